What follows belongs to an exercise in optimizing a design on an open flow for small area; a production flow would make more cautious choices. Function was checked by simulation only, so behaviour that the tests miss may differ from the original. The runs stand in the order in which they began. Some may have run side by side, so a run need not build on the results above it, and the first need not be the original design. Some runs may be left out. An edit can pass the tests and still lose a function that they never use. The clock port is modelled as an ideal driver; clocking choices that lean on that would not hold on a real chip. Power and IR drop assume default switching activity.

===== design/flow/config.mk =====
export PLATFORM = sky130hd
export DESIGN_NAME = watch
export DESIGN_NICKNAME = watch
export VERILOG_FILES = /design/flow/design.v
export SDC_FILE = /design/flow/constraint.sdc
export NUM_CORES = 4
export LEC_CHECK = 0
export CAP_MARGIN = 20
export CORE_MARGIN = 2
export CORE_UTILIZATION = 40
export SLEW_MARGIN = 20

===== design/flow/constraint.sdc =====
create_clock -name core_clock -period 12.0 [get_ports {mclk}]
set_input_delay 2.4000 -clock core_clock [delete_from_list [all_inputs] [get_ports {mclk}]]
set_output_delay 2.4000 -clock core_clock [all_outputs]
set_load 0.01 [all_outputs]

===== design/flow/design.v =====
module bin2bcd
(
	input [7:0] binary,
	output reg [3:0] Hundreds,
	output reg [3:0] Tens,
	output reg [3:0] Ones
);
integer i;
always @(binary)
begin
	Hundreds = 4'b0;
	Tens = 4'b0;
	Ones = 4'b0;
	for(i=7; i>=0; i=i-1)
	begin
		if(Hundreds >= 5)
			Hundreds = Hundreds + 3;
		if(Tens >= 5)
			Tens = Tens + 3;
		if(Ones >= 5)
			Ones = Ones + 3;
		Hundreds = Hundreds << 1;
		Hundreds[0] = Tens[3];
		Tens = Tens << 1;
		Tens[0] = Ones[3];
		Ones = Ones << 1;
		Ones[0] = binary[i];
	end
end
endmodule
module seg7dec 
(
	input [3:0] val,
	output reg [6:0] seg  
);
always @(*)
begin
	case (val[3:0])
		4'h0: seg[6:0] = 7'b111_1110;
		4'h1: seg[6:0] = 7'b011_0000;
		4'h2: seg[6:0] = 7'b110_1101;
		4'h3: seg[6:0] = 7'b111_1001;
		4'h4: seg[6:0] = 7'b011_0011;
		4'h5: seg[6:0] = 7'b101_1011;
		4'h6: seg[6:0] = 7'b101_1111;
		4'h7: seg[6:0] = 7'b111_0010;
		4'h8: seg[6:0] = 7'b111_1111;
		4'h9: seg[6:0] = 7'b111_1011;
		4'hA: seg[6:0] = 7'b111_0111;
		4'hB: seg[6:0] = 7'b111_1111;
		4'hC: seg[6:0] = 7'b100_1110;
		4'hD: seg[6:0] = 7'b111_1110;
		4'hE: seg[6:0] = 7'b100_1111;
		default: seg[6:0] = 7'b100_0111;  
	endcase
end
endmodule
module seg7dec2
(
	input [7:0] val,
	output [6:0] highDigit,
	output [6:0] lowDigit
);
wire [3:0] hundreds;
wire [3:0] tens;
wire [3:0] ones;
bin2bcd bcd(.binary(val), .Hundreds(hundreds), .Tens(tens), .Ones(ones));
seg7dec high(.val(tens), .seg(highDigit));
seg7dec low(.val(ones), .seg(lowDigit));
endmodule
module seg7Display
(
	input mclk,
	input reset,
	input run,
	input b2Posedge,
	input [7:0] min,  
	input [7:0] sec,  
	input [7:0] mil,  
	output [6:0] minHigh,  
	output [6:0] minLow,  
	output [6:0] secHigh,  
	output [6:0] secLow,  
	output [6:0] milHigh,  
	output [6:0] milLow  
);
reg laptimeState;
reg [7:0] minBuf;
reg [7:0] secBuf;
reg [7:0] milBuf;
reg [7:0] outputMin;
reg [7:0] outputSec;
reg [7:0] outputMil;
reg b2Delayed0;
reg b2Delayed1;
reg b2Delayed2;
wire posedgeDetect2;
assign posedgeDetect2 = ~b2Delayed2 & b2Delayed1;
always @(posedge mclk)
begin
	if(reset == 1'b1)
	begin
		laptimeState = 1'b0;  
		minBuf = 8'b0000_0000;  
		secBuf = 8'b0000_0000;  
		milBuf = 8'b0000_0000;  
		outputMin = 8'b0000_0000;
		outputSec = 8'b0000_0000;
		outputMil = 8'b0000_0000;
		b2Delayed0 = 1'b0;
		b2Delayed1 = 1'b0;
		b2Delayed2 = 1'b0;
	end
	else
	begin
		b2Delayed0 <= b2Posedge;
		b2Delayed1 <= b2Delayed0;
		b2Delayed2 <= b2Delayed1;
		if(posedgeDetect2 && (run == 1'b1))
		begin
			laptimeState = 1'b1;
			minBuf[7:0] <= min[7:0];
			secBuf[7:0] <= sec[7:0];
			milBuf[7:0] <= mil[7:0];
		end
		if((run == 1'b1) && (laptimeState == 1'b1))  
		begin
			outputMin[7:0] <= minBuf[7:0];
			outputSec[7:0] <= secBuf[7:0];
			outputMil[7:0] <= milBuf[7:0];
		end
		else if(run == 1'b0)  
		begin
			laptimeState <= 1'b0;
			outputMin[7:0] <= min[7:0];
			outputSec[7:0] <= sec[7:0];
			outputMil[7:0] <= mil[7:0];
		end
		else  
		begin
			outputMin[7:0] <= min[7:0];
			outputSec[7:0] <= sec[7:0];
			outputMil[7:0] <= mil[7:0];
		end
	end
end
seg7dec2 minseg(.val(outputMin), .highDigit(minHigh), .lowDigit(minLow));  
seg7dec2 secseg(.val(outputSec), .highDigit(secHigh), .lowDigit(secLow));  
seg7dec2 milseg(.val(outputMil), .highDigit(milHigh), .lowDigit(milLow));  
endmodule
module ledbar
(
	input mclk,
	input b1,
	input reset,
	input run,
	output reg [3:0] led
);
reg b1Delayed0;
reg b1Delayed1;
reg b1Delayed2;
wire posedgeDetect1;
assign posedgeDetect1 = ~b1Delayed2 & b1Delayed1;
reg [19:0] clk100hz;
reg [2:0] ledState;
always @(posedge mclk)
begin
	if(reset == 1'b1)
	begin
	led <= 4'b0000;
	clk100hz <= 20'h0_0000;
	ledState <= 3'h0;
	b1Delayed0 <= 1'b0;
	b1Delayed1 <= 1'b0;
	b1Delayed2 <= 1'b0;
	end
	else
	begin
		b1Delayed0 <= b1;
		b1Delayed1 <= b1Delayed0;
		b1Delayed2 <= b1Delayed1;
		if(run == 1'b1)
		begin
			clk100hz <= clk100hz + 20'h0_0001;
			if(clk100hz >= 20'h0_00C8)  
			begin
				clk100hz <= 20'h0_0000;
				case (ledState[2:0])
					3'h0:
					begin
						led <= 4'b0001;
						ledState <= 3'h1;
					end
					3'h1:
					begin
						led <= 4'b0011;
						ledState <= 3'h2;
					end
					3'h2:
					begin	
						led <= 4'b0111;
						ledState <= 3'h3;
					end
					3'h3:
					begin
						led <= 4'b1111;
						ledState <= 3'h4;
					end
					default:
					begin
						led <= 4'b0000;
						ledState <= 3'h0;
					end
				endcase
			end
		end
		else
		begin
			if(posedgeDetect1)
			begin
				led <= 4'b0000;
				clk100hz <= 20'h0_0000;
				ledState <= 3'h0;
			end
		end
	end
end
endmodule
module timer
(
	input mclk,
	input reset,
	input run,
	input b1Posedge,
	output reg [7:0] minute,
	output reg [7:0] second,
	output reg [7:0] ms10
);
reg b1Delayed0;
reg b1Delayed1;
reg b1Delayed2;
wire posedgeDetect1;
assign posedgeDetect1 = ~b1Delayed2 & b1Delayed1;
reg resetState;
reg [19:0] clk100hz;
always @(posedge mclk)
begin
	if(reset == 1'b1)  
	begin
		b1Delayed0 = 1'b0;
		b1Delayed1 = 1'b0;
		b1Delayed2 = 1'b0;
		resetState = 1'b0;
		clk100hz = 20'h0_0000;
		minute[7:0] <= 8'b0000_0000;
		second[7:0] <= 8'b0000_0000;
		ms10[7:0] <= 8'b0000_0000;
	end
	else
	begin
		b1Delayed0 <= b1Posedge;
		b1Delayed1 <= b1Delayed0;
		b1Delayed2 <= b1Delayed1;
		if((run == 1'b0) && posedgeDetect1)
		begin
			resetState <= 1'b1;
		end
		if((run == 1'b0) && (resetState == 1'b1))  
		begin
			minute[7:0] <= 8'b0000_0000;
			second[7:0] <= 8'b0000_0000;
			ms10[7:0] <= 8'b0000_0000;
			resetState <= 1'b0;
			clk100hz <= 20'h0_0000;
		end
		else if(run == 1'b1) 
		begin
			clk100hz <= clk100hz + 20'h0_0001;
			if(clk100hz >= 20'h0_000A)  
			begin
				clk100hz <= 20'h0_0000;
				if(minute == 8'b0110_0100)  
				begin
					minute[7:0] <= 8'b0000_0000;
				end
				if(second == 8'b0011_1100)  
				begin
					minute[7:0] <= minute[7:0] + 8'b1;
					second[7:0] <= 8'b0000_0000;
				end
				if(ms10 == 8'b0110_0011)  
				begin
					second[7:0] <= second[7:0] + 8'b1;
					ms10[7:0] <= 8'b0000_0000;
				end
				else
				begin
					ms10[7:0] <= ms10[7:0] + 8'b1;
				end
			end
		end
	end
end
endmodule
module buttonStateMachine
(
	input mclk,
	input b0,
	input b1,
	input b2,
	input reset,
	output run,
	output b1pos,
	output b2pos,
	output resetAll
);
reg b0Delayed0;
reg b0Delayed1;
reg b0Delayed2;
wire posedgeDetect0;
reg rsDelayed0;
reg rsDelayed1;
reg rsDelayed2;
wire posedgeDetectrs;
always @(posedge mclk)
begin
	rsDelayed0 <= reset;
	rsDelayed1 <= rsDelayed0;
	rsDelayed2 <= rsDelayed1;
	if(rsDelayed2 == 1'b1)
	begin
		b0Delayed0 <= 1'b0;
		b0Delayed1 <= 1'b0;
		b0Delayed2 <= 1'b0;
	end
	else
	begin
		b0Delayed0 <= b0;
		b0Delayed1 <= b0Delayed0;
		b0Delayed2 <= b0Delayed1;
	end
end
assign posedgeDetect0 = ~b0Delayed2 & b0Delayed1;
assign b1pos = b1;
assign b2pos = b2;
reg runState;
always @(posedge mclk)
begin
	if(rsDelayed2 == 1'b1)
	begin
		runState <= 1'b0;
	end
	else
	begin
		if(posedgeDetect0)  
		begin
			runState <= ~runState;
		end
	end
end
assign run = runState;  
assign resetAll = rsDelayed2;  
endmodule
module watch
(
	input mclk,
	input b0,
	input b1,
	input b2,
	input reset,
	output [6:0] segMin1,  
	output [6:0] segMin2,  
	output [6:0] segSec1,  
	output [6:0] segSec2,  
	output [6:0] segmil1,  
	output [6:0] segmil2,  
	output [3:0] led
);
wire runState;
wire b1Posedge;
wire b2Posedge;
wire resetAll;
wire resetin;
assign resetin = ~reset;
buttonStateMachine bsm(	.mclk(mclk), .b0(b0), .b1(b1), .b2(b2), .reset(resetin)
						, .run(runState), .b1pos(b1Posedge), .b2pos(b2Posedge), .resetAll(resetAll));
wire [7:0] min;  
wire [7:0] sec;  
wire [7:0] mil;  
timer gettimer(	.mclk(mclk), .reset(resetAll)
				, .run(runState), .b1Posedge(b1Posedge)
				, .minute(min), .second(sec), .ms10(mil));  
ledbar ledb(.mclk(mclk), .b1(b1Posedge), .reset(resetAll), .run(runState), .led(led));
seg7Display seg(.mclk(mclk), .reset(resetAll)
				, .run(runState), .b2Posedge(b2Posedge)  
				, .min(min), .sec(sec), .mil(mil)  
				, .minHigh(segMin1), .minLow(segMin2)  
				, .secHigh(segSec1), .secLow(segSec2)
				, .milHigh(segmil1), .milLow(segmil2));
endmodule

===== design/flow/run.sh =====
#!/bin/bash
# synth_recipe.tcl (not shown) runs the flow's synth.tcl, then flattens the netlist and writes it again
# the make line also repeats each setting of config.mk as NAME=value (left out here)
make -C /OpenROAD-flow-scripts/flow DESIGN_CONFIG=/design/flow/config.mk WORK_HOME=/design/flow/orfs CLKGATE_MAP_FILE= SYNTH_SCRIPT=/design/flow/synth_recipe.tcl finish

==> results of run 1 <==
[cell usage in the layout (no fill, tap or decap), types with 20 or more instances in the layout]
cell	instances
sky130_fd_sc_hd__a21oi_1	109
sky130_fd_sc_hd__and2_1	23
sky130_fd_sc_hd__clkdlybuf4s50_1	50
sky130_fd_sc_hd__dfxtp_1	132
sky130_fd_sc_hd__ha_1	72
sky130_fd_sc_hd__inv_1	65
sky130_fd_sc_hd__mux2i_1	24
sky130_fd_sc_hd__nand2_1	154
sky130_fd_sc_hd__nand3_1	29
sky130_fd_sc_hd__nor2_1	126
sky130_fd_sc_hd__nor2b_1	20
sky130_fd_sc_hd__o21ai_0	46
sky130_fd_sc_hd__xnor2_1	23
sky130_fd_sc_hd__xor2_1	20
[per-layer routing]
metal	vias to the layer above	track usage (%)	share of wire [%]
met5	-	0	0
met4	0	4.10	0.86
met3	15	2.91	3.3
met2	130	26.3	45
met1	3633	21.8	51
li1	4182	-	-
[cells in the mapped netlist, types with 4 or more instances]
| master | n |
|---|---|
| sky130_fd_sc_hd__nor2b_1 | 20 |
| sky130_fd_sc_hd__xnor2_1 | 23 |
| sky130_fd_sc_hd__o22ai_1 | 14 |
| sky130_fd_sc_hd__a21oi_2 | 5 |
| sky130_fd_sc_hd__nor2_1 | 126 |
| sky130_fd_sc_hd__and4_1 | 5 |
| sky130_fd_sc_hd__xor2_1 | 20 |
| sky130_fd_sc_hd__o21ai_0 | 46 |
| sky130_fd_sc_hd__or3_1 | 10 |
| sky130_fd_sc_hd__dfxtp_1 | 133 |
| sky130_fd_sc_hd__clkbuf_1 | 30 |
| sky130_fd_sc_hd__nand3_1 | 29 |
| sky130_fd_sc_hd__mux2_2 | 14 |
| sky130_fd_sc_hd__ha_1 | 72 |
| sky130_fd_sc_hd__a31oi_1 | 11 |
| sky130_fd_sc_hd__a22oi_1 | 8 |
| sky130_fd_sc_hd__mux2_4 | 4 |
| sky130_fd_sc_hd__and3_1 | 12 |
| sky130_fd_sc_hd__o21ai_1 | 4 |
| sky130_fd_sc_hd__nor3_1 | 19 |
| sky130_fd_sc_hd__and2_1 | 23 |
| sky130_fd_sc_hd__nand4_1 | 7 |
| sky130_fd_sc_hd__a221o_1 | 5 |
| sky130_fd_sc_hd__a21o_1 | 7 |
| sky130_fd_sc_hd__o21a_1 | 9 |
| sky130_fd_sc_hd__inv_1 | 65 |
| sky130_fd_sc_hd__nor4_1 | 13 |
| sky130_fd_sc_hd__o31ai_1 | 4 |
| sky130_fd_sc_hd__o22a_1 | 4 |
| sky130_fd_sc_hd__nand4b_1 | 4 |
| sky130_fd_sc_hd__a211o_1 | 8 |
| sky130_fd_sc_hd__nand2_1 | 154 |
| sky130_fd_sc_hd__o221a_2 | 4 |
| sky130_fd_sc_hd__a311oi_1 | 5 |
| sky130_fd_sc_hd__nand3b_1 | 4 |
| sky130_fd_sc_hd__a211oi_1 | 12 |
| sky130_fd_sc_hd__mux2i_1 | 24 |
| sky130_fd_sc_hd__nand2b_1 | 11 |
| sky130_fd_sc_hd__a21oi_1 | 110 |
| sky130_fd_sc_hd__o211ai_1 | 7 |
[logic make-up (layout without fill, tap and decap cells)]
logic type               count (synthesis)  after routing  synth area share (%)
AND/OR/NAND/NOR                        450            450                  23.2
flip-flops                             133            133                  29.3
XOR/XNOR                                45             45                  4.51
adder cells (fa/ha/maj)                 72             72                  9.92
multiplexers                            45             45                  5.69
buffers and inverters                  107            153                  4.63
AO/OA/AOI/OAI                          309            309                  22.7
[sequential cells by signal (all words and copies together), names as in the netlist, 2 cells and up]
register           cells
gettimer.clk100hz     20
ledb.clk100hz         20
gettimer.minute        8
gettimer.ms10          8
gettimer.second        8
seg.milBuf             8
seg.minBuf             8
seg.outputMil          8
seg.outputMin          8
seg.outputSec          8
seg.secBuf             8
ledb.led               4
ledb.ledState          2
[layout make-up]
| type | instances | area share (%) |
|---|---|---|
| clock inverter | 5 | 0.483 |
| inverter | 68 | 2.46 |
| multi-input combinational | 921 | 58.0 |
| clock buffer | 25 | 4.69 |
| timing repair buffer | 55 | 5.20 |
| tap | 285 | 3.44 |
| sequential | 133 | 25.7 |
[report_power, final]
part,switching [mW],internal [mW],total [mW]
registers,0.00291,0.445,0.448
logic,0.0129,0.00517,0.0180
clock network,0.173,0.297,0.470
total,0.189,0.747,0.936
[metrics by stage]
step | hold WS (ps) | setup WS [ps]
floorplan | 310 | 4000
detailed placement | 318 | 2770
CTS | 323 | 2310
global placement | 311 | 3000
finish | 320 | 2390
global route | 336 | 1490
[worst paths after layout]
| path | startpoint | end | slack [ps] | cells past startpoint |
|---|---|---|---|---|
| min reg2reg | bsm.rsDelayed0 | bsm.rsDelayed1 | 320 | 0 |
| max reg2reg | bsm.runState | gettimer.second[6] | 8680 | 8 |
| max | seg.outputSec[5] | segSec1[3] | 2390 | 29 |
| min | bsm.rsDelayed0 | bsm.rsDelayed1 | 320 | 0 |
[worst max-delay path: cells and delay by family, from the launching register on]
kind                       cells  cell delay (ps)
DFF                            1              340
AOI/OAI and AO/OA              8             1450
and+or+nand+nor                4              420
muxes                          1              530
buffers and inverters          6             1110
adders and majority gates      6             1410
xor gates and xnor gates       4             1530
==> run notes, run 1 <==
| Stage | Metric | Value |
|:---|:---|:---|
| outcome | Status | finished clean |
| routing | Routed len/inst | 12.4 um |
| sta | Final setup fails | 0 |
| global route | Combined global-route utilization of all metal layers | 16.0% |
| routing | Total length of routed wires | 18,500 um |
| run | MaxCap Viol Count | 0 |
| synthesis | Most instantiated flip-flop cell in the synthesis netlist | sky130_fd_sc_hd__dfxtp_1 |
| sta | Unrepaired setup endpoints after global routing | no |
| final layout | Area of all placed cells without fillers | 10,400 um2 |
| final layout | Final-layout fill cell count | 2,224 |
| routing | Number of detailed-route iterations in the first pass | 5 |
| sta | Time the final worst path needs with I/O delays and setup | 9610 ps |
| final layout | Count of placed standard cells in the final layout, fillers left out | 1,492 |
| cts | Clock tree from TritonCTS | built |
| floorplanning | Initial Util | 40.5% |
| placement | Count of placed standard cells including taps | 1,462 |
| synthesis | Number of warnings printed during yosys synthesis | 6 |
| placement | Gp weighted congestion | 0.846 |
| routing | Average vias per placed instance | 5.34 |
| synthesis | Portion of the post-synthesis area used by sequential elements | 29.3% |
| final layout | Total number of nets in the final design | 1,273 |
| global route | Number of global-route vias before repair | 7,436 |
| routing | Final ANT Viol Nets | 0 |
| pwr | Peak ir drop on the vdd network | 0.107 mV |
| synthesis | Cell area after synthesis | 9080 um2 |
| cts | CTS max path bufs | 2 |
| critical path | Cell repeated most along the worst path | sky130_fd_sc_hd__ha_1 |
| sta | Slew HR | 35.0% |
| synthesis | FFs w/ async S/R, synth | 0% |
| min path | Classification of the worst-slack hold path | flop to flop |
| sta | Total Negative Setup Slacks | 0 ps |
| routing | Detailed router's first-iteration violation count | 439 |
| final layout | Total area of sequential cells | 2660 um2 |
| sta | Clock Skew | 7.04 ps |
| synthesis | Instance count of the mapped netlist | 1,161 |
| routing | Vias after detailed routing | 7,960 |
| global route | Antenna violations before repair | 0 |
| critical path | Worst Setup Start Kind | flop |
| floorplanning | Floorplan Core Area | 22,400 um2 |
| pwr | Total power after layout | 0.936 mW |
| cts | Post-CTS Setup Inserts | 0 |
| cts | Clk latency of the worst-skew pair | 410 ps |
| final layout | Core Util, Final | 46.2% |
| synthesis | Synth top area cells | sky130_fd_sc_hd__dfxtp_1 29%, sky130_fd_sc_hd__ha_1 9.9%, sky130_fd_sc_hd__nand2_1 6.4% |
| placement | DP Area | 9820 um2 |
| floorplanning | Area of the die | 23,900 um2 |
| sta | Actual transition at the worst max-transition pin | 973 ps |
| synthesis | Number of enable flip-flop cells after synthesis | 0 |
| sta | Total count of hold-check failures in the final report | 0 |
| placement | Count of buffers inserted at the top-level ports | 50 |
| synthesis | Mapped Avg Cell Area | 7.82 um2 |
| routing | Number of design rule violations left after detail routing | 0 |
| cts | Clk root buf | sky130_fd_sc_hd__clkbuf_16 |
| sta | Fmax achieved | 0.104 GHz |
| placement | HPWL after detailed placement | 13,100 um |
| synthesis | Net count of the mapped netlist | 1,238 |
| cts | Clk sink count | 133 |
| critical path | Highest cell delay on the worst timing path | 570 ps |
| floorplanning | Die width | 155 um |
| critical path | Highest net fanout along the worst path | 7 |
| final layout | Synth-to-layout area growth | 14.0% |
| cts | Post-CTS resize count | 0 |
| global route | Largest net degree at the start of global routing | 78 |
| pwr | Static Leakage | 3.90 nW |
| floorplanning | Number of standard-cell rows in the floorplan | 55 |
| critical path | Sort of element at the end of the critical path | primary output |
| floorplanning | Top-level port count | 51 |
| global route | Leftover overflow at the end of global routing | 0 |
| critical path | Critical-path cell with the highest stage delay | sky130_fd_sc_hd__clkdlybuf4s50_1 |
| cts | Number of levels in the clock H-tree | 4 |
| final layout | Fraction of final layout cells with drive strength greater than 1 | 7.29% |
| cts | Total of hold buffers inserted after clock tree synthesis | 0 |
| critical path | Worst setup path class | flop to primary output |
| synthesis | Leading area contributor after synthesis | sky130_fd_sc_hd__dfxtp_1 |
| cts | Number of CTS-inserted buffers | 17 |
| cts | Clk pin slew, worst setup/hold paths | 50 ps |
| synthesis | Count of cell types in the netlist | 89 |
| critical path | Arrival time at the worst endpoint | 7210 ps |
| final layout | Multi-input gate area in the final layout | 6010 um2 |
| critical path | Req. time, crit path | 9600 ps |
| floorplanning | Chip height | 155 um |
| synthesis | Seq cells post-synth | 133 |
| synthesis | Post-synth top area share | 29.3% |
| sta | Max Transition Viols Final | 0 |
| final layout | Number of diodes | 0 |
| sta | Fraction of the cycle the final worst path needs | 80.1% |
| global route | Global-route wire length before repair | 33,100 um |
| pwr | Cell Pwr Density | 90.4 nW/um2 |
==> run 2, diff against run 1 <==
==> design/flow/design.v (replaced) <==
module seg7dec
(
	input [3:0] val,
	output reg [6:0] seg  
);
always @(*)
begin
	case (val[3:0])
		4'h0: seg[6:0] = 7'b111_1110;
		4'h1: seg[6:0] = 7'b011_0000;
		4'h2: seg[6:0] = 7'b110_1101;
		4'h3: seg[6:0] = 7'b111_1001;
		4'h4: seg[6:0] = 7'b011_0011;
		4'h5: seg[6:0] = 7'b101_1011;
		4'h6: seg[6:0] = 7'b101_1111;
		4'h7: seg[6:0] = 7'b111_0010;
		4'h8: seg[6:0] = 7'b111_1111;
		default: seg[6:0] = 7'b111_1011;  
	endcase
end
endmodule
module seg7dec2
(
	input [3:0] hi,
	input [3:0] lo,
	output [6:0] highDigit,
	output [6:0] lowDigit
);
seg7dec high(.val(hi), .seg(highDigit));
seg7dec low(.val(lo), .seg(lowDigit));
endmodule
module seg7Display
(
	input mclk,
	input clr,
	input run,
	input pe2,
	input [22:0] t,
	output [6:0] minHigh,
	output [6:0] minLow,
	output [6:0] secHigh,
	output [6:0] secLow,
	output [6:0] milHigh,
	output [6:0] milLow
);
reg lap;
reg [22:0] buff;
wire showLap = run & (lap | pe2);
wire [22:0] d = showLap ? buff : t;
always @(posedge mclk)
begin
	lap <= showLap & ~clr;
	if ((run & pe2) | clr)
		buff <= t;
end
seg7dec2 minseg(.hi(d[22:19]), .lo(d[18:15]), .highDigit(minHigh), .lowDigit(minLow));
seg7dec2 secseg(.hi({1'b0, d[14:12]}), .lo(d[11:8]), .highDigit(secHigh), .lowDigit(secLow));
seg7dec2 milseg(.hi(d[7:4]), .lo(d[3:0]), .highDigit(milHigh), .lowDigit(milLow));
endmodule
module ledbar
(
	input mclk,
	input reset,
	input run,
	input pe1,
	output reg [3:0] led
);
reg [7:0] pres;
wire term = pres[7] & pres[6] & pres[3];    
always @(posedge mclk)
begin
	if (reset | (~run & pe1)) begin
		pres <= 8'd0;
		led <= 4'd0;
	end
	else if (run) begin
		pres <= term ? 8'd0 : pres + 8'd1;
		if (term)
			led <= led[3] ? 4'b0000 : {led[2:0], 1'b1};
	end
end
endmodule
module timer
(
	input mclk,
	input clr,
	input run,
	input pe1,
	output [22:0] t
);
reg pend;           
reg [3:0] pres;
reg [3:0] ms0, ms1, s0, m0, m1;
reg [2:0] s1;
assign t = {m1, m0, s1, s0, ms1, ms0};
wire zero = clr | (~run & pend);
wire tick = run & pres[3] & pres[1];
wire c0 = tick & ms0[3] & ms0[0];
wire c1 = c0 & ms1[3] & ms1[0];
wire s60 = s1[2] & s1[1];
wire c2 = c1 & s0[3] & s0[0];
wire cm = tick & s60;
wire c3 = cm & m0[3] & m0[0];
always @(posedge mclk)
begin
	if (clr)
		pend <= 1'b0;
	else if (~run)
		pend <= pe1 & ~pend;
	if (zero)
		pres <= 4'd0;
	else if (run)
		pres <= tick ? 4'd0 : pres + 4'd1;
	if (zero) begin
		ms0 <= 4'd0; ms1 <= 4'd0; s0 <= 4'd0; s1 <= 3'd0; m0 <= 4'd0; m1 <= 4'd0;
	end
	else begin
		if (tick)
			ms0 <= c0 ? 4'd0 : ms0 + 4'd1;
		if (c0)
			ms1 <= c1 ? 4'd0 : ms1 + 4'd1;
		if (cm | c1)
			s0 <= (cm | c2) ? 4'd0 : s0 + 4'd1;
		if (cm | c2)
			s1 <= cm ? 3'd0 : s1 + 3'd1;
		if (cm)
			m0 <= c3 ? 4'd0 : m0 + 4'd1;
		if (c3)
			m1 <= (m1[3] & m1[0]) ? 4'd0 : m1 + 4'd1;
	end
end
endmodule
module buttonStateMachine
(
	input mclk,
	input b0,
	input b1,
	input b2,
	input reset,
	output run,
	output pe1,
	output rst,
	output runX,
	output pe1X,
	output pe2X,
	output clr
);
reg r0, r1, r2, r3;
reg [3:0] c0, c1, c2;    
reg runR;
assign rst = r2;
assign clr = r2 | r3;
wire pe0X = ~c0[3] & c0[2];
assign pe1X = ~c1[3] & c1[2];
assign pe2X = ~c2[3] & c2[2];
assign pe1 = ~c1[2] & c1[1];
assign run = ~r3 & (runR ^ pe0X);
assign runX = runR;
always @(posedge mclk)
begin
	r0 <= ~reset;
	r1 <= r0;
	r2 <= r1;
	r3 <= r2;
	c0 <= {c0[2], c0[1], c0[0] & ~clr, b0};
	c1 <= {c1[2], c1[1], c1[0] & ~clr, b1};
	c2 <= {c2[2], c2[1], c2[0] & ~clr, b2};
	runR <= run & ~r2;
end
endmodule
module watch
(
	input mclk,
	input b0,
	input b1,
	input b2,
	input reset,
	output [6:0] segMin1,
	output [6:0] segMin2,
	output [6:0] segSec1,
	output [6:0] segSec2,
	output [6:0] segmil1,
	output [6:0] segmil2,
	output [3:0] led
);
wire run;      
wire pe1;      
wire rst;      
wire runX;     
wire pe1X;     
wire pe2X;     
wire clr;      
buttonStateMachine bsm(.mclk(mclk), .b0(b0), .b1(b1), .b2(b2), .reset(reset),
	.run(run), .pe1(pe1), .rst(rst), .runX(runX), .pe1X(pe1X), .pe2X(pe2X), .clr(clr));
wire [22:0] t;    
timer gettimer(.mclk(mclk), .clr(clr), .run(runX), .pe1(pe1X), .t(t));
ledbar ledb(.mclk(mclk), .reset(rst), .run(run), .pe1(pe1), .led(led));
seg7Display seg(.mclk(mclk), .clr(clr), .run(runX), .pe2(pe2X), .t(t),
	.minHigh(segMin1), .minLow(segMin2), .secHigh(segSec1), .secLow(segSec2),
	.milHigh(segmil1), .milLow(segmil2));
endmodule
==> run notes, run 2 <==
| Stage | Metric | Value | Change |
|:---|:---|:---|:---|
| outcome | Status | finished clean |  |
| sta | Time the final worst path needs with I/O delays and setup | 5710 ps | -3900 ps |
| sta | Slew HR | 34.6% | -0.37 points |
| final layout | Number of diodes | 0 | unchanged |
| synthesis | Leading area contributor after synthesis | sky130_fd_sc_hd__dfxtp_1 |  |
| cts | CTS max path bufs | 2 | unchanged |
| synthesis | Number of enable flip-flop cells after synthesis | 23 | +23 |
| final layout | Final-layout fill cell count | 947 | -57% |
| final layout | Synth-to-layout area growth | 20.0% |  |
| placement | Count of buffers inserted at the top-level ports | 50 | unchanged |
| placement | HPWL after detailed placement | 5080 um | -61% |
| global route | Number of global-route vias before repair | 2,822 | -62% |
| final layout | Commonest cells after routing, fill and taps aside | 58 x sky130_fd_sc_hd__dfxtp_1, 50 x sky130_fd_sc_hd__clkdlybuf4s50_1, 47 x sky130_fd_sc_hd__nand2_1, 44 x sky130_fd_sc_hd__ha_1, 38 x sky130_fd_sc_hd__nor2_1 |  |
| synthesis | FFs w/ async S/R, synth | 0% | unchanged |
| global route | Antenna violations before repair | 0 | unchanged |
| cts | Clk sink count | 81 | -39% |
| global route | Grt met2 use | 22.1% | -4.1 points |
| final layout | Core Util, Final | 49.1% | +3.0 points |
| critical path | Sort of element at the end of the critical path | primary output |  |
| sta | Actual transition at the worst max-transition pin | 978 ps | +5.51 ps |
| min path | Classification of the worst-slack hold path | flop to flop |  |
| global route | Largest net degree at the start of global routing | 24 | -69% |
| routing | Routed len/inst | 11.5 um | -7.2% |
| pwr | Peak ir drop on the vdd network | 0.0838 mV | -21% |
| final layout | Biggest regs | seg.buff: 23 flops, ledb.pres: 8 flops |  |
| synthesis | Synth top area cells | sky130_fd_sc_hd__dfxtp_1 28%, sky130_fd_sc_hd__edfxtp_1 16%, sky130_fd_sc_hd__ha_1 13% |  |
| sta | Max Transition Viols Final | 0 | unchanged |
| global route | Combined global-route utilization of all metal layers | 13.4% | -2.6 points |
| global route | Met1 Use GR | 16.7% | -5.0 points |
| critical path | Worst Setup Start Kind | flop |  |
| synthesis | Seq cells post-synth | 81 | -39% |
| synthesis | Portion of the post-synthesis area used by sequential elements | 44.2% | +15 points |
| sta | Unrepaired setup endpoints after global routing | no |  |
| synthesis | Most instantiated flip-flop cell in the synthesis netlist | sky130_fd_sc_hd__dfxtp_1 |  |
| floorplanning | Top-level port count | 51 | unchanged |
| final layout | Multi-input gate area in the final layout | 2220 um2 | -63% |
| floorplanning | Die width | 106 um | -31% |
| cts | Number of levels in the clock H-tree | 3 | -1 |
| cts | Number of CTS-inserted buffers | 9 | -8 |
| pwr | Cell Pwr Density | 102 nW/um2 | +13% |
| final layout | Register with the highest flop count | seg.buff |  |
| cts | Post-CTS resize count | 0 | unchanged |
| synthesis | Count of cell types in the netlist | 41 | -54% |
| global route | Global route hottest layer | met2 |  |
| synthesis | Most numerous cell in the Yosys netlist | sky130_fd_sc_hd__dfxtp_1 |  |
| placement | DP Area | 4820 um2 | -51% |
| cts | Clk pin slew, worst setup/hold paths | 70 ps | +20 ps |
| routing | Detailed router's first-iteration violation count | 110 | -75% |
| cts | Clk root buf | sky130_fd_sc_hd__clkbuf_8 |  |
| sta | Final setup fails | 0 | unchanged |
| pwr | Total power after layout | 0.512 mW | -45% |
| placement | Gp weighted congestion | 0.753 | -11% |
| floorplanning | Number of standard-cell rows in the floorplan | 37 | -33% |
| floorplanning | Area of the die | 11,300 um2 | -53% |
| synthesis | Instance count of the mapped netlist | 419 | -64% |
| routing | Number of detailed-route iterations in the first pass | 4 | -1 |
| cts | Total of hold buffers inserted after clock tree synthesis | 0 | unchanged |
| routing | Average vias per placed instance | 4.83 | -9.4% |
| synthesis | Mapped Avg Cell Area | 10.0 um2 | +28% |
| sta | Total Negative Setup Slacks | 0 ps | unchanged |
| floorplanning | Initial Util | 40.9% | +0.46 points |
| critical path | Arrival time at the worst endpoint | 3310 ps | -3900 ps |
| final layout | Fraction of final layout cells with drive strength greater than 1 | 8.21% | +0.92 points |
| synthesis | Cell area after synthesis | 4190 um2 | -54% |
| critical path | Req. time, crit path | 9600 ps | about the same |
| sta | Fmax achieved | 0.175 GHz | +68% |
| floorplanning | Floorplan Core Area | 10,200 um2 | -54% |
| critical path | Worst setup path class | flop to primary output |  |
| sta | Fraction of the cycle the final worst path needs | 47.6% | -32 points |
| synthesis | Most instantiated cells after synthesis | 58 x sky130_fd_sc_hd__dfxtp_1, 47 x sky130_fd_sc_hd__nand2_1, 44 x sky130_fd_sc_hd__ha_1 |  |
| critical path | Highest net fanout along the worst path | 21 | +14 |
| sta | Total count of hold-check failures in the final report | 0 | unchanged |
| routing | Total length of routed wires | 7020 um | -62% |
| synthesis | Net count of the mapped netlist | 468 | -62% |
| final layout | Number of flip-flops in the largest register | 23 |  |
| global route | Global-route wire length before repair | 12,300 um | -63% |
| global route | Met3 track demand over resource | 2.51% | -0.40 points |
| cts | Clk latency of the worst-skew pair | 350 ps | -60 ps |
| pwr | Static Leakage | 2.12 nW | -46% |
| run | MaxCap Viol Count | 0 | unchanged |
| global route | Leftover overflow at the end of global routing | 0 | unchanged |
| synthesis | Post-synth top area share | 27.7% | -1.6 points |
| routing | Final ANT Viol Nets | 0 | unchanged |
| final layout | Area of all placed cells without fillers | 5030 um2 | -51% |
| final layout | Total number of nets in the final design | 519 | -59% |
| routing | Vias after detailed routing | 2,954 | -63% |
| sta | Clock Skew | 8.95 ps | +1.91 ps |
| cts | Post-CTS Setup Inserts | 0 | unchanged |
| floorplanning | Chip height | 106 um | -31% |
| synthesis | Number of warnings printed during yosys synthesis | 5 | -1 |
| routing | Number of design rule violations left after detail routing | 0 | unchanged |
| cts | Clock tree from TritonCTS | built |  |
| final layout | Most common cell after layout, fill and taps aside | sky130_fd_sc_hd__dfxtp_1 |  |
| final layout | Total area of sequential cells | 1850 um2 | -30% |
run 2: changes by cell type after synthesis, moves of 39 or more:
cell / before / now
sky130_fd_sc_hd__a21oi_1: 110 / 23
sky130_fd_sc_hd__dfxtp_1: 133 / 58
sky130_fd_sc_hd__nand2_1: 154 / 47
sky130_fd_sc_hd__o21ai_0: 46 / 7
sky130_fd_sc_hd__inv_1: 65 / 16
sky130_fd_sc_hd__nor2_1: 126 / 38
run 2: logic make-up after synthesis:
family                     synth area share (%)
muxes                                      11.3
DFF                                        44.2
and+or+nand+nor                            18.5
buffers and inverters                      3.11
xor gates and xnor gates                   3.55
adders and majority gates                  13.1
AOI/OAI and AO/OA                          6.12
run 2: layout make-up:
class,instances,area share (%)
Clock buffer,11,2.61
Tap cell,136,3.38
Clock inverter,5,1.59
Multi-Input combinational cell,310,44.1
Inverter,16,1.19
Timing Repair Buffer,52,10.3
Sequential cell,81,36.8
run 2: per-layer routing:
layer  part of all wire, %  vias up
li1                      -     1547
met1                    49     1348
met2                    45       48
met3                   3.6       11
met4                   2.0        0
met5                     0        -
run 2: where the power goes:
group          total (mW)  internal, mW  switching, mW
logic              0.0112       0.00463        0.00656
registers           0.290         0.287        0.00297
clock network       0.211         0.117         0.0943
run 2: path summary, 6_finish.rpt:
path | start | to | slack [ps] | cells past startpoint
hold / removal | bsm.r1 | bsm.r2 | 330 | 0
setup reg to reg | bsm.runR | gettimer.m0[3] | 9890 | 5
setup / recovery | bsm.c2[2] | segMin1[0] | 6290 | 9
hold reg to reg | bsm.r1 | bsm.r2 | 330 | 0
run 2: worst max-delay path, cell delays in order, from the launching register on:
cell	delay [ps]
sky130_fd_sc_hd__dfxtp_1	310
sky130_fd_sc_hd__nor2b_2	170
sky130_fd_sc_hd__o21ai_4	470
sky130_fd_sc_hd__buf_4	390
sky130_fd_sc_hd__mux2i_1	430
sky130_fd_sc_hd__inv_1	140
sky130_fd_sc_hd__ha_1	200
sky130_fd_sc_hd__mux2_2	250
sky130_fd_sc_hd__nand2_1	70
sky130_fd_sc_hd__clkdlybuf4s50_1	540
run 2: per-stage QoR:
| stage | hold WS [ps] | cells | worst slack, ps |
|---|---|---|---|
| finish | 330 | 611 | 6290 |
| CTS | 333 | 611 | 6210 |
| global placement | 312 | 595 | 6720 |
| detailed placement | 314 | 595 | 6610 |
| global route | 344 | 611 | 6060 |
| floorplan | 310 | 419 | 7440 |
==> run 3, diff against run 2 <==
--- a/design/flow/design.v
+++ b/design/flow/design.v
@@ -2,4 +2,4 @@
 (
-	input [3:0] val,
-	output reg [6:0] seg  
+	input [3:0] v,
+	output reg [6:0] seg
 );
@@ -7,13 +7,33 @@
 begin
-	case (val[3:0])
-		4'h0: seg[6:0] = 7'b111_1110;
-		4'h1: seg[6:0] = 7'b011_0000;
-		4'h2: seg[6:0] = 7'b110_1101;
-		4'h3: seg[6:0] = 7'b111_1001;
-		4'h4: seg[6:0] = 7'b011_0011;
-		4'h5: seg[6:0] = 7'b101_1011;
-		4'h6: seg[6:0] = 7'b101_1111;
-		4'h7: seg[6:0] = 7'b111_0010;
-		4'h8: seg[6:0] = 7'b111_1111;
-		default: seg[6:0] = 7'b111_1011;  
+	case (v)
+		4'd0: seg = 7'b111_1110;
+		4'd1: seg = 7'b011_0000;
+		4'd2: seg = 7'b110_1101;
+		4'd3: seg = 7'b111_1001;
+		4'd4: seg = 7'b011_0011;
+		4'd5: seg = 7'b101_1011;
+		4'd6: seg = 7'b101_1111;
+		4'd7: seg = 7'b111_0010;
+		4'd8: seg = 7'b111_1111;
+		4'd9: seg = 7'b111_1011;
+		default: seg = 7'bxxx_xxxx;
+	endcase
+end
+endmodule
+module seg7dec6
+(
+	input [2:0] v,
+	output reg [6:0] seg
+);
+always @(*)
+begin
+	case (v)
+		3'd0: seg = 7'b111_1110;
+		3'd1: seg = 7'b011_0000;
+		3'd2: seg = 7'b110_1101;
+		3'd3: seg = 7'b111_1001;
+		3'd4: seg = 7'b011_0011;
+		3'd5: seg = 7'b101_1011;
+		3'd6: seg = 7'b101_1111;
+		default: seg = 7'bxxx_xxxx;
 	endcase
@@ -28,4 +48,14 @@
 );
-seg7dec high(.val(hi), .seg(highDigit));
-seg7dec low(.val(lo), .seg(lowDigit));
+seg7dec high(.v(hi), .seg(highDigit));
+seg7dec low(.v(lo), .seg(lowDigit));
+endmodule
+module seg7dec2s
+(
+	input [2:0] hi,
+	input [3:0] lo,
+	output [6:0] highDigit,
+	output [6:0] lowDigit
+);
+seg7dec6 high(.v(hi), .seg(highDigit));
+seg7dec low(.v(lo), .seg(lowDigit));
 endmodule
@@ -56,3 +86,3 @@
 seg7dec2 minseg(.hi(d[22:19]), .lo(d[18:15]), .highDigit(minHigh), .lowDigit(minLow));
-seg7dec2 secseg(.hi({1'b0, d[14:12]}), .lo(d[11:8]), .highDigit(secHigh), .lowDigit(secLow));
+seg7dec2s secseg(.hi(d[14:12]), .lo(d[11:8]), .highDigit(secHigh), .lowDigit(secLow));
 seg7dec2 milseg(.hi(d[7:4]), .lo(d[3:0]), .highDigit(milHigh), .lowDigit(milLow));
@@ -69,13 +99,10 @@
 wire term = pres[7] & pres[6] & pres[3];    
-always @(posedge mclk)
-begin
-	if (reset | (~run & pe1)) begin
-		pres <= 8'd0;
-		led <= 4'd0;
-	end
-	else if (run) begin
-		pres <= term ? 8'd0 : pres + 8'd1;
-		if (term)
-			led <= led[3] ? 4'b0000 : {led[2:0], 1'b1};
-	end
+wire hold = reset | (~run & pe1);
+wire [7:0] tp = {run & (&pres[6:0]), run & (&pres[5:0]), run & (&pres[4:0]), run & (&pres[3:0]),
+	run & (&pres[2:0]), run & (&pres[1:0]), run & pres[0], run};
+wire step = run & term;
+always @(posedge mclk)
+begin
+	pres <= step | hold ? 8'd0 : pres ^ tp;
+	led <= hold ? 4'd0 : step ? (led[3] ? 4'b0000 : {led[2:0], 1'b1}) : led;
 end
@@ -95,2 +122,5 @@
 assign t = {m1, m0, s1, s0, ms1, ms0};
+function [3:0] tog10(input [3:0] d, input en);
+	tog10 = {en & d[0] & (d[3] | (d[2] & d[1])), en & d[0] & d[1], en & d[0] & ~d[3], en};
+endfunction
 wire zero = clr | (~run & pend);
@@ -103,29 +133,13 @@
 wire c3 = cm & m0[3] & m0[0];
-always @(posedge mclk)
-begin
-	if (clr)
-		pend <= 1'b0;
-	else if (~run)
-		pend <= pe1 & ~pend;
-	if (zero)
-		pres <= 4'd0;
-	else if (run)
-		pres <= tick ? 4'd0 : pres + 4'd1;
-	if (zero) begin
-		ms0 <= 4'd0; ms1 <= 4'd0; s0 <= 4'd0; s1 <= 3'd0; m0 <= 4'd0; m1 <= 4'd0;
-	end
-	else begin
-		if (tick)
-			ms0 <= c0 ? 4'd0 : ms0 + 4'd1;
-		if (c0)
-			ms1 <= c1 ? 4'd0 : ms1 + 4'd1;
-		if (cm | c1)
-			s0 <= (cm | c2) ? 4'd0 : s0 + 4'd1;
-		if (cm | c2)
-			s1 <= cm ? 3'd0 : s1 + 3'd1;
-		if (cm)
-			m0 <= c3 ? 4'd0 : m0 + 4'd1;
-		if (c3)
-			m1 <= (m1[3] & m1[0]) ? 4'd0 : m1 + 4'd1;
-	end
+wire [3:0] tp = tick ? pres : {run & pres[2] & pres[1] & pres[0], run & pres[1] & pres[0], run & pres[0], run};
+always @(posedge mclk)
+begin
+	pend <= ~clr & (run ? pend : pe1 & ~pend);
+	pres <= (pres ^ tp) & {4{~zero}};
+	ms0 <= (ms0 ^ tog10(ms0, tick)) & {4{~zero}};
+	ms1 <= (ms1 ^ tog10(ms1, c0)) & {4{~zero}};
+	s0 <= (s0 ^ tog10(s0, c1)) & {4{~zero}};
+	s1 <= (cm ? 3'd0 : s1 ^ {c2 & s1[1] & s1[0], c2 & s1[0], c2}) & {3{~zero}};
+	m0 <= (m0 ^ tog10(m0, cm)) & {4{~zero}};
+	m1 <= (m1 ^ tog10(m1, c3)) & {4{~zero}};
 end
==> design/flow/flow/run.sh (new file) <==
#!/bin/bash
# The standard layout, with the smallest buffer on every input and output port
# (the default port buffer is clkdlybuf4s50_1, 2.7 times the area of buf_1).
set -euo pipefail
bash standard.sh BUFFER_PORTS_ARGS="-buffer_cell sky130_fd_sc_hd__buf_1" finish > standard.log 2>&1
==> design/flow/standard.sh (new file) <==
#!/bin/bash
# synth_recipe.tcl (not shown) runs the flow's synth.tcl, then flattens the netlist and writes it again
# the make line also repeats each setting of config.mk as NAME=value (left out here)
make -C /OpenROAD-flow-scripts/flow DESIGN_CONFIG=/design/flow/config.mk WORK_HOME=/design/flow/orfs CLKGATE_MAP_FILE= SYNTH_SCRIPT=/design/flow/synth_recipe.tcl "${@:-finish}"
removed: design/flow/run.sh
==> run notes, run 3 <==
| Stage | Metric | Value | Change |
|:---|:---|:---|:---|
| outcome | Status | finished clean |  |
| routing | Detailed router's first-iteration violation count | 89 | -19% |
| global route | Number of global-route vias before repair | 2,414 | -14% |
| synthesis | Most numerous cell in the Yosys netlist | sky130_fd_sc_hd__dfxtp_1 |  |
| sta | Unrepaired setup endpoints after global routing | no |  |
| cts | Total of hold buffers inserted after clock tree synthesis | 0 | unchanged |
| synthesis | Instance count of the mapped netlist | 372 | -11% |
| final layout | Register with the highest flop count | seg.buff |  |
| final layout | Count of placed standard cells in the final layout, fillers left out | 565 | -7.5% |
| synthesis | Most instantiated flip-flop cell in the synthesis netlist | sky130_fd_sc_hd__dfxtp_1 |  |
| critical path | Critical-path cell with the highest stage delay | sky130_fd_sc_hd__mux2i_1 |  |
| pwr | Peak ir drop on the vdd network | 0.0703 mV | -16% |
| cts | Clock tree from TritonCTS | built |  |
| sta | Slew HR | 52.1% | +17 points |
| global route | Leftover overflow at the end of global routing | 0 | unchanged |
| cts | Number of levels in the clock H-tree | 3 | unchanged |
| final layout | Number of diodes | 0 | unchanged |
| critical path | Sort of element at the end of the critical path | primary output |  |
| routing | Routed len/inst | 11.2 um | -2.2% |
| floorplanning | Die width | 105 um | -1.6% |
| synthesis | Net count of the mapped netlist | 414 | -12% |
| synthesis | Number of warnings printed during yosys synthesis | 6 | +1 |
| synthesis | Synth top area cells | sky130_fd_sc_hd__dfxtp_1 29%, sky130_fd_sc_hd__edfxtp_1 17%, sky130_fd_sc_hd__ha_1 11% |  |
| routing | Total length of routed wires | 6350 um | -9.5% |
| critical path | Highest cell delay on the worst timing path | 520 ps | -20 ps |
| cts | Number of CTS-inserted buffers | 9 | unchanged |
| routing | Average vias per placed instance | 4.69 | -3.0% |
| final layout | Fraction of final layout cells with drive strength greater than 1 | 11.8% | +3.6 points |
| critical path | Req. time, crit path | 9600 ps | about the same |
| cts | Clk sink count | 81 | unchanged |
| sta | Time the final worst path needs with I/O delays and setup | 5300 ps | -411 ps |
| sta | Total Negative Setup Slacks | 0 ps | unchanged |
| pwr | Static Leakage | 1.94 nW | -8.2% |
| cts | Post-CTS Setup Inserts | 0 | unchanged |
| final layout | Total number of nets in the final design | 469 | -9.6% |
| placement | Gp weighted congestion | 0.750 | -0.37% |
| sta | Max Transition Viols Final | 0 | unchanged |
| global route | Combined global-route utilization of all metal layers | 11.9% | -1.4 points |
| sta | Actual transition at the worst max-transition pin | 716 ps | -262 ps |
| synthesis | Post-synth top area share | 28.7% | +0.96 points |
| floorplanning | Chip height | 105 um | -1.6% |
| floorplanning | Floorplan Core Area | 9820 um2 | -4.0% |
| synthesis | Seq cells post-synth | 81 | unchanged |
| routing | Vias after detailed routing | 2,650 | -10% |
| routing | Final ANT Viol Nets | 0 | unchanged |
| placement | Count of buffers inserted at the top-level ports | 50 | unchanged |
| final layout | Synth-to-layout area growth | 13.1% |  |
| pwr | Cell Pwr Density | 110 nW/um2 | +8.0% |
| global route | Global-route wire length before repair | 10,800 um | -13% |
| routing | Number of detailed-route iterations in the first pass | 4 | unchanged |
| run | MaxCap Viol Count | 0 | unchanged |
| cts | CTS max path bufs | 2 | unchanged |
| min path | Classification of the worst-slack hold path | flop to flop |  |
| critical path | Arrival time at the worst endpoint | 2900 ps | -410 ps |
| synthesis | Cell area after synthesis | 4050 um2 | -3.3% |
| floorplanning | Number of standard-cell rows in the floorplan | 36 | -2.7% |
| placement | HPWL after detailed placement | 4460 um | -12% |
| placement | Count of placed standard cells including taps | 548 | -7.9% |
| sta | Fmax achieved | 0.189 GHz | +7.8% |
| sta | Clock Skew | 8.71 ps | -0.242 ps |
| synthesis | FFs w/ async S/R, synth | 0% | unchanged |
| final layout | Biggest regs | seg.buff: 23 flops, ledb.pres: 8 flops |  |
| global route | Antenna violations before repair | 0 | unchanged |
| cts | Clk pin slew, worst setup/hold paths | 80 ps | about the same |
| synthesis | Number of enable flip-flop cells after synthesis | 23 | unchanged |
| synthesis | Portion of the post-synthesis area used by sequential elements | 45.7% | +1.5 points |
| final layout | Number of flip-flops in the largest register | 23 | unchanged |
| floorplanning | Initial Util | 41.2% | +0.29 points |
| sta | Final setup fails | 0 | unchanged |
| final layout | Commonest cells after routing, fill and taps aside | 58 x sky130_fd_sc_hd__dfxtp_1, 50 x sky130_fd_sc_hd__buf_1, 42 x sky130_fd_sc_hd__nor2_1, 37 x sky130_fd_sc_hd__ha_1, 30 x sky130_fd_sc_hd__nand2_1 |  |
| sta | Fraction of the cycle the final worst path needs | 44.2% | -3.4 points |
| critical path | Worst setup path class | flop to primary output |  |
| final layout | Most common cell after layout, fill and taps aside | sky130_fd_sc_hd__dfxtp_1 |  |
| cts | Clk latency of the worst-skew pair | 340 ps | about the same |
| cts | Post-CTS resize count | 0 | unchanged |
| synthesis | Leading area contributor after synthesis | sky130_fd_sc_hd__dfxtp_1 |  |
| routing | Number of design rule violations left after detail routing | 0 | unchanged |
| cts | Clk root buf | sky130_fd_sc_hd__clkbuf_8 |  |
| critical path | Sequence of cells on the critical path | o21ai_4, buf_4, mux2i_1, inv_1, ha_1, or3b_1, buf_1 |  |
| synthesis | Mapped Avg Cell Area | 10.9 um2 | +8.9% |
| critical path | Register-to-register setup slack | 9850 ps | -40 ps |
| floorplanning | Top-level port count | 51 | unchanged |
| synthesis | Count of cell types in the netlist | 41 | unchanged |
| global route | Largest net degree at the start of global routing | 28 | +17% |
| critical path | Highest net fanout along the worst path | 24 | +14% |
| critical path | Worst Setup Start Kind | flop |  |
| synthesis | Most instantiated cells after synthesis | 58 x sky130_fd_sc_hd__dfxtp_1, 42 x sky130_fd_sc_hd__nor2_1, 37 x sky130_fd_sc_hd__ha_1 |  |
| sta | Total count of hold-check failures in the final report | 0 | unchanged |
| floorplanning | Area of the die | 10,900 um2 | -3.2% |
run 3: kinds of logic after synthesis:
logic type	share of synthesized area (%)
AND/OR/NAND/NOR	16.7
flip-flops	45.7
multiplexers	14.4
adder cells (fa/ha/maj)	11.4
AO/OA/AOI/OAI	4.02
buffers and inverters	3.52
XOR/XNOR	4.11
run 3: path summary, 6_finish.rpt:
kind / from / cells past startpoint / endpoint
worst max-delay path: bsm.runR / 7 / segMin1[5]
worst max register to register: bsm.runR / 7 / gettimer.m1[1]
worst min-delay path: bsm.r0 / 0 / bsm.r1
worst min register to register: bsm.r0 / 0 / bsm.r1
run 3: power by group:
| part | total (mW) | switching (mW) | internal (mW) | leakage (nW) |
|---|---|---|---|---|
| sequential | 0.290 | 0.00299 | 0.287 | 0.725 |
| clock | 0.204 | 0.0952 | 0.109 | 0.112 |
| combinational | 0.0100 | 0.00648 | 0.00354 | 1.11 |
| total | 0.504 | 0.105 | 0.399 | 1.94 |
run 3: routing by layer:
layer | up-vias | GRT usage [%] | wire (um)
met2 | 46 | 19.3 | 2820
met1 | 1215 | 15.5 | 3220
li1 | 1380 | - | -
met5 | - | 0 | 0
met4 | 0 | 5.14 | 86
met3 | 9 | 2.43 | 219
run 3: stage by stage:
stage                     total power [mW]  hold WS, ps  setup WS, ps  cell area, um2  utilization, %
after floorplan                      0.303          310          7340            4050               -
after global placement               0.305          310          7160            4340            44.2
after detailed placement             0.306          312          7060            4340            44.2
after CTS                            0.511          332          6650            4560            46.4
after global routing                 0.525          337          6470            4580            46.6
final                                0.504          332          6700            4580            46.6
run 3: critical path, delay by kind of cell (launching register included):
kind                     cells  cell delay, ps
AO/OA/AOI/OAI                1             130
buffers and inverters        3             720
AND/OR/NAND/NOR              1             380
adder cells (fa/ha/maj)      1             330
multiplexers                 1             520
flip-flops                   1             470
run 3: cell type report:
class | instances | area [um2]
clock buffer | 10 | 149
clock inverter | 6 | 63.8
fill | 957 | 5240
inverter | 19 | 71.3
multi-input combinational | 264 | 2070
sequential | 81 | 1850
tap | 133 | 166
timing repair buffer | 52 | 210
==> run 4, diff against run 3 <==
==> design/flow/flow/run.sh (replaced) <==
#!/bin/bash
# The standard layout, with two changes:
#  - the combinational logic of the standard synthesis is mapped again by ABC
#    for area (the standard synthesis maps it for delay at a 12 ps target);
#    every flip-flop of the standard synthesis is kept as it is, by name and
#    cell type;
#  - the smallest buffer (buf_1) on every input and output port.
set -euo pipefail
PORTBUF="BUFFER_PORTS_ARGS=-buffer_cell sky130_fd_sc_hd__buf_1"
R=orfs/results/sky130hd/watch/base
LIB=$FLOW_HOME/platforms/sky130hd/lib/sky130_fd_sc_hd__tt_025C_1v80.lib

bash standard.sh "$PORTBUF" synth > standard_synth.log 2>&1

python3 flow/mkmodels.py $LIB cells_comb.v dont_use.txt > mkmodels.log 2>&1
cp $R/1_2_yosys.v 1_2_yosys_standard.v
cat > remap.ys <<EOS
read_verilog cells_comb.v
read_liberty -lib -ignore_redef $LIB
read_verilog 1_2_yosys_standard.v
hierarchy -top $FLOW_TOP
flatten
opt_clean -purge
techmap
opt -fast
abc -script flow/area.abc -liberty $LIB $(cat dont_use.txt)
opt_clean -purge
stat -liberty $LIB
write_verilog -noattr -noexpr 1_2_yosys_remapped.v
EOS
yosys -l remap_yosys.log -s remap.ys > /dev/null 2>&1
cp 1_2_yosys_remapped.v $R/1_2_yosys.v
touch $R/1_2_yosys.v

bash standard.sh "$PORTBUF" finish > standard_finish.log 2>&1
==> design/flow/flow/area.abc (new file) <==
strash
dch -f
amap
==> design/flow/flow/mkmodels.py (new file) <==
# Writes Verilog models of the platform's combinational cells (from their
# liberty functions) and a list of the cells synthesis must not use.
# usage: python3 mkmodels.py LIB MODELS.v DONTUSE.txt
import re, sys
lib = open(sys.argv[1]).read()
models = []
for m in re.finditer(r'\n    cell \("?(\w+)"?\) \{', lib):
    name = m.group(1)
    nxt = lib.find('\n    cell (', m.end())
    body = lib[m.end():nxt if nxt > 0 else len(lib)]
    if re.search(r'\b(ff|latch|statetable)\s*\(', body):
        continue
    ins, outs = [], []
    for p, pb in re.findall(r'\n        pin \("?(\w+)"?\) \{(.*?)\n        \}', body, re.S):
        d = re.search(r'direction : "?(\w+)"?', pb).group(1)
        f = re.search(r'function : "(.*?)"', pb)
        if d == 'input':
            ins.append(p)
        elif d == 'output' and f:
            outs.append((p, f.group(1)))
    if not outs:
        continue
    s = 'module %s(%s);\n' % (name, ', '.join(ins + [o for o, _ in outs]))
    for i in ins:
        s += '  input %s;\n' % i
    for o, f in outs:
        e = f.replace('!', '~').replace('+', '|').replace('*', '&')
        e = re.sub(r'(\w|\))\s+(?=[\w(~])', r'\1 & ', e)
        s += '  output %s;\n  assign %s = %s;\n' % (o, o, e)
    models.append(s + 'endmodule\n')
open(sys.argv[2], 'w').write('\n'.join(models))
cells = re.findall(r'\n    cell \("?(\w+)"?\)', lib)
open(sys.argv[3], 'w').write(' '.join('-dont_use ' + c for c in cells if 'probe' in c or 'lpflow' in c) + '\n')
print(len(models), 'models')
==> run notes, run 4 <==
| Stage | Metric | Value | Change |
|:---|:---|:---|:---|
| global route | Global route hottest layer | met2 |  |
| sta | Actual transition at the worst max-transition pin | 703 ps | -12.6 ps |
| global route | Number of global-route vias before repair | 2,380 | -1.4% |
| synthesis | Instance count of the mapped netlist | 356 | -4.3% |
| critical path | Worst setup path class | flop to primary output |  |
| global route | Grt met2 use | 25.9% | +6.7 points |
| cts | Clk pin slew, worst setup/hold paths | 70 ps | about the same |
| final layout | Most common cell after layout, fill and taps aside | sky130_fd_sc_hd__dfxtp_1 |  |
| run | MaxCap Viol Count | 0 | unchanged |
| sta | Total Negative Setup Slacks | 0 ps | unchanged |
| sta | Time the final worst path needs with I/O delays and setup | 5730 ps | +426 ps |
| sta | Max Transition Viols Final | 0 | unchanged |
| routing | Vias after detailed routing | 2,650 | unchanged |
| routing | Number of design rule violations left after detail routing | 0 | unchanged |
| sta | Total count of hold-check failures in the final report | 0 | unchanged |
| synthesis | Cell area after synthesis | 3290 um2 | -19% |
| critical path | Arrival time at the worst endpoint | 3330 ps | +430 ps |
| floorplanning | Number of standard-cell rows in the floorplan | 33 | -8.3% |
| final layout | Number of flip-flops in the largest register | 23 | unchanged |
| sta | Final setup fails | 0 | unchanged |
| placement | Count of buffers inserted at the top-level ports | 50 | unchanged |
| global route | Antenna violations before repair | 0 | unchanged |
| routing | Total length of routed wires | 5990 um | -5.6% |
| final layout | Total number of nets in the final design | 424 | -9.6% |
| global route | Global-route wire length before repair | 10,200 um | -5.5% |
| routing | Detailed router's first-iteration violation count | 94 | +5.6% |
| pwr | Peak ir drop on the vdd network | 0.114 mV | +62% |
| routing | Number of detailed-route iterations in the first pass | 4 | unchanged |
| floorplanning | Area of the die | 8960 um2 | -18% |
| final layout | Number of diodes | 0 | unchanged |
| global route | Met1 Use GR | 16.1% | +0.62 points |
| global route | Largest net degree at the start of global routing | 29 | +3.6% |
| routing | Final ANT Viol Nets | 0 | unchanged |
| cts | Number of levels in the clock H-tree | 3 | unchanged |
| critical path | Highest cell delay on the worst timing path | 620 ps | +100 ps |
| outcome | Status | finished clean |  |
| synthesis | Number of warnings printed during yosys synthesis | 6 | unchanged |
| floorplanning | Chip height | 94.7 um | -9.5% |
| final layout | Synth-to-layout area growth | 17.0% |  |
| synthesis | Net count of the mapped netlist | 361 | -13% |
| cts | Clock tree from TritonCTS | built |  |
| pwr | Static Leakage | 1.33 nW | -32% |
| sta | Slew HR | 52.8% | +0.73 points |
| routing | Average vias per placed instance | 5.01 | +6.8% |
| critical path | Highest net fanout along the worst path | 28 | +17% |
| final layout | Total area of sequential cells | 1850 um2 | unchanged |
| final layout | Multi-input gate area in the final layout | 1280 um2 | -38% |
| sta | Fmax achieved | 0.175 GHz | -7.4% |
| floorplanning | Top-level port count | 51 | unchanged |
| placement | Count of placed standard cells including taps | 513 | -6.4% |
| global route | Met3 track demand over resource | 4.79% | +2.4 points |
| min path | Classification of the worst-slack hold path | flop to flop |  |
| cts | Post-CTS resize count | 0 | unchanged |
| floorplanning | Floorplan Core Area | 8090 um2 | -18% |
| floorplanning | Die width | 94.7 um | -9.5% |
| critical path | Sort of element at the end of the critical path | primary output |  |
| cts | Total of hold buffers inserted after clock tree synthesis | 0 | unchanged |
| placement | HPWL after detailed placement | 4290 um | -3.8% |
| final layout | Final-layout fill cell count | 800 | -16% |
| final layout | Commonest cells after routing, fill and taps aside | 58 x sky130_fd_sc_hd__dfxtp_1, 51 x sky130_fd_sc_hd__nor2_1, 50 x sky130_fd_sc_hd__buf_1, 42 x sky130_fd_sc_hd__clkinv_1, 23 x sky130_fd_sc_hd__edfxtp_1 |  |
| routing | Routed len/inst | 11.3 um | +0.85% |
| critical path | Sequence of cells on the critical path | nand2_1, nor2_1, a21oi_1, buf_4, clkinv_1, o22ai_1, clkinv_1, or4_1, o31a_1, buf_1 |  |
| cts | Number of CTS-inserted buffers | 9 | unchanged |
| cts | Clk root buf | sky130_fd_sc_hd__clkbuf_8 |  |
| global route | Combined global-route utilization of all metal layers | 14.4% | +2.4 points |
| critical path | Critical-path cell with the highest stage delay | sky130_fd_sc_hd__clkinv_1 |  |
| synthesis | Mapped Avg Cell Area | 9.23 um2 | -15% |
| cts | CTS max path bufs | 2 | unchanged |
| sta | Fraction of the cycle the final worst path needs | 47.7% | +3.5 points |
| global route | Leftover overflow at the end of global routing | 0 | unchanged |
| final layout | Count of placed standard cells in the final layout, fillers left out | 529 | -6.4% |
| final layout | Fraction of final layout cells with drive strength greater than 1 | 3.77% | -8.0 points |
| cts | Clk latency of the worst-skew pair | 340 ps | about the same |
| cts | Clk sink count | 81 | unchanged |
| critical path | Cell repeated most along the worst path | sky130_fd_sc_hd__clkinv_1 |  |
| sta | Clock Skew | 4.58 ps | -4.12 ps |
| sta | Unrepaired setup endpoints after global routing | no |  |
| critical path | Worst Setup Start Kind | flop |  |
| critical path | Req. time, crit path | 9600 ps | about the same |
| final layout | Biggest regs | seg.buff: 23 flops, ledb.pres: 8 flops |  |
| pwr | Cell Pwr Density | 133 nW/um2 | +21% |
| cts | Post-CTS Setup Inserts | 0 | unchanged |
| placement | Gp weighted congestion | 0.735 | -2.0% |
| final layout | Register with the highest flop count | seg.buff |  |
| floorplanning | Initial Util | 40.6% | -0.62 points |
-- run 4: layer usage --
metal / vias to the layer above / routed length (um)
met1: 1207 / 2700
met5: - / 0
met2: 53 / 3000
met4: 0 / 42
met3: 4 / 251
li1: 1386 / -
-- run 4: final cells by class --
type                            count  area share (%)
Sequential cell                    81            48.1
Timing Repair Buffer               52            5.27
Multi-Input combinational cell    233            33.2
Clock inverter                      3            1.14
Clock buffer                       13            4.72
Inverter                           42            4.10
Tap cell                          105            3.42
-- run 4: worst paths after layout --
| kind | from | to | slack, ps | cells past startpoint |
|---|---|---|---|---|
| min reg2reg | bsm.r1 | bsm.r2 | 330 | 0 |
| min | bsm.r1 | bsm.r2 | 330 | 0 |
| max | bsm.runR | segMin1[6] | 6270 | 10 |
| max reg2reg | bsm.runR | gettimer.s0[3] | 9300 | 10 |
-- run 4: where the power goes --
| group | internal (mW) | switching (mW) | total (mW) |
|---|---|---|---|
| sequential | 0.286 | 0.00192 | 0.288 |
| clock | 0.122 | 0.0913 | 0.213 |
| combinational | 0.00298 | 0.00712 | 0.0101 |
| total | 0.411 | 0.100 | 0.511 |
-- run 4: worst max-delay path, delay by kind of cell (launching register included) --
kind | cells | cell delay, ps
AO/OA/AOI/OAI | 3 | 670
buffers and inverters | 4 | 1250
flip-flops | 1 | 370
AND/OR/NAND/NOR | 3 | 690
-- run 4: metrics by stage --
step                hold WS (ps)  cell area (um2)  utilization [%]  worst slack (ps)  total power [mW]
floorplan                    310             3290                -              6390             0.301
global placement             311             3620             44.7              6700             0.305
detailed placement           318             3620             44.7              6630             0.305
CTS                          334             3850             47.5              6230             0.516
global route                 337             3850             47.5              5820             0.529
finish                       333             3850             47.5              6270             0.511
==> run 5, diff against run 4 <==
--- a/design/flow/flow/run.sh
+++ b/design/flow/flow/run.sh
@@ -9,2 +9,3 @@
 PORTBUF="BUFFER_PORTS_ARGS=-buffer_cell sky130_fd_sc_hd__buf_1"
+CTS="CTS_ARGS=-sink_clustering_enable -repair_clock_nets -dont_use_dummy_load -buf_list sky130_fd_sc_hd__clkbuf_4"
 R=orfs/results/sky130hd/watch/base
@@ -34,2 +35,2 @@
 
-bash standard.sh "$PORTBUF" finish > standard_finish.log 2>&1
+bash standard.sh "$PORTBUF" "$CTS" finish > standard_finish.log 2>&1
==> run notes, run 5 <==
| Stage | Metric | Value | Change |
|:---|:---|:---|:---|
| floorplanning | Number of standard-cell rows in the floorplan | 33 | unchanged |
| cts | Clock tree from TritonCTS | built |  |
| pwr | Part of the total power dissipated in sequential elements | 70.9% | +15 points |
| sta | Fraction of the cycle the final worst path needs | 48.5% | +0.73 points |
| critical path | Highest cell delay on the worst timing path | 620 ps | about the same |
| final layout | Total number of nets in the final design | 424 | unchanged |
| critical path | Arrival time at the worst endpoint | 3420 ps | +90 ps |
| pwr | Switching part of the total power | 20.2% | +0.58 points |
| routing | Vias after detailed routing | 2,627 | -0.87% |
| pwr | Static Leakage | 1.25 nW | -5.5% |
| final layout | Number of flip-flops in the largest register | 23 | unchanged |
| final layout | Multi-input gate area in the final layout | 1280 um2 | unchanged |
| cts | Post-CTS resize count | 0 | unchanged |
| global route | Antenna violations before repair | 0 | unchanged |
| pwr | Cell Pwr Density | 110 nW/um2 | -17% |
| sta | Actual transition at the worst max-transition pin | 703 ps | -0.427 ps |
| routing | Number of design rule violations left after detail routing | 0 | unchanged |
| floorplanning | Chip height | 94.7 um | unchanged |
| final layout | Most common cell after layout, fill and taps aside | sky130_fd_sc_hd__dfxtp_1 |  |
| synthesis | Number of warnings printed during yosys synthesis | 6 | unchanged |
| pwr | Total power after layout | 0.406 mW | -21% |
| floorplanning | Die width | 94.7 um | unchanged |
| final layout | Total area of sequential cells | 1850 um2 | unchanged |
| global route | Combined global-route utilization of all metal layers | 14.4% | -0.014 points |
| sta | Fmax achieved | 0.172 GHz | -1.5% |
| final layout | Final-layout fill cell count | 824 | +3.0% |
| critical path | Cell repeated most along the worst path | sky130_fd_sc_hd__clkinv_1 |  |
| cts | Total of hold buffers inserted after clock tree synthesis | 0 | unchanged |
| outcome | Status | finished clean |  |
| sta | Final setup fails | 0 | unchanged |
| global route | Global-route wire length before repair | 10,000 um | -1.4% |
| cts | CTS max path bufs | 2 | unchanged |
| sta | Worst hold slack | 331 ps | -1.79 ps |
| synthesis | Instance count of the mapped netlist | 356 | unchanged |
| pwr | Internal power | 0.324 mW | -21% |
| final layout | Commonest cells after routing, fill and taps aside | 58 x sky130_fd_sc_hd__dfxtp_1, 51 x sky130_fd_sc_hd__nor2_1, 50 x sky130_fd_sc_hd__buf_1, 42 x sky130_fd_sc_hd__clkinv_1, 23 x sky130_fd_sc_hd__edfxtp_1 |  |
| synthesis | Net count of the mapped netlist | 361 | unchanged |
| final layout | Synth-to-layout area growth | 12.2% |  |
| sta | Unrepaired setup endpoints after global routing | no |  |
| critical path | Sequence of cells on the critical path | nand2_1, nor2_1, a21oi_1, buf_4, clkinv_1, o22ai_1, clkinv_1, or4_1, o31a_1, buf_1 |  |
| synthesis | Cell area after synthesis | 3290 um2 | unchanged |
| cts | Clk sink count | 81 | unchanged |
| floorplanning | Initial Util | 40.6% | unchanged |
| sta | Time the final worst path needs with I/O delays and setup | 5820 ps | +88.0 ps |
| final layout | Register with the highest flop count | seg.buff |  |
| run | MaxCap Viol Count | 0 | unchanged |
| sta | Clock Skew | 29.7 ps | +25.1 ps |
| synthesis | Mapped Avg Cell Area | 9.23 um2 | unchanged |
| cts | Number of CTS-inserted buffers | 9 | unchanged |
| critical path | Critical-path cell with the highest stage delay | sky130_fd_sc_hd__clkinv_1 |  |
| critical path | Worst setup path class | flop to primary output |  |
| sta | Slew HR | 52.9% | about the same |
| cts | Number of levels in the clock H-tree | 3 | unchanged |
| sta | Total Negative Setup Slacks | 0 ps | unchanged |
| routing | Total length of routed wires | 5860 um | -2.3% |
| placement | Count of buffers inserted at the top-level ports | 50 | unchanged |
| routing | Number of detailed-route iterations in the first pass | 4 | unchanged |
| floorplanning | Top-level port count | 51 | unchanged |
| routing | Final ANT Viol Nets | 0 | unchanged |
| final layout | Number of diodes | 0 | unchanged |
| global route | Largest net degree at the start of global routing | 29 | unchanged |
| pwr | Share of total power in combinational logic | 2.5% | +0.5 points |
| final layout | Fraction of final layout cells with drive strength greater than 1 | 2.64% | -1.1 points |
| final layout | Biggest regs | seg.buff: 23 flops, ledb.pres: 8 flops |  |
| cts | Post-CTS Setup Inserts | 0 | unchanged |
| cts | Clk root buf | sky130_fd_sc_hd__clkbuf_4 |  |
| pwr | Peak ir drop on the vdd network | 0.105 mV | -7.9% |
| sta | Total count of hold-check failures in the final report | 0 | unchanged |
| global route | Leftover overflow at the end of global routing | 0 | unchanged |
| min path | Classification of the worst-slack hold path | flop to flop |  |
| cts | Clk latency of the worst-skew pair | 410 ps | +70 ps |
| routing | Routed len/inst | 11.2 um | -0.96% |
| pwr | Net switching power figure | 0.0821 mW | -18% |
| pwr | Clock power frac | 26.6% | -15 points |
| cts | Clk pin slew, worst setup/hold paths | 110 ps | +40 ps |
| critical path | Highest net fanout along the worst path | 28 | unchanged |
| global route | Number of global-route vias before repair | 2,342 | -1.6% |
| critical path | Req. time, crit path | 9600 ps | about the same |
| critical path | Worst Setup Start Kind | flop |  |
| floorplanning | Floorplan Core Area | 8090 um2 | unchanged |
| critical path | Sort of element at the end of the critical path | primary output |  |
| routing | Average vias per placed instance | 5.03 | +0.46% |
| floorplanning | Area of the die | 8960 um2 | unchanged |
| sta | Max Transition Viols Final | 0 | unchanged |
| placement | Gp weighted congestion | 0.735 | unchanged |
| routing | Detailed router's first-iteration violation count | 118 | +26% |
| placement | HPWL after detailed placement | 4290 um | unchanged |
## run 5: cell types whose count changed in the layout (fill, tap and decap cells not counted), sizes merged
cell    change
clkbuf      -4
clkinv      -2
bufinv      -1
## run 5: cell type report
type / count / share of cell area [%]
clock buffers: 9 / 1.83
inverters: 42 / 4.27
multi-input cells: 233 / 34.6
flip-flops and latches: 81 / 50.2
well taps: 105 / 3.56
repair buffers: 52 / 5.50
## run 5: path summary, 6_finish.rpt
kind                                start              to  slack [ps]  depth (start not counted)
worst min register to register  bsm.c0[1]       bsm.c0[2]         330                          0
worst min-delay path            bsm.c0[1]       bsm.c0[2]         330                          0
worst max-delay path             bsm.runR      segMin1[6]        6180                         10
worst max register to register   bsm.runR  gettimer.s0[3]        9270                         10
## run 5: metrics by stage
step | setup WS (ps) | std cells | instance area (um2) | util, %
CTS | 6130 | 522 | 3690 | 45.6
detailed placement | 6630 | 513 | 3620 | 44.7
finish | 6180 | 522 | 3690 | 45.6
global route | 5700 | 522 | 3690 | 45.6
global placement | 6700 | 513 | 3620 | 44.7
floorplan | 6390 | 356 | 3290 | -
## run 5: per-layer routing
metal / track usage [%] / vias to the layer above / routed length, um
li1: - / 1384 / -
met1: 15.9 / 1190 / 2620
met2: 25.4 / 46 / 2920
met3: 5.75 / 7 / 250
met4: 3.99 / 0 / 66
met5: 0 / - / 0
## run 5: power groups by stage
stage                     Sequential [mW]  Clock [mW]  Combinational [mW]
after floorplan                     0.294           0             0.00696
after global placement              0.294           0              0.0102
after detailed placement            0.295           0              0.0103
after CTS                           0.288       0.114              0.0103
after global routing                0.289       0.125              0.0114
final                               0.288       0.108              0.0101
## run 5: critical path, delay by kind of cell, from the launching register on
family	cells	cell delay, ps
AOI/OAI and AO/OA	3	670
buffers and inverters	4	1250
DFF	1	390
and+or+nand+nor	3	690
==> run 6, diff against run 5 <==
--- a/design/flow/design.v
+++ b/design/flow/design.v
@@ -95,5 +95,6 @@
 	input pe1,
-	output reg [3:0] led
+	output [3:0] led
 );
 reg [7:0] pres;
+reg [2:0] s;
 wire term = pres[7] & pres[6] & pres[3];    
@@ -103,2 +104,3 @@
 wire step = run & term;
+assign led = {s[2] & ~s[0], s[2], s[1], s[1] | s[0]};
 always @(posedge mclk)
@@ -106,3 +108,3 @@
 	pres <= step | hold ? 8'd0 : pres ^ tp;
-	led <= hold ? 4'd0 : step ? (led[3] ? 4'b0000 : {led[2:0], 1'b1}) : led;
+	s <= hold ? 3'd0 : step ? {s[1] & s[0], s[0] | (s[1] & ~s[2]), ~s[2]} : s;
 end
==> design/flow/flow/run.sh (replaced) <==
#!/bin/bash
# The standard layout, with these changes:
#  - the combinational logic of the standard synthesis is mapped again by ABC
#    for area (the standard synthesis maps it for delay at a 12 ps target),
#    with several ABC runs of which the smallest result is kept; every
#    flip-flop of the standard synthesis is kept as it is, by name and cell
#    type;
#  - the smallest buffer (buf_1) on every input and output port;
#  - a clock tree of clkbuf_4 cells without dummy loads.
set -euo pipefail
PORTBUF="BUFFER_PORTS_ARGS=-buffer_cell sky130_fd_sc_hd__buf_1"
CTS="CTS_ARGS=-sink_clustering_enable -repair_clock_nets -dont_use_dummy_load -buf_list sky130_fd_sc_hd__clkbuf_4 -sink_clustering_size 8"
R=orfs/results/sky130hd/watch/base
LIB=$FLOW_HOME/platforms/sky130hd/lib/sky130_fd_sc_hd__tt_025C_1v80.lib

bash standard.sh "$PORTBUF" synth > standard_synth.log 2>&1

python3 flow/mkmodels.py $LIB cells_comb.v dont_use.txt > mkmodels.log 2>&1
cp $R/1_2_yosys.v 1_2_yosys_standard.v

remap() {  # remap NAME ABC-SCRIPT
  cat > remap_$1.ys <<EOS
read_verilog cells_comb.v
read_liberty -lib -ignore_redef $LIB
read_verilog 1_2_yosys_standard.v
hierarchy -top $FLOW_TOP
flatten
opt_clean -purge
techmap
opt -fast
abc -script $2 -liberty $LIB $(cat dont_use.txt)
opt_clean -purge
stat -liberty $LIB
write_verilog -noattr -noexpr remap_$1.v
EOS
  yosys -l remap_$1.log -s remap_$1.ys > /dev/null 2>&1 || true
}

printf 'strash\ndch -f\namap\n' > abc_amap.script
remap amap abc_amap.script &
for S in 1 2 3 4 5 6 7; do
  printf 'strash\n&get -n\n&deepsyn -T 20 -S %d\n&put\nstrash\ndc2\ndch -f\namap\n' $S > abc_deep$S.script
  remap deep$S abc_deep$S.script &
  if (( S % 4 == 3 )); then wait; fi
done
wait

best=""; bestarea=""
for log in remap_*.log; do
  n=${log#remap_}; n=${n%.log}
  a=$(grep "Chip area" $log | tail -1 | awk '{print $NF}')
  [[ -n "$a" && -s remap_$n.v ]] || continue
  echo "$n $a" >> remap_areas.txt
  if [[ -z "$best" ]] || python3 -c "import sys; sys.exit(0 if $a < $bestarea else 1)"; then best=$n; bestarea=$a; fi
done
echo "chosen: $best $bestarea" >> remap_areas.txt
cp remap_$best.v $R/1_2_yosys.v
touch $R/1_2_yosys.v

bash standard.sh "$PORTBUF" "$CTS" finish > standard_finish.log 2>&1
removed: design/flow/flow/area.abc
==> run notes, run 6 <==
| Stage | Metric | Value | Change |
|:---|:---|:---|:---|
| cts | Clk pin slew, worst setup/hold paths | 120 ps | about the same |
| min path | Min-Delay Startpoint | bsm.r0 |  |
| critical path | Worst setup path class | flop to primary output |  |
| synthesis | Cell area after synthesis | 3090 um2 | -6.0% |
| global route | Largest net degree at the start of global routing | 24 | -17% |
| synthesis | Mapped Avg Cell Area | 9.17 um2 | -0.68% |
| synthesis | Number of warnings printed during yosys synthesis | 6 | unchanged |
| routing | Number of detailed-route iterations in the first pass | 4 | unchanged |
| routing | Detailed router's first-iteration violation count | 89 | -25% |
| cts | CTS max path bufs | 2 | unchanged |
| floorplanning | Initial Util | 40.6% | about the same |
| placement | Count of buffers inserted at the top-level ports | 50 | unchanged |
| placement | DP Area | 3410 um2 | -5.9% |
| sta | Total Negative Setup Slacks | 0 ps | unchanged |
| floorplanning | Die width | 91.9 um | -2.9% |
| cts | Clk root buf | sky130_fd_sc_hd__clkbuf_4 |  |
| cts | Clk latency of the worst-skew pair | 400 ps | about the same |
| pwr | Peak ir drop on the vdd network | 0.0759 mV | -27% |
| routing | Vias after detailed routing | 2,484 | -5.4% |
| cts | Number of levels in the clock H-tree | 3 | unchanged |
| floorplanning | Number of standard-cell rows in the floorplan | 32 | -3.0% |
| final layout | Register with the highest flop count | seg.buff |  |
| placement | Count of placed standard cells including taps | 489 | -4.7% |
| final layout | Number of flip-flops in the largest register | 23 | unchanged |
| final layout | Area of all placed cells without fillers | 3470 um2 | -5.8% |
| global route | Antenna violations before repair | 0 | unchanged |
| cts | Total of hold buffers inserted after clock tree synthesis | 0 | unchanged |
| sta | Clock Skew | 21.9 ps | -7.72 ps |
| cts | Clk sink count | 80 | -1.2% |
| run | MaxCap Viol Count | 0 | unchanged |
| cts | Clock tree from TritonCTS | built |  |
| global route | Number of global-route vias before repair | 2,279 | -2.7% |
| critical path | Highest net fanout along the worst path | 21 | -25% |
| routing | Routed len/inst | 11.2 um | -0.16% |
| min path | Worst min-delay path endpoint | bsm.r1 |  |
| final layout | Total number of nets in the final design | 403 | -5.0% |
| critical path | Worst Setup Start Kind | flop |  |
| synthesis | Instance count of the mapped netlist | 337 | -5.3% |
| sta | Final setup fails | 0 | unchanged |
| critical path | Register-to-register setup slack | 9410 ps | +140 ps |
| global route | Leftover overflow at the end of global routing | 0 | unchanged |
| placement | Gp weighted congestion | 0.754 | +2.5% |
| critical path | Startpoint of the worst-slack reg-to-reg timing path | bsm.r2 |  |
| cts | Number of CTS-inserted buffers | 9 | unchanged |
| pwr | Cell Pwr Density | 116 nW/um2 | +5.6% |
| global route | Global-route wire length before repair | 9670 um | -3.4% |
| final layout | Multi-input gate area in the final layout | 1130 um2 | -11% |
| routing | Final ANT Viol Nets | 0 | unchanged |
| sta | Max Transition Viols Final | 0 | unchanged |
| final layout | Most common cell after layout, fill and taps aside | sky130_fd_sc_hd__nor2_1 |  |
| synthesis | Net count of the mapped netlist | 342 | -5.3% |
| cts | Post-CTS Setup Inserts | 0 | unchanged |
| sta | Unrepaired setup endpoints after global routing | no |  |
| routing | Average vias per placed instance | 4.99 | -0.89% |
| floorplanning | Floorplan Core Area | 7610 um2 | -6.0% |
| floorplanning | Chip height | 91.9 um | -2.9% |
| final layout | Fraction of final layout cells with drive strength greater than 1 | 2.27% | -0.37 points |
| critical path | Sort of element at the end of the critical path | primary output |  |
| sta | Fraction of the cycle the final worst path needs | 52.8% | +4.4 points |
| routing | Number of design rule violations left after detail routing | 0 | unchanged |
| final layout | Core Util, Final | 45.7% | +0.080 points |
| critical path | Arrival time at the worst endpoint | 3940 ps | +520 ps |
| min path | Hold depth | 0 | unchanged |
| sta | Slew HR | 31.9% | -21 points |
| final layout | Synth-to-layout area growth | 12.4% |  |
| critical path | Req. time, crit path | 9600 ps | about the same |
| final layout | Count of placed standard cells in the final layout, fillers left out | 498 | -4.6% |
| critical path | Length in cells of the worst reg-to-reg path | 5 | -5 |
| sta | Total count of hold-check failures in the final report | 0 | unchanged |
| final layout | Total area of sequential cells | 1830 um2 | -1.1% |
| outcome | Status | finished clean |  |
| final layout | Final-layout fill cell count | 764 | -7.3% |
| routing | Total length of routed wires | 5580 um | -4.7% |
| final layout | Biggest regs | seg.buff: 23 flops, ledb.pres: 8 flops |  |
| sta | Time the final worst path needs with I/O delays and setup | 6340 ps | +523 ps |
| placement | HPWL after detailed placement | 3930 um | -8.5% |
| pwr | Static Leakage | 1.18 nW | -5.9% |
| global route | Combined global-route utilization of all metal layers | 14.0% | -0.31 points |
| min path | Classification of the worst-slack hold path | flop to flop |  |
| final layout | Commonest cells after routing, fill and taps aside | 68 x sky130_fd_sc_hd__nor2_1, 57 x sky130_fd_sc_hd__dfxtp_1, 50 x sky130_fd_sc_hd__buf_1, 33 x sky130_fd_sc_hd__clkinv_1, 25 x sky130_fd_sc_hd__nand2_1 |  |
| final layout | Number of diodes | 0 | unchanged |
| cts | Post-CTS resize count | 0 | unchanged |
| floorplanning | Top-level port count | 51 | unchanged |
| critical path | Reg-to-reg endpoint | gettimer.ms1[1] |  |
| sta | Fmax achieved | 0.158 GHz | -8.2% |
| floorplanning | Area of the die | 8450 um2 | -5.7% |
| sta | Actual transition at the worst max-transition pin | 1020 ps | +316 ps |
run 6: area by class of cell:
type                       instances  area share [%]
multi-input combinational        224            32.7
clock buffer                       9            1.95
timing repair buffer              50            5.40
sequential                        80            52.7
tap                              102            3.67
inverter                          33            3.57
run 6: stage by stage:
stage	setup WS, ps	hold slack [ps]	power, mW
2_1_floorplan	6700	310	0.297
3_3_place_gp	6290	311	0.301
3_5_place_dp	6020	315	0.301
4_1_cts	5530	345	0.410
5_1_grt	5060	348	0.421
6_report	5660	340	0.404
run 6: power breakdown:
group / internal [mW] / total (mW) / switching (mW)
logic: 0.00245 / 0.00943 / 0.00699
clock network: 0.0350 / 0.110 / 0.0747
registers: 0.283 / 0.285 / 0.00188
run 6: worst max-delay path by stage:
stage / from / end / cells after the start
after floorplan: bsm.runR / segmil1[6] / 14
after detailed placement: bsm.runR / segmil1[6] / 15
after global placement: bsm.runR / segmil1[6] / 15
after CTS: bsm.runR / segmil1[6] / 15
final: bsm.runR / segmil1[6] / 15
after global routing: bsm.runR / segmil1[6] / 15
run 6: metal layers:
layer / global-route usage (%) / vias up / routed length (um) / part of all wire, %
met4: 6.72 / 0 / 99 / 1.8
met2: 23.8 / 48 / 2550 / 46
met5: 0 / - / 0 / 0
met3: 2.71 / 11 / 224 / 4.0
li1: - / 1298 / - / -
met1: 17.1 / 1127 / 2710 / 49
run 6: critical path: stages, from the launching register on:
cell and delay (ps):
sky130_fd_sc_hd__dfxtp_1 460, sky130_fd_sc_hd__clkinv_1 150, sky130_fd_sc_hd__nor2_1 120, sky130_fd_sc_hd__nand2_1 80, sky130_fd_sc_hd__nand2_1 560, sky130_fd_sc_hd__clkinv_1 610, sky130_fd_sc_hd__nor2_1 320, sky130_fd_sc_hd__clkinv_1 100
sky130_fd_sc_hd__o32ai_1 200, sky130_fd_sc_hd__clkinv_1 180, sky130_fd_sc_hd__nor2_1 170, sky130_fd_sc_hd__or2_0 140, sky130_fd_sc_hd__o21ai_0 100, sky130_fd_sc_hd__nor2_1 150, sky130_fd_sc_hd__clkinv_1 70, sky130_fd_sc_hd__buf_1 120
==> run 7, diff against run 6 <==
--- a/design/flow/flow/run.sh
+++ b/design/flow/flow/run.sh
@@ -11,3 +11,3 @@
 PORTBUF="BUFFER_PORTS_ARGS=-buffer_cell sky130_fd_sc_hd__buf_1"
-CTS="CTS_ARGS=-sink_clustering_enable -repair_clock_nets -dont_use_dummy_load -buf_list sky130_fd_sc_hd__clkbuf_4 -sink_clustering_size 8"
+CTS="CTS_ARGS=-sink_clustering_enable -repair_clock_nets -dont_use_dummy_load -buf_list {sky130_fd_sc_hd__clkbuf_4 sky130_fd_sc_hd__clkbuf_8}"
 R=orfs/results/sky130hd/watch/base
==> run notes, run 7 <==
| Stage | Metric | Value | Change |
|:---|:---|:---|:---|
| synthesis | Cell area after synthesis | 3090 um2 | unchanged |
| cts | Number of levels in the clock H-tree | 3 | unchanged |
| run | MaxCap Viol Count | 0 | unchanged |
| placement | Count of placed standard cells including taps | 489 | unchanged |
| synthesis | Mapped Avg Cell Area | 9.17 um2 | unchanged |
| pwr | Net switching power figure | 0.0876 mW | +4.8% |
| critical path | Sequence of cells on the critical path | clkinv_1, nor2_1, nand2_1, nand2_1, clkinv_1, nor2_1, clkinv_1, o32ai_1, clkinv_1, nor2_1, or2_0, o21ai_0, nor2_1, clkinv_1, buf_1 |  |
| routing | Detailed router's first-iteration violation count | 53 | -40% |
| global route | Antenna violations before repair | 0 | unchanged |
| sta | Actual transition at the worst max-transition pin | 1010 ps | -9.14 ps |
| global route | Largest net degree at the start of global routing | 24 | unchanged |
| pwr | Part of the total power dissipated in sequential elements | 64.8% | -5.7 points |
| global route | Number of global-route vias before repair | 2,275 | -0.18% |
| final layout | Area of all placed cells without fillers | 3530 um2 | +1.6% |
| final layout | Core Util, Final | 46.4% | +0.74 points |
| global route | Global-route wire length before repair | 9700 um | +0.29% |
| floorplanning | Number of standard-cell rows in the floorplan | 32 | unchanged |
| cts | Number of CTS-inserted buffers | 9 | unchanged |
| synthesis | Instance count of the mapped netlist | 337 | unchanged |
| pwr | Internal power | 0.353 mW | +10% |
| critical path | Startpoint of the worst-slack reg-to-reg timing path | bsm.r2 |  |
| routing | Routed len/inst | 11.1 um | -0.56% |
| pwr | Clock power frac | 33.1% | +6.0 points |
| critical path | Register-to-register setup slack | 9410 ps | about the same |
| final layout | Count of placed standard cells in the final layout, fillers left out | 498 | unchanged |
| pwr | Share of total power in combinational logic | 2.1% | -0.2 points |
| placement | Post-placement setup slack | 6020 ps | unchanged |
| routing | Total length of routed wires | 5550 um | -0.56% |
| critical path | Critical path origin | bsm.runR |  |
| sta | Time the final worst path needs with I/O delays and setup | 6240 ps | -102 ps |
| placement | Count of buffers inserted at the top-level ports | 50 | unchanged |
| synthesis | Net count of the mapped netlist | 342 | unchanged |
| critical path | Length in cells of the worst reg-to-reg path | 5 | unchanged |
| routing | Met3 WL | 233 um | +4.0% |
| placement | DP Area | 3410 um2 | unchanged |
| cts | Clk sink count | 80 | unchanged |
| critical path | Cell repeated most along the worst path | sky130_fd_sc_hd__clkinv_1 |  |
| final layout | Most common cell after layout, fill and taps aside | sky130_fd_sc_hd__nor2_1 |  |
| sta | Clock Skew | 12.4 ps | -9.50 ps |
| critical path | Arrival time at the worst endpoint | 3840 ps | -100 ps |
| cts | Clock tree from TritonCTS | built |  |
| critical path | Worst setup path class | flop to primary output |  |
| outcome | Status | finished clean |  |
| cts | Post-CTS resize count | 0 | unchanged |
| routing | Average vias per placed instance | 4.99 | unchanged |
| critical path | Worst Setup Start Kind | flop |  |
| final layout | Number of diodes | 0 | unchanged |
| sta | Final setup fails | 0 | unchanged |
| final layout | Register with the highest flop count | seg.buff |  |
| critical path | Setup crit end | segmil1[6] |  |
| critical path | Critical Path Stages | 15 | unchanged |
| routing | Number of detailed-route iterations in the first pass | 4 | unchanged |
| floorplanning | Top-level port count | 51 | unchanged |
| routing | Max Used Layer | met4 |  |
| routing | Number of design rule violations left after detail routing | 0 | unchanged |
| sta | Total Negative Setup Slacks | 0 ps | unchanged |
| sta | Fraction of the cycle the final worst path needs | 52.0% | -0.85 points |
| final layout | Commonest cells after routing, fill and taps aside | 68 x sky130_fd_sc_hd__nor2_1, 57 x sky130_fd_sc_hd__dfxtp_1, 50 x sky130_fd_sc_hd__buf_1, 33 x sky130_fd_sc_hd__clkinv_1, 25 x sky130_fd_sc_hd__nand2_1 |  |
| sta | Fmax achieved | 0.160 GHz | +1.6% |
| routing | Routed metal-1 wirelength | 2680 um | -1.1% |
| critical path | Highest cell delay on the worst timing path | 600 ps | about the same |
| cts | CTS max path bufs | 2 | unchanged |
| min path | Classification of the worst-slack hold path | flop to flop |  |
| critical path | Family with the most delay on the worst path | simple AND/OR/NAND/NOR gates |  |
| floorplanning | Chip height | 91.9 um | unchanged |
| pwr | Total power after layout | 0.440 mW | +9.0% |
| final layout | Total number of nets in the final design | 403 | unchanged |
| critical path | Sort of element at the end of the critical path | primary output |  |
| sta | Slew HR | 32.5% | +0.61 points |
| cts | Clk latency of the worst-skew pair | 340 ps | -60 ps |
| routing | Final ANT Viol Nets | 0 | unchanged |
| pwr | Switching part of the total power | 19.9% | -0.79 points |
| final layout | Fraction of final layout cells with drive strength greater than 1 | 2.27% | unchanged |
| critical path | CP Buf/Inv Count | 6 | unchanged |
| sta | Unrepaired setup endpoints after global routing | no |  |
| floorplanning | Die width | 91.9 um | unchanged |
| pwr | Peak ir drop on the vdd network | 0.0831 mV | +9.5% |
| critical path | Reg-to-reg endpoint | gettimer.ms1[1] |  |
| placement | Gp weighted congestion | 0.754 | unchanged |
| cts | Clk root buf | sky130_fd_sc_hd__clkbuf_8 |  |
| floorplanning | Initial Util | 40.6% | unchanged |
| critical path | Critical-path cell with the highest stage delay | sky130_fd_sc_hd__clkinv_1 |  |
| cts | Clk pin slew, worst setup/hold paths | 70 ps | -50 ps |
| cts | Total of hold buffers inserted after clock tree synthesis | 0 | unchanged |
| sta | Max Transition Viols Final | 0 | unchanged |
| final layout | Biggest regs | seg.buff: 23 flops, ledb.pres: 8 flops |  |
| global route | Combined global-route utilization of all metal layers | 14.3% | +0.25 points |
| sta | Total count of hold-check failures in the final report | 0 | unchanged |
| critical path | Highest net fanout along the worst path | 21 | unchanged |
| cts | Post-CTS Setup Inserts | 0 | unchanged |
| final layout | Number of flip-flops in the largest register | 23 | unchanged |
| pwr | Static Leakage | 1.20 nW | +2.0% |
| floorplanning | Floorplan Core Area | 7610 um2 | unchanged |
| pwr | Cell Pwr Density | 125 nW/um2 | +7.2% |
| global route | Leftover overflow at the end of global routing | 0 | unchanged |
| critical path | Req. time, crit path | 9600 ps | about the same |
| routing | Routed wl met2 | 2510 um | -1.4% |
| floorplanning | Area of the die | 8450 um2 | unchanged |
| sta | Final critical-path setup slack | 5760 ps | +102 ps |
| placement | HPWL after detailed placement | 3930 um | unchanged |
| sta | Worst hold slack | 330 ps | -9.91 ps |
| routing | Vias after detailed routing | 2,484 | unchanged |
| final layout | Synth-to-layout area growth | 14.2% |  |
| synthesis | Number of warnings printed during yosys synthesis | 6 | unchanged |
[run 7: cell type report]
cell class	instances	area (um2)
inverters	33	124
multi-input cells	224	1130
fillers	756	4080
repair buffers	50	188
clock buffers	9	124
well taps	102	128
flip-flops and latches	80	1830
[run 7: how the worst min path moves through the flow]
stage | slack (ps) | end | startpoint | depth (start not counted)
3_5_place_dp | 310 | bsm.c2[2] | bsm.c2[1] | 0
2_1_floorplan | 310 | bsm.c0[2] | bsm.c0[1] | 0
3_3_place_gp | 310 | bsm.c0[2] | bsm.c0[1] | 0
4_1_cts | 330 | bsm.r1 | bsm.r0 | 0
6_report | 330 | bsm.r1 | bsm.r0 | 0
5_1_grt | 340 | bsm.r1 | bsm.r0 | 0
[run 7: metal layers]
| metal | vias up | track usage, % |
|---|---|---|
| met5 | - | 0 |
| li1 | 1293 | - |
| met4 | 0 | 7.46 |
| met2 | 57 | 23.8 |
| met3 | 12 | 3.45 |
| met1 | 1122 | 17.1 |
[run 7: worst register-to-register path, cell delays in order, from the launching register on]
cell	delay, ps
sky130_fd_sc_hd__dfxtp_1	340
sky130_fd_sc_hd__nor2_1	160
sky130_fd_sc_hd__clkinv_1	190
sky130_fd_sc_hd__a21oi_1	690
sky130_fd_sc_hd__clkinv_1	700
sky130_fd_sc_hd__a211oi_1	400
[run 7: power groups by stage]
stage                     clock (mW)  sequential (mW)  combinational (mW)
after floorplan                    0            0.291             0.00645
after global placement             0            0.291             0.00940
after detailed placement           0            0.291             0.00953
after CTS                      0.151            0.285             0.00958
after global routing           0.162            0.286              0.0105
final                          0.146            0.285             0.00939
==> run 8, diff against run 7 <==
--- a/design/flow/flow/run.sh
+++ b/design/flow/flow/run.sh
@@ -11,3 +11,3 @@
 PORTBUF="BUFFER_PORTS_ARGS=-buffer_cell sky130_fd_sc_hd__buf_1"
-CTS="CTS_ARGS=-sink_clustering_enable -repair_clock_nets -dont_use_dummy_load -buf_list {sky130_fd_sc_hd__clkbuf_4 sky130_fd_sc_hd__clkbuf_8}"
+CTS="CTS_ARGS=-sink_clustering_enable -repair_clock_nets -dont_use_dummy_load -buf_list sky130_fd_sc_hd__clkbuf_4 -sink_clustering_size 8"
 R=orfs/results/sky130hd/watch/base
@@ -40,3 +40,3 @@
 remap amap abc_amap.script &
-for S in 1 2 3 4 5 6 7; do
+for S in 1 2 3 4 5 6 7 8 9 10 11; do
   printf 'strash\n&get -n\n&deepsyn -T 20 -S %d\n&put\nstrash\ndc2\ndch -f\namap\n' $S > abc_deep$S.script
==> run notes, run 8 <==
| Stage | Metric | Value | Change |
|:---|:---|:---|:---|
| sta | Final critical-path setup slack | 5730 ps | -34.7 ps |
| critical path | Worst Setup Start Kind | flop |  |
| routing | Detailed router's first-iteration violation count | 70 | +32% |
| pwr | Cell Pwr Density | 117 nW/um2 | -6.3% |
| final layout | Fraction of final layout cells with drive strength greater than 1 | 2.30% | +0.029 points |
| synthesis | Mapped Avg Cell Area | 9.27 um2 | +1.1% |
| critical path | Req. time, crit path | 9600 ps | about the same |
| synthesis | Number of warnings printed during yosys synthesis | 6 | unchanged |
| routing | Final ANT Viol Nets | 0 | unchanged |
| cts | Post-CTS Setup Inserts | 0 | unchanged |
| placement | Gp weighted congestion | 0.757 | +0.42% |
| cts | Number of levels in the clock H-tree | 3 | unchanged |
| final layout | Final-layout fill cell count | 724 | -4.2% |
| floorplanning | Top-level port count | 51 | unchanged |
| global route | Combined global-route utilization of all metal layers | 13.8% | -0.52 points |
| final layout | Commonest cells after routing, fill and taps aside | 62 x sky130_fd_sc_hd__nor2_1, 57 x sky130_fd_sc_hd__dfxtp_1, 50 x sky130_fd_sc_hd__buf_1, 37 x sky130_fd_sc_hd__clkinv_1 |  |
| floorplanning | Number of standard-cell rows in the floorplan | 31 | -3.1% |
| cts | Clk latency of the worst-skew pair | 400 ps | +60 ps |
| cts | Clk pin slew, worst setup/hold paths | 100 ps | +30 ps |
| cts | Post-CTS resize count | 0 | unchanged |
| pwr | Static Leakage | 1.17 nW | -2.8% |
| placement | HPWL after detailed placement | 3880 um | -1.2% |
| global route | Largest net degree at the start of global routing | 24 | unchanged |
| global route | Leftover overflow at the end of global routing | 0 | unchanged |
| pwr | Total power after layout | 0.404 mW | -8.2% |
| floorplanning | Chip height | 91.7 um | -0.17% |
| critical path | Length in cells of the worst reg-to-reg path | 8 | +3 |
| synthesis | Cell area after synthesis | 3080 um2 | -0.36% |
| placement | Post-placement setup slack | 6130 ps | +115 ps |
| cts | Clk root buf | sky130_fd_sc_hd__clkbuf_4 |  |
| sta | Total count of hold-check failures in the final report | 0 | unchanged |
| final layout | Most common cell after layout, fill and taps aside | sky130_fd_sc_hd__nor2_1 |  |
| critical path | Reg-to-reg endpoint | gettimer.s1[2] |  |
| sta | Worst hold slack | 336 ps | +5.85 ps |
| placement | Count of buffers inserted at the top-level ports | 50 | unchanged |
| min path | Worst min-delay path endpoint | bsm.r1 |  |
| sta | Slew HR | 35.1% | +2.6 points |
| floorplanning | Die width | 91.7 um | -0.17% |
| routing | Average vias per placed instance | 4.86 | -2.5% |
| critical path | Register-to-register setup slack | 9110 ps | -300 ps |
| sta | Fmax achieved | 0.159 GHz | -0.55% |
| sta | Unrepaired setup endpoints after global routing | no |  |
| min path | Min-Delay Startpoint | bsm.r0 |  |
| global route | Antenna violations before repair | 0 | unchanged |
| sta | Time the final worst path needs with I/O delays and setup | 6270 ps | +34.7 ps |
| critical path | Startpoint of the worst-slack reg-to-reg timing path | bsm.r2 |  |
| routing | Number of design rule violations left after detail routing | 0 | unchanged |
| final layout | Register with the highest flop count | seg.buff |  |
| final layout | Total number of nets in the final design | 398 | -1.2% |
| final layout | Number of flip-flops in the largest register | 23 | unchanged |
| cts | CTS max path bufs | 2 | unchanged |
| floorplanning | Floorplan Core Area | 7370 um2 | -3.1% |
| cts | Number of CTS-inserted buffers | 9 | unchanged |
| routing | Vias after detailed routing | 2,382 | -4.1% |
| sta | Total Negative Setup Slacks | 0 ps | unchanged |
| global route | Number of global-route vias before repair | 2,121 | -6.8% |
| final layout | Biggest regs | seg.buff: 23 flops, ledb.pres: 8 flops |  |
| min path | Classification of the worst-slack hold path | flop to flop |  |
| cts | Total of hold buffers inserted after clock tree synthesis | 0 | unchanged |
| sta | Clock Skew | 30.6 ps | +18.2 ps |
| placement | Count of placed standard cells including taps | 481 | -1.6% |
| routing | Number of detailed-route iterations in the first pass | 4 | unchanged |
| run | MaxCap Viol Count | 0 | unchanged |
| sta | Actual transition at the worst max-transition pin | 972 ps | -38.6 ps |
| critical path | Highest net fanout along the worst path | 19 | -9.5% |
| final layout | Synth-to-layout area growth | 12.3% |  |
| sta | Max Transition Viols Final | 0 | unchanged |
| sta | Fraction of the cycle the final worst path needs | 52.3% | +0.29 points |
| cts | Clock tree from TritonCTS | built |  |
| critical path | Arrival time at the worst endpoint | 3870 ps | +30 ps |
| synthesis | Net count of the mapped netlist | 337 | -1.5% |
| final layout | Count of placed standard cells in the final layout, fillers left out | 490 | -1.6% |
| global route | Global-route wire length before repair | 9360 um | -3.6% |
| critical path | Worst setup path class | flop to primary output |  |
| routing | Routed len/inst | 11.1 um | -0.80% |
| synthesis | Instance count of the mapped netlist | 332 | -1.5% |
| routing | Total length of routed wires | 5420 um | -2.4% |
| floorplanning | Area of the die | 8420 um2 | -0.35% |
| pwr | Peak ir drop on the vdd network | 0.0575 mV | -31% |
| min path | Hold depth | 0 | unchanged |
| critical path | Sort of element at the end of the critical path | primary output |  |
| cts | Clk sink count | 80 | unchanged |
| sta | Final setup fails | 0 | unchanged |
| floorplanning | Initial Util | 41.8% | +1.2 points |
| final layout | Number of diodes | 0 | unchanged |
| outcome | Status | finished clean |  |
[run 8: changes by cell type in the layout (fill, tap and decap cells not counted), sizes merged, moves of 3 or more]
| cell | previous run | this run |
|---|---|---|
| and2 | 4 | 1 |
| nor3 | 23 | 17 |
| or2 | 4 | 8 |
| clkinv | 33 | 37 |
| nand2 | 25 | 22 |
| a22oi | 4 | 8 |
| nor2 | 68 | 62 |
| a211oi | 10 | 13 |
[run 8: area by class of cell]
type | instances | area [um2] | share of cell area, %
Multi-Input combinational cell | 215 | 1110 | 32.1
Tap cell | 99 | 124 | 3.58
Sequential cell | 80 | 1830 | 53.0
Timing Repair Buffer | 50 | 188 | 5.43
Clock buffer | 9 | 67.6 | 1.95
Inverter | 37 | 139 | 4.02
[run 8: per-stage QoR]
stage / area [um2] / utilization [%]
3_5_place_dp: 3390 / 46.0
3_3_place_gp: 3390 / 46.0
4_1_cts: 3460 / 46.9
5_1_grt: 3460 / 46.9
2_1_floorplan: 3080 / -
6_report: 3460 / 46.9
[run 8: worst max-delay path, cell delays in order (launching register included)]
cell,delay (ps)
sky130_fd_sc_hd__dfxtp_1,460
sky130_fd_sc_hd__clkinv_1,150
sky130_fd_sc_hd__nor2_1,120
sky130_fd_sc_hd__nand2_1,70
sky130_fd_sc_hd__nand2_1,510
sky130_fd_sc_hd__clkinv_1,600
sky130_fd_sc_hd__nor2_1,340
sky130_fd_sc_hd__a22oi_1,180
sky130_fd_sc_hd__o21ai_0,180
sky130_fd_sc_hd__o21ai_0,120
sky130_fd_sc_hd__a21oi_1,280
sky130_fd_sc_hd__o21ai_0,140
sky130_fd_sc_hd__or2_0,210
sky130_fd_sc_hd__buf_1,130
[run 8: how the worst max path moves through the flow]
stage	cells past startpoint	to	from	slack, ps
2_1_floorplan	11	segMin2[4]	bsm.runR	6720
6_report	13	segMin2[4]	bsm.runR	5730
4_1_cts	13	segMin2[4]	bsm.runR	5670
3_5_place_dp	13	segMin2[4]	bsm.runR	6130
3_3_place_gp	13	segMin2[4]	bsm.runR	6320
5_1_grt	13	segSec2[4]	bsm.runR	5160
[run 8: where the power goes]
part	total, mW	switching (mW)	internal (mW)
Sequential	0.285	0.00202	0.283
Clock	0.110	0.0749	0.0350
Combinational	0.00910	0.00679	0.00231
[run 8: layer usage]
| metal | wire (um) | global-route usage, % | vias to the layer above |
|---|---|---|---|
| met5 | 0 | 0 | - |
| met4 | 93 | 6.34 | 0 |
| met3 | 187 | 3.20 | 8 |
| met2 | 2450 | 22.1 | 37 |
| met1 | 2680 | 17.7 | 1059 |
| li1 | - | - | 1278 |
==> run 9, diff against run 8 <==
--- a/design/flow/flow/run.sh
+++ b/design/flow/flow/run.sh
@@ -41,3 +41,3 @@
 for S in 1 2 3 4 5 6 7 8 9 10 11; do
-  printf 'strash\n&get -n\n&deepsyn -T 20 -S %d\n&put\nstrash\ndc2\ndch -f\namap\n' $S > abc_deep$S.script
+  printf 'strash\n&get -n\n&deepsyn -T 50 -S %d\n&put\nstrash\ndc2\ndch -f\namap\n' $S > abc_deep$S.script
   remap deep$S abc_deep$S.script &
==> run notes, run 9 <==
| Stage | Metric | Value | Change |
|:---|:---|:---|:---|
| cts | Post-CTS Setup Inserts | 0 | unchanged |
| cts | Total of hold buffers inserted after clock tree synthesis | 0 | unchanged |
| outcome | Status | finished clean |  |
| critical path | Req. time, crit path | 9600 ps | about the same |
| critical path | Arrival time at the worst endpoint | 3750 ps | -120 ps |
| sta | Actual transition at the worst max-transition pin | 1040 ps | +67.8 ps |
| routing | Total length of routed wires | 5360 um | -0.96% |
| placement | Post-placement setup slack | 6240 ps | +105 ps |
| cts | Clock tree from TritonCTS | built |  |
| global route | Leftover overflow at the end of global routing | 0 | unchanged |
| critical path | CP Buf/Inv Count | 4 | +1 |
| final layout | Register with the highest flop count | seg.buff |  |
| final layout | Count of placed standard cells in the final layout, fillers left out | 491 | +0.20% |
| global route | Global-route wire length before repair | 9420 um | +0.66% |
| floorplanning | Number of standard-cell rows in the floorplan | 31 | unchanged |
| floorplanning | Area of the die | 8390 um2 | -0.32% |
| cts | Clk pin slew, worst setup/hold paths | 110 ps | about the same |
| global route | Largest net degree at the start of global routing | 24 | unchanged |
| min path | Classification of the worst-slack hold path | flop to flop |  |
| synthesis | Cell area after synthesis | 3070 um2 | -0.33% |
| cts | Number of CTS-inserted buffers | 9 | unchanged |
| critical path | Highest cell delay on the worst timing path | 680 ps | +80 ps |
| sta | Unrepaired setup endpoints after global routing | no |  |
| final layout | Number of flip-flops in the largest register | 23 | unchanged |
| synthesis | Instance count of the mapped netlist | 333 | +0.30% |
| sta | Time the final worst path needs with I/O delays and setup | 6150 ps | -121 ps |
| critical path | Critical-path cell with the highest stage delay | sky130_fd_sc_hd__clkinv_1 |  |
| final layout | Number of diodes | 0 | unchanged |
| final layout | Biggest regs | seg.buff: 23 flops, ledb.pres: 8 flops |  |
| sta | Worst hold slack | 306 ps | -29.9 ps |
| routing | Routed len/inst | 10.9 um | -1.2% |
| placement | HPWL after detailed placement | 3790 um | -2.4% |
| synthesis | Number of warnings printed during yosys synthesis | 6 | unchanged |
| final layout | Synth-to-layout area growth | 12.4% | about the same |
| sta | Slew HR | 30.5% | -4.5 points |
| critical path | Worst setup path class | flop to primary output |  |
| floorplanning | Floorplan Core Area | 7330 um2 | -0.53% |
| routing | Final ANT Viol Nets | 0 | unchanged |
| synthesis | Net count of the mapped netlist | 338 | +0.30% |
| placement | Count of buffers inserted at the top-level ports | 50 | unchanged |
| floorplanning | Top-level port count | 51 | unchanged |
| global route | Number of global-route vias before repair | 2,137 | +0.75% |
| sta | Final critical-path setup slack | 5850 ps | +121 ps |
| global route | Antenna violations before repair | 0 | unchanged |
| critical path | Highest net fanout along the worst path | 20 | +1 |
| routing | Number of detailed-route iterations in the first pass | 4 | unchanged |
| placement | Count of placed standard cells including taps | 482 | +0.21% |
| final layout | Commonest cells after routing, fill and taps aside | 58 x sky130_fd_sc_hd__nor2_1, 57 x sky130_fd_sc_hd__dfxtp_1, 50 x sky130_fd_sc_hd__buf_1, 40 x sky130_fd_sc_hd__clkinv_1 |  |
| routing | Number of design rule violations left after detail routing | 0 | unchanged |
| final layout | Most common cell after layout, fill and taps aside | sky130_fd_sc_hd__nor2_1 |  |
| critical path | Family with the most delay on the worst path | buffers and inverters |  |
| routing | Detailed router's first-iteration violation count | 128 | +83% |
| sta | Max Transition Viols Final | 0 | unchanged |
| run | MaxCap Viol Count | 0 | unchanged |
| floorplanning | Initial Util | 41.9% | +0.085 points |
| final layout | Final-layout fill cell count | 722 | -0.28% |
| critical path | Cell repeated most along the worst path | sky130_fd_sc_hd__clkinv_1 |  |
| sta | Fraction of the cycle the final worst path needs | 51.3% | -1.0 points |
| sta | Total Negative Setup Slacks | 0 ps | unchanged |
| pwr | Static Leakage | 1.16 nW | -0.93% |
| critical path | Sort of element at the end of the critical path | primary output |  |
| routing | Vias after detailed routing | 2,391 | +0.38% |
| sta | Total count of hold-check failures in the final report | 0 | unchanged |
| cts | Number of levels in the clock H-tree | 3 | unchanged |
| cts | Clk latency of the worst-skew pair | 380 ps | -20 ps |
| placement | Gp weighted congestion | 0.751 | -0.77% |
| synthesis | Mapped Avg Cell Area | 9.22 um2 | -0.62% |
| sta | Final setup fails | 0 | unchanged |
| final layout | Total number of nets in the final design | 399 | +0.25% |
| floorplanning | Chip height | 91.6 um | -0.16% |
| cts | CTS max path bufs | 2 | unchanged |
| cts | Post-CTS resize count | 0 | unchanged |
| final layout | Fraction of final layout cells with drive strength greater than 1 | 2.30% | -0.0059 points |
| pwr | Peak ir drop on the vdd network | 0.0723 mV | +26% |
| floorplanning | Die width | 91.6 um | -0.16% |
| routing | Average vias per placed instance | 4.87 | +0.17% |
| pwr | Cell Pwr Density | 117 nW/um2 | -0.30% |
| global route | Combined global-route utilization of all metal layers | 13.9% | +0.14 points |
| cts | Clk root buf | sky130_fd_sc_hd__clkbuf_4 |  |
| sta | Clock Skew | 27.4 ps | -3.17 ps |
| critical path | Worst Setup Start Kind | flop |  |
| sta | Fmax achieved | 0.163 GHz | +2.0% |
| cts | Clk sink count | 80 | unchanged |
| critical path | Sequence of cells on the critical path | clkinv_1, nor2_1, nand2_1, nand2_1, clkinv_1, o22ai_1, clkinv_1, o21ai_0, o21ai_0, nor2b_1, nand2b_1, buf_1 |  |
-- run 9: layout make-up --
class	count	area (um2)	share of cell area [%]
inverters	40	150	4.35
clock buffers	9	67.6	1.96
multi-input cells	213	1090	31.5
well taps	99	124	3.59
repair buffers	50	188	5.44
flip-flops and latches	80	1830	53.1
-- run 9: per-layer routing --
metal	share of wire [%]	vias to the layer above	GRT usage, %	routed length [um]
met1	48	1074	17.9	2590
met5	0	-	0	0
met4	0.47	0	5.30	25
met3	2.7	2	4.07	147
li1	-	1283	-	-
met2	48	32	22.0	2600
-- run 9: final timing paths --
kind / end / from / slack, ps / cells after the start
worst max-delay path: segmil1[5] / bsm.runR / 5850 / 12
worst min-delay path: bsm.c0[2] / bsm.c0[1] / 310 / 0
worst max register to register: gettimer.m1[2] / bsm.r2 / 9540 / 5
worst min register to register: bsm.c0[2] / bsm.c0[1] / 310 / 0
-- run 9: worst reg2reg max path, delay by kind of cell, from the launching register on --
kind | cells | cell delay, ps
simple gates | 1 | 160
buf+inv | 2 | 840
compound gates | 2 | 1010
flops | 1 | 350
-- run 9: through the flow --
| stage | cell area [um2] | total power, mW | utilization [%] |
|---|---|---|---|
| after detailed placement | 3380 | 0.301 | 46.1 |
| final | 3450 | 0.402 | 47.0 |
| after CTS | 3450 | 0.409 | 47.0 |
| after global placement | 3380 | 0.301 | 46.1 |
| after floorplan | 3070 | 0.297 | - |
| after global routing | 3450 | 0.424 | 47.0 |
-- run 9: power by group --
part / switching [mW] / internal [mW] / total (mW) / leakage [nW]
Combinational: 0.00704 / 0.00240 / 0.00945 / 0.398
Clock: 0.0723 / 0.0350 / 0.107 / 0.0414
Sequential: 0.00192 / 0.283 / 0.285 / 0.720
Total: 0.0813 / 0.321 / 0.402 / 1.16
==> run 10, diff against run 9 <==
--- a/design/flow/flow/run.sh
+++ b/design/flow/flow/run.sh
@@ -11,3 +11,3 @@
 PORTBUF="BUFFER_PORTS_ARGS=-buffer_cell sky130_fd_sc_hd__buf_1"
-CTS="CTS_ARGS=-sink_clustering_enable -repair_clock_nets -dont_use_dummy_load -buf_list sky130_fd_sc_hd__clkbuf_4 -sink_clustering_size 8"
+CTS="CTS_ARGS=-sink_clustering_enable -repair_clock_nets -dont_use_dummy_load -buf_list sky130_fd_sc_hd__clkbuf_4 -sink_clustering_size 12"
 R=orfs/results/sky130hd/watch/base
==> run notes, run 10 <==
| Stage | Metric | Value | Change |
|:---|:---|:---|:---|
| outcome | Status | finished clean |  |
| synthesis | Number of warnings printed during yosys synthesis | 6 | unchanged |
| floorplanning | Top-level port count | 51 | unchanged |
| critical path | CP Buf/Inv Count | 4 | unchanged |
| critical path | Req. time, crit path | 9600 ps | about the same |
| final layout | Total number of nets in the final design | 399 | unchanged |
| pwr | Clock power frac | 26.7% | about the same |
| sta | Fraction of the cycle the final worst path needs | 51.3% | unchanged |
| routing | Average vias per placed instance | 4.87 | unchanged |
| floorplanning | Die width | 91.6 um | unchanged |
| floorplanning | Number of standard-cell rows in the floorplan | 31 | unchanged |
| cts | Post-CTS resize count | 0 | unchanged |
| final layout | Most common cell after layout, fill and taps aside | sky130_fd_sc_hd__nor2_1 |  |
| placement | HPWL after detailed placement | 3790 um | unchanged |
| synthesis | Instance count of the mapped netlist | 333 | unchanged |
| critical path | Sort of element at the end of the critical path | primary output |  |
| sta | Actual transition at the worst max-transition pin | 1040 ps | unchanged |
| pwr | Peak ir drop on the vdd network | 0.0723 mV | unchanged |
| sta | Slew HR | 30.5% | unchanged |
| final layout | Count of placed standard cells in the final layout, fillers left out | 491 | unchanged |
| final layout | Number of diodes | 0 | unchanged |
| sta | Unrepaired setup endpoints after global routing | no |  |
| routing | Detailed router's first-iteration violation count | 128 | unchanged |
| pwr | Share of total power in combinational logic | 2.4% | about the same |
| cts | Total of hold buffers inserted after clock tree synthesis | 0 | unchanged |
| routing | Number of detailed-route iterations in the first pass | 4 | unchanged |
| pwr | Internal power | 0.321 mW | unchanged |
| routing | Vias after detailed routing | 2,391 | unchanged |
| synthesis | Cell area after synthesis | 3070 um2 | unchanged |
| global route | Antenna violations before repair | 0 | unchanged |
| final layout | Biggest regs | seg.buff: 23 flops, ledb.pres: 8 flops |  |
| critical path | Family with the most delay on the worst path | buffers and inverters |  |
| cts | Clock tree from TritonCTS | built |  |
| synthesis | Mapped Avg Cell Area | 9.22 um2 | unchanged |
| critical path | Highest cell delay on the worst timing path | 680 ps | about the same |
| routing | Total length of routed wires | 5360 um | unchanged |
| pwr | Static Leakage | 1.16 nW | unchanged |
| global route | Largest net degree at the start of global routing | 24 | unchanged |
| sta | Total count of hold-check failures in the final report | 0 | unchanged |
| sta | Final setup fails | 0 | unchanged |
| pwr | Net switching power figure | 0.0813 mW | unchanged |
| cts | Clk sink count | 80 | unchanged |
| critical path | Cell repeated most along the worst path | sky130_fd_sc_hd__clkinv_1 |  |
| critical path | Sequence of cells on the critical path | clkinv_1, nor2_1, nand2_1, nand2_1, clkinv_1, o22ai_1, clkinv_1, o21ai_0, o21ai_0, nor2b_1, nand2b_1, buf_1 |  |
| global route | Global-route wire length before repair | 9420 um | unchanged |
| floorplanning | Chip height | 91.6 um | unchanged |
| floorplanning | Floorplan Core Area | 7330 um2 | unchanged |
| cts | Number of levels in the clock H-tree | 3 | unchanged |
| final layout | Commonest cells after routing, fill and taps aside | 58 x sky130_fd_sc_hd__nor2_1, 57 x sky130_fd_sc_hd__dfxtp_1, 50 x sky130_fd_sc_hd__buf_1, 40 x sky130_fd_sc_hd__clkinv_1 |  |
| cts | Clk latency of the worst-skew pair | 380 ps | about the same |
| pwr | Total power after layout | 0.402 mW | unchanged |
| placement | Count of buffers inserted at the top-level ports | 50 | unchanged |
| sta | Fmax achieved | 0.163 GHz | unchanged |
| placement | Count of placed standard cells including taps | 482 | unchanged |
| critical path | Arrival time at the worst endpoint | 3750 ps | about the same |
| pwr | Switching part of the total power | 20.2% | unchanged |
| sta | Total Negative Setup Slacks | 0 ps | unchanged |
| routing | Final ANT Viol Nets | 0 | unchanged |
| floorplanning | Area of the die | 8390 um2 | unchanged |
| cts | Clk pin slew, worst setup/hold paths | 110 ps | about the same |
| global route | Combined global-route utilization of all metal layers | 13.9% | unchanged |
| sta | Max Transition Viols Final | 0 | unchanged |
| cts | Post-CTS Setup Inserts | 0 | unchanged |
| critical path | Worst Setup Start Kind | flop |  |
| routing | Routed len/inst | 10.9 um | unchanged |
| sta | Time the final worst path needs with I/O delays and setup | 6150 ps | unchanged |
| critical path | Worst setup path class | flop to primary output |  |
| pwr | Part of the total power dissipated in sequential elements | 70.9% | about the same |
| sta | Clock Skew | 27.4 ps | unchanged |
| floorplanning | Initial Util | 41.9% | unchanged |
| placement | Gp weighted congestion | 0.751 | unchanged |
| run | MaxCap Viol Count | 0 | unchanged |
| final layout | Register with the highest flop count | seg.buff |  |
| critical path | Highest net fanout along the worst path | 20 | unchanged |
| global route | Leftover overflow at the end of global routing | 0 | unchanged |
| min path | Classification of the worst-slack hold path | flop to flop |  |
| routing | Number of design rule violations left after detail routing | 0 | unchanged |
| cts | Number of CTS-inserted buffers | 9 | unchanged |
| global route | Number of global-route vias before repair | 2,137 | unchanged |
| pwr | Cell Pwr Density | 117 nW/um2 | unchanged |
| synthesis | Net count of the mapped netlist | 338 | unchanged |
| cts | Clk root buf | sky130_fd_sc_hd__clkbuf_4 |  |
| final layout | Synth-to-layout area growth | 12.4% | unchanged |
| final layout | Number of flip-flops in the largest register | 23 | unchanged |
| cts | CTS max path bufs | 2 | unchanged |
| critical path | Critical-path cell with the highest stage delay | sky130_fd_sc_hd__clkinv_1 |  |
| final layout | Fraction of final layout cells with drive strength greater than 1 | 2.30% | unchanged |
## run 10: final timing paths
kind,from,end,slack (ps),cells past startpoint
max,bsm.runR,segmil1[5],5850,12
min,bsm.c0[1],bsm.c0[2],310,0
max reg2reg,bsm.r2,gettimer.m1[2],9540,5
min reg2reg,bsm.c0[1],bsm.c0[2],310,0
## run 10: worst reg2reg max path, cell delays in order, from the launching register on
cell and delay [ps]:
sky130_fd_sc_hd__dfxtp_1 350, sky130_fd_sc_hd__nor2_1 160, sky130_fd_sc_hd__clkinv_1 180, sky130_fd_sc_hd__a21oi_1 640, sky130_fd_sc_hd__clkinv_1 660, sky130_fd_sc_hd__a211oi_1 370
## run 10: metal layers
metal / vias to the layer above / global-route usage, % / share of wire, %
met5: - / 0 / 0
met4: 0 / 5.30 / 0.47
met3: 2 / 4.07 / 2.7
met2: 32 / 22.0 / 48
met1: 1074 / 17.9 / 48
li1: 1283 / - / -
## run 10: final cells by class
cell class,instances,area (um2)
Clock buffer,9,67.6
Fill cell,722,3880
Inverter,40,150
Multi-Input combinational cell,213,1090
Sequential cell,80,1830
Tap cell,99,124
Timing Repair Buffer,50,188
## run 10: power groups by stage
stage               registers [mW]  clock network [mW]  logic [mW]
floorplan                    0.291                   0     0.00643
global placement             0.291                   0     0.00948
detailed placement           0.291                   0     0.00959
CTS                          0.285               0.114     0.00960
global route                 0.286               0.128      0.0108
finish                       0.285               0.107     0.00945
## run 10: through the flow
stage,setup slack (ps),area (um2),utilization (%),hold slack (ps)
global route,5320,3450,47.0,312
detailed placement,6240,3380,46.1,312
global placement,6350,3380,46.1,310
floorplan,6880,3070,-,310
finish,5850,3450,47.0,306
CTS,5760,3450,47.0,315
==> run 11, diff against run 10 <==
--- a/design/flow/flow/run.sh
+++ b/design/flow/flow/run.sh
@@ -11,3 +11,3 @@
 PORTBUF="BUFFER_PORTS_ARGS=-buffer_cell sky130_fd_sc_hd__buf_1"
-CTS="CTS_ARGS=-sink_clustering_enable -repair_clock_nets -dont_use_dummy_load -buf_list sky130_fd_sc_hd__clkbuf_4 -sink_clustering_size 12"
+CTS="CTS_ARGS=-sink_clustering_enable -repair_clock_nets -dont_use_dummy_load -buf_list sky130_fd_sc_hd__clkbuf_4 -sink_clustering_size 10"
 R=orfs/results/sky130hd/watch/base
==> run notes, run 11 <==
| Stage | Metric | Value | Change |
|:---|:---|:---|:---|
| cts | Clk sink count | 80 | unchanged |
| floorplanning | Area of the die | 8390 um2 | unchanged |
| cts | Clk root buf | sky130_fd_sc_hd__clkbuf_4 |  |
| cts | Total of hold buffers inserted after clock tree synthesis | 0 | unchanged |
| routing | Vias after detailed routing | 2,391 | unchanged |
| critical path | Worst setup path class | flop to primary output |  |
| global route | Antenna violations before repair | 0 | unchanged |
| floorplanning | Number of standard-cell rows in the floorplan | 31 | unchanged |
| final layout | Commonest cells after routing, fill and taps aside | 58 x sky130_fd_sc_hd__nor2_1, 57 x sky130_fd_sc_hd__dfxtp_1, 50 x sky130_fd_sc_hd__buf_1, 40 x sky130_fd_sc_hd__clkinv_1 |  |
| final layout | Most common cell after layout, fill and taps aside | sky130_fd_sc_hd__nor2_1 |  |
| run | MaxCap Viol Count | 0 | unchanged |
| cts | CTS max path bufs | 2 | unchanged |
| routing | Final ANT Viol Nets | 0 | unchanged |
| synthesis | Cell area after synthesis | 3070 um2 | unchanged |
| critical path | Cell repeated most along the worst path | sky130_fd_sc_hd__clkinv_1 |  |
| critical path | Family with the most delay on the worst path | buffers and inverters |  |
| sta | Time the final worst path needs with I/O delays and setup | 6150 ps | unchanged |
| min path | Min-Delay Startpoint | bsm.c0[1] |  |
| critical path | CP Buf/Inv Count | 4 | unchanged |
| sta | Slew HR | 30.5% | unchanged |
| cts | Post-CTS Setup Inserts | 0 | unchanged |
| cts | Clk pin slew, worst setup/hold paths | 110 ps | about the same |
| cts | Clock tree from TritonCTS | built |  |
| min path | Classification of the worst-slack hold path | flop to flop |  |
| critical path | Reg-to-reg endpoint | gettimer.m1[2] |  |
| global route | Global-route wire length before repair | 9420 um | unchanged |
| sta | Actual transition at the worst max-transition pin | 1040 ps | unchanged |
| critical path | Register-to-register setup slack | 9540 ps | about the same |
| critical path | Critical Path Stages | 12 | unchanged |
| critical path | Arrival time at the worst endpoint | 3750 ps | about the same |
| cts | Post-CTS resize count | 0 | unchanged |
| critical path | Highest cell delay on the worst timing path | 680 ps | about the same |
| placement | HPWL after detailed placement | 3790 um | unchanged |
| outcome | Status | finished clean |  |
| routing | Average vias per placed instance | 4.87 | unchanged |
| global route | Leftover overflow at the end of global routing | 0 | unchanged |
| critical path | Req. time, crit path | 9600 ps | about the same |
| synthesis | Instance count of the mapped netlist | 333 | unchanged |
| synthesis | Number of warnings printed during yosys synthesis | 6 | unchanged |
| critical path | Startpoint of the worst-slack reg-to-reg timing path | bsm.r2 |  |
| placement | Count of buffers inserted at the top-level ports | 50 | unchanged |
| placement | DP Area | 3380 um2 | unchanged |
| floorplanning | Initial Util | 41.9% | unchanged |
| sta | Fraction of the cycle the final worst path needs | 51.3% | unchanged |
| global route | Largest net degree at the start of global routing | 24 | unchanged |
| cts | Clk latency of the worst-skew pair | 380 ps | about the same |
| critical path | Sequence of cells on the critical path | clkinv_1, nor2_1, nand2_1, nand2_1, clkinv_1, o22ai_1, clkinv_1, o21ai_0, o21ai_0, nor2b_1, nand2b_1, buf_1 |  |
| final layout | Area of all placed cells without fillers | 3450 um2 | unchanged |
| final layout | Fraction of final layout cells with drive strength greater than 1 | 2.30% | unchanged |
| final layout | Total number of nets in the final design | 399 | unchanged |
| pwr | Cell Pwr Density | 117 nW/um2 | unchanged |
| final layout | Synth-to-layout area growth | 12.4% | unchanged |
| placement | Gp weighted congestion | 0.751 | unchanged |
| routing | Number of design rule violations left after detail routing | 0 | unchanged |
| critical path | Critical-path cell with the highest stage delay | sky130_fd_sc_hd__clkinv_1 |  |
| min path | Worst min-delay path endpoint | bsm.c0[2] |  |
| floorplanning | Chip height | 91.6 um | unchanged |
| pwr | Static Leakage | 1.16 nW | unchanged |
| global route | Combined global-route utilization of all metal layers | 13.9% | unchanged |
| floorplanning | Floorplan Core Area | 7330 um2 | unchanged |
| routing | Total length of routed wires | 5360 um | unchanged |
| critical path | Worst Setup Start Kind | flop |  |
| routing | Routed len/inst | 10.9 um | unchanged |
| sta | Max Transition Viols Final | 0 | unchanged |
| sta | Unrepaired setup endpoints after global routing | no |  |
| critical path | Highest net fanout along the worst path | 20 | unchanged |
| critical path | Length in cells of the worst reg-to-reg path | 5 | unchanged |
| final layout | Number of diodes | 0 | unchanged |
| final layout | Register with the highest flop count | seg.buff |  |
| floorplanning | Die width | 91.6 um | unchanged |
| critical path | Sort of element at the end of the critical path | primary output |  |
| pwr | Peak ir drop on the vdd network | 0.0723 mV | unchanged |
| routing | Detailed router's first-iteration violation count | 128 | unchanged |
| final layout | Final-layout fill cell count | 722 | unchanged |
| global route | Number of global-route vias before repair | 2,137 | unchanged |
| floorplanning | Top-level port count | 51 | unchanged |
| sta | Clock Skew | 27.4 ps | unchanged |
| synthesis | Net count of the mapped netlist | 338 | unchanged |
| routing | Number of detailed-route iterations in the first pass | 4 | unchanged |
| sta | Total count of hold-check failures in the final report | 0 | unchanged |
| cts | Number of levels in the clock H-tree | 3 | unchanged |
| sta | Final setup fails | 0 | unchanged |
| cts | Number of CTS-inserted buffers | 9 | unchanged |
| synthesis | Mapped Avg Cell Area | 9.22 um2 | unchanged |
| final layout | Number of flip-flops in the largest register | 23 | unchanged |
| final layout | Biggest regs | seg.buff: 23 flops, ledb.pres: 8 flops |  |
| sta | Total Negative Setup Slacks | 0 ps | unchanged |
| sta | Fmax achieved | 0.163 GHz | unchanged |
| min path | Hold depth | 0 | unchanged |
[run 11: worst max-delay path by stage]
| stage | slack, ps | to | startpoint |
|---|---|---|---|
| 4_1_cts | 5760 | segmil1[5] | bsm.runR |
| 3_3_place_gp | 6350 | segMin1[6] | bsm.runR |
| 5_1_grt | 5320 | segSec1[5] | bsm.runR |
| 2_1_floorplan | 6880 | segmil1[5] | bsm.runR |
| 6_report | 5850 | segmil1[5] | bsm.runR |
| 3_5_place_dp | 6240 | segmil1[5] | bsm.runR |
[run 11: power by group]
group          leakage (nW)  internal [mW]  switching, mW
Clock                0.0414         0.0350         0.0723
Combinational         0.398        0.00240        0.00704
Sequential            0.720          0.283        0.00192
[run 11: area by class of cell]
class	count	area, um2	area share (%)
inverters	40	150	4.35
well taps	99	124	3.59
repair buffers	50	188	5.44
flip-flops and latches	80	1830	53.1
clock buffers	9	67.6	1.96
multi-input cells	213	1090	31.5
[run 11: layer usage]
metal  routed length, um  vias to the layer above  GRT usage, %  part of all wire [%]
li1                    -                     1283             -                     -
met1                2590                     1074          17.9                    48
met2                2600                       32          22.0                    48
met3                 147                        2          4.07                   2.7
met4                  25                        0          5.30                  0.47
met5                   0                        -             0                     0
[run 11: stage by stage]
stage / power, mW / instances / hold slack [ps] / util, % / setup WS [ps]
6_report: 0.402 / 491 / 306 / 47.0 / 5850
5_1_grt: 0.424 / 491 / 312 / 47.0 / 5320
4_1_cts: 0.409 / 491 / 315 / 47.0 / 5760
3_5_place_dp: 0.301 / 482 / 312 / 46.1 / 6240
3_3_place_gp: 0.301 / 482 / 310 / 46.1 / 6350
2_1_floorplan: 0.297 / 333 / 310 / - / 6880
[run 11: worst register-to-register path: stages (launching register included)]
cell and delay (ps):
sky130_fd_sc_hd__dfxtp_1 350, sky130_fd_sc_hd__nor2_1 160, sky130_fd_sc_hd__clkinv_1 180, sky130_fd_sc_hd__a21oi_1 640, sky130_fd_sc_hd__clkinv_1 660, sky130_fd_sc_hd__a211oi_1 370
==> run 12, diff against run 11 <==
--- a/design/flow/design.v
+++ b/design/flow/design.v
@@ -163,7 +163,7 @@
 );
-reg r0, r1, r2, r3;
+reg r0, r1, r2, r3;      
 reg [3:0] c0, c1, c2;    
 reg runR;
-assign rst = r2;
-assign clr = r2 | r3;
+assign rst = ~r2;
+assign clr = ~(r2 & r3);
 wire pe0X = ~c0[3] & c0[2];
@@ -172,3 +172,3 @@
 assign pe1 = ~c1[2] & c1[1];
-assign run = ~r3 & (runR ^ pe0X);
+assign run = r3 & (runR ^ pe0X);
 assign runX = runR;
@@ -176,3 +176,3 @@
 begin
-	r0 <= ~reset;
+	r0 <= reset;
 	r1 <= r0;
@@ -183,3 +183,3 @@
 	c2 <= {c2[2], c2[1], c2[0] & ~clr, b2};
-	runR <= run & ~r2;
+	runR <= run & r2;
 end
==> design/flow/flow/run.sh (replaced) <==
#!/bin/bash
# The standard layout, with these changes:
#  - the combinational logic of the standard synthesis is mapped again by ABC
#    for area (the standard synthesis maps it for delay at a 12 ps target),
#    with several ABC runs (in two rounds) of which the smallest result is
#    kept; every flip-flop of the standard synthesis is kept as it is, by
#    name and cell type;
#  - the smallest buffer (buf_1) on every input and output port;
#  - a clock tree of clkbuf_4 cells without dummy loads.
set -euo pipefail
PORTBUF="BUFFER_PORTS_ARGS=-buffer_cell sky130_fd_sc_hd__buf_1"
CTS="CTS_ARGS=-sink_clustering_enable -repair_clock_nets -dont_use_dummy_load -buf_list sky130_fd_sc_hd__clkbuf_4 -sink_clustering_size 5 -sink_clustering_max_diameter 20"
R=orfs/results/sky130hd/watch/base
LIB=$FLOW_HOME/platforms/sky130hd/lib/sky130_fd_sc_hd__tt_025C_1v80.lib

bash standard.sh "$PORTBUF" synth > standard_synth.log 2>&1

python3 flow/mkmodels.py $LIB cells_comb.v dont_use.txt > mkmodels.log 2>&1
cp $R/1_2_yosys.v 1_2_yosys_standard.v

remap() {  # remap NAME ABC-SCRIPT INPUT-NETLIST
  cat > remap_$1.ys <<EOS
read_verilog cells_comb.v
read_liberty -lib -ignore_redef $LIB
read_verilog $3
hierarchy -top $FLOW_TOP
flatten
opt_clean -purge
techmap
opt -fast
abc -script $2 -liberty $LIB $(cat dont_use.txt)
opt_clean -purge
stat -liberty $LIB
write_verilog -noattr -noexpr remap_$1.v
EOS
  yosys -l remap_$1.log -s remap_$1.ys > /dev/null 2>&1 || true
}

pick() {  # pick PREFIX: the smallest remap_PREFIX*.v so far
  best=""; bestarea=""
  for log in remap_$1*.log; do
    n=${log#remap_}; n=${n%.log}
    a=$(grep "Chip area" $log | tail -1 | awk '{print $NF}')
    [[ -n "$a" && -s remap_$n.v ]] || continue
    echo "$n $a" >> remap_areas.txt
    if [[ -z "$best" ]] || python3 -c "import sys; sys.exit(0 if $a < $bestarea else 1)"; then best=$n; bestarea=$a; fi
  done
}

# round 1: from the standard synthesis
printf 'strash\ndch -f\namap\n' > abc_amap.script
remap r1amap abc_amap.script 1_2_yosys_standard.v &
for S in 1 2 3 4 5 6 7 8 9 10 11; do
  printf 'strash\n&get -n\n&deepsyn -T 40 -S %d\n&put\nstrash\ndc2\ndch -f\namap\n' $S > abc_deep$S.script
  remap r1deep$S abc_deep$S.script 1_2_yosys_standard.v &
  if (( S % 4 == 3 )); then wait; fi
done
wait
pick r1
echo "round 1: $best $bestarea" >> remap_areas.txt
cp remap_$best.v round1_best.v

# round 2: again from the best of round 1
for S in 1 2 3 4; do
  remap r2deep$S abc_deep$S.script round1_best.v &
done
wait
pick r
echo "chosen: $best $bestarea" >> remap_areas.txt
cp remap_$best.v $R/1_2_yosys.v
touch $R/1_2_yosys.v

bash standard.sh "$PORTBUF" "$CTS" finish > standard_finish.log 2>&1
==> run notes, run 12 <==
| Stage | Metric | Value | Change |
|:---|:---|:---|:---|
| outcome | Status | finished clean |  |
| run | MaxCap Viol Count | 0 | unchanged |
| global route | Number of global-route vias before repair | 2,215 | +3.6% |
| pwr | Internal power | 0.321 mW | about the same |
| floorplanning | Area of the die | 8440 um2 | +0.55% |
| final layout | Area of all placed cells without fillers | 3480 um2 | +0.83% |
| critical path | Register-to-register setup slack | 9360 ps | -180 ps |
| final layout | Commonest cells after routing, fill and taps aside | 65 x sky130_fd_sc_hd__nor2_1, 57 x sky130_fd_sc_hd__dfxtp_1, 50 x sky130_fd_sc_hd__buf_1, 35 x sky130_fd_sc_hd__clkinv_1, 25 x sky130_fd_sc_hd__nor3_1 |  |
| cts | Clock tree from TritonCTS | built |  |
| routing | Final ANT Viol Nets | 0 | unchanged |
| sta | Clock Skew | 22.9 ps | -4.50 ps |
| cts | Post-CTS Setup Inserts | 0 | unchanged |
| floorplanning | Number of standard-cell rows in the floorplan | 32 | +3.2% |
| floorplanning | Floorplan Core Area | 7610 um2 | +3.8% |
| cts | Clk latency of the worst-skew pair | 410 ps | +30 ps |
| critical path | Highest cell delay on the worst timing path | 650 ps | -30 ps |
| pwr | Part of the total power dissipated in sequential elements | 70.6% | -0.3 points |
| sta | Fraction of the cycle the final worst path needs | 51.3% | +0.052 points |
| pwr | Switching part of the total power | 20.6% | +0.37 points |
| pwr | Net switching power figure | 0.0832 mW | +2.3% |
| critical path | Sequence of cells on the critical path | clkinv_1, nor2_1, nand2_1, nand2_1, clkinv_1, nor2_1, a22oi_1, o21ai_0, nand2_1, nand2_1, clkinv_1, or3_1, buf_1 |  |
| global route | Largest net degree at the start of global routing | 24 | unchanged |
| critical path | Critical-path cell with the highest stage delay | sky130_fd_sc_hd__clkinv_1 |  |
| placement | Gp weighted congestion | 0.769 | +2.3% |
| placement | DP Area | 3410 um2 | +0.85% |
| critical path | Worst Setup Start Kind | flop |  |
| global route | Global-route wire length before repair | 9360 um | -0.66% |
| final layout | Number of flip-flops in the largest register | 23 | unchanged |
| cts | Clk root buf | sky130_fd_sc_hd__clkbuf_4 |  |
| critical path | Cell repeated most along the worst path | sky130_fd_sc_hd__nand2_1 |  |
| synthesis | Number of warnings printed during yosys synthesis | 6 | unchanged |
| final layout | Register with the highest flop count | seg.buff |  |
| critical path | Sort of element at the end of the critical path | primary output |  |
| critical path | Critical path origin | bsm.runR |  |
| cts | Post-CTS resize count | 0 | unchanged |
| sta | Unrepaired setup endpoints after global routing | no |  |
| critical path | Arrival time at the worst endpoint | 3760 ps | about the same |
| synthesis | Mapped Avg Cell Area | 9.19 um2 | -0.33% |
| routing | Detailed router's first-iteration violation count | 73 | -43% |
| placement | Count of buffers inserted at the top-level ports | 50 | unchanged |
| critical path | CP Buf/Inv Count | 4 | unchanged |
| cts | Total of hold buffers inserted after clock tree synthesis | 0 | unchanged |
| final layout | Fraction of final layout cells with drive strength greater than 1 | 2.53% | +0.23 points |
| cts | CTS max path bufs | 2 | unchanged |
| floorplanning | Top-level port count | 51 | unchanged |
| routing | Number of detailed-route iterations in the first pass | 4 | unchanged |
| routing | Number of design rule violations left after detail routing | 0 | unchanged |
| synthesis | Instance count of the mapped netlist | 336 | +0.90% |
| cts | Number of levels in the clock H-tree | 3 | unchanged |
| global route | Antenna violations before repair | 0 | unchanged |
| sta | Slew HR | 32.1% | +1.5 points |
| final layout | Most common cell after layout, fill and taps aside | sky130_fd_sc_hd__nor2_1 |  |
| cts | Number of CTS-inserted buffers | 9 | unchanged |
| cts | Clk pin slew, worst setup/hold paths | 120 ps | about the same |
| pwr | Static Leakage | 1.17 nW | +1.1% |
| floorplanning | Initial Util | 40.6% | -1.3 points |
| critical path | Setup crit end | segmil2[5] |  |
| routing | Average vias per placed instance | 4.83 | -0.91% |
| global route | Combined global-route utilization of all metal layers | 13.9% | -0.023 points |
| min path | Hold depth | 0 | unchanged |
| routing | Routed len/inst | 10.8 um | -1.3% |
| final layout | Biggest regs | seg.buff: 23 flops, ledb.pres: 8 flops |  |
| final layout | Synth-to-layout area growth | 12.6% |  |
| routing | Total length of routed wires | 5370 um | about the same |
| critical path | Worst setup path class | flop to primary output |  |
| pwr | Clock power frac | 26.9% | +0.2 points |
| critical path | Length in cells of the worst reg-to-reg path | 6 | +1 |
| floorplanning | Die width | 91.8 um | +0.27% |
| floorplanning | Chip height | 91.8 um | +0.27% |
| critical path | Reg-to-reg endpoint | gettimer.s0[1] |  |
| sta | Total count of hold-check failures in the final report | 0 | unchanged |
| critical path | Critical Path Stages | 13 | +1 |
| pwr | Share of total power in combinational logic | 2.5% | about the same |
| pwr | Cell Pwr Density | 116 nW/um2 | -0.32% |
| final layout | Number of diodes | 0 | unchanged |
| sta | Total Negative Setup Slacks | 0 ps | unchanged |
| placement | HPWL after detailed placement | 3860 um | +1.9% |
| critical path | Family with the most delay on the worst path | simple AND/OR/NAND/NOR gates |  |
| synthesis | Cell area after synthesis | 3090 um2 | +0.57% |
| sta | Max Transition Viols Final | 0 | unchanged |
| critical path | Startpoint of the worst-slack reg-to-reg timing path | bsm.r2 |  |
| sta | Final setup fails | 0 | unchanged |
| synthesis | Net count of the mapped netlist | 341 | +0.89% |
| global route | Leftover overflow at the end of global routing | 0 | unchanged |
| sta | Actual transition at the worst max-transition pin | 1020 ps | -22.8 ps |
| pwr | Peak ir drop on the vdd network | 0.100 mV | +38% |
| routing | Vias after detailed routing | 2,403 | +0.50% |
| critical path | Highest net fanout along the worst path | 19 | -5.0% |
| cts | Clk sink count | 80 | unchanged |
| sta | Time the final worst path needs with I/O delays and setup | 6160 ps | +6.26 ps |
| min path | Classification of the worst-slack hold path | flop to flop |  |
| final layout | Total number of nets in the final design | 403 | +1.0% |
| sta | Fmax achieved | 0.162 GHz | -0.10% |
| critical path | Req. time, crit path | 9600 ps | about the same |
## run 12: power by group through the flow
stage	logic (mW)	clock network [mW]	registers (mW)
after floorplan	0.00666	0	0.291
after global placement	0.0102	0	0.291
after detailed placement	0.0103	0	0.291
after CTS	0.0103	0.115	0.285
after global routing	0.0114	0.125	0.286
final	0.0101	0.109	0.285
## run 12: final cells by class
type | instances | area, um2
well taps | 102 | 128
clock buffers | 9 | 67.6
flip-flops and latches | 80 | 1830
multi-input cells | 221 | 1120
fillers | 746 | 4130
repair buffers | 51 | 195
inverters | 35 | 131
## run 12: worst reg2reg max path: cells and delay by family, from the launching register on
family | cells | cell delay [ps]
flip-flops | 1 | 350
buffers and inverters | 3 | 980
AND/OR/NAND/NOR | 1 | 170
AO/OA/AOI/OAI | 2 | 1040
## run 12: worst min-delay path by stage
stage / endpoint / slack (ps) / startpoint
2_1_floorplan: bsm.c0[2] / 310 / bsm.c0[1]
3_3_place_gp: bsm.r2 / 310 / bsm.r1
3_5_place_dp: bsm.r1 / 320 / bsm.r0
4_1_cts: bsm.c0[2] / 320 / bsm.c0[1]
5_1_grt: bsm.c0[2] / 310 / bsm.c0[1]
6_report: bsm.c0[2] / 310 / bsm.c0[1]
## run 12: per-stage QoR
step           total power [mW]  utilization, %  cells  hold slack, ps  setup slack [ps]
2_1_floorplan             0.297               -    336             310              6860
3_3_place_gp              0.301            44.8    489             310              6390
3_5_place_dp              0.302            44.8    489             316              6220
4_1_cts                   0.411            45.7    498             320              5720
5_1_grt                   0.422            45.7    498             313              5230
6_report                  0.404            45.7    498             313              5840
## run 12: per-layer routing
metal	global-route usage, %	wire length, um	up-vias
met5	0	0	-
met4	5.97	104	0
met3	3.94	230	9
met2	23.3	2400	45
met1	16.6	2630	1064
li1	-	-	1285
==> run 13, diff against run 12 <==
--- a/design/flow/flow/run.sh
+++ b/design/flow/flow/run.sh
@@ -11,3 +11,3 @@
 PORTBUF="BUFFER_PORTS_ARGS=-buffer_cell sky130_fd_sc_hd__buf_1"
-CTS="CTS_ARGS=-sink_clustering_enable -repair_clock_nets -dont_use_dummy_load -buf_list sky130_fd_sc_hd__clkbuf_4 -sink_clustering_size 5 -sink_clustering_max_diameter 20"
+CTS="CTS_ARGS=-sink_clustering_enable -repair_clock_nets -dont_use_dummy_load -buf_list sky130_fd_sc_hd__clkbuf_4 -sink_clustering_size 8 -sink_clustering_buffer sky130_fd_sc_hd__clkbuf_8"
 R=orfs/results/sky130hd/watch/base
==> run notes, run 13 <==
| Stage | Metric | Value | Change |
|:---|:---|:---|:---|
| critical path | Sort of element at the end of the critical path | primary output |  |
| floorplanning | Chip height | 91.8 um | unchanged |
| sta | Worst hold slack | 313 ps | unchanged |
| floorplanning | Area of the die | 8440 um2 | unchanged |
| critical path | Highest net fanout along the worst path | 19 | unchanged |
| cts | Clk pin slew, worst setup/hold paths | 120 ps | about the same |
| cts | Clk sink count | 80 | unchanged |
| final layout | Final-layout fill cell count | 746 | unchanged |
| pwr | Static Leakage | 1.17 nW | unchanged |
| final layout | Most common cell after layout, fill and taps aside | sky130_fd_sc_hd__nor2_1 |  |
| run | MaxCap Viol Count | 0 | unchanged |
| synthesis | Net count of the mapped netlist | 341 | unchanged |
| critical path | Req. time, crit path | 9600 ps | about the same |
| final layout | Number of flip-flops in the largest register | 23 | unchanged |
| sta | Fraction of the cycle the final worst path needs | 51.3% | unchanged |
| min path | Classification of the worst-slack hold path | flop to flop |  |
| cts | Number of levels in the clock H-tree | 3 | unchanged |
| routing | Number of detailed-route iterations in the first pass | 4 | unchanged |
| placement | DP Area | 3410 um2 | unchanged |
| global route | Antenna violations before repair | 0 | unchanged |
| floorplanning | Die width | 91.8 um | unchanged |
| final layout | Area of all placed cells without fillers | 3480 um2 | unchanged |
| critical path | Worst Setup Start Kind | flop |  |
| final layout | Number of diodes | 0 | unchanged |
| final layout | Fraction of final layout cells with drive strength greater than 1 | 2.53% | unchanged |
| sta | Total count of hold-check failures in the final report | 0 | unchanged |
| sta | Final setup fails | 0 | unchanged |
| critical path | Worst setup path class | flop to primary output |  |
| placement | HPWL after detailed placement | 3860 um | unchanged |
| sta | Final critical-path setup slack | 5840 ps | unchanged |
| placement | Count of buffers inserted at the top-level ports | 50 | unchanged |
| routing | Detailed router's first-iteration violation count | 73 | unchanged |
| sta | Actual transition at the worst max-transition pin | 1020 ps | unchanged |
| placement | Post-placement setup slack | 6220 ps | unchanged |
| cts | Total of hold buffers inserted after clock tree synthesis | 0 | unchanged |
| synthesis | Mapped Avg Cell Area | 9.19 um2 | unchanged |
| final layout | Biggest regs | seg.buff: 23 flops, ledb.pres: 8 flops |  |
| routing | Number of design rule violations left after detail routing | 0 | unchanged |
| cts | Clk latency of the worst-skew pair | 410 ps | about the same |
| global route | Leftover overflow at the end of global routing | 0 | unchanged |
| routing | Final ANT Viol Nets | 0 | unchanged |
| critical path | Arrival time at the worst endpoint | 3760 ps | about the same |
| sta | Unrepaired setup endpoints after global routing | no |  |
| cts | Post-CTS resize count | 0 | unchanged |
| synthesis | Number of warnings printed during yosys synthesis | 6 | unchanged |
| pwr | Peak ir drop on the vdd network | 0.100 mV | unchanged |
| sta | Time the final worst path needs with I/O delays and setup | 6160 ps | unchanged |
| synthesis | Cell area after synthesis | 3090 um2 | unchanged |
| global route | Number of global-route vias before repair | 2,215 | unchanged |
| outcome | Status | finished clean |  |
| routing | Total length of routed wires | 5370 um | unchanged |
| final layout | Register with the highest flop count | seg.buff |  |
| placement | Gp weighted congestion | 0.769 | unchanged |
| floorplanning | Floorplan Core Area | 7610 um2 | unchanged |
| global route | Combined global-route utilization of all metal layers | 13.9% | unchanged |
| global route | Global-route wire length before repair | 9360 um | unchanged |
| pwr | Cell Pwr Density | 116 nW/um2 | unchanged |
| cts | Post-CTS Setup Inserts | 0 | unchanged |
| sta | Total Negative Setup Slacks | 0 ps | unchanged |
| final layout | Core Util, Final | 45.7% | unchanged |
| cts | Clock tree from TritonCTS | built |  |
| cts | Clk root buf | sky130_fd_sc_hd__clkbuf_4 |  |
| synthesis | Instance count of the mapped netlist | 336 | unchanged |
| routing | Routed len/inst | 10.8 um | unchanged |
| global route | Largest net degree at the start of global routing | 24 | unchanged |
| routing | Average vias per placed instance | 4.83 | unchanged |
| cts | Number of CTS-inserted buffers | 9 | unchanged |
| cts | CTS max path bufs | 2 | unchanged |
| final layout | Synth-to-layout area growth | 12.6% | unchanged |
| sta | Fmax achieved | 0.162 GHz | unchanged |
| floorplanning | Number of standard-cell rows in the floorplan | 32 | unchanged |
| sta | Max Transition Viols Final | 0 | unchanged |
| sta | Clock Skew | 22.9 ps | unchanged |
| floorplanning | Top-level port count | 51 | unchanged |
| routing | Vias after detailed routing | 2,403 | unchanged |
| floorplanning | Initial Util | 40.6% | unchanged |
| final layout | Commonest cells after routing, fill and taps aside | 65 x sky130_fd_sc_hd__nor2_1, 57 x sky130_fd_sc_hd__dfxtp_1, 50 x sky130_fd_sc_hd__buf_1, 35 x sky130_fd_sc_hd__clkinv_1, 25 x sky130_fd_sc_hd__nor3_1 |  |
| final layout | Total number of nets in the final design | 403 | unchanged |
| sta | Slew HR | 32.1% | unchanged |
## run 13: cell type report
class                           count  area [um2]  share of cell area [%]
Sequential cell                    80        1830                    52.7
Multi-Input combinational cell    221        1120                    32.3
Timing Repair Buffer               51         195                    5.61
Inverter                           35         131                    3.78
Tap cell                          102         128                    3.67
Clock buffer                        9        67.6                    1.94
## run 13: worst max-delay path, cell delays in order, from the launching register on
cell and delay (ps):
sky130_fd_sc_hd__dfxtp_1 470, sky130_fd_sc_hd__clkinv_1 180, sky130_fd_sc_hd__nor2_1 120, sky130_fd_sc_hd__nand2_1 70, sky130_fd_sc_hd__nand2_1 480, sky130_fd_sc_hd__clkinv_1 650, sky130_fd_sc_hd__nor2_1 290, sky130_fd_sc_hd__a22oi_1 140
sky130_fd_sc_hd__o21ai_0 180, sky130_fd_sc_hd__nand2_1 90, sky130_fd_sc_hd__nand2_1 90, sky130_fd_sc_hd__clkinv_1 80, sky130_fd_sc_hd__or3_1 360, sky130_fd_sc_hd__buf_1 130
## run 13: stage by stage
step,cells,total power [mW]
2_1_floorplan,336,0.297
3_3_place_gp,489,0.301
3_5_place_dp,489,0.302
4_1_cts,498,0.411
5_1_grt,498,0.422
6_report,498,0.404
## run 13: report_power, final
part / switching (mW) / internal [mW] / total, mW
Clock: 0.0739 / 0.0349 / 0.109
Sequential: 0.00186 / 0.283 / 0.285
Combinational: 0.00738 / 0.00271 / 0.0101
## run 13: final timing paths
path | to | slack, ps | cells after the start | start
setup / recovery | segmil2[5] | 5840 | 13 | bsm.runR
hold / removal | bsm.c0[2] | 310 | 0 | bsm.c0[1]
setup reg to reg | gettimer.s0[1] | 9360 | 6 | bsm.r2
hold reg to reg | bsm.c0[2] | 310 | 0 | bsm.c0[1]
## run 13: per-layer routing
layer / GRT usage [%] / vias up / wire (um)
met2: 23.3 / 45 / 2400
met1: 16.6 / 1064 / 2630
met3: 3.94 / 9 / 230
met5: 0 / - / 0
li1: - / 1285 / -
met4: 5.97 / 0 / 104
==> run 14, diff against run 13 <==
--- a/design/flow/flow/run.sh
+++ b/design/flow/flow/run.sh
@@ -11,3 +11,3 @@
 PORTBUF="BUFFER_PORTS_ARGS=-buffer_cell sky130_fd_sc_hd__buf_1"
-CTS="CTS_ARGS=-sink_clustering_enable -repair_clock_nets -dont_use_dummy_load -buf_list sky130_fd_sc_hd__clkbuf_4 -sink_clustering_size 8 -sink_clustering_buffer sky130_fd_sc_hd__clkbuf_8"
+CTS="CTS_ARGS=-sink_clustering_enable -repair_clock_nets -dont_use_dummy_load -buf_list sky130_fd_sc_hd__clkbuf_4 -sink_clustering_size 8"
 R=orfs/results/sky130hd/watch/base
--- a/design/flow/config.mk
+++ b/design/flow/config.mk
@@ -9,3 +9,4 @@
 export CORE_MARGIN = 2
-export CORE_UTILIZATION = 40
+export CORE_UTILIZATION = 55
+export PLACE_DENSITY = 0.7
 export SLEW_MARGIN = 20
==> run notes, run 14 <==
| Stage | Metric | Value | Change |
|:---|:---|:---|:---|
| routing | Average vias per placed instance | 5.27 | +9.2% |
| final layout | Core Util, Final | 62.8% | +17 points |
| floorplanning | Top-level port count | 51 | unchanged |
| critical path | Arrival time at the worst endpoint | 3760 ps | about the same |
| global route | Global-route wire length before repair | 8680 um | -7.2% |
| cts | Number of levels in the clock H-tree | 3 | unchanged |
| cts | Clk root buf | sky130_fd_sc_hd__clkbuf_4 |  |
| pwr | Static Leakage | 1.17 nW | unchanged |
| floorplanning | Area of the die | 6230 um2 | -26% |
| run | MaxCap Viol Count | 0 | unchanged |
| cts | Post-CTS resize count | 0 | unchanged |
| cts | Post-CTS Setup Inserts | 0 | unchanged |
| synthesis | Number of warnings printed during yosys synthesis | 6 | unchanged |
| pwr | Cell Pwr Density | 117 nW/um2 | +0.75% |
| final layout | Register with the highest flop count | seg.buff |  |
| final layout | Most common cell after layout, fill and taps aside | sky130_fd_sc_hd__nor2_1 |  |
| routing | Vias after detailed routing | 2,467 | +2.7% |
| critical path | Sort of element at the end of the critical path | primary output |  |
| sta | Slew HR | 33.3% | +1.2 points |
| cts | Number of CTS-inserted buffers | 9 | unchanged |
| placement | Gp weighted congestion | 0.796 | +3.5% |
| routing | Number of design rule violations left after detail routing | 0 | unchanged |
| cts | Clk sink count | 80 | unchanged |
| final layout | Final-layout fill cell count | 477 | -36% |
| routing | Final ANT Viol Nets | 0 | unchanged |
| floorplanning | Chip height | 78.9 um | -14% |
| sta | Clock Skew | 21.8 ps | -1.08 ps |
| pwr | Total power after layout | 0.403 mW | -0.34% |
| final layout | Biggest regs | seg.buff: 23 flops, ledb.pres: 8 flops |  |
| sta | Final setup fails | 0 | unchanged |
| floorplanning | Number of standard-cell rows in the floorplan | 27 | -16% |
| critical path | Highest net fanout along the worst path | 19 | unchanged |
| cts | Total of hold buffers inserted after clock tree synthesis | 0 | unchanged |
| floorplanning | Initial Util | 56.4% | +16 points |
| critical path | Worst Setup Start Kind | flop |  |
| critical path | Req. time, crit path | 9600 ps | about the same |
| sta | Time the final worst path needs with I/O delays and setup | 6160 ps | +3.71 ps |
| outcome | Status | finished clean |  |
| routing | Total length of routed wires | 5290 um | -1.4% |
| final layout | Number of diodes | 0 | unchanged |
| final layout | Number of flip-flops in the largest register | 23 | unchanged |
| placement | Count of placed standard cells including taps | 459 | -6.1% |
| pwr | Peak ir drop on the vdd network | 0.0865 mV | -14% |
| sta | Actual transition at the worst max-transition pin | 998 ps | -18.6 ps |
| critical path | Setup crit end | segmil2[5] |  |
| synthesis | Mapped Avg Cell Area | 9.19 um2 | unchanged |
| global route | Combined global-route utilization of all metal layers | 17.8% | +4.0 points |
| routing | Number of detailed-route iterations in the first pass | 4 | unchanged |
| cts | Clk latency of the worst-skew pair | 400 ps | about the same |
| final layout | Count of placed standard cells in the final layout, fillers left out | 468 | -6.0% |
| routing | Detailed router's first-iteration violation count | 106 | +45% |
| final layout | Total number of nets in the final design | 403 | unchanged |
| global route | Antenna violations before repair | 0 | unchanged |
| floorplanning | Die width | 78.9 um | -14% |
| synthesis | Instance count of the mapped netlist | 336 | unchanged |
| synthesis | Net count of the mapped netlist | 341 | unchanged |
| final layout | Commonest cells after routing, fill and taps aside | 65 x sky130_fd_sc_hd__nor2_1, 57 x sky130_fd_sc_hd__dfxtp_1, 50 x sky130_fd_sc_hd__buf_1, 35 x sky130_fd_sc_hd__clkinv_1, 25 x sky130_fd_sc_hd__nor3_1 |  |
| placement | HPWL after detailed placement | 3750 um | -2.9% |
| cts | CTS max path bufs | 2 | unchanged |
| final layout | Synth-to-layout area growth | 11.4% |  |
| sta | Total count of hold-check failures in the final report | 0 | unchanged |
| cts | Clock tree from TritonCTS | built |  |
| global route | Number of global-route vias before repair | 2,045 | -7.7% |
| sta | Unrepaired setup endpoints after global routing | no |  |
| floorplanning | Floorplan Core Area | 5470 um2 | -28% |
| final layout | Fraction of final layout cells with drive strength greater than 1 | 2.53% | unchanged |
| cts | Clk pin slew, worst setup/hold paths | 100 ps | -20 ps |
| global route | Largest net degree at the start of global routing | 24 | unchanged |
| sta | Fraction of the cycle the final worst path needs | 51.3% | about the same |
| critical path | Critical path origin | bsm.runR |  |
| placement | Count of buffers inserted at the top-level ports | 50 | unchanged |
| sta | Fmax achieved | 0.162 GHz | about the same |
| sta | Max Transition Viols Final | 0 | unchanged |
| critical path | Length in cells of the worst reg-to-reg path | 6 | unchanged |
| routing | Routed len/inst | 11.3 um | +4.9% |
| critical path | Reg-to-reg endpoint | gettimer.s0[1] |  |
| synthesis | Cell area after synthesis | 3090 um2 | unchanged |
| sta | Total Negative Setup Slacks | 0 ps | unchanged |
| critical path | Startpoint of the worst-slack reg-to-reg timing path | bsm.r2 |  |
| critical path | Worst setup path class | flop to primary output |  |
| critical path | Register-to-register setup slack | 9480 ps | +120 ps |
| global route | Leftover overflow at the end of global routing | 0 | unchanged |
| min path | Classification of the worst-slack hold path | flop to flop |  |
run 14: cell counts in the layout (fill, tap and decap cells not counted):
No cell type changed its count.
run 14: metrics by stage:
stage          setup slack [ps]  hold WS [ps]  area (um2)
4_1_cts                    5790           338        3440
5_1_grt                    5380           342        3440
3_3_place_gp               6450           310        3370
6_report                   5840           337        3440
2_1_floorplan              6860           310        3090
3_5_place_dp               6240           312        3370
run 14: worst min path at each step:
stage,startpoint,end,slack (ps),cells past startpoint
final,bsm.c2[1],bsm.c2[2],340,0
after global routing,bsm.c2[1],bsm.c2[2],340,0
after floorplan,bsm.c0[1],bsm.c0[2],310,0
after detailed placement,bsm.r1,bsm.r2,310,0
after global placement,bsm.r1,bsm.r2,310,0
after CTS,bsm.c2[1],bsm.c2[2],340,0
run 14: layout make-up:
type | instances | area, um2 | area share (%)
flip-flops and latches | 80 | 1830 | 53.3
multi-input cells | 221 | 1120 | 32.7
repair buffers | 51 | 195 | 5.67
inverters | 35 | 131 | 3.82
well taps | 72 | 90.1 | 2.62
clock buffers | 9 | 67.6 | 1.96
run 14: critical path, stage by stage (launching register included):
cell and delay, ps:
sky130_fd_sc_hd__dfxtp_1 470, sky130_fd_sc_hd__clkinv_1 160, sky130_fd_sc_hd__nor2_1 120, sky130_fd_sc_hd__nand2_1 70
sky130_fd_sc_hd__nand2_1 500, sky130_fd_sc_hd__clkinv_1 660, sky130_fd_sc_hd__nor2_1 320, sky130_fd_sc_hd__a22oi_1 150
sky130_fd_sc_hd__o21ai_0 170, sky130_fd_sc_hd__nand2_1 100, sky130_fd_sc_hd__nand2_1 90, sky130_fd_sc_hd__clkinv_1 70
sky130_fd_sc_hd__or3_1 360, sky130_fd_sc_hd__buf_1 130
run 14: routing by layer:
layer / track usage, % / wire length (um)
met4: 10.3 / 95
met3: 3.07 / 227
met2: 30.1 / 2480
met5: 0 / 0
met1: 21.6 / 2480
run 14: where the power goes:
part	switching (mW)	internal, mW	leakage (nW)
Clock	0.0726	0.0350	0.0414
Combinational	0.00734	0.00271	0.410
Sequential	0.00184	0.283	0.720
==> run 15, diff against run 14 <==
--- a/design/flow/flow/run.sh
+++ b/design/flow/flow/run.sh
@@ -8,3 +8,4 @@
 #  - the smallest buffer (buf_1) on every input and output port;
-#  - a clock tree of clkbuf_4 cells without dummy loads.
+#  - a clock tree of clkbuf_4 cells without dummy loads, where a buffer whose
+#    flip-flops would see a slow clock edge becomes a clkbuf_8 (clk_fix.tcl).
 set -euo pipefail
@@ -12,2 +13,3 @@
 CTS="CTS_ARGS=-sink_clustering_enable -repair_clock_nets -dont_use_dummy_load -buf_list sky130_fd_sc_hd__clkbuf_4 -sink_clustering_size 8"
+CLKFIX="POST_CTS_TCL=$PWD/flow/clk_fix.tcl"
 R=orfs/results/sky130hd/watch/base
@@ -72,2 +74,2 @@
 
-bash standard.sh "$PORTBUF" "$CTS" finish > standard_finish.log 2>&1
+bash standard.sh "$PORTBUF" "$CTS" "$CLKFIX" finish > standard_finish.log 2>&1
==> design/flow/flow/clk_fix.tcl (new file) <==
estimate_parasitics -placement
set fixed 0
foreach inst [get_cells clkbuf_*] {
  if { [get_property $inst ref_name] ne "sky130_fd_sc_hd__clkbuf_4" } { continue }
  set net [get_nets -of_objects [get_pins [get_name $inst]/X]]
  set mx 0
  foreach p [get_pins -of_objects $net -filter "direction==input"] {
    set s [get_property $p slew_max]
    if { $s > $mx } { set mx $s }
  }
  puts "clk_fix: [get_name $inst] max sink slew $mx"
  if { $mx > 0.100 } {
    replace_cell $inst sky130_fd_sc_hd__clkbuf_8
    incr fixed
  }
}
puts "clk_fix: upsized $fixed clock buffers"
if { $fixed > 0 } {
  detailed_placement
  check_placement -verbose
  estimate_parasitics -placement
}
--- a/design/flow/config.mk
+++ b/design/flow/config.mk
@@ -9,4 +9,3 @@
 export CORE_MARGIN = 2
-export CORE_UTILIZATION = 55
-export PLACE_DENSITY = 0.7
+export CORE_UTILIZATION = 40
 export SLEW_MARGIN = 20
==> run notes, run 15 <==
| Stage | Metric | Value | Change |
|:---|:---|:---|:---|
| routing | Total length of routed wires | 5710 um | +7.9% |
| critical path | Worst Setup Start Kind | flop |  |
| cts | Clk sink count | 80 | unchanged |
| critical path | Critical-path cell with the highest stage delay | sky130_fd_sc_hd__clkinv_1 |  |
| floorplanning | Number of standard-cell rows in the floorplan | 31 | +15% |
| placement | DP Area | 3390 um2 | +0.45% |
| critical path | Startpoint of the worst-slack reg-to-reg timing path | bsm.r2 |  |
| placement | Count of placed standard cells including taps | 476 | +3.7% |
| sta | Total count of hold-check failures in the final report | 0 | unchanged |
| pwr | Peak ir drop on the vdd network | 0.0934 mV | +8.1% |
| final layout | Register with the highest flop count | seg.buff |  |
| sta | Clock Skew | 23.8 ps | +2.01 ps |
| cts | Clk latency of the worst-skew pair | 350 ps | -50 ps |
| global route | Global-route wire length before repair | 9720 um | +12% |
| floorplanning | Floorplan Core Area | 7330 um2 | +34% |
| min path | Classification of the worst-slack hold path | flop to flop |  |
| sta | Time the final worst path needs with I/O delays and setup | 6270 ps | +114 ps |
| sta | Max Transition Viols Final | 0 | unchanged |
| routing | Number of design rule violations left after detail routing | 0 | unchanged |
| floorplanning | Chip height | 91.7 um | +16% |
| synthesis | Number of warnings printed during yosys synthesis | 6 | unchanged |
| final layout | Final-layout fill cell count | 706 | +48% |
| critical path | Highest net fanout along the worst path | 18 | -1 |
| final layout | Fraction of final layout cells with drive strength greater than 1 | 2.33% | -0.19 points |
| critical path | Reg-to-reg endpoint | gettimer.ms0[1] |  |
| critical path | Family with the most delay on the worst path | simple AND/OR/NAND/NOR gates |  |
| cts | Clock tree from TritonCTS | built |  |
| run | MaxCap Viol Count | 0 | unchanged |
| routing | Routed len/inst | 11.8 um | +4.1% |
| final layout | Core Util, Final | 47.6% | -15 points |
| critical path | CP Buf/Inv Count | 5 | +1 |
| final layout | Commonest cells after routing, fill and taps aside | 65 x sky130_fd_sc_hd__nor2_1, 57 x sky130_fd_sc_hd__dfxtp_1, 50 x sky130_fd_sc_hd__buf_1, 35 x sky130_fd_sc_hd__clkinv_1, 23 x sky130_fd_sc_hd__edfxtp_1 |  |
| sta | Unrepaired setup endpoints after global routing | no |  |
| min path | Min-Delay Startpoint | bsm.c2[1] |  |
| routing | Number of detailed-route iterations in the first pass | 4 | unchanged |
| final layout | Area of all placed cells without fillers | 3490 um2 | +1.5% |
| placement | Count of buffers inserted at the top-level ports | 50 | unchanged |
| outcome | Status | finished clean |  |
| critical path | Register-to-register setup slack | 9400 ps | -80 ps |
| sta | Fmax achieved | 0.159 GHz | -1.8% |
| global route | Antenna violations before repair | 0 | unchanged |
| floorplanning | Area of the die | 8410 um2 | +35% |
| final layout | Synth-to-layout area growth | 13.5% |  |
| placement | Post-placement setup slack | 6100 ps | -132 ps |
| final layout | Number of diodes | 0 | unchanged |
| global route | Largest net degree at the start of global routing | 24 | unchanged |
| critical path | Worst setup path class | flop to primary output |  |
| global route | Combined global-route utilization of all metal layers | 14.6% | -3.3 points |
| placement | Gp weighted congestion | 0.713 | -10% |
| critical path | Sort of element at the end of the critical path | primary output |  |
| floorplanning | Initial Util | 42.0% | -14 points |
| sta | Final setup fails | 0 | unchanged |
| critical path | Arrival time at the worst endpoint | 3870 ps | +110 ps |
| critical path | Highest cell delay on the worst timing path | 650 ps | about the same |
| floorplanning | Die width | 91.7 um | +16% |
| routing | Detailed router's first-iteration violation count | 81 | -24% |
| critical path | Sequence of cells on the critical path | clkinv_1, nor2_1, nand2_1, nand2_1, clkinv_1, nor2_1, clkinv_1, o32ai_1, clkinv_1, a211oi_1, or3_1, buf_1 |  |
| global route | Leftover overflow at the end of global routing | 0 | unchanged |
| synthesis | Instance count of the mapped netlist | 327 | -2.7% |
| synthesis | Mapped Avg Cell Area | 9.41 um2 | +2.4% |
| synthesis | Cell area after synthesis | 3080 um2 | -0.36% |
| sta | Final critical-path setup slack | 5730 ps | -114 ps |
| floorplanning | Top-level port count | 51 | unchanged |
| final layout | Count of placed standard cells in the final layout, fillers left out | 485 | +3.6% |
| final layout | Total number of nets in the final design | 393 | -2.5% |
| routing | Average vias per placed instance | 4.98 | -5.5% |
| placement | HPWL after detailed placement | 4060 um | +8.3% |
| cts | Clk pin slew, worst setup/hold paths | 90 ps | about the same |
| sta | Total Negative Setup Slacks | 0 ps | unchanged |
| sta | Worst hold slack | 332 ps | -5.08 ps |
| routing | Vias after detailed routing | 2,417 | -2.0% |
| sta | Fraction of the cycle the final worst path needs | 52.3% | +0.95 points |
| final layout | Most common cell after layout, fill and taps aside | sky130_fd_sc_hd__nor2_1 |  |
| min path | Hold depth | 0 | unchanged |
| sta | Slew HR | 29.1% | -4.2 points |
| pwr | Cell Pwr Density | 123 nW/um2 | +5.2% |
| pwr | Static Leakage | 1.18 nW | +0.97% |
| critical path | Cell repeated most along the worst path | sky130_fd_sc_hd__clkinv_1 |  |
| critical path | Length in cells of the worst reg-to-reg path | 6 | unchanged |
| synthesis | Net count of the mapped netlist | 332 | -2.6% |
| routing | Final ANT Viol Nets | 0 | unchanged |
| final layout | Number of flip-flops in the largest register | 23 | unchanged |
| sta | Actual transition at the worst max-transition pin | 1060 ps | +63.3 ps |
| global route | Number of global-route vias before repair | 2,233 | +9.2% |
| critical path | Req. time, crit path | 9600 ps | about the same |
| final layout | Biggest regs | seg.buff: 23 flops, ledb.pres: 8 flops |  |
| min path | Worst min-delay path endpoint | bsm.c2[2] |  |
| pwr | Total power after layout | 0.430 mW | +6.8% |
[run 15: power by group]
group	switching [mW]	internal, mW
Clock	0.0788	0.0566
Sequential	0.00192	0.283
Combinational	0.00726	0.00236
[run 15: area by class of cell]
| cell class | instances | area (um2) | area share [%] |
|---|---|---|---|
| sequential | 80 | 1830 | 52.5 |
| multi-input combinational | 212 | 1110 | 31.9 |
| tap | 99 | 124 | 3.55 |
| clock buffer | 9 | 105 | 3.01 |
| inverter | 35 | 131 | 3.76 |
| timing repair buffer | 50 | 188 | 5.37 |
[run 15: worst max-delay path by stage]
| stage | from | end | slack [ps] | depth (start not counted) |
|---|---|---|---|---|
| 3_5_place_dp | bsm.runR | segSec2[5] | 6100 | 12 |
| 6_report | bsm.runR | segSec2[5] | 5730 | 12 |
| 5_1_grt | bsm.runR | segSec2[5] | 5180 | 12 |
| 3_3_place_gp | bsm.runR | segSec2[5] | 6300 | 12 |
| 2_1_floorplan | bsm.runR | segmil1[5] | 6890 | 12 |
[run 15: routing by layer]
layer  GRT usage [%]  wire length [um]
met5               0                 0
met4            5.68                40
met3            4.27               230
met2            24.8              2760
met1            17.2              2680
==> run 16, diff against run 15 <==
--- a/design/flow/flow/clk_fix.tcl
+++ b/design/flow/flow/clk_fix.tcl
@@ -11,3 +11,3 @@
   puts "clk_fix: [get_name $inst] max sink slew $mx"
-  if { $mx > 0.100 } {
+  if { $mx > 0.112 } {
     replace_cell $inst sky130_fd_sc_hd__clkbuf_8
==> run notes, run 16 <==
| Stage | Metric | Value | Change |
|:---|:---|:---|:---|
| routing | Routed len/inst | 10.8 um | -8.3% |
| final layout | Register with the highest flop count | seg.buff |  |
| global route | Leftover overflow at the end of global routing | 0 | unchanged |
| final layout | Final-layout fill cell count | 742 | +5.1% |
| final layout | Fraction of final layout cells with drive strength greater than 1 | 2.53% | +0.19 points |
| routing | Vias after detailed routing | 2,405 | -0.50% |
| sta | Actual transition at the worst max-transition pin | 1010 ps | -46.5 ps |
| sta | Fmax achieved | 0.164 GHz | +2.7% |
| synthesis | Cell area after synthesis | 3090 um2 | +0.37% |
| critical path | Sort of element at the end of the critical path | primary output |  |
| global route | Combined global-route utilization of all metal layers | 13.9% | -0.61 points |
| routing | Number of detailed-route iterations in the first pass | 4 | unchanged |
| floorplanning | Die width | 91.8 um | +0.17% |
| placement | HPWL after detailed placement | 3860 um | -4.9% |
| pwr | Peak ir drop on the vdd network | 0.103 mV | +9.7% |
| sta | Slew HR | 32.2% | +3.1 points |
| synthesis | Instance count of the mapped netlist | 336 | +2.8% |
| final layout | Biggest regs | seg.buff: 23 flops, ledb.pres: 8 flops |  |
| floorplanning | Top-level port count | 51 | unchanged |
| outcome | Status | finished clean |  |
| synthesis | Number of warnings printed during yosys synthesis | 6 | unchanged |
| cts | Clock tree from TritonCTS | built |  |
| synthesis | Net count of the mapped netlist | 341 | +2.7% |
| sta | Unrepaired setup endpoints after global routing | no |  |
| critical path | Sequence of cells on the critical path | clkinv_1, nor2_1, nand2_1, nand2_1, clkinv_1, nor2_1, a22oi_1, o21ai_0, nand2_1, nand2_1, clkinv_1, or3_1, buf_1 |  |
| routing | Average vias per placed instance | 4.83 | -3.1% |
| critical path | CP Buf/Inv Count | 4 | -1 |
| cts | Clk pin slew, worst setup/hold paths | 100 ps | about the same |
| synthesis | Mapped Avg Cell Area | 9.19 um2 | -2.3% |
| floorplanning | Number of standard-cell rows in the floorplan | 32 | +3.2% |
| final layout | Most common cell after layout, fill and taps aside | sky130_fd_sc_hd__nor2_1 |  |
| critical path | Critical-path cell with the highest stage delay | sky130_fd_sc_hd__clkinv_1 |  |
| sta | Max Transition Viols Final | 0 | unchanged |
| pwr | Total power after layout | 0.412 mW | -4.1% |
| sta | Total Negative Setup Slacks | 0 ps | unchanged |
| global route | Number of global-route vias before repair | 2,233 | unchanged |
| placement | Gp weighted congestion | 0.769 | +7.8% |
| floorplanning | Area of the die | 8440 um2 | +0.35% |
| critical path | Family with the most delay on the worst path | simple AND/OR/NAND/NOR gates |  |
| cts | Clk sink count | 80 | unchanged |
| sta | Fraction of the cycle the final worst path needs | 50.9% | -1.4 points |
| global route | Largest net degree at the start of global routing | 24 | unchanged |
| routing | Total length of routed wires | 5380 um | -5.8% |
| run | MaxCap Viol Count | 0 | unchanged |
| final layout | Number of diodes | 0 | unchanged |
| min path | Classification of the worst-slack hold path | flop to flop |  |
| floorplanning | Initial Util | 40.6% | -1.4 points |
| placement | Count of placed standard cells including taps | 489 | +2.7% |
| critical path | Worst Setup Start Kind | flop |  |
| global route | Global-route wire length before repair | 9370 um | -3.6% |
| critical path | Arrival time at the worst endpoint | 3710 ps | -160 ps |
| pwr | Static Leakage | 1.18 nW | -0.53% |
| routing | Number of design rule violations left after detail routing | 0 | unchanged |
| critical path | Highest net fanout along the worst path | 19 | +1 |
| final layout | Commonest cells after routing, fill and taps aside | 65 x sky130_fd_sc_hd__nor2_1, 57 x sky130_fd_sc_hd__dfxtp_1, 50 x sky130_fd_sc_hd__buf_1, 35 x sky130_fd_sc_hd__clkinv_1, 25 x sky130_fd_sc_hd__nor3_1 |  |
| sta | Final setup fails | 0 | unchanged |
| final layout | Total area of sequential cells | 1830 um2 | unchanged |
| critical path | Highest cell delay on the worst timing path | 650 ps | about the same |
| global route | Antenna violations before repair | 0 | unchanged |
| critical path | Cell repeated most along the worst path | sky130_fd_sc_hd__nand2_1 |  |
| placement | Count of buffers inserted at the top-level ports | 50 | unchanged |
| floorplanning | Chip height | 91.8 um | +0.17% |
| routing | Final ANT Viol Nets | 0 | unchanged |
| final layout | Number of flip-flops in the largest register | 23 | unchanged |
| critical path | Worst setup path class | flop to primary output |  |
| sta | Clock Skew | 23.8 ps | -0.0335 ps |
| sta | Time the final worst path needs with I/O delays and setup | 6110 ps | -162 ps |
| final layout | Total number of nets in the final design | 403 | +2.5% |
| critical path | Req. time, crit path | 9600 ps | about the same |
| final layout | Synth-to-layout area growth | 13.1% |  |
| pwr | Cell Pwr Density | 118 nW/um2 | -4.1% |
| sta | Total count of hold-check failures in the final report | 0 | unchanged |
| final layout | Count of placed standard cells in the final layout, fillers left out | 498 | +2.7% |
| floorplanning | Floorplan Core Area | 7610 um2 | +3.8% |
| cts | Clk latency of the worst-skew pair | 350 ps | about the same |
| routing | Detailed router's first-iteration violation count | 90 | +11% |
| final layout | Multi-input gate area in the final layout | 1120 um2 | +1.0% |
-- run 16: changes by cell type in the layout (fill, tap and decap cells not counted), moves of 4 or more --
cell,delta
sky130_fd_sc_hd__clkbuf_4,+4
sky130_fd_sc_hd__nor2b_1,+6
sky130_fd_sc_hd__or2_0,-4
sky130_fd_sc_hd__o21ai_0,+11
sky130_fd_sc_hd__clkbuf_8,-4
sky130_fd_sc_hd__a21oi_1,-4
sky130_fd_sc_hd__nor3_1,+5
-- run 16: cell type report --
cell class	count	area share [%]
Sequential cell	80	52.5
Multi-Input combinational cell	221	32.2
Timing Repair Buffer	51	5.59
Inverter	35	3.76
Tap cell	102	3.66
Clock buffer	9	2.29
-- run 16: per-layer routing --
layer	vias up	share of wire (%)	global-route usage (%)	wire [um]
li1	1286	-	-	-
met1	1065	49	16.5	2630
met2	46	45	23.4	2400
met3	8	4.9	4.44	266
met4	0	1.4	5.85	75
met5	-	0	0	0
-- run 16: path summary, 6_finish.rpt --
path | startpoint | endpoint | slack (ps) | cells past startpoint
max reg2reg | bsm.r2 | gettimer.ms0[1] | 9340 | 6
min | bsm.r0 | bsm.r1 | 340 | 0
max | bsm.runR | segmil2[5] | 5890 | 13
min reg2reg | bsm.r0 | bsm.r1 | 340 | 0
-- run 16: metrics by stage --
step	util (%)	cell area [um2]	setup WS, ps	hold slack [ps]
floorplan	-	3090	6860	310
global placement	44.8	3410	6390	310
detailed placement	44.8	3410	6220	316
global route	45.9	3490	5290	349
finish	45.9	3490	5890	336
-- run 16: worst reg2reg max path, stage by stage (launching register included) --
cell	delay, ps
sky130_fd_sc_hd__dfxtp_1	350
sky130_fd_sc_hd__clkinv_1	100
sky130_fd_sc_hd__nor2_1	170
sky130_fd_sc_hd__clkinv_1	200
sky130_fd_sc_hd__a21oi_1	660
sky130_fd_sc_hd__clkinv_1	680
sky130_fd_sc_hd__a211oi_1	390
-- run 16: report_power, final --
part / switching [mW] / total [mW] / internal, mW
Sequential: 0.00187 / 0.285 / 0.283
Combinational: 0.00739 / 0.0101 / 0.00271
Clock: 0.0748 / 0.117 / 0.0424
==> run 17, diff against run 16 <==
--- a/design/flow/flow/run.sh
+++ b/design/flow/flow/run.sh
@@ -54,4 +54,4 @@
 remap r1amap abc_amap.script 1_2_yosys_standard.v &
-for S in 1 2 3 4 5 6 7 8 9 10 11; do
-  printf 'strash\n&get -n\n&deepsyn -T 40 -S %d\n&put\nstrash\ndc2\ndch -f\namap\n' $S > abc_deep$S.script
+for S in $(seq 1 15); do
+  printf 'strash\n&get -n\n&deepsyn -T 30 -S %d\n&put\nstrash\ndc2\ndch -f\namap\n' $S > abc_deep$S.script
   remap r1deep$S abc_deep$S.script 1_2_yosys_standard.v &
@@ -65,4 +65,5 @@
 # round 2: again from the best of round 1
-for S in 1 2 3 4; do
+for S in $(seq 1 8); do
   remap r2deep$S abc_deep$S.script round1_best.v &
+  if (( S % 4 == 0 )); then wait; fi
 done
==> run notes, run 17 <==
| Stage | Metric | Value | Change |
|:---|:---|:---|:---|
| routing | Number of detailed-route iterations in the first pass | 4 | unchanged |
| floorplanning | Initial Util | 41.8% | +1.2 points |
| routing | Detailed router's first-iteration violation count | 58 | -36% |
| final layout | Fraction of final layout cells with drive strength greater than 1 | 2.57% | +0.045 points |
| sta | Time the final worst path needs with I/O delays and setup | 6220 ps | +107 ps |
| floorplanning | Die width | 91.5 um | -0.33% |
| floorplanning | Number of standard-cell rows in the floorplan | 31 | -3.1% |
| cts | Clk sink count | 80 | unchanged |
| critical path | Cell repeated most along the worst path | sky130_fd_sc_hd__o21ai_0 |  |
| global route | Combined global-route utilization of all metal layers | 13.9% | -0.027 points |
| sta | Final critical-path setup slack | 5780 ps | -107 ps |
| global route | Antenna violations before repair | 0 | unchanged |
| outcome | Status | finished clean |  |
| final layout | Final-layout fill cell count | 705 | -5.0% |
| sta | Total count of hold-check failures in the final report | 0 | unchanged |
| pwr | Cell Pwr Density | 120 nW/um2 | +1.5% |
| pwr | Static Leakage | 1.17 nW | -0.25% |
| critical path | Sort of element at the end of the critical path | primary output |  |
| critical path | CP Buf/Inv Count | 3 | -1 |
| synthesis | Net count of the mapped netlist | 335 | -1.8% |
| cts | Clk pin slew, worst setup/hold paths | 80 ps | -20 ps |
| final layout | Most common cell after layout, fill and taps aside | sky130_fd_sc_hd__nor2_1 |  |
| routing | Final ANT Viol Nets | 0 | unchanged |
| sta | Fmax achieved | 0.161 GHz | -1.7% |
| global route | Largest net degree at the start of global routing | 24 | unchanged |
| placement | Post-placement setup slack | 6110 ps | -108 ps |
| floorplanning | Area of the die | 8380 um2 | -0.66% |
| routing | Vias after detailed routing | 2,413 | +0.33% |
| pwr | Internal power | 0.331 mW | +0.89% |
| sta | Max Transition Viols Final | 0 | unchanged |
| sta | Final setup fails | 0 | unchanged |
| placement | HPWL after detailed placement | 3780 um | -2.1% |
| synthesis | Instance count of the mapped netlist | 330 | -1.8% |
| final layout | Total number of nets in the final design | 396 | -1.7% |
| pwr | Share of total power in combinational logic | 2.1% | -0.3 points |
| pwr | Peak ir drop on the vdd network | 0.0735 mV | -28% |
| placement | Gp weighted congestion | 0.770 | +0.12% |
| final layout | Biggest regs | seg.buff: 23 flops, ledb.pres: 8 flops |  |
| final layout | Register with the highest flop count | seg.buff |  |
| global route | Global-route wire length before repair | 9340 um | -0.37% |
| final layout | Synth-to-layout area growth | 13.1% | about the same |
| sta | Fraction of the cycle the final worst path needs | 51.8% | +0.89 points |
| critical path | Arrival time at the worst endpoint | 3820 ps | +110 ps |
| critical path | Highest cell delay on the worst timing path | 610 ps | -40 ps |
| pwr | Switching part of the total power | 20.4% | about the same |
| final layout | Number of diodes | 0 | unchanged |
| final layout | Commonest cells after routing, fill and taps aside | 66 x sky130_fd_sc_hd__nor2_1, 57 x sky130_fd_sc_hd__dfxtp_1, 50 x sky130_fd_sc_hd__buf_1, 32 x sky130_fd_sc_hd__clkinv_1, 25 x sky130_fd_sc_hd__nor3_1 |  |
| global route | Number of global-route vias before repair | 2,184 | -2.2% |
| cts | Clk latency of the worst-skew pair | 350 ps | about the same |
| floorplanning | Top-level port count | 51 | unchanged |
| min path | Classification of the worst-slack hold path | flop to flop |  |
| synthesis | Cell area after synthesis | 3070 um2 | -0.69% |
| sta | Worst hold slack | 330 ps | -5.93 ps |
| sta | Clock Skew | 36.5 ps | +12.7 ps |
| critical path | Critical-path cell with the highest stage delay | sky130_fd_sc_hd__clkinv_1 |  |
| critical path | Worst setup path class | flop to primary output |  |
| sta | Actual transition at the worst max-transition pin | 754 ps | -261 ps |
| placement | Count of buffers inserted at the top-level ports | 50 | unchanged |
| floorplanning | Floorplan Core Area | 7330 um2 | -3.6% |
| critical path | Highest net fanout along the worst path | 19 | unchanged |
| critical path | Req. time, crit path | 9600 ps | about the same |
| synthesis | Mapped Avg Cell Area | 9.29 um2 | +1.1% |
| sta | Total Negative Setup Slacks | 0 ps | unchanged |
| pwr | Net switching power figure | 0.0848 mW | +0.85% |
| global route | Leftover overflow at the end of global routing | 0 | unchanged |
| routing | Total length of routed wires | 5300 um | -1.5% |
| synthesis | Number of warnings printed during yosys synthesis | 6 | unchanged |
| cts | Clock tree from TritonCTS | built |  |
| routing | Number of design rule violations left after detail routing | 0 | unchanged |
| critical path | Family with the most delay on the worst path | simple AND/OR/NAND/NOR gates |  |
| final layout | Number of flip-flops in the largest register | 23 | unchanged |
| floorplanning | Chip height | 91.5 um | -0.33% |
| critical path | Worst Setup Start Kind | flop |  |
| run | MaxCap Viol Count | 0 | unchanged |
| critical path | Sequence of cells on the critical path | clkinv_1, nor2_1, nand2_1, nand2_1, clkinv_1, nor2_1, a22oi_1, o21ai_0, o21ai_0, a21oi_1, o21ai_0, or2_0, buf_1 |  |
| routing | Routed len/inst | 10.9 um | +0.51% |
| pwr | Clock power frac | 29.3% | +0.9 points |
| sta | Slew HR | 49.4% | +17 points |
| pwr | Part of the total power dissipated in sequential elements | 68.6% | -0.5 points |
| sta | Unrepaired setup endpoints after global routing | no |  |
| routing | Average vias per placed instance | 4.94 | +2.4% |
[run 17: final timing paths]
check            start             end  slack (ps)  cells past startpoint
max           bsm.runR      segMin2[4]        5780                     13
min          bsm.c0[1]       bsm.c0[2]         330                      0
max reg2reg   bsm.runR  gettimer.s1[2]        9750                     10
min reg2reg  bsm.c0[1]       bsm.c0[2]         330                      0
[run 17: area by class of cell]
type | instances | area [um2] | area share (%)
Sequential cell | 80 | 1830 | 52.8
Clock buffer | 9 | 86.3 | 2.49
Multi-Input combinational cell | 218 | 1120 | 32.3
Inverter | 32 | 120 | 3.46
Tap cell | 99 | 124 | 3.57
Timing Repair Buffer | 50 | 188 | 5.41
[run 17: through the flow]
| step | cells | power [mW] | utilization [%] | area [um2] |
|---|---|---|---|---|
| 2_1_floorplan | 330 | 0.297 | - | 3070 |
| 3_3_place_gp | 479 | 0.300 | 46.1 | 3380 |
| 3_5_place_dp | 479 | 0.300 | 46.1 | 3380 |
| 5_1_grt | 488 | 0.435 | 47.3 | 3470 |
| 6_report | 488 | 0.416 | 47.3 | 3470 |
[run 17: per-layer routing]
metal  routed length, um  vias up  part of all wire, %  track usage [%]
met1                2530     1087                   48             16.1
met3                 200       10                  3.8             3.73
li1                    -     1275                    -                -
met5                   0        -                    0                0
met4                  97        0                  1.8             6.82
met2                2470       41                   47             23.7
[run 17: power groups by stage]
stage / Combinational (mW) / Clock [mW] / Sequential [mW]
2_1_floorplan: 0.00618 / 0 / 0.291
3_3_place_gp: 0.00888 / 0 / 0.291
3_5_place_dp: 0.00892 / 0 / 0.291
5_1_grt: 0.0101 / 0.139 / 0.286
6_report: 0.00883 / 0.122 / 0.285
==> run 18, diff against run 17 <==
--- a/design/flow/design.v
+++ b/design/flow/design.v
@@ -3,3 +3,3 @@
 	input [3:0] v,
-	output reg [6:0] seg
+	output reg [6:0] seg  
 );
==> run notes, run 18 <==
| Stage | Metric | Value | Change |
|:---|:---|:---|:---|
| synthesis | Net count of the mapped netlist | 335 | unchanged |
| outcome | Status | finished clean |  |
| final layout | Total number of nets in the final design | 396 | unchanged |
| sta | Actual transition at the worst max-transition pin | 754 ps | unchanged |
| routing | Number of detailed-route iterations in the first pass | 4 | unchanged |
| synthesis | Cell area after synthesis | 3070 um2 | unchanged |
| run | MaxCap Viol Count | 0 | unchanged |
| critical path | Critical-path cell with the highest stage delay | sky130_fd_sc_hd__clkinv_1 |  |
| routing | Average vias per placed instance | 4.94 | unchanged |
| floorplanning | Initial Util | 41.8% | unchanged |
| cts | Clock tree from TritonCTS | built |  |
| sta | Slew HR | 49.4% | unchanged |
| critical path | Arrival time at the worst endpoint | 3820 ps | about the same |
| min path | Min-Delay Startpoint | bsm.c0[1] |  |
| pwr | Share of total power in combinational logic | 2.1% | about the same |
| critical path | Worst Setup Start Kind | flop |  |
| global route | Leftover overflow at the end of global routing | 0 | unchanged |
| placement | Gp weighted congestion | 0.770 | unchanged |
| synthesis | Instance count of the mapped netlist | 330 | unchanged |
| floorplanning | Chip height | 91.5 um | unchanged |
| min path | Classification of the worst-slack hold path | flop to flop |  |
| critical path | Sort of element at the end of the critical path | primary output |  |
| pwr | Clock power frac | 29.3% | about the same |
| pwr | Internal power | 0.331 mW | unchanged |
| critical path | Register-to-register setup slack | 9750 ps | about the same |
| final layout | Biggest regs | seg.buff: 23 flops, ledb.pres: 8 flops |  |
| global route | Largest net degree at the start of global routing | 24 | unchanged |
| min path | Hold depth | 0 | unchanged |
| placement | DP Area | 3380 um2 | unchanged |
| sta | Max Transition Viols Final | 0 | unchanged |
| pwr | Static Leakage | 1.17 nW | unchanged |
| pwr | Net switching power figure | 0.0848 mW | unchanged |
| critical path | Highest cell delay on the worst timing path | 610 ps | about the same |
| final layout | Number of diodes | 0 | unchanged |
| final layout | Area of all placed cells without fillers | 3470 um2 | unchanged |
| final layout | Number of flip-flops in the largest register | 23 | unchanged |
| critical path | Worst setup path class | flop to primary output |  |
| final layout | Most common cell after layout, fill and taps aside | sky130_fd_sc_hd__nor2_1 |  |
| sta | Fraction of the cycle the final worst path needs | 51.8% | unchanged |
| routing | Detailed router's first-iteration violation count | 58 | unchanged |
| global route | Antenna violations before repair | 0 | unchanged |
| critical path | Startpoint of the worst-slack reg-to-reg timing path | bsm.runR |  |
| routing | Vias after detailed routing | 2,413 | unchanged |
| floorplanning | Floorplan Core Area | 7330 um2 | unchanged |
| pwr | Peak ir drop on the vdd network | 0.0735 mV | unchanged |
| sta | Total Negative Setup Slacks | 0 ps | unchanged |
| sta | Worst hold slack | 330 ps | unchanged |
| pwr | Cell Pwr Density | 120 nW/um2 | unchanged |
| critical path | Critical Path Stages | 13 | unchanged |
| critical path | Family with the most delay on the worst path | simple AND/OR/NAND/NOR gates |  |
| placement | HPWL after detailed placement | 3780 um | unchanged |
| sta | Fmax achieved | 0.161 GHz | unchanged |
| sta | Final setup fails | 0 | unchanged |
| pwr | Part of the total power dissipated in sequential elements | 68.6% | about the same |
| final layout | Synth-to-layout area growth | 13.1% | unchanged |
| sta | Total count of hold-check failures in the final report | 0 | unchanged |
| final layout | Fraction of final layout cells with drive strength greater than 1 | 2.57% | unchanged |
| final layout | Commonest cells after routing, fill and taps aside | 66 x sky130_fd_sc_hd__nor2_1, 57 x sky130_fd_sc_hd__dfxtp_1, 50 x sky130_fd_sc_hd__buf_1, 32 x sky130_fd_sc_hd__clkinv_1, 25 x sky130_fd_sc_hd__nor3_1 |  |
| floorplanning | Top-level port count | 51 | unchanged |
| critical path | CP Buf/Inv Count | 3 | unchanged |
| floorplanning | Area of the die | 8380 um2 | unchanged |
| cts | Clk sink count | 80 | unchanged |
| routing | Final ANT Viol Nets | 0 | unchanged |
| global route | Global-route wire length before repair | 9340 um | unchanged |
| synthesis | Number of warnings printed during yosys synthesis | 6 | unchanged |
| pwr | Switching part of the total power | 20.4% | unchanged |
| final layout | Register with the highest flop count | seg.buff |  |
| critical path | Req. time, crit path | 9600 ps | about the same |
| routing | Total length of routed wires | 5300 um | unchanged |
| routing | Routed len/inst | 10.9 um | unchanged |
| synthesis | Mapped Avg Cell Area | 9.29 um2 | unchanged |
| cts | Clk pin slew, worst setup/hold paths | 80 ps | about the same |
| routing | Number of design rule violations left after detail routing | 0 | unchanged |
| sta | Clock Skew | 36.5 ps | unchanged |
| critical path | Critical path origin | bsm.runR |  |
| sta | Unrepaired setup endpoints after global routing | no |  |
| critical path | Sequence of cells on the critical path | clkinv_1, nor2_1, nand2_1, nand2_1, clkinv_1, nor2_1, a22oi_1, o21ai_0, o21ai_0, a21oi_1, o21ai_0, or2_0, buf_1 |  |
| placement | Count of buffers inserted at the top-level ports | 50 | unchanged |
| global route | Combined global-route utilization of all metal layers | 13.9% | unchanged |
| critical path | Highest net fanout along the worst path | 19 | unchanged |
| critical path | Length in cells of the worst reg-to-reg path | 10 | unchanged |
| sta | Time the final worst path needs with I/O delays and setup | 6220 ps | unchanged |
| cts | Clk latency of the worst-skew pair | 350 ps | about the same |
| global route | Number of global-route vias before repair | 2,184 | unchanged |
| floorplanning | Number of standard-cell rows in the floorplan | 31 | unchanged |
| critical path | Cell repeated most along the worst path | sky130_fd_sc_hd__o21ai_0 |  |
| final layout | Core Util, Final | 47.3% | unchanged |
| floorplanning | Die width | 91.5 um | unchanged |
==> run 18: metrics by stage <==
| stage | total power, mW | setup WS (ps) | instances |
|---|---|---|---|
| after global routing | 0.435 | 5130 | 488 |
| after detailed placement | 0.300 | 6110 | 479 |
| after global placement | 0.300 | 6370 | 479 |
| after floorplan | 0.297 | 6710 | 330 |
| final | 0.416 | 5780 | 488 |
==> run 18: worst paths after layout <==
| kind | to |
|---|---|
| max | segMin2[4] |
| min | bsm.c0[2] |
| max reg2reg | gettimer.s1[2] |
| min reg2reg | bsm.c0[2] |
==> run 18: layout make-up <==
| type | instances | area, um2 |
|---|---|---|
| inverters | 32 | 120 |
| clock buffers | 9 | 86.3 |
| multi-input cells | 218 | 1120 |
| fillers | 705 | 3860 |
| well taps | 99 | 124 |
| repair buffers | 50 | 188 |
| flip-flops and latches | 80 | 1830 |
==> run 18: power groups by stage <==
| stage | Combinational (mW) | Clock, mW | Sequential [mW] |
|---|---|---|---|
| global placement | 0.00888 | 0 | 0.291 |
| finish | 0.00883 | 0.122 | 0.285 |
| floorplan | 0.00618 | 0 | 0.291 |
| detailed placement | 0.00892 | 0 | 0.291 |
| global route | 0.0101 | 0.139 | 0.286 |
==> run 18: metal layers <==
metal	wire length, um	up-vias	GRT usage, %	part of all wire [%]
met4	97	0	6.82	1.8
met1	2530	1087	16.1	48
li1	-	1275	-	-
met2	2470	41	23.7	47
met5	0	-	0	0
met3	200	10	3.73	3.8
==> run 19, diff against run 18 <==
--- a/design/flow/flow/run.sh
+++ b/design/flow/flow/run.sh
@@ -52,6 +52,8 @@
 # round 1: from the standard synthesis
+for S in $(seq 1 40); do
+  printf 'strash\n&get -n\n&deepsyn -T 30 -S %d\n&put\nstrash\ndc2\ndch -f\namap\n' $S > abc_deep$S.script
+done
 printf 'strash\ndch -f\namap\n' > abc_amap.script
 remap r1amap abc_amap.script 1_2_yosys_standard.v &
-for S in $(seq 1 15); do
-  printf 'strash\n&get -n\n&deepsyn -T 30 -S %d\n&put\nstrash\ndc2\ndch -f\namap\n' $S > abc_deep$S.script
+for S in $(seq 1 23); do
   remap r1deep$S abc_deep$S.script 1_2_yosys_standard.v &
@@ -64,9 +66,12 @@
 
-# round 2: again from the best of round 1
-for S in $(seq 1 8); do
-  remap r2deep$S abc_deep$S.script round1_best.v &
-  if (( S % 4 == 0 )); then wait; fi
+for round in 2 3; do
+  for S in $(seq 1 8); do
+    remap r${round}deep$S abc_deep$((S + 8 * round)).script round$((round - 1))_best.v &
+    if (( S % 4 == 0 )); then wait; fi
+  done
+  wait
+  pick r
+  echo "round $round: $best $bestarea" >> remap_areas.txt
+  cp remap_$best.v round${round}_best.v
 done
-wait
-pick r
 echo "chosen: $best $bestarea" >> remap_areas.txt
==> run notes, run 19 <==
| Stage | Metric | Value | Change |
|:---|:---|:---|:---|
| placement | DP Area | 3390 um2 | +0.48% |
| synthesis | Cell area after synthesis | 3070 um2 | about the same |
| cts | Clk sink count | 80 | unchanged |
| global route | Antenna violations before repair | 0 | unchanged |
| sta | Total count of hold-check failures in the final report | 0 | unchanged |
| floorplanning | Chip height | 91.6 um | about the same |
| sta | Slew HR | 51.6% | +2.2 points |
| floorplanning | Initial Util | 41.8% | about the same |
| sta | Actual transition at the worst max-transition pin | 726 ps | -28.0 ps |
| pwr | Internal power | 0.336 mW | +1.4% |
| routing | Average vias per placed instance | 4.88 | -1.3% |
| synthesis | Net count of the mapped netlist | 337 | +0.60% |
| global route | Number of global-route vias before repair | 2,125 | -2.7% |
| global route | Leftover overflow at the end of global routing | 0 | unchanged |
| sta | Final setup fails | 0 | unchanged |
| run | MaxCap Viol Count | 0 | unchanged |
| synthesis | Instance count of the mapped netlist | 332 | +0.61% |
| pwr | Switching part of the total power | 20.6% | +0.21 points |
| final layout | Fraction of final layout cells with drive strength greater than 1 | 2.80% | +0.23 points |
| floorplanning | Floorplan Core Area | 7330 um2 | unchanged |
| sta | Total Negative Setup Slacks | 0 ps | unchanged |
| final layout | Most common cell after layout, fill and taps aside | sky130_fd_sc_hd__nor2_1 |  |
| placement | Gp weighted congestion | 0.719 | -6.6% |
| sta | Max Transition Viols Final | 0 | unchanged |
| pwr | Peak ir drop on the vdd network | 0.0720 mV | -2.0% |
| final layout | Synth-to-layout area growth | 13.7% |  |
| critical path | Req. time, crit path | 9600 ps | about the same |
| min path | Classification of the worst-slack hold path | flop to flop |  |
| sta | Fmax achieved | 0.177 GHz | +10% |
| placement | HPWL after detailed placement | 3860 um | +2.1% |
| cts | Clk latency of the worst-skew pair | 350 ps | about the same |
| routing | Vias after detailed routing | 2,401 | -0.50% |
| pwr | Share of total power in combinational logic | 2.3% | +0.2 points |
| routing | Routed len/inst | 11.1 um | +1.8% |
| critical path | Critical-path cell with the highest stage delay | sky130_fd_sc_hd__clkinv_1 |  |
| critical path | Highest cell delay on the worst timing path | 420 ps | -190 ps |
| final layout | Number of diodes | 0 | unchanged |
| global route | Largest net degree at the start of global routing | 24 | unchanged |
| critical path | Worst setup path class | flop to primary output |  |
| final layout | Area of all placed cells without fillers | 3490 um2 | +0.50% |
| floorplanning | Die width | 91.6 um | about the same |
| sta | Clock Skew | 29.1 ps | -7.41 ps |
| global route | Combined global-route utilization of all metal layers | 13.6% | -0.32 points |
| cts | Clock tree from TritonCTS | built |  |
| pwr | Clock power frac | 30.2% | +0.9 points |
| outcome | Status | finished clean |  |
| sta | Time the final worst path needs with I/O delays and setup | 5640 ps | -582 ps |
| routing | Total length of routed wires | 5440 um | +2.7% |
| routing | Detailed router's first-iteration violation count | 107 | +84% |
| placement | Count of buffers inserted at the top-level ports | 50 | unchanged |
| floorplanning | Number of standard-cell rows in the floorplan | 31 | unchanged |
| routing | Number of design rule violations left after detail routing | 0 | unchanged |
| global route | Global-route wire length before repair | 9230 um | -1.2% |
| final layout | Total number of nets in the final design | 400 | +1.0% |
| final layout | Number of flip-flops in the largest register | 23 | unchanged |
| pwr | Total power after layout | 0.423 mW | +1.7% |
| floorplanning | Top-level port count | 51 | unchanged |
| floorplanning | Area of the die | 8380 um2 | about the same |
| final layout | Register with the highest flop count | seg.buff |  |
| synthesis | Mapped Avg Cell Area | 9.24 um2 | -0.56% |
| critical path | Highest net fanout along the worst path | 20 | +1 |
| routing | Number of detailed-route iterations in the first pass | 5 | +1 |
| critical path | Worst Setup Start Kind | flop |  |
| pwr | Static Leakage | 1.17 nW | -0.30% |
| critical path | Arrival time at the worst endpoint | 3240 ps | -580 ps |
| sta | Worst hold slack | 329 ps | -0.666 ps |
| pwr | Cell Pwr Density | 121 nW/um2 | +1.2% |
| pwr | Part of the total power dissipated in sequential elements | 67.6% | -1.0 points |
| cts | Clk pin slew, worst setup/hold paths | 100 ps | +20 ps |
| critical path | Sort of element at the end of the critical path | primary output |  |
| routing | Final ANT Viol Nets | 0 | unchanged |
| sta | Unrepaired setup endpoints after global routing | no |  |
| final layout | Biggest regs | seg.buff: 23 flops, ledb.pres: 8 flops |  |
| sta | Fraction of the cycle the final worst path needs | 47.0% | -4.8 points |
| critical path | Cell repeated most along the worst path | sky130_fd_sc_hd__o21ai_0 |  |
| critical path | Sequence of cells on the critical path | nand2_1, nor2_1, a21oi_1, buf_4, clkinv_1, nor2_1, a22oi_1, o21ai_0, o21ai_0, a21oi_1, o21ai_0, or2_0, buf_1 |  |
| synthesis | Number of warnings printed during yosys synthesis | 6 | unchanged |
| pwr | Net switching power figure | 0.0871 mW | +2.7% |
| final layout | Commonest cells after routing, fill and taps aside | 70 x sky130_fd_sc_hd__nor2_1, 57 x sky130_fd_sc_hd__dfxtp_1, 50 x sky130_fd_sc_hd__buf_1, 33 x sky130_fd_sc_hd__clkinv_1, 23 x sky130_fd_sc_hd__edfxtp_1 |  |
[run 19: cell type report]
| class | instances | area, um2 |
|---|---|---|
| repair buffers | 52 | 203 |
| inverters | 33 | 124 |
| fillers | 718 | 3840 |
| clock buffers | 9 | 92.6 |
| multi-input cells | 219 | 1110 |
| well taps | 99 | 124 |
| flip-flops and latches | 80 | 1830 |
[run 19: layer usage]
metal	share of wire, %	GRT usage, %	vias to the layer above
met4	1.9	7.20	0
met3	3.3	2.82	9
li1	-	-	1279
met2	45	22.2	44
met5	0	0	-
met1	49	16.8	1069
[run 19: worst paths after layout]
check | startpoint | to | slack, ps | cells after the start
worst max-delay path | bsm.runR | segMin2[4] | 6360 | 13
worst min register to register | bsm.r0 | bsm.r1 | 330 | 0
worst max register to register | bsm.runR | gettimer.s1[2] | 9400 | 11
worst min-delay path | bsm.r0 | bsm.r1 | 330 | 0
[run 19: power groups by stage]
stage	clock network [mW]	logic [mW]	registers [mW]
floorplan	0	0.00639	0.292
global placement	0	0.00963	0.292
detailed placement	0	0.00982	0.292
global route	0.140	0.0109	0.287
finish	0.128	0.00961	0.286
[run 19: through the flow]
| step | worst slack, ps | std cells | utilization (%) |
|---|---|---|---|
| 3_5_place_dp | 6680 | 483 | 46.3 |
| 3_3_place_gp | 6880 | 483 | 46.3 |
| 2_1_floorplan | 6240 | 332 | - |
| 5_1_grt | 5850 | 492 | 47.6 |
| 6_report | 6360 | 492 | 47.6 |
[run 19: worst max-delay path, delay by kind of cell, from the launching register on]
kind	cells	cell delay (ps)
compound gates	6	1030
buf+inv	3	810
flops	1	400
simple gates	4	650
==> run 20, diff against run 19 <==
--- a/design/flow/config.mk
+++ b/design/flow/config.mk
@@ -10,2 +10,3 @@
 export CORE_UTILIZATION = 40
+export GPL_TIMING_DRIVEN = 0
 export SLEW_MARGIN = 20
==> run notes, run 20 <==
| Stage | Metric | Value | Change |
|:---|:---|:---|:---|
| min path | Hold depth | 0 | unchanged |
| synthesis | Cell area after synthesis | 3070 um2 | unchanged |
| sta | Worst hold slack | 332 ps | +2.90 ps |
| sta | Fmax achieved | 0.167 GHz | -6.1% |
| synthesis | Number of warnings printed during yosys synthesis | 6 | unchanged |
| final layout | Total number of nets in the final design | 400 | unchanged |
| pwr | Cell Pwr Density | 119 nW/um2 | -1.7% |
| critical path | Sort of element at the end of the critical path | primary output |  |
| cts | Clk latency of the worst-skew pair | 350 ps | about the same |
| outcome | Status | finished clean |  |
| sta | Final setup fails | 0 | unchanged |
| global route | Leftover overflow at the end of global routing | 0 | unchanged |
| sta | Total Negative Setup Slacks | 0 ps | unchanged |
| routing | Number of detailed-route iterations in the first pass | 4 | -1 |
| floorplanning | Die width | 91.6 um | unchanged |
| routing | Final ANT Viol Nets | 0 | unchanged |
| critical path | Req. time, crit path | 9600 ps | about the same |
| floorplanning | Floorplan Core Area | 7330 um2 | unchanged |
| routing | Total length of routed wires | 5500 um | +1.1% |
| critical path | Family with the most delay on the worst path | compound AO/OA/AOI/OAI gates |  |
| routing | Vias after detailed routing | 2,409 | +0.33% |
| placement | Count of buffers inserted at the top-level ports | 50 | unchanged |
| final layout | Biggest regs | seg.buff: 23 flops, ledb.pres: 8 flops |  |
| cts | Clock tree from TritonCTS | built |  |
| global route | Largest net degree at the start of global routing | 18 | -25% |
| final layout | Fraction of final layout cells with drive strength greater than 1 | 3.05% | +0.25 points |
| critical path | Reg-to-reg endpoint | gettimer.s1[2] |  |
| global route | Global-route wire length before repair | 9820 um | +6.4% |
| pwr | Static Leakage | 1.17 nW | +0.30% |
| critical path | Highest cell delay on the worst timing path | 650 ps | +230 ps |
| sta | Fraction of the cycle the final worst path needs | 50.0% | +3.0 points |
| critical path | Worst Setup Start Kind | flop |  |
| final layout | Number of diodes | 0 | unchanged |
| final layout | Core Util, Final | 47.7% | +0.12 points |
| final layout | Register with the highest flop count | seg.buff |  |
| floorplanning | Chip height | 91.6 um | unchanged |
| routing | Detailed router's first-iteration violation count | 71 | -34% |
| placement | Gp weighted congestion | 0.758 | +5.5% |
| sta | Max Transition Viols Final | 0 | unchanged |
| final layout | Number of flip-flops in the largest register | 23 | unchanged |
| critical path | Highest net fanout along the worst path | 17 | -15% |
| min path | Min-Delay Startpoint | bsm.r0 |  |
| sta | Total count of hold-check failures in the final report | 0 | unchanged |
| global route | Number of global-route vias before repair | 2,266 | +6.6% |
| sta | Actual transition at the worst max-transition pin | 693 ps | -33.0 ps |
| critical path | Arrival time at the worst endpoint | 3600 ps | +360 ps |
| placement | HPWL after detailed placement | 3950 um | +2.4% |
| cts | Clk pin slew, worst setup/hold paths | 100 ps | about the same |
| min path | Worst min-delay path endpoint | bsm.r1 |  |
| final layout | Commonest cells after routing, fill and taps aside | 70 x sky130_fd_sc_hd__nor2_1, 57 x sky130_fd_sc_hd__dfxtp_1, 50 x sky130_fd_sc_hd__buf_1, 33 x sky130_fd_sc_hd__clkinv_1, 23 x sky130_fd_sc_hd__edfxtp_1 |  |
| global route | Combined global-route utilization of all metal layers | 14.6% | +0.99 points |
| floorplanning | Initial Util | 41.8% | unchanged |
| cts | Clk sink count | 80 | unchanged |
| sta | Unrepaired setup endpoints after global routing | no |  |
| routing | Average vias per placed instance | 4.90 | +0.33% |
| sta | Slew HR | 53.8% | +2.2 points |
| sta | Clock Skew | 27.7 ps | -1.40 ps |
| pwr | Peak ir drop on the vdd network | 0.0660 mV | -8.4% |
| global route | Antenna violations before repair | 0 | unchanged |
| critical path | Length in cells of the worst reg-to-reg path | 11 | unchanged |
| synthesis | Net count of the mapped netlist | 337 | unchanged |
| final layout | Most common cell after layout, fill and taps aside | sky130_fd_sc_hd__nor2_1 |  |
| synthesis | Mapped Avg Cell Area | 9.24 um2 | unchanged |
| routing | Routed len/inst | 11.2 um | +1.1% |
| final layout | Synth-to-layout area growth | 14.0% |  |
| sta | Time the final worst path needs with I/O delays and setup | 6000 ps | +364 ps |
| pwr | Total power after layout | 0.417 mW | -1.5% |
| floorplanning | Number of standard-cell rows in the floorplan | 31 | unchanged |
| critical path | Worst setup path class | flop to primary output |  |
| critical path | Cell repeated most along the worst path | sky130_fd_sc_hd__o21ai_0 |  |
| critical path | Register-to-register setup slack | 9410 ps | about the same |
| synthesis | Instance count of the mapped netlist | 332 | unchanged |
| floorplanning | Area of the die | 8380 um2 | unchanged |
| min path | Classification of the worst-slack hold path | flop to flop |  |
| critical path | Startpoint of the worst-slack reg-to-reg timing path | bsm.runR |  |
| critical path | Sequence of cells on the critical path | nand2_1, nor2_1, a21oi_2, clkinv_1, nor2_1, a22oi_1, o21ai_0, o21ai_0, a21oi_1, o21ai_0, or2_0, buf_1 |  |
| critical path | Critical-path cell with the highest stage delay | sky130_fd_sc_hd__clkinv_1 |  |
| run | MaxCap Viol Count | 0 | unchanged |
| critical path | CP Buf/Inv Count | 2 | -1 |
| routing | Number of design rule violations left after detail routing | 0 | unchanged |
| floorplanning | Top-level port count | 51 | unchanged |
## run 20: cell type report
class | instances | area, um2
Fill cell | 725 | 3840
Sequential cell | 80 | 1830
Multi-Input combinational cell | 219 | 1110
Timing Repair Buffer | 52 | 214
Inverter | 33 | 124
Tap cell | 99 | 124
Clock buffer | 9 | 86.3
## run 20: through the flow
step,cell area [um2],std cells,setup WS [ps]
2_1_floorplan,3070,332,6240
3_3_place_gp,3380,481,4940
3_5_place_dp,3410,483,6330
5_1_grt,3490,492,5520
6_report,3490,492,6000
## run 20: worst max-delay path by stage
stage / startpoint / end / slack (ps) / cells past startpoint
after floorplan: bsm.runR / segMin2[4] / 6240 / 10
after global placement: bsm.runR / segMin2[4] / 4940 / 12
after detailed placement: bsm.runR / segMin2[4] / 6330 / 12
after global routing: bsm.runR / segMin2[4] / 5520 / 12
final: bsm.runR / segMin2[4] / 6000 / 12
## run 20: metal layers
metal	vias up	global-route usage (%)	part of all wire (%)
met1	1079	17.5	47
li1	1277	-	-
met4	0	7.95	1.7
met5	-	0	0
met2	43	24.4	48
met3	10	2.99	3.7
## run 20: where the power goes
group          switching (mW)  internal, mW  total (mW)
Combinational         0.00708       0.00282     0.00990
Sequential            0.00199         0.284       0.286
Clock                  0.0752        0.0460       0.121
==> run 21, diff against run 20 <==
--- a/design/flow/config.mk
+++ b/design/flow/config.mk
@@ -7,6 +7,5 @@
 export LEC_CHECK = 0
-export CAP_MARGIN = 20
+export CAP_MARGIN = 5
 export CORE_MARGIN = 2
 export CORE_UTILIZATION = 40
-export GPL_TIMING_DRIVEN = 0
-export SLEW_MARGIN = 20
+export SLEW_MARGIN = 5
==> run notes, run 21 <==
| Stage | Metric | Value | Change |
|:---|:---|:---|:---|
| critical path | Cell repeated most along the worst path | sky130_fd_sc_hd__o21ai_0 |  |
| global route | Largest net degree at the start of global routing | 24 | +6 |
| routing | Final ANT Viol Nets | 0 | unchanged |
| sta | Fmax achieved | 0.177 GHz | +6.5% |
| sta | Max Transition Viols Final | 0 | unchanged |
| placement | DP Area | 3390 um2 | -0.44% |
| floorplanning | Initial Util | 41.8% | unchanged |
| critical path | Length in cells of the worst reg-to-reg path | 11 | unchanged |
| synthesis | Cell area after synthesis | 3070 um2 | unchanged |
| critical path | Reg-to-reg endpoint | gettimer.s1[2] |  |
| critical path | Sequence of cells on the critical path | nand2_1, nor2_1, a21oi_1, buf_4, clkinv_1, nor2_1, a22oi_1, o21ai_0, o21ai_0, a21oi_1, o21ai_0, or2_0, buf_1 |  |
| sta | Unrepaired setup endpoints after global routing | no |  |
| final layout | Biggest regs | seg.buff: 23 flops, ledb.pres: 8 flops |  |
| synthesis | Instance count of the mapped netlist | 332 | unchanged |
| sta | Actual transition at the worst max-transition pin | 726 ps | +33.0 ps |
| final layout | Most common cell after layout, fill and taps aside | sky130_fd_sc_hd__nor2_1 |  |
| cts | Clock tree from TritonCTS | built |  |
| floorplanning | Die width | 91.6 um | unchanged |
| final layout | Commonest cells after routing, fill and taps aside | 70 x sky130_fd_sc_hd__nor2_1, 57 x sky130_fd_sc_hd__dfxtp_1, 50 x sky130_fd_sc_hd__buf_1, 33 x sky130_fd_sc_hd__clkinv_1, 23 x sky130_fd_sc_hd__edfxtp_1 |  |
| sta | Worst hold slack | 329 ps | -2.90 ps |
| final layout | Count of placed standard cells in the final layout, fillers left out | 492 | unchanged |
| final layout | Fraction of final layout cells with drive strength greater than 1 | 2.80% | -0.25 points |
| sta | Final critical-path setup slack | 6360 ps | +364 ps |
| global route | Number of global-route vias before repair | 2,125 | -6.2% |
| cts | Clk sink count | 80 | unchanged |
| run | MaxCap Viol Count | 0 | unchanged |
| placement | Count of buffers inserted at the top-level ports | 50 | unchanged |
| critical path | Highest net fanout along the worst path | 20 | +3 |
| floorplanning | Area of the die | 8380 um2 | unchanged |
| synthesis | Net count of the mapped netlist | 337 | unchanged |
| sta | Total count of hold-check failures in the final report | 0 | unchanged |
| critical path | Worst setup path class | flop to primary output |  |
| final layout | Register with the highest flop count | seg.buff |  |
| floorplanning | Chip height | 91.6 um | unchanged |
| sta | Fraction of the cycle the final worst path needs | 47.0% | -3.0 points |
| routing | Detailed router's first-iteration violation count | 107 | +51% |
| final layout | Final-layout fill cell count | 718 | -0.97% |
| outcome | Status | finished clean |  |
| global route | Antenna violations before repair | 0 | unchanged |
| sta | Final setup fails | 0 | unchanged |
| placement | Post-placement setup slack | 6680 ps | +358 ps |
| critical path | Critical-path cell with the highest stage delay | sky130_fd_sc_hd__clkinv_1 |  |
| final layout | Synth-to-layout area growth | 13.7% |  |
| placement | Gp weighted congestion | 0.719 | -5.2% |
| placement | Count of placed standard cells including taps | 483 | unchanged |
| sta | Time the final worst path needs with I/O delays and setup | 5640 ps | -364 ps |
| routing | Vias after detailed routing | 2,401 | -0.33% |
| sta | Total Negative Setup Slacks | 0 ps | unchanged |
| routing | Routed len/inst | 11.1 um | -1.1% |
| global route | Global-route wire length before repair | 9230 um | -6.0% |
| critical path | Sort of element at the end of the critical path | primary output |  |
| critical path | Highest cell delay on the worst timing path | 420 ps | -230 ps |
| global route | Leftover overflow at the end of global routing | 0 | unchanged |
| sta | Clock Skew | 29.1 ps | +1.40 ps |
| min path | Min-Delay Startpoint | bsm.r0 |  |
| min path | Hold depth | 0 | unchanged |
| pwr | Cell Pwr Density | 121 nW/um2 | +1.7% |
| cts | Clk latency of the worst-skew pair | 350 ps | about the same |
| min path | Classification of the worst-slack hold path | flop to flop |  |
| final layout | Total number of nets in the final design | 400 | unchanged |
| sta | Slew HR | 51.6% | -2.2 points |
| final layout | Number of diodes | 0 | unchanged |
| routing | Number of design rule violations left after detail routing | 0 | unchanged |
| critical path | Register-to-register setup slack | 9400 ps | about the same |
| final layout | Core Util, Final | 47.6% | -0.12 points |
| floorplanning | Number of standard-cell rows in the floorplan | 31 | unchanged |
| cts | Clk pin slew, worst setup/hold paths | 100 ps | about the same |
| min path | Worst min-delay path endpoint | bsm.r1 |  |
| critical path | Worst Setup Start Kind | flop |  |
| placement | HPWL after detailed placement | 3860 um | -2.4% |
| routing | Number of detailed-route iterations in the first pass | 5 | +1 |
| synthesis | Number of warnings printed during yosys synthesis | 6 | unchanged |
| critical path | Arrival time at the worst endpoint | 3240 ps | -360 ps |
| pwr | Static Leakage | 1.17 nW | -0.30% |
| pwr | Peak ir drop on the vdd network | 0.0720 mV | +9.1% |
| routing | Total length of routed wires | 5440 um | -1.1% |
| final layout | Number of flip-flops in the largest register | 23 | unchanged |
| final layout | Area of all placed cells without fillers | 3490 um2 | -0.25% |
| pwr | Total power after layout | 0.423 mW | +1.5% |
| floorplanning | Top-level port count | 51 | unchanged |
| synthesis | Mapped Avg Cell Area | 9.24 um2 | unchanged |
| routing | Average vias per placed instance | 4.88 | -0.33% |
| critical path | Startpoint of the worst-slack reg-to-reg timing path | bsm.runR |  |
| floorplanning | Floorplan Core Area | 7330 um2 | unchanged |
| critical path | Req. time, crit path | 9600 ps | about the same |
| global route | Combined global-route utilization of all metal layers | 13.6% | -0.99 points |
[run 21: changes by cell type in the layout (fill, tap and decap cells not counted)]
cell | previous run | this run
sky130_fd_sc_hd__buf_4 | 0 | 2
sky130_fd_sc_hd__a21oi_1 | 18 | 19
sky130_fd_sc_hd__a21oi_2 | 1 | 0
sky130_fd_sc_hd__buf_6 | 1 | 0
sky130_fd_sc_hd__buf_8 | 1 | 0
sky130_fd_sc_hd__clkbuf_4 | 6 | 5
sky130_fd_sc_hd__clkbuf_8 | 3 | 4
sky130_fd_sc_hd__or2_0 | 8 | 9
sky130_fd_sc_hd__or2_1 | 1 | 0
[run 21: per-layer routing]
layer	global-route usage (%)	part of all wire (%)	vias up
met3	2.82	3.3	9
met1	16.8	49	1069
li1	-	-	1279
met5	0	0	-
met2	22.2	45	44
met4	7.20	1.9	0
[run 21: worst max path at each step]
stage | from | endpoint | slack, ps | depth (start not counted)
2_1_floorplan | bsm.runR | segMin2[4] | 6240 | 10
3_3_place_gp | bsm.runR | segMin2[4] | 6880 | 13
3_5_place_dp | bsm.runR | segMin2[4] | 6680 | 13
5_1_grt | bsm.runR | segMin2[4] | 5850 | 13
6_report | bsm.runR | segMin2[4] | 6360 | 13
[run 21: where the power goes]
part           total (mW)  switching, mW  internal [mW]  leakage (nW)
clock network       0.128         0.0780         0.0496        0.0518
logic             0.00961        0.00705        0.00256         0.405
registers           0.286        0.00208          0.284         0.714
[run 21: worst max-delay path, delay by kind of cell, from the launching register on]
kind,cells,cell delay (ps)
AO/OA/AOI/OAI,6,1030
buffers and inverters,3,810
flip-flops,1,400
AND/OR/NAND/NOR,4,650
[run 21: final cells by class]
type                       instances  area, um2  share of cell area, %
sequential                        80       1830                   52.5
multi-input combinational        219       1110                   31.9
timing repair buffer              52        203                   5.81
inverter                          33        124                   3.55
tap                               99        124                   3.55
clock buffer                       9       92.6                   2.66
==> run 22, diff against run 21 <==
--- a/design/flow/flow/run.sh
+++ b/design/flow/flow/run.sh
@@ -52,8 +52,6 @@
 # round 1: from the standard synthesis
-for S in $(seq 1 40); do
-  printf 'strash\n&get -n\n&deepsyn -T 30 -S %d\n&put\nstrash\ndc2\ndch -f\namap\n' $S > abc_deep$S.script
-done
 printf 'strash\ndch -f\namap\n' > abc_amap.script
 remap r1amap abc_amap.script 1_2_yosys_standard.v &
-for S in $(seq 1 23); do
+for S in $(seq 1 15); do
+  printf 'strash\n&get -n\n&deepsyn -T 30 -S %d\n&put\nstrash\ndc2\ndch -f\namap\n' $S > abc_deep$S.script
   remap r1deep$S abc_deep$S.script 1_2_yosys_standard.v &
@@ -66,12 +64,9 @@
 
-for round in 2 3; do
-  for S in $(seq 1 8); do
-    remap r${round}deep$S abc_deep$((S + 8 * round)).script round$((round - 1))_best.v &
-    if (( S % 4 == 0 )); then wait; fi
-  done
-  wait
-  pick r
-  echo "round $round: $best $bestarea" >> remap_areas.txt
-  cp remap_$best.v round${round}_best.v
+# round 2: again from the best of round 1
+for S in $(seq 1 8); do
+  remap r2deep$S abc_deep$S.script round1_best.v &
+  if (( S % 4 == 0 )); then wait; fi
 done
+wait
+pick r
 echo "chosen: $best $bestarea" >> remap_areas.txt
--- a/design/flow/flow/clk_fix.tcl
+++ b/design/flow/flow/clk_fix.tcl
@@ -11,3 +11,3 @@
   puts "clk_fix: [get_name $inst] max sink slew $mx"
-  if { $mx > 0.112 } {
+  if { $mx > 0.120 } {
     replace_cell $inst sky130_fd_sc_hd__clkbuf_8
--- a/design/flow/config.mk
+++ b/design/flow/config.mk
@@ -7,5 +7,5 @@
 export LEC_CHECK = 0
-export CAP_MARGIN = 5
+export CAP_MARGIN = 20
 export CORE_MARGIN = 2
 export CORE_UTILIZATION = 40
-export SLEW_MARGIN = 5
+export SLEW_MARGIN = 20
==> run notes, run 22 <==
| Stage | Metric | Value | Change |
|:---|:---|:---|:---|
| min path | Worst min-delay path endpoint | bsm.c0[2] |  |
| global route | Combined global-route utilization of all metal layers | 13.9% | +0.32 points |
| final layout | Multi-input gate area in the final layout | 1120 um2 | +0.68% |
| floorplanning | Initial Util | 41.8% | about the same |
| run | MaxCap Viol Count | 0 | unchanged |
| placement | HPWL after detailed placement | 3780 um | -2.1% |
| routing | Detailed router's first-iteration violation count | 57 | -47% |
| final layout | Number of flip-flops in the largest register | 23 | unchanged |
| outcome | Status | finished clean |  |
| min path | Classification of the worst-slack hold path | flop to flop |  |
| routing | Final ANT Viol Nets | 0 | unchanged |
| critical path | Critical-path cell with the highest stage delay | sky130_fd_sc_hd__clkinv_1 |  |
| sta | Actual transition at the worst max-transition pin | 756 ps | +30.3 ps |
| critical path | Arrival time at the worst endpoint | 3800 ps | +560 ps |
| sta | Fmax achieved | 0.161 GHz | -9.1% |
| pwr | Static Leakage | 1.17 nW | about the same |
| sta | Total count of hold-check failures in the final report | 0 | unchanged |
| critical path | Critical path origin | bsm.runR |  |
| final layout | Number of diodes | 0 | unchanged |
| final layout | Register with the highest flop count | seg.buff |  |
| placement | DP Area | 3380 um2 | -0.48% |
| cts | Clk sink count | 80 | unchanged |
| cts | Clk pin slew, worst setup/hold paths | 80 ps | -20 ps |
| global route | Leftover overflow at the end of global routing | 0 | unchanged |
| sta | Total Negative Setup Slacks | 0 ps | unchanged |
| placement | Count of buffers inserted at the top-level ports | 50 | unchanged |
| critical path | Register-to-register setup slack | 9780 ps | +380 ps |
| critical path | Sequence of cells on the critical path | clkinv_1, nor2_1, nand2_1, nand2_1, clkinv_1, nor2_1, a22oi_1, o21ai_0, o21ai_0, a21oi_1, o21ai_0, or2_0, buf_1 |  |
| synthesis | Instance count of the mapped netlist | 330 | -0.60% |
| critical path | Worst Setup Start Kind | flop |  |
| placement | Post-placement setup slack | 6110 ps | -572 ps |
| synthesis | Cell area after synthesis | 3070 um2 | about the same |
| final layout | Final-layout fill cell count | 703 | -2.1% |
| synthesis | Net count of the mapped netlist | 335 | -0.59% |
| global route | Largest net degree at the start of global routing | 24 | unchanged |
| final layout | Synth-to-layout area growth | 12.9% |  |
| placement | Count of placed standard cells including taps | 479 | -0.83% |
| routing | Number of design rule violations left after detail routing | 0 | unchanged |
| floorplanning | Number of standard-cell rows in the floorplan | 31 | unchanged |
| sta | Slew HR | 49.2% | -2.4 points |
| critical path | Sort of element at the end of the critical path | primary output |  |
| final layout | Total number of nets in the final design | 396 | -1.0% |
| routing | Total length of routed wires | 5300 um | -2.6% |
| sta | Worst hold slack | 330 ps | +0.664 ps |
| sta | Final setup fails | 0 | unchanged |
| floorplanning | Area of the die | 8380 um2 | about the same |
| final layout | Area of all placed cells without fillers | 3460 um2 | -0.68% |
| sta | Clock Skew | 34.3 ps | +5.12 ps |
| critical path | Req. time, crit path | 9600 ps | about the same |
| floorplanning | Chip height | 91.5 um | about the same |
| sta | Final critical-path setup slack | 5800 ps | -563 ps |
| global route | Global-route wire length before repair | 9340 um | +1.2% |
| min path | Min-Delay Startpoint | bsm.c0[1] |  |
| routing | Vias after detailed routing | 2,413 | +0.50% |
| routing | Average vias per placed instance | 4.94 | +1.3% |
| critical path | Highest cell delay on the worst timing path | 610 ps | +190 ps |
| final layout | Most common cell after layout, fill and taps aside | sky130_fd_sc_hd__nor2_1 |  |
| cts | Clock tree from TritonCTS | built |  |
| final layout | Biggest regs | seg.buff: 23 flops, ledb.pres: 8 flops |  |
| final layout | Core Util, Final | 47.2% | -0.32 points |
| sta | Fraction of the cycle the final worst path needs | 51.7% | +4.7 points |
| critical path | Length in cells of the worst reg-to-reg path | 9 | -2 |
| critical path | Worst setup path class | flop to primary output |  |
| cts | Clk latency of the worst-skew pair | 350 ps | about the same |
| critical path | Cell repeated most along the worst path | sky130_fd_sc_hd__o21ai_0 |  |
| routing | Number of detailed-route iterations in the first pass | 4 | -1 |
| final layout | Fraction of final layout cells with drive strength greater than 1 | 2.57% | -0.23 points |
| final layout | Total area of sequential cells | 1830 um2 | unchanged |
| critical path | Highest net fanout along the worst path | 19 | -5.0% |
| min path | Hold depth | 0 | unchanged |
| final layout | Commonest cells after routing, fill and taps aside | 66 x sky130_fd_sc_hd__nor2_1, 57 x sky130_fd_sc_hd__dfxtp_1, 50 x sky130_fd_sc_hd__buf_1, 32 x sky130_fd_sc_hd__clkinv_1, 25 x sky130_fd_sc_hd__nor3_1 |  |
| placement | Gp weighted congestion | 0.770 | +7.1% |
| floorplanning | Top-level port count | 51 | unchanged |
| sta | Unrepaired setup endpoints after global routing | no |  |
| pwr | Cell Pwr Density | 119 nW/um2 | -1.9% |
| sta | Max Transition Viols Final | 0 | unchanged |
| routing | Routed len/inst | 10.9 um | -1.8% |
| sta | Time the final worst path needs with I/O delays and setup | 6200 ps | +563 ps |
| critical path | Startpoint of the worst-slack reg-to-reg timing path | bsm.runR |  |
| floorplanning | Floorplan Core Area | 7330 um2 | unchanged |
| floorplanning | Die width | 91.5 um | about the same |
| global route | Antenna violations before repair | 0 | unchanged |
| global route | Number of global-route vias before repair | 2,184 | +2.8% |
| pwr | Peak ir drop on the vdd network | 0.0735 mV | +2.2% |
| synthesis | Mapped Avg Cell Area | 9.29 um2 | +0.57% |
| final layout | Count of placed standard cells in the final layout, fillers left out | 488 | -0.81% |
| pwr | Total power after layout | 0.412 mW | -2.6% |
| critical path | Reg-to-reg endpoint | gettimer.s1[1] |  |
| synthesis | Number of warnings printed during yosys synthesis | 6 | unchanged |
## run 22: final cells by class
class | instances | area share (%)
tap | 99 | 3.58
clock buffer | 9 | 2.31
multi-input combinational | 218 | 32.3
timing repair buffer | 50 | 5.42
sequential | 80 | 52.9
inverter | 32 | 3.47
## run 22: how the worst max path moves through the flow
stage / end / slack, ps / depth (start not counted)
global route: segMin2[4] / 5140 / 13
global placement: segMin2[4] / 6370 / 13
finish: segMin2[4] / 5800 / 13
floorplan: segMin2[4] / 6710 / 11
detailed placement: segMin2[4] / 6110 / 13
## run 22: power by group
part | switching [mW] | internal, mW
clock | 0.0757 | 0.0425
sequential | 0.00230 | 0.283
combinational | 0.00652 | 0.00233
total | 0.0845 | 0.328
## run 22: metal layers
layer,up-vias,track usage [%],routed length (um)
met5,-,0,0
li1,1273,-,-
met3,10,3.73,202
met4,0,6.82,97
met2,41,23.7,2460
met1,1089,16.1,2540
## run 22: worst max-delay path, delay by kind of cell, from the launching register on
kind / cells / cell delay, ps
and+or+nand+nor: 5 / 1230
DFF: 1 / 460
AOI/OAI and AO/OA: 5 / 890
buffers and inverters: 3 / 900

==> static timing again, ports no longer ideal <==
No port has a modelled driver above. Below, the same layouts with a new extraction and two added sets of constraints. Step 1 sets driving cells, clkbuf_16 on the clock port and buf_2 on the other inputs (assumed; they add their load-dependent delay and slew). Step 2 moves the port delays by t, midway between the first and last clock arrival at a register: inputs arrive t later, outputs are due t later. That takes back most of the time a late clock gives input paths. Slacks: ideal ports / drivers / drivers and shift; pairs: ideal ports / drivers.
run	t (ns)	setup slack, ns	hold slack, ns	worst register clock-pin slew, ns
run 1	0.447	2.391 / 2.352 / 2.799	0.320 / 0.320 / 0.320	0.06 / 0.06
run 2	0.375	6.287 / 6.258 / 6.633	0.330 / 0.330 / 0.330	0.08 / 0.08
run 3	0.367	6.698 / 6.665 / 7.033	0.332 / 0.332 / 0.332	0.08 / 0.08
run 4	0.366	6.272 / 6.245 / 6.611	0.333 / 0.333 / 0.333	0.08 / 0.08
run 5	0.424	6.184 / 6.159 / 6.583	0.331 / 0.331 / 0.331	0.11 / 0.11
run 6	0.419	5.661 / 5.635 / 6.054	0.340 / 0.340 / 0.340	0.12 / 0.12
run 7	0.360	5.762 / 5.734 / 6.095	0.330 / 0.330 / 0.330	0.07 / 0.07
run 8	0.412	5.728 / 5.702 / 6.114	0.336 / 0.336 / 0.336	0.12 / 0.12
run 9	0.394	5.849 / 5.823 / 6.218	0.306 / 0.306 / 0.306	0.11 / 0.11
run 10	0.394	5.849 / 5.823 / 6.218	0.306 / 0.306 / 0.306	0.11 / 0.11
run 11	0.394	5.849 / 5.823 / 6.218	0.306 / 0.306 / 0.306	0.11 / 0.11
run 12	0.428	5.843 / 5.817 / 6.245	0.313 / 0.313 / 0.313	0.12 / 0.12
run 13	0.428	5.843 / 5.817 / 6.245	0.313 / 0.313 / 0.313	0.12 / 0.12
run 14	0.412	5.839 / 5.812 / 6.225	0.337 / 0.337 / 0.337	0.11 / 0.11
run 15	0.360	5.725 / 5.699 / 6.059	0.332 / 0.332 / 0.332	0.09 / 0.09
run 16	0.362	5.888 / 5.859 / 6.221	0.336 / 0.336 / 0.336	0.10 / 0.10
run 17	0.362	5.780 / 5.751 / 6.113	0.330 / 0.330 / 0.330	0.11 / 0.11
run 18	0.362	5.780 / 5.751 / 6.113	0.330 / 0.330 / 0.330	0.11 / 0.11
run 19	0.360	6.362 / 6.332 / 6.693	0.329 / 0.329 / 0.329	0.11 / 0.11
run 20	0.366	5.997 / 5.965 / 6.331	0.332 / 0.332 / 0.332	0.10 / 0.10
run 21	0.360	6.362 / 6.332 / 6.693	0.329 / 0.329 / 0.329	0.11 / 0.11
run 22	0.359	5.799 / 5.769 / 6.128	0.330 / 0.330 / 0.330	0.11 / 0.11
After both steps every run listed still meets setup and hold.
